From an optimization exercise on the open Yosys and OpenROAD flow, aimed at small area; shortcuts taken in it are not production practice. At most, simulation tests tie the RTL to the original design; equivalence was not proved. Order is by start time. A run may have started before the one above it ended, and the first run may already hold edits. Some runs may be left out. An edit can pass the tests and still lose a function that they never use. No functional check of the RTL was part of run 18. The clock port is modelled as an ideal driver; clocking choices that lean on that would not hold on a real chip. No activity file was given, so power comes from the tool's default toggle rates.

**config.mk**
```make
export PLATFORM = sky130hd
export DESIGN_NAME = median_filter
export DESIGN_NICKNAME = median_filter
export VERILOG_FILES = /design/flow/design.v
export SDC_FILE = /design/flow/constraint.sdc
export NUM_CORES = 4
export LEC_CHECK = 0
export CAP_MARGIN = 20
export CORE_MARGIN = 2
export CORE_UTILIZATION = 40
export SLEW_MARGIN = 20
```
**design.v**
```verilog
`timescale 1ns / 1ps
module register(
    input clk,
    input en,
    input  [7:0] d,
    output [7:0] q
    );
    reg [7:0] out_q;
    always @(posedge clk) begin 
        if (en) 
            out_q <= d;
    end
    assign q = out_q;
endmodule
`timescale 1ns / 1ps
module comparator(
    input  [7:0] input1,
    input  [7:0] input2,
    output [7:0] max,
    output [7:0] min
    );
    reg [7:0] max_reg; 
    reg [7:0] min_reg;
    always @(*) begin 
        if (input1 > input2) begin
            max_reg <= input1;
            min_reg <= input2;
        end else begin 
            max_reg <= input2;
            min_reg <= input1;
        end 
    end
    assign max = max_reg;
    assign min = min_reg;
endmodule
`timescale 1ns / 1ps
module median_filter(
    input       clk,
    input [7:0] i_data,
    input       en1,
    input       en2,
    output [7:0] o_med
    );
    wire [7:0] d1_d2_s2;
    register d1(
    .clk(clk),
    .en(en1),
    .d(i_data),
    .q(d1_d2_s2)
    );
    wire [7:0] d2_s1;
    register d2(
    .clk(clk),
    .en(en1),
    .d(d1_d2_s2),
    .q(d2_s1)
    );
    wire [7:0] s1_c0;
    wire [7:0] s2_c0;
    wire [7:0] s3_c1;
    wire [7:0] c0_c2;
    wire [7:0] c0_c1;
    wire [7:0] c1_c2;
    wire [7:0] c1_l1;
    wire [7:0] c2_h1;
    wire [7:0] c2_m1;
    register s1(
    .clk(clk),
    .en(en2),
    .d(d2_s1),
    .q(s1_c0)
    );
    register s2(
    .clk(clk),
    .en(en2),
    .d(d1_d2_s2),
    .q(s2_c0)
    );
    register s3(
    .clk(clk),
    .en(en2),
    .d(i_data),
    .q(s3_c1)
    );
    comparator c0(
    .input1(s1_c0),
    .input2(s2_c0),
    .max(c0_c2),
    .min(c0_c1)
    );
    comparator c1(
    .input1(s3_c1),
    .input2(c0_c1),
    .max(c1_c2),
    .min(c1_l1)
    );
    comparator c2(
    .input1(c0_c2),
    .input2(c1_c2),
    .max(c2_h1),
    .min(c2_m1)
    );
    wire [7:0] h1_h2_c3_c6;
    wire [7:0] m1_m2_c4_c7;
    wire [7:0] l1_l2_c5_c8;
    register h1(
    .clk(clk),
    .en(en2),
    .d(c2_h1),
    .q(h1_h2_c3_c6)
    );
    register m1(
    .clk(clk),
    .en(en2),
    .d(c2_m1),
    .q(m1_m2_c4_c7)
    );
    register l1(
    .clk(clk),
    .en(en2),
    .d(c1_l1),
    .q(l1_l2_c5_c8)
    );
    wire [7:0] h2_c3;
    wire [7:0] m2_c4;
    wire [7:0] l2_c5;
    wire [7:0] c3_h3;
    wire [7:0] c4_mh3;
    wire [7:0] c4_ml3;
    wire [7:0] c5_l3;
    register h2(
    .clk(clk),
    .en(en2),
    .d(h1_h2_c3_c6),
    .q(h2_c3)
    );
    register m2(
    .clk(clk),
    .en(en2),
    .d(m1_m2_c4_c7),
    .q(m2_c4)
    );
    register l2(
    .clk(clk),
    .en(en2),
    .d(l1_l2_c5_c8),
    .q(l2_c5)
    );
    comparator c3(
    .input1(h2_c3),
    .input2(h1_h2_c3_c6),
    .max(),
    .min(c3_h3)
    );
    comparator c4(
    .input1(m2_c4),
    .input2(m1_m2_c4_c7),
    .max(c4_mh3),
    .min(c4_ml3)
    );
    comparator c5(
    .input1(l2_c5),
    .input2(l1_l2_c5_c8),
    .max(c5_l3),
    .min()
    );
    wire [7:0] h3_c6;
    wire [7:0] mh3_c9;
    wire [7:0] ml3_c7;
    wire [7:0] l3_c8;
    wire [7:0] c6_h4;
    wire [7:0] c7_c9;
    wire [7:0] c8_l4;
    wire [7:0] c9_m4;
    register h3(
    .clk(clk),
    .en(en2),
    .d(c3_h3),
    .q(h3_c6)
    );
    register mh3(
    .clk(clk),
    .en(en2),
    .d(c4_mh3),
    .q(mh3_c9)
    );
    register ml3(
    .clk(clk),
    .en(en2),
    .d(c4_ml3),
    .q(ml3_c7)
    );
    register l3(
    .clk(clk),
    .en(en2),
    .d(c5_l3),
    .q(l3_c8)
    );
    comparator c6(
    .input1(h3_c6),
    .input2(h1_h2_c3_c6),
    .max(),
    .min(c6_h4)
    );
    comparator c7(
    .input1(ml3_c7),
    .input2(m1_m2_c4_c7),
    .max(c7_c9),
    .min()
    );
    comparator c8(
    .input1(l3_c8),
    .input2(l1_l2_c5_c8),
    .max(c8_l4),
    .min()
    );
    comparator c9(
    .input1(c7_c9),
    .input2(mh3_c9),
    .max(),
    .min(c9_m4)
    );
    wire [7:0] h4_c10;
    wire [7:0] m4_c10;
    wire [7:0] l4_c11;
    wire [7:0] c10_c12;
    wire [7:0] c10_c11;
    wire [7:0] c11_c12;
     register h4(
    .clk(clk),
    .en(en2),
    .d(c6_h4),
    .q(h4_c10)
    );
    register m4(
    .clk(clk),
    .en(en2),
    .d(c9_m4),
    .q(m4_c10)
    );
    register l4(
    .clk(clk),
    .en(en2),
    .d(c8_l4),
    .q(l4_c11)
    );
    comparator c10(
    .input1(h4_c10),
    .input2(m4_c10),
    .max(c10_c12),
    .min(c10_c11)
    );
    comparator c11(
    .input1(c10_c11),
    .input2(l4_c11),
    .max(c11_c12),
    .min()
    );
    comparator c12(
    .input1(c10_c12),
    .input2(c11_c12),
    .max(),
    .min(o_med)
    );
endmodule
```
**run.sh**
```bash
#!/bin/bash
# synth_recipe.tcl (not shown) runs the flow's synth.tcl, then flattens the netlist and writes it again
# the make line also repeats each setting of config.mk as NAME=value (left out here)
make -C /OpenROAD-flow-scripts/flow DESIGN_CONFIG=/design/flow/config.mk WORK_HOME=/design/flow/orfs CLKGATE_MAP_FILE= SYNTH_SCRIPT=/design/flow/synth_recipe.tcl finish
```
**constraint.sdc**
```tcl
create_clock -name core_clock -period 10.0 [get_ports {clk}]
set_input_delay 2.0000 -clock core_clock [delete_from_list [all_inputs] [get_ports {clk}]]
set_output_delay 2.0000 -clock core_clock [all_outputs]
set_load 0.01 [all_outputs]
```
==> summary.md, run 1 <==
Logic synthesis
- async set or reset register ratio after synthesis: 0
- synthesis warning total: 2
- Post-synth EDFFs: 144
- count of unique library cells instantiated by Yosys: 40
- cell count after synthesis: 746
- synthesized flop and latch total: 144
- netlist area before placement: 8666 µm²
- syn nets: 860
- post-synthesis sequential area ratio: 0.4990
- mean area per synthesized cell: 11.62 µm²
- top flip-flop cell by instance count after synthesis: edfxtp_1

Power and ir drop
- portion of total power attributed to combinational logic: 0.530
- relative contribution of the clock network to total power: 0.188
- power dissipated by switching net loads: 1.301 mW
- cell area power density: 356.1 nW/µm²
- proportion of power drawn by flip-flops and latches: 0.282
- switching part of the total: 0.3752
- static leakage: 4.049 nW
- Max VDD drop: 0.0001750 V
- internal power of the cells: 2.166 mW

Clock tree
- cell at the root of the clock tree: clkbuf_16
- clock tree from TritonCTS: yes
- count of H-tree levels built during CTS: 4
- total of cells resized after clock tree synthesis: 0
- clock-pin slew on the worst setup and hold paths: 60 ps
- clock insertion delay at the later pin of the skew report: 430 ps
- post-CTS setup buffer count: 0
- total of hold buffers inserted after clock tree synthesis: 0
- Clock Sinks: 144
- Max Root-Sink Buffers: 2
- cts bufs inserted: 17

Placement
- weighted congestion reported at the end of routability-driven placement: 0.8541
- DP Area: 9139 µm²
- Post-DP HPWL: 12.54 mm
- placed cells: 1027
- input/output buffers: 18

GRT
- pin count of the biggest net entering global routing: 67
- grt ovf: 0
- number of antenna violations at the first check in global routing: 0
- global-route total usage across every layer: 0.1623
- number of global-route vias before repair: 5751
- global-route wire length before repair: 28.61 mm

Die
- initial standard-cell utilization of the core: 0.4097
- Total Die Area: 22860 µm²
- vertical die dimension: 151.2 µm
- Core Box Area: 21150 µm²
- Rows: 53
- die span in x: 151.2 µm
- top-level port count: 19

Layout
- final cell count without fillers: 1058
- Final Util: 0.4603
- layout cells sized above 1: 0.1379
- diode insertion count for antenna repair: 0
- area grow syn2layout: 12.36%
- final instance area: 9737 µm²
- fill cell total of the finished layout: 1944
- Final #Nets: 885

Timing
- Max transition margin: 0.4315
- largest clock skew in the final design: 9.756 ps
- count of endpoints failing setup in the final report: 0
- slew of the pin with the lowest slew margin: 852.8 ps
- number of hold violations in the final report: 0
- worst hold slack: 417.3 ps
- final setup TNS: 0 ps
- peak clock frequency supported by timing: 124.0 MHz
- number of pins with negative max-slew slack in the final report: 0
- RSZ-0062 raised after global routing: false
- Final Cycle Share: 0.8068
- minimum clock period after layout: 8068 ps

Status
- result of the run: finished clean

Detailed routing
- via count: 5604
- post-detailed-route DRC marker count: 0
- Pre-antenna DRT Iters: 7
- antenna-violating nets left: 0
- initial DRC count: 308
- WL/cell: 16.01 µm
- vias per std cell: 5.297
- final wirelength: 16.94 mm

Worst setup path
- data arrival time at the worst-slack endpoint: 6070 ps
- kind of critical path: flip-flop to output port
- crit path from: m4.out_q[3]
- worst endpoint required time: 8000 ps
- nature of the critical path endpoint: output port
- startpoint of the worst-slack reg-to-reg timing path: s2.out_q[1]
- crit-path max FO: 30
- kind of launch point of the worst setup path: flip-flop

Job
- number of max-cap violations: 0

Hold path
- Min-Delay Startpoint: d2.out_q[5]
- type of the worst min-delay path: flip-flop to flip-flop

[path summary, 6_finish.rpt]
kind	slack (ps)	end	cells past startpoint
worst min register to register	420	s1.out_q[5]	0
worst max register to register	2800	h1.out_q[0]	22
worst max-delay path	1930	o_med[1]	26
worst min-delay path	420	s1.out_q[5]	0
[synthesized netlist by cell type (16+ instances only)]
master,instances,area (µm²)
a21o_1,17,127.6
a21oi_1,34,170.2
a221oi_1,16,140.1
edfxtp_1,144,4324
ha_1,103,1289
inv_1,89,334.1
mux2_2,69,777.0
nand2_1,48,180.2
nand3_1,26,130.1
nor2_1,19,71.32
o21ai_0,68,340.3
[routing by layer]
metal	global-route usage	wire length (µm)
met3	0.02892	394
met4	0.06729	454
met5	0	0
met2	0.2726	8190
met1	0.2070	7898
[worst max-delay path, stage by stage, from the launching register on]
cell	delay, ps
edfxtp_1	390
inv_1	110
ha_1	250
and3_1	200
a221oi_1	250
o21ai_0	110
o21ai_1	70
buf_4	290
nand2_1	80
o21ai_0	130
ha_1	300
and3_1	200
a221oi_1	290
o21ai_0	120
o21ai_0	80
buf_4	230
mux2i_1	210
ha_1	250
nor2b_1	130
o21ai_0	140
a21oi_1	90
o21bai_1	130
a21o_1	260
nor2_1	80
mux2_2	320
a221oi_1	340
clkdlybuf4s50_1	590
[kinds of logic (layout without fill, tap and decap cells)]
family                     count (synthesis)  count (layout)  synth area share
AOI/OAI and AO/OA                        172             172            0.1239
adders and majority gates                103             103            0.1487
buffers and inverters                    105             142           0.04765
DFF                                      144             144            0.4990
muxes                                     79              79            0.1014
and+or+nand+nor                          143             143           0.07941
[state kept, by name, summed over array words and instances, names as in the netlist]
register,flops
m2.out_q,8
l3.out_q,8
h4.out_q,8
l2.out_q,8
s2.out_q,8
s3.out_q,8
m1.out_q,8
ml3.out_q,8
h1.out_q,8
h2.out_q,8
d2.out_q,8
l1.out_q,8
d1.out_q,8
l4.out_q,8
s1.out_q,8
mh3.out_q,8
m4.out_q,8
h3.out_q,8
[metrics by stage]
step	setup slack (ps)	power, mW
2_1_floorplan	2714	2.229
3_3_place_gp	2515	2.813
3_5_place_dp	2412	2.830
4_1_cts	1935	3.500
5_1_grt	1384	3.778
6_report	1932	3.467
[cell usage in the layout, fill, tap and decap left out, types with 2 or more instances in the layout]
master	synthesis	layout
edfxtp_1	144	144
ha_1	103	103
inv_1	89	89
mux2_2	69	69
o21ai_0	68	67
nand2_1	48	48
a21oi_1	34	34
nand3_1	26	26
nor2_1	19	19
a21o_1	17	17
clkbuf_16	0	17
clkdlybuf4s50_1	0	17
a221oi_1	16	16
nand2b_1	10	10
nor3_1	10	10
nor2b_1	9	9
mux2i_1	9	9
o21a_1	9	9
and3_1	8	8
o21ai_1	7	8
a222oi_1	7	7
nand4_1	5	5
buf_4	0	5
clkinv_1	0	4
bufinv_16	0	4
o21ai_2	3	3
or2_2	3	3
o2111ai_1	2	2
and2_1	2	2
a211oi_1	2	2
clkinvlp_4	0	2
clkinv_2	0	2
[final cells by class]
cell class | instances | area, µm² | area share
Inverter | 89 | 334.1 | 0.03431
Sequential cell | 144 | 4324 | 0.4441
Multi-Input combinational cell | 497 | 3929 | 0.4035
Timing Repair Buffer | 22 | 207.7 | 0.02133
Clock buffer | 18 | 429.2 | 0.04408
Tap cell | 275 | 344.1 | 0.03534
Clock inverter | 13 | 168.9 | 0.01735
[power groups by stage]
stage | clock network (mW) | registers, mW | logic [mW]
3_5_place_dp | 0 | 0.993 | 1.84
5_1_grt | 0.688 | 0.999 | 2.09
3_3_place_gp | 0 | 0.989 | 1.82
6_report | 0.651 | 0.978 | 1.84
2_1_floorplan | 0 | 0.943 | 1.29
4_1_cts | 0.666 | 0.981 | 1.85
==> run 2, diff against run 1 <==
==> design.v (replaced) <==
module register #(parameter W = 8) (
    input          clk,
    input          en,
    input  [W-1:0] d,
    output [W-1:0] q
    );
    reg [W-1:0] out_q;
    always @(posedge clk) begin
        if (en)
            out_q <= d;
    end
    assign q = out_q;
endmodule
module comparator(
    input  [7:0] input1,
    input  [7:0] input2,
    output       gt
    );
    wire [8:0] g;
    assign g[0] = 1'b0;
    genvar i;
    generate
        for (i = 0; i < 8; i = i + 1) begin : bit_gt
            assign g[i+1] = (input1[i] & ~input2[i]) | ((input1[i] | ~input2[i]) & g[i]);
        end
    endgenerate
    assign gt = g[8];
endmodule
`timescale 1ns / 1ps
module median_filter(
    input        clk,
    input  [7:0] i_data,
    input        en1,
    input        en2,
    output [7:0] o_med
    );
    reg  [7:0] p1, p2;
    reg        p2_gt_p1;
    reg  [7:0] lo1, mi1, hi1;
    reg  [7:0] lo12, hi12, mi2;
    reg        mi1_gt_mi2;
    reg  [7:0] med_n2, med_n1, med_o;
    wire p1_gt_d, p2_gt_d;
    comparator c_p1d (.input1(p1), .input2(i_data), .gt(p1_gt_d));
    comparator c_p2d (.input1(p2), .input2(i_data), .gt(p2_gt_d));
    reg [7:0] lo0, mi0, hi0;
    always @(*) begin
        if (p2_gt_p1) begin
            if (p1_gt_d) begin
                lo0 = i_data; mi0 = p1; hi0 = p2;
            end else if (p2_gt_d) begin
                lo0 = p1; mi0 = i_data; hi0 = p2;
            end else begin
                lo0 = p1; mi0 = p2; hi0 = i_data;
            end
        end else begin
            if (p2_gt_d) begin
                lo0 = i_data; mi0 = p2; hi0 = p1;
            end else if (p1_gt_d) begin
                lo0 = p2; mi0 = i_data; hi0 = p1;
            end else begin
                lo0 = p2; mi0 = p1; hi0 = i_data;
            end
        end
    end
    wire lo0_gt_lo12, hi0_gt_hi12;
    comparator c_lo (.input1(lo0), .input2(lo12), .gt(lo0_gt_lo12));
    comparator c_hi (.input1(hi0), .input2(hi12), .gt(hi0_gt_hi12));
    wire [7:0] lo_max = lo0_gt_lo12 ? lo0 : lo12;
    wire [7:0] hi_min = hi0_gt_hi12 ? hi12 : hi0;
    wire mi0_gt_mi1, mi0_gt_mi2;
    comparator c_m1 (.input1(mi0), .input2(mi1), .gt(mi0_gt_mi1));
    comparator c_m2 (.input1(mi0), .input2(mi2), .gt(mi0_gt_mi2));
    reg [7:0] mi_med;
    always @(*) begin
        if (mi0_gt_mi1 != mi0_gt_mi2)
            mi_med = mi0;
        else if (mi0_gt_mi1)
            mi_med = mi1_gt_mi2 ? mi1 : mi2;
        else
            mi_med = mi1_gt_mi2 ? mi2 : mi1;
    end
    wire a_gt_b, a_gt_c, b_gt_c;
    comparator c_ab (.input1(lo_max), .input2(mi_med), .gt(a_gt_b));
    comparator c_ac (.input1(lo_max), .input2(hi_min), .gt(a_gt_c));
    comparator c_bc (.input1(mi_med), .input2(hi_min), .gt(b_gt_c));
    reg [7:0] med;
    always @(*) begin
        if (a_gt_b != a_gt_c)
            med = lo_max;
        else if (a_gt_b)
            med = b_gt_c ? mi_med : hi_min;
        else
            med = b_gt_c ? hi_min : mi_med;
    end
    wire lo0_gt_lo1, hi0_gt_hi1;
    comparator c_l1 (.input1(lo0), .input2(lo1), .gt(lo0_gt_lo1));
    comparator c_h1 (.input1(hi0), .input2(hi1), .gt(hi0_gt_hi1));
    always @(posedge clk) begin
        if (en1) begin
            p1 <= i_data;
            p2 <= p1;
            p2_gt_p1 <= p1_gt_d;
        end
        if (en2) begin
            lo1 <= lo0;
            mi1 <= mi0;
            hi1 <= hi0;
            lo12 <= lo0_gt_lo1 ? lo0 : lo1;
            hi12 <= hi0_gt_hi1 ? hi1 : hi0;
            mi2 <= mi1;
            mi1_gt_mi2 <= mi0_gt_mi1;
            med_n2 <= med;
            med_n1 <= med_n2;
            med_o <= med_n1;
        end
    end
    assign o_med = med_o;
endmodule
--- a/config.mk
+++ b/config.mk
@@ -5,7 +5,8 @@
 export SDC_FILE = /design/flow/constraint.sdc
 export NUM_CORES = 4
 export LEC_CHECK = 0
+export ABC_AREA = 1
 export CAP_MARGIN = 20
 export CORE_MARGIN = 2
-export CORE_UTILIZATION = 40
+export CORE_UTILIZATION = 70
 export SLEW_MARGIN = 20
==> summary.md, run 2 <==
Clock tree
- post-CTS setup buffer count: 0, unchanged
- Clock Sinks: 90, -38%
- cts bufs inserted: 9, -8
- clock tree from TritonCTS: yes
- Max Root-Sink Buffers: 2, unchanged
- count of H-tree levels built during CTS: 3, -1
- cell at the root of the clock tree: clkbuf_8
- clock insertion delay at the later pin of the skew report: 370 ps, -60 ps
- total of cells resized after clock tree synthesis: 0, unchanged
- total of hold buffers inserted after clock tree synthesis: 0, unchanged
- clock-pin slew on the worst setup and hold paths: 90 ps, +30 ps

Timing
- final setup TNS: 0 ps, unchanged
- slew of the pin with the lowest slew margin: 785.3 ps, -67.50 ps
- largest clock skew in the final design: 8.401 ps, -1.355 ps
- Max transition margin: 0.4765, +0.04500
- number of pins with negative max-slew slack in the final report: 0, unchanged
- RSZ-0062 raised after global routing: false
- number of hold violations in the final report: 0, unchanged
- minimum clock period after layout: 6364 ps, -1703 ps
- count of endpoints failing setup in the final report: 0, unchanged
- Final Cycle Share: 0.6364, -0.1703
- peak clock frequency supported by timing: 157.1 MHz, +27%

Worst setup path
- Crit path largest cell delay: 600 ps, about the same
- crit-path max FO: 18, -40%
- nature of the critical path endpoint: flip-flop
- worst endpoint required time: 10140 ps, +2140 ps
- cell with the biggest individual delay on the critical path: clkdlybuf4s50_1
- data arrival time at the worst-slack endpoint: 6500 ps, +430 ps
- kind of launch point of the worst setup path: input port
- cell seen most often among critical-path stages: nand2_1
- kind of critical path: input port to flip-flop

Logic synthesis
- synthesis warning total: 1, -1
- async set or reset register ratio after synthesis: 0, unchanged
- netlist area before placement: 5974 µm², -31%
- Synth top cells by count: nand2_1 (285), inv_1 (113), edfxtp_1 (90)
- syn nets: 798, -7.2%
- Post-synth EDFFs: 90, -38%
- synthesized flop and latch total: 90, -38%
- top flip-flop cell by instance count after synthesis: edfxtp_1
- synth top area cells: edfxtp_1 (45%), nand2_1 (18%), inv_1 (7.1%)
- count of unique library cells instantiated by Yosys: 36, -10%
- post-synthesis sequential area ratio: 0.4524, -0.04663
- most frequently used cell type in the post-synthesis netlist: nand2_1
- top-area cell type share of the netlist area: 0.4524, -0.04663
- cell taking the most area after synthesis: edfxtp_1
- cell count after synthesis: 787, +5.5%
- mean area per synthesized cell: 7.591 µm², -35%

Detailed routing
- via count: 5313, -5.2%
- antenna-violating nets left: 0, unchanged
- final wirelength: 13.72 mm, -19%
- vias per std cell: 5.807, +9.6%
- Pre-antenna DRT Iters: 5, -2
- post-detailed-route DRC marker count: 0, unchanged
- initial DRC count: 442, +44%
- WL/cell: 14.99 µm, -6.4%

Layout
- most common cell after layout, fill and taps aside: nand2_1
- Final #Nets: 816, -7.8%
- commonest cells after routing, fill and taps aside: nand2_1 (285), inv_1 (113), edfxtp_1 (90)
- area grow syn2layout: 7.309%
- layout cells sized above 1: 0.1111, -0.02682
- diode insertion count for antenna repair: 0, unchanged
- final instance area: 6411 µm², -34%

GRT
- number of global-route vias before repair: 4885, -15%
- global-route total usage across every layer: 0.3162, +0.1539
- global-route wire length before repair: 22.36 mm, -22%
- pin count of the biggest net entering global routing: 64, -4.5%
- grt ovf: 0, unchanged
- number of antenna violations at the first check in global routing: 0, unchanged

Hold path
- type of the worst min-delay path: flip-flop to flip-flop

Placement
- input/output buffers: 18, unchanged
- DP Area: 6211 µm², -32%
- Post-DP HPWL: 10.36 mm, -17%
- weighted congestion reported at the end of routability-driven placement: 0.9412, +10%

Die
- Core Box Area: 8258 µm², -61%
- Rows: 33, -38%
- die span in x: 96.39 µm, -36%
- vertical die dimension: 96.39 µm, -36%
- top-level port count: 19, unchanged
- initial standard-cell utilization of the core: 0.7235, +0.3138
- Total Die Area: 9290 µm², -59%

Job
- number of max-cap violations: 0, unchanged

Power and ir drop
- Max VDD drop: 0.0001214 V, -31%
- static leakage: 3.056 nW, -25%
- cell area power density: 247.8 nW/µm², -30%

Status
- result of the run: finished clean

## run 2: layout make-up
type                            count  area [µm²]
Timing Repair Buffer               22       202.7
Fill cell                         573        1847
Clock buffer                        9       123.9
Tap cell                          105       131.4
Clock inverter                      7       76.32
Sequential cell                    90        2703
Multi-Input combinational cell    553        2685
Inverter                          129       489.2
## run 2: critical path: cells and delay by family
kind	cells	cell delay, ps
AO/OA/AOI/OAI	5	390
AND/OR/NAND/NOR	32	2860
buffers and inverters	7	1250
## run 2: kinds of logic after synthesis
group	after synthesis	share of synthesized area
and+or+nand+nor	424	0.3179
buffers and inverters	144	0.09822
AOI/OAI and AO/OA	126	0.1257
DFF	90	0.4524
xor gates and xnor gates	2	0.004189
adders and majority gates	1	0.001675
## run 2: final timing paths
path | start | endpoint | slack (ps) | cells after the start
setup / recovery | i_data[4] | med_n2[1] | 3640 | 44
hold / removal | med_n1[3] | med_o[3] | 430 | 0
hold reg to reg | med_n1[3] | med_o[3] | 430 | 0
setup reg to reg | p2[1] | med_n2[1] | 5410 | 44
## run 2: metal layers
layer | up-vias | global-route usage | share of wire | wire [µm]
li1 | 2609 | - | - | -
met1 | 2358 | 0.4074 | 0.41 | 5687
met2 | 295 | 0.5231 | 0.47 | 6390
met3 | 51 | 0.04888 | 0.076 | 1043
met4 | 0 | 0.1538 | 0.043 | 593
met5 | - | 0 | 0 | 0
## run 2: power breakdown
part	internal (mW)	total (mW)	switching, mW
registers	0.522	0.561	0.0397
clock network	0.118	0.260	0.142
logic	0.247	0.767	0.521
total	0.887	1.59	0.702
## run 2: through the flow
step | std cells | hold slack [ps] | setup WS (ps) | power (mW) | utilization
finish | 915 | 425.4 | 3636 | 1.589 | 0.7764
global route | 915 | 435.2 | 3259 | 1.709 | 0.7764
CTS | 915 | 426.4 | 3722 | 1.570 | 0.7764
detailed placement | 899 | 405.4 | 3381 | 1.314 | 0.7521
global placement | 898 | 402.0 | 3535 | 1.277 | 0.7515
floorplan | 787 | 400.3 | 4839 | 1.148 | -
==> run 3, diff against run 2 <==
==> flow/run.sh (new file) <==
#!/bin/bash
# The standard layout, with two changes:
#  - synthesis maps the logic with an area-oriented ABC script (area.abc)
#    and leaves out the full/half adder extraction; every step that makes
#    or names registers is the standard one, so the registers are the same;
#  - the port buffers are the smallest buffer, sky130_fd_sc_hd__buf_1.
# Each step's full output is in orfs/logs/; make's output is in flow.log.
set -euo pipefail
W=$PWD
sed -e "s#SYNTH_SCRIPT=[^ ]*#SYNTH_SCRIPT=$W/flow/synth.tcl ABC_SCRIPT_FILE=$W/flow/area.abc BUFFER_PORTS_ARGS=\"-buffer_cell sky130_fd_sc_hd__buf_1\"#" \
    standard.sh > my_standard.sh
bash my_standard.sh > flow.log 2>&1
==> flow/area.abc (new file) <==
strash
&get -n
&st
&synch2
&if -K 6 -a
&mfs
&st
&synch2
&put
dch -f
amap
==> flow/synth.tcl (new file) <==
# synth_recipe.tcl with an area-oriented ABC script and without adder extraction.
proc synth {args} { yosys synth -nofsm -noshare {*}$args }
proc extract_fa {args} { puts "extract_fa skipped" }
proc abc {args} {
  set out {}
  set skip 0
  foreach a $args {
    if { $skip } { set skip 0; continue }
    if { $a eq "-script" || $a eq "-D" } { set skip 1; continue }
    lappend out $a
  }
  yosys abc -script $::env(ABC_SCRIPT_FILE) {*}$out
}
source $::env(SCRIPTS_DIR)/synth.tcl
# left out here: clear keep_hierarchy, flatten, clean up, hide names made inside functions, write 1_2_yosys.v
==> standard.sh (new file) <==
#!/bin/bash
# synth_recipe.tcl (not shown) runs the flow's synth.tcl, then flattens the netlist and writes it again
# the make line also repeats each setting of config.mk as NAME=value (left out here)
make -C /OpenROAD-flow-scripts/flow DESIGN_CONFIG=/design/flow/config.mk WORK_HOME=/design/flow/orfs CLKGATE_MAP_FILE= SYNTH_SCRIPT=/design/flow/synth_recipe.tcl "${@:-finish}"
removed: run.sh
==> summary.md, run 3 <==
Worst setup path
- crit-path max FO: 10, -8
- kind of critical path: input port to flip-flop
- cell with the biggest individual delay on the critical path: nor2_1
- kind of launch point of the worst setup path: input port
- cell seen most often among critical-path stages: o21ai_0
- data arrival time at the worst-slack endpoint: 9220 ps, +2720 ps
- Crit path largest cell delay: 520 ps, -80 ps
- worst endpoint required time: 10080 ps, -60 ps
- Worst R2R Setup Slack: 2250 ps, -3160 ps
- nature of the critical path endpoint: flip-flop

Clock tree
- clock-pin slew on the worst setup and hold paths: 90 ps, about the same
- cell at the root of the clock tree: clkbuf_8
- total of cells resized after clock tree synthesis: 0, unchanged
- Clock Sinks: 90, unchanged
- count of H-tree levels built during CTS: 3, unchanged
- total of hold buffers inserted after clock tree synthesis: 0, unchanged
- cts bufs inserted: 9, unchanged
- post-CTS setup buffer count: 0, unchanged
- clock tree from TritonCTS: yes
- Max Root-Sink Buffers: 2, unchanged
- clock insertion delay at the later pin of the skew report: 370 ps, about the same

Logic synthesis
- cell taking the most area after synthesis: edfxtp_1
- most frequently used cell type in the post-synthesis netlist: edfxtp_1
- synth top area cells: edfxtp_1 (59%), o22ai_1 (9.2%), clkinv_1 (6.2%)
- Post-synth EDFFs: 90, unchanged
- simple-gate share of the synthesized area: 0.07201, -0.2459
- mean area per synthesized cell: 10.32 µm², +36%
- multiplexer share of the synthesized area: 0, unchanged
- synthesized flop and latch total: 90, unchanged
- syn nets: 457, -43%
- top flip-flop cell by instance count after synthesis: edfxtp_1
- synthesis warning total: 1, unchanged
- share of the synthesized netlist area taken by xor and xnor gates: 0, -0.004188
- netlist area before placement: 4604 µm², -23%
- count of unique library cells instantiated by Yosys: 22, -39%
- dominant combinational cell family by area after synthesis: compound AO/OA/AOI/OAI gates
- Post-Synth Adder-Cell Area: 0, -0.001675
- top-area cell type share of the netlist area: 0.5870, +0.1346
- async set or reset register ratio after synthesis: 0, unchanged
- Synth top cells by count: edfxtp_1 (90), clkinv_1 (76), o22ai_1 (68)
- Synth Area in Compound Gates: 0.2791, +0.1534
- post-synthesis sequential area ratio: 0.5870, +0.1346
- cell count after synthesis: 446, -43%

Layout
- most common cell after layout, fill and taps aside: edfxtp_1
- commonest cells after routing, fill and taps aside: edfxtp_1 (90), clkinv_1 (76), o22ai_1 (68)
- layout cells sized above 1: 0.05703, -0.05408
- final instance area: 5100 µm², -20%
- final cell count without fillers: 568, -38%
- area grow syn2layout: 10.76%
- diode insertion count for antenna repair: 0, unchanged
- Final #Nets: 497, -39%

Die
- Core Box Area: 6350 µm², -23%
- top-level port count: 19, unchanged
- vertical die dimension: 85.11 µm, -12%
- Rows: 29, -12%
- Total Die Area: 7243 µm², -22%
- die span in x: 85.11 µm, -12%
- initial standard-cell utilization of the core: 0.7251, +0.001638

Status
- result of the run: finished clean

GRT
- global-route wire length before repair: 16.66 mm, -25%
- number of antenna violations at the first check in global routing: 0, unchanged
- global-route total usage across every layer: 0.2973, -0.01890
- pin count of the biggest net entering global routing: 74, +16%
- grt ovf: 0, unchanged
- number of global-route vias before repair: 3424, -30%

Placement
- input/output buffers: 18, unchanged
- weighted congestion reported at the end of routability-driven placement: 1.008, +7.1%
- Post-DP HPWL: 7.371 mm, -29%
- DP Area: 4852 µm², -22%
- placed cells: 552, -39%

Timing
- final setup TNS: 0 ps, unchanged
- count of endpoints failing setup in the final report: 0, unchanged
- minimum clock period after layout: 9138 ps, +2774 ps
- Final Cycle Share: 0.9138, +0.2774
- slew of the pin with the lowest slew margin: 946.9 ps, +161.7 ps
- Max transition margin: 0.3687, -0.1078
- number of hold violations in the final report: 0, unchanged
- largest clock skew in the final design: 10.95 ps, +2.552 ps
- RSZ-0062 raised after global routing: false
- peak clock frequency supported by timing: 109.4 MHz, -30%
- number of pins with negative max-slew slack in the final report: 0, unchanged

Power and ir drop
- cell area power density: 279.7 nW/µm², +13%
- Max VDD drop: 0.0002273 V, +87%
- static leakage: 1.673 nW, -45%

Detailed routing
- routed length on met3: 1.007 mm, -3.5%
- top routing layer in use: met4
- initial DRC count: 562, +27%
- via count: 3970, -25%
- antenna-violating nets left: 0, unchanged
- metal2 WL: 4.756 mm, -26%
- final wirelength: 10.60 mm, -23%
- WL/cell: 18.67 µm, +25%
- post-detailed-route DRC marker count: 0, unchanged
- Pre-antenna DRT Iters: 6, +1
- vias per std cell: 6.989, +20%
- routed metal-1 wirelength: 4.448 mm, -22%

Job
- number of max-cap violations: 0, unchanged

Hold path
- type of the worst min-delay path: flip-flop to flip-flop

==> run 3: changes by cell type in the layout (fill, tap and decap cells not counted), moves of 34 or more <==
| cell | delta |
|---|---|
| nand2_1 | -266 |
| inv_1 | -113 |
| nand3_1 | -80 |
| clkinv_1 | +75 |
| o22ai_1 | +55 |
| nor2_1 | +46 |
| a21oi_1 | +34 |
==> run 3: cell type report <==
cell class                 count  area, µm²
inverter                      76      285.3
clock inverter                 7      123.9
fill                         385       1250
timing repair buffer          29      151.4
tap                           77      96.34
clock buffer                   9      123.9
sequential                    90       2703
multi-input combinational    280       1617
==> run 3: per-layer routing <==
metal  global-route usage  vias to the layer above
met1               0.4277                     1820
met3              0.04864                       48
met4               0.1342                        0
met2               0.4510                      270
met5                    0                        -
li1                     -                     1832
==> run 3: report_power, final <==
| part | switching [mW] | internal (mW) |
|---|---|---|
| logic | 0.357 | 0.210 |
| registers | 0.0382 | 0.520 |
| clock network | 0.133 | 0.168 |
==> run 3: path summary, 6_finish.rpt <==
check | cells past startpoint | to | start
worst min-delay path | 0 | med_n1[6] | med_n2[6]
worst max-delay path | 38 | med_n2[3] | i_data[1]
worst min register to register | 0 | med_n1[6] | med_n2[6]
worst max register to register | 39 | med_n2[3] | p1[1]
==> run 3: worst max-delay path, delay by kind of cell <==
| kind | cells | cell delay [ps] |
|---|---|---|
| AND/OR/NAND/NOR | 4 | 850 |
| AO/OA/AOI/OAI | 26 | 4800 |
| buffers and inverters | 8 | 1570 |
==> run 3: logic make-up after synthesis <==
kind of cell | Yosys count
AND/OR/NAND/NOR | 85
flip-flops | 90
AO/OA/AOI/OAI | 195
buffers and inverters | 76
==> run 3: through the flow <==
stage	utilization	worst slack, ps	hold slack [ps]	power, mW
finish	0.8032	862.0	414.8	1.426
CTS	0.8032	1157	417.7	1.406
global route	0.8032	15.16	423.6	1.493
floorplan	-	1651	400.3	0.9489
detailed placement	0.7641	785.9	404.5	1.109
global placement	0.7641	1165	402.7	1.093
==> run 4, diff against run 3 <==
==> flow/run.sh (replaced) <==
#!/bin/bash
# The standard layout, with two changes:
#  - synthesis maps the logic with an area-oriented ABC script (area.abc)
#    and leaves out the full/half adder extraction; every step that makes
#    or names registers is the standard one, so the registers are the same;
#  - the port buffers are the smallest buffer, sky130_fd_sc_hd__buf_1;
#  - clock tree synthesis uses small clock buffers, larger sink clusters
#    and no dummy loads.
# Each step's full output is in orfs/logs/; make's output is in flow.log.
set -euo pipefail
W=$PWD
CTS="-sink_clustering_enable -repair_clock_nets -dont_use_dummy_load -root_buf sky130_fd_sc_hd__clkbuf_16 -buf_list sky130_fd_sc_hd__clkbuf_16 -sink_clustering_size 100 -sink_clustering_max_diameter 500"
sed -e "s#SYNTH_SCRIPT=[^ ]*#SYNTH_SCRIPT=$W/flow/synth.tcl ABC_SCRIPT_FILE=$W/flow/area.abc BUFFER_PORTS_ARGS=\"-buffer_cell sky130_fd_sc_hd__buf_1\" CTS_ARGS=\"$CTS\"#" \
    standard.sh > my_standard.sh
bash my_standard.sh > flow.log 2>&1
==> summary.md, run 4 <==
Clock tree
- post-CTS setup buffer count: 0, unchanged
- Max Root-Sink Buffers: 2, unchanged
- clock tree from TritonCTS: yes
- cell at the root of the clock tree: clkbuf_16
- clock insertion delay at the later pin of the skew report: 340 ps, -30 ps
- count of H-tree levels built during CTS: 3, unchanged
- Clock Sinks: 90, unchanged
- cts bufs inserted: 9, unchanged
- clock-pin slew on the worst setup and hold paths: 70 ps, -20 ps

GRT
- global-route wire length before repair: 16.77 mm, +0.66%
- grt ovf: 0, unchanged
- number of antenna violations at the first check in global routing: 0, unchanged
- pin count of the biggest net entering global routing: 74, unchanged
- global-route total usage across every layer: 0.2963, -0.001049
- number of global-route vias before repair: 3483, +1.7%

Detailed routing
- vias per std cell: 6.986, about the same
- final wirelength: 10.58 mm, -0.20%
- WL/cell: 18.86 µm, +1.0%
- via count: 3919, -1.3%
- Pre-antenna DRT Iters: 7, +1
- antenna-violating nets left: 0, unchanged
- post-detailed-route DRC marker count: 0, unchanged
- initial DRC count: 513, -8.7%

Timing
- largest clock skew in the final design: 18.81 ps, +7.861 ps
- number of hold violations in the final report: 0, unchanged
- slew of the pin with the lowest slew margin: 933.1 ps, -13.83 ps
- number of pins with negative max-slew slack in the final report: 0, unchanged
- Max transition margin: 0.3779, +0.009223
- final critical-path setup slack: 867.6 ps, +5.570 ps
- RSZ-0062 raised after global routing: false
- Final Cycle Share: 0.9132, about the same
- peak clock frequency supported by timing: 109.5 MHz, about the same
- count of endpoints failing setup in the final report: 0, unchanged
- final setup TNS: 0 ps, unchanged
- minimum clock period after layout: 9132 ps, -5.570 ps

Die
- Core Box Area: 6350 µm², unchanged
- die span in x: 85.11 µm, unchanged
- Total Die Area: 7243 µm², unchanged
- initial standard-cell utilization of the core: 0.7251, unchanged
- vertical die dimension: 85.11 µm, unchanged
- top-level port count: 19, unchanged
- Rows: 29, unchanged

Status
- result of the run: finished clean

Logic synthesis
- top-area cell type share of the netlist area: 0.5870, unchanged
- Post-Synth Adder-Cell Area: 0, unchanged
- mean area per synthesized cell: 10.32 µm², unchanged
- synthesized flop and latch total: 90, unchanged
- synthesis warning total: 1, unchanged
- Synth Area in Compound Gates: 0.2791, unchanged
- count of unique library cells instantiated by Yosys: 22, unchanged
- simple-gate share of the synthesized area: 0.07201, unchanged
- cell taking the most area after synthesis: edfxtp_1
- share of the synthesized netlist area taken by xor and xnor gates: 0, unchanged
- most frequently used cell type in the post-synthesis netlist: edfxtp_1
- netlist area before placement: 4604 µm², unchanged
- multiplexer share of the synthesized area: 0, unchanged
- syn nets: 457, unchanged
- synth top area cells: edfxtp_1 (59%), o22ai_1 (9.2%), clkinv_1 (6.2%)
- post-synthesis sequential area ratio: 0.5870, unchanged
- dominant combinational cell family by area after synthesis: compound AO/OA/AOI/OAI gates
- Synth top cells by count: edfxtp_1 (90), clkinv_1 (76), o22ai_1 (68)
- top flip-flop cell by instance count after synthesis: edfxtp_1
- cell count after synthesis: 446, unchanged
- async set or reset register ratio after synthesis: 0, unchanged
- Post-synth EDFFs: 90, unchanged

Worst setup path
- worst endpoint required time: 10050 ps, -30 ps
- startpoint of the worst-slack reg-to-reg timing path: p1[1]
- data arrival time at the worst-slack endpoint: 9180 ps, -40 ps
- cell seen most often among critical-path stages: a221oi_1
- crit-path max FO: 8, -2
- nature of the critical path endpoint: flip-flop
- kind of critical path: input port to flip-flop
- crit path from: i_data[0]
- Crit path largest cell delay: 540 ps, +20 ps
- cell with the biggest individual delay on the critical path: o32ai_1
- kind of launch point of the worst setup path: input port

Power and ir drop
- cell area power density: 276.7 nW/µm², -1.1%
- Max VDD drop: 0.0002184 V, -3.9%
- static leakage: 1.663 nW, -0.57%

Layout
- final instance area: 5080 µm², -0.39%
- commonest cells after routing, fill and taps aside: edfxtp_1 (90), clkinv_1 (76), o22ai_1 (68)
- most common cell after layout, fill and taps aside: edfxtp_1
- Final #Nets: 497, unchanged
- area grow syn2layout: 10.33%
- final cell count without fillers: 561, -1.2%
- layout cells sized above 1: 0.04545, -0.01157
- fill cell total of the finished layout: 384, -0.26%
- diode insertion count for antenna repair: 0, unchanged

Placement
- Post-DP HPWL: 7.371 mm, unchanged
- minimum setup slack after placement: 785.9 ps, unchanged
- placed cells: 552, unchanged
- input/output buffers: 18, unchanged
- weighted congestion reported at the end of routability-driven placement: 1.008, unchanged
- DP Area: 4852 µm², unchanged

Job
- number of max-cap violations: 0, unchanged

Hold path
- Min-Delay Startpoint: med_n2[6]
- type of the worst min-delay path: flip-flop to flip-flop

[run 4: cell counts after synthesis]
No cell type changed its count.
[run 4: worst max-delay path: cells and delay by family]
family,cells,cell delay [ps]
AO/OA/AOI/OAI,24,4590
AND/OR/NAND/NOR,10,1510
buffers and inverters,6,1080
[run 4: power by group]
part	switching, mW	total, mW	leakage, nW	internal (mW)
clock network	0.118	0.276	0.111	0.158
logic	0.359	0.570	0.674	0.211
registers	0.0380	0.559	0.878	0.521
[run 4: cell type report]
cell class | count | area (µm²) | area share
Sequential cell | 90 | 2703 | 0.5320
Multi-Input combinational cell | 280 | 1619 | 0.3187
Clock buffer | 9 | 225.2 | 0.04433
Timing Repair Buffer | 29 | 151.4 | 0.02980
Inverter | 76 | 285.3 | 0.05616
Tap cell | 77 | 96.34 | 0.01897
[run 4: worst paths after layout]
path / slack (ps) / depth (start not counted) / end
max reg2reg: 2160 / 40 / med_n2[2]
min reg2reg: 410 / 0 / med_n1[6]
min: 410 / 0 / med_n1[6]
max: 870 / 40 / med_n2[2]
[run 4: layer usage]
metal  vias to the layer above  share of wire  global-route usage
met5                         -              0                   0
met4                         0          0.037              0.1400
met3                        46           0.10             0.05447
met2                       269           0.45              0.4489
met1                      1777           0.41              0.4197
li1                       1827              -                   -
[run 4: logic make-up (layout without fill, tap and decap cells)]
family	after synthesis	count (layout)
AOI/OAI and AO/OA	195	195
and+or+nand+nor	85	85
buffers and inverters	76	114
DFF	90	90
[run 4: per-stage QoR]
stage | total power [mW] | util | hold slack, ps
2_1_floorplan | 0.9489 | - | 400.3
6_report | 1.405 | 0.8000 | 409.3
4_1_cts | 1.388 | 0.7996 | 408.7
5_1_grt | 1.474 | 0.8000 | 418.7
3_5_place_dp | 1.109 | 0.7641 | 404.5
3_3_place_gp | 1.093 | 0.7641 | 402.7
[run 4: what timing repair did]
item | 4_1_cts | 5_1_grt
setup endpoints to repair | 0 | 5
hold buffers | 0 | 0
gates resized for setup | 0 | 1
==> run 5, diff against run 4 <==
--- a/flow/run.sh
+++ b/flow/run.sh
@@ -9,7 +9,7 @@
 # Each step's full output is in orfs/logs/; make's output is in flow.log.
 set -euo pipefail
 W=$PWD
-CTS="-sink_clustering_enable -repair_clock_nets -dont_use_dummy_load -root_buf sky130_fd_sc_hd__clkbuf_16 -buf_list sky130_fd_sc_hd__clkbuf_16 -sink_clustering_size 100 -sink_clustering_max_diameter 500"
+CTS="-sink_clustering_enable -repair_clock_nets -dont_use_dummy_load -root_buf sky130_fd_sc_hd__clkbuf_8 -buf_list sky130_fd_sc_hd__clkbuf_8"
 sed -e "s#SYNTH_SCRIPT=[^ ]*#SYNTH_SCRIPT=$W/flow/synth.tcl ABC_SCRIPT_FILE=$W/flow/area.abc BUFFER_PORTS_ARGS=\"-buffer_cell sky130_fd_sc_hd__buf_1\" CTS_ARGS=\"$CTS\"#" \
     standard.sh > my_standard.sh
 bash my_standard.sh > flow.log 2>&1
==> summary.md, run 5 <==
Placement
- Post-DP HPWL: 7.371 mm, unchanged
- input/output buffers: 18, unchanged
- weighted congestion reported at the end of routability-driven placement: 1.008, unchanged
- minimum setup slack after placement: 785.9 ps, unchanged
- placed cells: 552, unchanged

Layout
- commonest cells after routing, fill and taps aside: edfxtp_1 (90), clkinv_1 (76), o22ai_1 (68)
- diode insertion count for antenna repair: 0, unchanged
- most common cell after layout, fill and taps aside: edfxtp_1
- area grow syn2layout: 8.125%
- Final Util: 0.7840, -0.01596
- final cell count without fillers: 561, unchanged
- Final #Nets: 497, unchanged
- area taken by flip-flops and latches: 2703 µm², unchanged
- layout cells sized above 1: 0.04545, unchanged
- fill cell total of the finished layout: 393, +2.3%
- area occupied by multi-input gates: 1619 µm², unchanged

Worst setup path
- Crit path largest cell delay: 530 ps, about the same
- nature of the critical path endpoint: flip-flop
- kind of launch point of the worst setup path: input port
- worst endpoint required time: 10200 ps, +150 ps
- crit-path max FO: 8, unchanged
- family with the most delay on the worst path: compound AO/OA/AOI/OAI gates
- kind of critical path: input port to flip-flop
- buffering stage count on the worst path with inverters included: 6, unchanged
- cell with the biggest individual delay on the critical path: o32ai_1
- cell seen most often among critical-path stages: nor2_1
- data arrival time at the worst-slack endpoint: 9210 ps, +30 ps

Detailed routing
- top routing layer in use: met4
- Pre-antenna DRT Iters: 10, +3
- initial DRC count: 512, -0.19%
- post-detailed-route DRC marker count: 0, unchanged
- final wirelength: 10.54 mm, -0.38%
- vias per std cell: 6.963, -0.33%
- routed metal-1 wirelength: 4.424 mm, +1.3%
- metal2 WL: 4.884 mm, +2.8%
- via count: 3906, -0.33%
- antenna-violating nets left: 0, unchanged
- WL/cell: 18.79 µm, -0.38%
- routed length on met3: 986 µm, -7.8%

Die
- Rows: 29, unchanged
- initial standard-cell utilization of the core: 0.7251, unchanged
- die span in x: 85.11 µm, unchanged
- Total Die Area: 7243 µm², unchanged
- top-level port count: 19, unchanged
- vertical die dimension: 85.11 µm, unchanged
- Core Box Area: 6350 µm², unchanged

Clock tree
- Max Root-Sink Buffers: 2, unchanged
- Clock Sinks: 90, unchanged
- cell at the root of the clock tree: clkbuf_8
- count of H-tree levels built during CTS: 3, unchanged
- clock tree from TritonCTS: yes
- clock-pin slew on the worst setup and hold paths: 90 ps, +20 ps
- clock insertion delay at the later pin of the skew report: 370 ps, +30 ps
- cts bufs inserted: 9, unchanged
- post-CTS setup buffer count: 0, unchanged
- total of hold buffers inserted after clock tree synthesis: 0, unchanged

Hold path
- type of the worst min-delay path: flip-flop to flip-flop

Job
- number of max-cap violations: 0, unchanged

Power and ir drop
- relative contribution of the clock network to total power: 0.145, -0.052
- proportion of power drawn by flip-flops and latches: 0.426, +0.028
- static leakage: 1.617 nW, -2.8%
- portion of total power attributed to combinational logic: 0.430, +0.025
- switching part of the total: 0.3820, +0.01523
- cell area power density: 263.8 nW/µm², -4.7%
- power dissipated by switching net loads: 0.5016 mW, -2.7%
- Max VDD drop: 0.0001760 V, -19%
- internal power of the cells: 0.8115 mW, -8.8%

Logic synthesis
- async set or reset register ratio after synthesis: 0, unchanged
- Synth top cells by count: edfxtp_1 (90), clkinv_1 (76), o22ai_1 (68)
- multiplexer share of the synthesized area: 0, unchanged
- most frequently used cell type in the post-synthesis netlist: edfxtp_1
- mean area per synthesized cell: 10.32 µm², unchanged
- synthesized flop and latch total: 90, unchanged
- netlist area before placement: 4604 µm², unchanged
- dominant combinational cell family by area after synthesis: compound AO/OA/AOI/OAI gates
- synth top area cells: edfxtp_1 (59%), o22ai_1 (9.2%), clkinv_1 (6.2%)
- share of the synthesized netlist area taken by xor and xnor gates: 0, unchanged
- post-synthesis sequential area ratio: 0.5870, unchanged
- Synth Area in Compound Gates: 0.2791, unchanged
- top-area cell type share of the netlist area: 0.5870, unchanged
- Post-synth EDFFs: 90, unchanged
- cell taking the most area after synthesis: edfxtp_1
- syn nets: 457, unchanged
- cell count after synthesis: 446, unchanged
- Post-Synth Adder-Cell Area: 0, unchanged
- synthesis warning total: 1, unchanged
- simple-gate share of the synthesized area: 0.07201, unchanged
- top flip-flop cell by instance count after synthesis: edfxtp_1
- count of unique library cells instantiated by Yosys: 22, unchanged

GRT
- pin count of the biggest net entering global routing: 74, unchanged
- global-route total usage across every layer: 0.2976, +0.001321
- number of global-route vias before repair: 3468, -0.43%
- grt ovf: 0, unchanged
- global-route wire length before repair: 16.77 mm, unchanged
- number of antenna violations at the first check in global routing: 0, unchanged

Timing
- Final Cycle Share: 0.9011, -0.01214
- count of endpoints failing setup in the final report: 0, unchanged
- Max transition margin: 0.3753, -0.002601
- minimum clock period after layout: 9011 ps, -121.4 ps
- RSZ-0062 raised after global routing: false
- final setup TNS: 0 ps, unchanged
- number of pins with negative max-slew slack in the final report: 0, unchanged
- number of hold violations in the final report: 0, unchanged
- final critical-path setup slack: 989.0 ps, +121.4 ps
- largest clock skew in the final design: 30.04 ps, +11.23 ps
- slew of the pin with the lowest slew margin: 937.0 ps, +3.902 ps
- peak clock frequency supported by timing: 111.0 MHz, +1.3%

Status
- result of the run: finished clean

-- run 5: final timing paths --
check	start	cells past startpoint	slack [ps]	end
max	i_data[0]	40	990	med_n2[0]
min	med_n2[6]	0	400	med_n1[6]
max reg2reg	p1[1]	40	2240	med_n2[0]
min reg2reg	med_n2[6]	0	400	med_n1[6]
-- run 5: power by group through the flow --
stage	combinational, mW	sequential, mW	clock (mW)
after floorplan	0.393	0.555	0
after global placement	0.529	0.564	0
after detailed placement	0.543	0.566	0
after CTS	0.548	0.558	0.190
after global routing	0.614	0.566	0.202
final	0.564	0.559	0.190
-- run 5: cell families after synthesis --
kind of cell / Yosys count
AO/OA/AOI/OAI: 195
flip-flops: 90
AND/OR/NAND/NOR: 85
buffers and inverters: 76
-- run 5: what timing repair did --
item / in CTS / in global routing
hold endpoints to repair: 0 / 0
resized for setup: 0 / 1
setup endpoints to repair: 0 / 1
-- run 5: layout make-up --
class / count / share of cell area
inverters: 76 / 0.05730
flip-flops and latches: 90 / 0.5429
repair buffers: 29 / 0.03041
well taps: 77 / 0.01935
clock buffers: 9 / 0.02488
multi-input cells: 280 / 0.3252
-- run 5: through the flow --
stage / cell area, µm² / total power [mW] / hold WS, ps
global placement: 4852 / 1.093 / 402.7
global route: 4979 / 1.382 / 409.9
detailed placement: 4852 / 1.109 / 404.5
finish: 4979 / 1.313 / 401.1
CTS: 4976 / 1.296 / 403.5
floorplan: 4604 / 0.9489 / 400.3
-- run 5: worst reg2reg max path, delay by kind of cell (launching register included) --
kind,cells,cell delay (ps)
and+or+nand+nor,11,1660
AOI/OAI and AO/OA,23,4440
DFF,1,410
buffers and inverters,6,1100
-- run 5: routing by layer --
metal | vias up | track usage
met5 | - | 0
met4 | 0 | 0.1255
met3 | 23 | 0.05253
met2 | 274 | 0.4553
met1 | 1791 | 0.4260
li1 | 1818 | -
==> run 6, diff against run 5 <==
--- a/design.v
+++ b/design.v
@@ -34,11 +34,25 @@
     input        en2,
     output [7:0] o_med
     );
-    reg  [7:0] p1, p2;
+    localparam [7:0] INV_P = 8'hFF;
+    localparam [7:0] INV_LO1 = 8'hFF;
+    localparam [7:0] INV_MI1  = 8'h00;
+    localparam [7:0] INV_HI1  = 8'h00;
+    localparam [7:0] INV_LO12 = 8'h00;
+    localparam [7:0] INV_HI12 = 8'hFF;
+    reg  [7:0] p1_q, p2_q;
     reg        p2_gt_p1;
-    reg  [7:0] lo1, mi1, hi1;
-    reg  [7:0] lo12, hi12, mi2;
+    wire [7:0] p1 = p1_q ^ INV_P;
+    wire [7:0] p2 = p2_q ^ INV_P;
+    reg  [7:0] lo1_q, mi1_q, hi1_q;
+    wire [7:0] lo1 = lo1_q ^ INV_LO1;
+    wire [7:0] mi1 = mi1_q ^ INV_MI1;
+    wire [7:0] hi1 = hi1_q ^ INV_HI1;
+    reg  [7:0] lo12_q, hi12_q, mi2_q;
     reg        mi1_gt_mi2;
+    wire [7:0] lo12 = lo12_q ^ INV_LO12;
+    wire [7:0] hi12 = hi12_q ^ INV_HI12;
+    wire [7:0] mi2  = mi2_q ^ INV_MI1;
     reg  [7:0] med_n2, med_n1, med_o;
     wire p1_gt_d, p2_gt_d;
     comparator c_p1d (.input1(p1), .input2(i_data), .gt(p1_gt_d));
@@ -98,21 +112,21 @@
     comparator c_h1 (.input1(hi0), .input2(hi1), .gt(hi0_gt_hi1));
     always @(posedge clk) begin
         if (en1) begin
-            p1 <= i_data;
-            p2 <= p1;
+            p1_q <= i_data ^ INV_P;
+            p2_q <= p1_q;
             p2_gt_p1 <= p1_gt_d;
         end
         if (en2) begin
-            lo1 <= lo0;
-            mi1 <= mi0;
-            hi1 <= hi0;
-            lo12 <= lo0_gt_lo1 ? lo0 : lo1;
-            hi12 <= hi0_gt_hi1 ? hi1 : hi0;
-            mi2 <= mi1;
+            lo1_q  <= lo0 ^ INV_LO1;
+            mi1_q  <= mi0 ^ INV_MI1;
+            hi1_q  <= hi0 ^ INV_HI1;
+            lo12_q <= (lo0_gt_lo1 ? lo0 : lo1) ^ INV_LO12;
+            hi12_q <= (hi0_gt_hi1 ? hi1 : hi0) ^ INV_HI12;
+            mi2_q  <= mi1_q;
             mi1_gt_mi2 <= mi0_gt_mi1;
             med_n2 <= med;
             med_n1 <= med_n2;
-            med_o <= med_n1;
+            med_o  <= med_n1;
         end
     end
     assign o_med = med_o;
==> flow/run.sh (replaced) <==
#!/bin/bash
# The standard layout, with these changes:
#  - synthesis maps the logic with several area-oriented ABC scripts (abc/), keeping the smallest result,
#    and leaves out the full/half adder extraction; every step that makes
#    or names registers is the standard one, so the registers are the same;
#  - the port buffers are the smallest buffer, sky130_fd_sc_hd__buf_1;
#  - clock tree synthesis uses small clock buffers (clkbuf_4) and no dummy
#    loads; after it, post_cts.tcl upsizes each clock buffer whose flip-flop
#    clock pins would see a slow edge.
# Each step's full output is in orfs/logs/; make's output is in flow.log.
set -euo pipefail
W=$PWD
CTS="-sink_clustering_enable -repair_clock_nets -dont_use_dummy_load -root_buf sky130_fd_sc_hd__clkbuf_4 -buf_list sky130_fd_sc_hd__clkbuf_4"
sed -e "s#SYNTH_SCRIPT=[^ ]*#SYNTH_SCRIPT=$W/flow/synth.tcl ABC_SCRIPT_DIR=$W/flow/abc BUFFER_PORTS_ARGS=\"-buffer_cell sky130_fd_sc_hd__buf_1\"#" \
    standard.sh > my_standard.sh
export CTS_ARGS="$CTS"
export POST_CTS_TCL=$W/flow/post_cts.tcl
export CLOCK_SLEW_UPSIZE_NS=0.105
bash my_standard.sh > flow.log 2>&1
==> flow/abc/s01.abc (new file) <==
strash
&get -n
&st
&synch2
&if -K 6 -a
&mfs
&st
&synch2
&put
dch -f
amap
==> flow/abc/s02.abc (new file) <==
strash
&get -n
&st
&synch2
&put
dch -f
amap
==> flow/abc/s03.abc (new file) <==
strash
&get -n
&st
&synch2
&put
dch -f
amap -F 2
==> flow/abc/s04.abc (new file) <==
strash
&get -n
&st
&synch2
&if -K 4 -a
&mfs
&st
&synch2
&put
dch -f
amap
==> flow/abc/s05.abc (new file) <==
strash
&get -n
&st
&synch2
&if -K 5 -a
&mfs
&st
&synch2
&put
dch -f
amap
==> flow/abc/s06.abc (new file) <==
strash
&get -n
&st
&synch2
&if -K 6 -a
&mfs
&st
&synch2
&if -K 6 -a
&mfs
&st
&synch2
&put
dch -f
amap
==> flow/abc/s07.abc (new file) <==
strash
&get -n
&st
&dch
&if -K 6 -a
&mfs
&st
&synch2
&put
dch -f
amap
==> flow/abc/s08.abc (new file) <==
strash
&get -n
&st
&synch2
&if -K 6 -a
&mfs
&st
&synch2
&put
dch -f
amap
strash
dch -f
amap
==> flow/abc/s09.abc (new file) <==
strash
&get -n
&st
&synch2
&if -K 6 -a
&mfs
&st
&synch2
&put
dch
amap
==> flow/abc/s10.abc (new file) <==
strash
&get -n
&st
&syn2
&if -K 6 -a
&mfs
&st
&synch2
&put
dch -f
amap
==> flow/post_cts.tcl (new file) <==
# After clock tree synthesis: a clock buffer whose flip-flop clock pins see
# a slow edge is replaced by the next larger clock buffer, then the
# placement is legalised again.
estimate_parasitics -placement
set upsized 0
foreach inst [get_cells *] {
  set master [get_property $inst ref_name]
  if { $master ne "sky130_fd_sc_hd__clkbuf_4" } { continue }
  set out [get_pins -of_objects $inst -filter "direction == output"]
  set net [get_nets -of_objects $out]
  set worst 0
  foreach p [get_pins -of_objects $net -filter "direction == input"] {
    set s [get_property $p slew_max]
    if { $s > $worst } { set worst $s }
  }
  if { $worst > $::env(CLOCK_SLEW_UPSIZE_NS) } {
    puts "post_cts: [get_property $inst full_name] worst sink slew $worst ns, upsized to clkbuf_8"
    replace_cell $inst sky130_fd_sc_hd__clkbuf_8
    incr upsized
  }
}
if { $upsized > 0 } {
  detailed_placement
  check_placement -verbose
  estimate_parasitics -placement
}
puts "post_cts: $upsized clock buffers upsized"
==> flow/synth.tcl (replaced) <==
# synth_recipe.tcl, except for the ABC step and the adder extraction:
#  - full/half adder extraction is left out;
#  - the logic is mapped with each ABC script in ABC_SCRIPT_DIR (area
#    oriented, no delay target) and the mapping with the smallest cell area
#    is kept.
# Every step that makes or names registers is the standard one.
proc synth {args} { yosys synth -nofsm -noshare {*}$args }
proc extract_fa {args} { puts "extract_fa skipped" }
proc abc {args} {
  set out {}
  set lib {}
  set skip 0
  set prev {}
  foreach a $args {
    if { $prev eq "-liberty" } { set lib $a }
    set prev $a
    if { $skip } { set skip 0; continue }
    if { $a eq "-script" || $a eq "-D" } { set skip 1; continue }
    lappend out $a
  }
  yosys design -save pre_abc
  set best_area 1e30
  set best {}
  foreach s [lsort [glob $::env(ABC_SCRIPT_DIR)/*.abc]] {
    yosys design -load pre_abc
    yosys abc -script $s {*}$out
    set rpt $::env(OBJECTS_DIR)/abc_try.txt
    yosys tee -q -o $rpt stat -liberty $lib
    set fh [open $rpt r]
    set txt [read $fh]
    close $fh
    regexp {Chip area for module[^:]*:\s*([0-9.]+)} $txt -> area
    puts "ABC script [file tail $s]: area $area"
    if { $area < $best_area } {
      set best_area $area
      set best $s
      yosys design -save best_abc
    }
  }
  puts "ABC script kept: [file tail $best], area $best_area"
  yosys design -load best_abc
}
source $::env(SCRIPTS_DIR)/synth.tcl
# left out here: clear keep_hierarchy, flatten, clean up, hide names made inside functions, write 1_2_yosys.v
removed: flow/area.abc
==> summary.md, run 6 <==
Logic synthesis
- top-area cell type share of the netlist area: 0.6012, +0.01421
- cell count after synthesis: 406, -9.0%
- most frequently used cell type in the post-synthesis netlist: edfxtp_1
- Post-synth EDFFs: 90, unchanged
- Synth top cells by count: edfxtp_1 (90), o22ai_1 (64), clkinv_1 (51)
- synthesis warning total: 1, unchanged
- syn nets: 417, -8.8%
- async set or reset register ratio after synthesis: 0, unchanged
- cell taking the most area after synthesis: edfxtp_1
- netlist area before placement: 4496 µm², -2.4%
- mean area per synthesized cell: 11.07 µm², +7.3%
- post-synthesis sequential area ratio: 0.6012, +0.01421
- synthesized flop and latch total: 90, unchanged
- top flip-flop cell by instance count after synthesis: edfxtp_1
- count of unique library cells instantiated by Yosys: 25, +14%
- synth top area cells: edfxtp_1 (60%), o22ai_1 (8.9%), clkinv_1 (4.3%)

Status
- result of the run: finished clean

Placement
- input/output buffers: 18, unchanged
- weighted congestion reported at the end of routability-driven placement: 0.9067, -10%
- Post-DP HPWL: 7.277 mm, -1.3%

Power and ir drop
- static leakage: 1.533 nW, -5.2%
- portion of total power attributed to combinational logic: 0.431, about the same
- cell area power density: 266.8 nW/µm², +1.1%
- internal power of the cells: 0.7749 mW, -4.5%
- power dissipated by switching net loads: 0.5039 mW, +0.45%
- Max VDD drop: 0.0001982 V, +13%
- relative contribution of the clock network to total power: 0.131, -0.014
- proportion of power drawn by flip-flops and latches: 0.438, +0.012
- switching part of the total: 0.3940, +0.01203

Clock tree
- Clock Sinks: 90, unchanged
- clock-pin slew on the worst setup and hold paths: 110 ps, +20 ps
- clock insertion delay at the later pin of the skew report: 370 ps, about the same
- clock tree from TritonCTS: yes

Timing
- final setup TNS: 0 ps, unchanged
- RSZ-0062 raised after global routing: false
- peak clock frequency supported by timing: 107.3 MHz, -3.3%
- Final Cycle Share: 0.9317, +0.03063
- count of endpoints failing setup in the final report: 0, unchanged
- slew of the pin with the lowest slew margin: 1065 ps, +128.4 ps
- number of pins with negative max-slew slack in the final report: 0, unchanged
- Max transition margin: 0.2823, -0.09308
- minimum clock period after layout: 9317 ps, +306.3 ps
- largest clock skew in the final design: 28.83 ps, -1.218 ps
- number of hold violations in the final report: 0, unchanged

Detailed routing
- via count: 3800, -2.7%
- antenna-violating nets left: 0, unchanged
- vias per std cell: 7.393, +6.2%
- final wirelength: 10.33 mm, -2.0%
- Pre-antenna DRT Iters: 8, -2
- WL/cell: 20.10 µm, +7.0%
- post-detailed-route DRC marker count: 0, unchanged
- initial DRC count: 446, -13%

GRT
- pin count of the biggest net entering global routing: 74, unchanged
- global-route total usage across every layer: 0.3064, +0.008776
- global-route wire length before repair: 16.79 mm, +0.13%
- number of global-route vias before repair: 3368, -2.9%
- grt ovf: 0, unchanged
- number of antenna violations at the first check in global routing: 0, unchanged

Worst setup path
- worst endpoint required time: 10080 ps, -120 ps
- cell with the biggest individual delay on the critical path: nor2_1
- crit-path max FO: 11, +3
- data arrival time at the worst-slack endpoint: 9400 ps, +190 ps
- kind of launch point of the worst setup path: input port
- Crit path largest cell delay: 580 ps, +50 ps
- buffering stage count on the worst path with inverters included: 7, +1
- kind of critical path: input port to flip-flop
- family with the most delay on the worst path: compound AO/OA/AOI/OAI gates
- nature of the critical path endpoint: flip-flop

Die
- Rows: 29, unchanged
- Core Box Area: 6277 µm², -1.1%
- die span in x: 84.14 µm, -1.1%
- Total Die Area: 7080 µm², -2.3%
- initial standard-cell utilization of the core: 0.7162, -0.008958
- top-level port count: 19, unchanged
- vertical die dimension: 84.14 µm, -1.1%

Layout
- Final Util: 0.7636, -0.02044
- commonest cells after routing, fill and taps aside: edfxtp_1 (90), o22ai_1 (64), clkinv_1 (51)
- fill cell total of the finished layout: 411, +4.6%
- area grow syn2layout: 6.624%
- most common cell after layout, fill and taps aside: edfxtp_1
- layout cells sized above 1: 0.04119, -0.004265
- Final #Nets: 450, -9.5%
- diode insertion count for antenna repair: 0, unchanged

Job
- number of max-cap violations: 0, unchanged

Hold path
- type of the worst min-delay path: flip-flop to flip-flop

-- run 6: cell types whose count changed after synthesis, sizes merged, moves of 4 or more --
| cell | change |
|---|---|
| a21oi | -22 |
| a222oi | +9 |
| a22oi | -4 |
| clkinv | -25 |
| nor2 | -10 |
| nor3 | +4 |
| o21ai | +6 |
| o22ai | -4 |
-- run 6: area by class of cell --
type / count / area [µm²] / area share
sequential: 90 / 2703 / 0.5638
multi-input combinational: 265 / 1612 / 0.3362
inverter: 51 / 191.4 / 0.03994
timing repair buffer: 22 / 98.84 / 0.02062
tap: 77 / 96.34 / 0.02010
clock buffer: 9 / 92.59 / 0.01932
-- run 6: worst register-to-register path, delay by kind of cell, from the launching register on --
family | cells | cell delay [ps]
buffers and inverters | 5 | 1020
AND/OR/NAND/NOR | 9 | 2040
flip-flops | 1 | 470
AO/OA/AOI/OAI | 25 | 4150
-- run 6: cells by family (layout without fill, tap and decap cells) --
| group | after synthesis | after routing | share of synthesized area |
|---|---|---|---|
| compound gates | 184 | 184 | 0.2839 |
| simple gates | 81 | 81 | 0.07236 |
| flops | 90 | 90 | 0.6012 |
| buf+inv | 51 | 82 | 0.04258 |
-- run 6: final timing paths --
path,end,cells past startpoint,from,slack [ps]
setup reg to reg,med_n2[3],39,p2_q[1],2040
setup / recovery,med_n2[3],40,i_data[0],680
hold / removal,med_n1[3],0,med_n2[3],410
hold reg to reg,med_n1[3],0,med_n2[3],410
-- run 6: power groups by stage --
stage | Sequential, mW | Clock (mW) | Combinational [mW]
finish | 0.560 | 0.168 | 0.551
global route | 0.566 | 0.180 | 0.599
detailed placement | 0.565 | 0 | 0.529
global placement | 0.563 | 0 | 0.499
floorplan | 0.555 | 0 | 0.387
-- run 6: routing by layer --
metal  wire (µm)  global-route usage  vias up
li1            -                   -     1728
met1        4265              0.4361     1761
met2        4801              0.4596      277
met3         954             0.05998       34
met4         311              0.1496        0
met5           0                   0        -
-- run 6: metrics by stage --
stage          cell area (µm²)  setup WS (ps)  power (mW)  hold slack [ps]  cells
5_1_grt                   4793          7.130       1.345            421.8    514
3_3_place_gp              4691          714.9       1.062            400.9    505
2_1_floorplan             4496           1509      0.9426            400.3    406
6_report                  4793          682.7       1.279            411.9    514
3_5_place_dp              4691          381.6       1.093            404.5    505
==> run 7, diff against run 6 <==
--- a/config.mk
+++ b/config.mk
@@ -9,4 +9,5 @@
 export CAP_MARGIN = 20
 export CORE_MARGIN = 2
 export CORE_UTILIZATION = 70
+export GPL_TIMING_DRIVEN = 0
 export SLEW_MARGIN = 20
==> summary.md, run 7 <==
Hold path
- type of the worst min-delay path: flip-flop to flip-flop
- Hold Crit Depth: 0, unchanged
- Min-Delay Startpoint: med_n1[3]
- worst min-delay path endpoint: med_o[3]

GRT
- global-route wire length before repair: 16.08 mm, -4.2%
- number of antenna violations at the first check in global routing: 0, unchanged
- global-route total usage across every layer: 0.2883, -0.01806
- pin count of the biggest net entering global routing: 38, -49%
- number of global-route vias before repair: 3250, -3.5%
- grt ovf: 0, unchanged

Worst setup path
- Worst R2R Setup Slack: 2200 ps, +160 ps
- buffering stage count on the worst path with inverters included: 6, -1
- worst endpoint required time: 10060 ps, -20 ps
- startpoint of the worst-slack reg-to-reg timing path: p1_q[1]
- crit-path max FO: 11, unchanged
- kind of critical path: input port to flip-flop
- Crit path largest cell delay: 440 ps, -140 ps
- reg2reg path depth: 38, -2.6%
- Critical R2R Capture: med_n2[5]
- kind of launch point of the worst setup path: input port
- data arrival time at the worst-slack endpoint: 9180 ps, -220 ps
- cell with the biggest individual delay on the critical path: o22ai_1
- nature of the critical path endpoint: flip-flop
- family with the most delay on the worst path: compound AO/OA/AOI/OAI gates
- cell seen most often among critical-path stages: clkinv_1

Logic synthesis
- top flip-flop cell by instance count after synthesis: edfxtp_1
- count of unique library cells instantiated by Yosys: 25, unchanged
- syn nets: 417, unchanged
- cell count after synthesis: 406, unchanged
- Post-synth EDFFs: 90, unchanged
- cell taking the most area after synthesis: edfxtp_1
- most frequently used cell type in the post-synthesis netlist: edfxtp_1
- mean area per synthesized cell: 11.07 µm², unchanged
- Synth top cells by count: edfxtp_1 (90), o22ai_1 (64), clkinv_1 (51)
- synthesized flop and latch total: 90, unchanged
- synthesis warning total: 1, unchanged
- async set or reset register ratio after synthesis: 0, unchanged
- synth top area cells: edfxtp_1 (60%), o22ai_1 (8.9%), clkinv_1 (4.3%)
- top-area cell type share of the netlist area: 0.6012, unchanged
- post-synthesis sequential area ratio: 0.6012, unchanged
- netlist area before placement: 4496 µm², unchanged

Die
- die span in x: 84.14 µm, unchanged
- vertical die dimension: 84.14 µm, unchanged
- top-level port count: 19, unchanged
- Total Die Area: 7080 µm², unchanged
- initial standard-cell utilization of the core: 0.7162, unchanged
- Core Box Area: 6277 µm², unchanged
- Rows: 29, unchanged

Layout
- area taken by flip-flops and latches: 2703 µm², unchanged
- area grow syn2layout: 7.487%
- diode insertion count for antenna repair: 0, unchanged
- commonest cells after routing, fill and taps aside: edfxtp_1 (90), o22ai_1 (64), clkinv_1 (51)
- layout cells sized above 1: 0.05057, +0.009385
- area occupied by multi-input gates: 1634 µm², +1.4%
- Final Util: 0.7698, +0.006179
- Final #Nets: 448, -0.44%
- most common cell after layout, fill and taps aside: edfxtp_1
- fill cell total of the finished layout: 415, +0.97%

Clock tree
- clock insertion delay at the later pin of the skew report: 360 ps, about the same
- clock-pin slew on the worst setup and hold paths: 90 ps, -20 ps
- clock tree from TritonCTS: yes
- Clock Sinks: 90, unchanged

Timing
- Max transition margin: 0.2364, -0.04592
- number of pins with negative max-slew slack in the final report: 0, unchanged
- worst hold slack: 425.5 ps, +13.60 ps
- Final Cycle Share: 0.9114, -0.02031
- number of hold violations in the final report: 0, unchanged
- minimum clock period after layout: 9114 ps, -203.1 ps
- count of endpoints failing setup in the final report: 0, unchanged
- RSZ-0062 raised after global routing: false
- peak clock frequency supported by timing: 109.7 MHz, +2.2%
- slew of the pin with the lowest slew margin: 1145 ps, +80.13 ps
- largest clock skew in the final design: 25.60 ps, -3.224 ps

Detailed routing
- antenna-violating nets left: 0, unchanged
- initial DRC count: 560, +26%
- via count: 3705, -2.5%
- post-detailed-route DRC marker count: 0, unchanged
- final wirelength: 9.919 mm, -4.0%
- Pre-antenna DRT Iters: 8, unchanged
- WL/cell: 19.37 µm, -3.6%
- vias per std cell: 7.236, -2.1%

Power and ir drop
- Max VDD drop: 0.0001733 V, -13%
- cell area power density: 262.8 nW/µm², -1.5%
- static leakage: 1.539 nW, +0.44%

Placement
- weighted congestion reported at the end of routability-driven placement: 0.9336, +3.0%
- input/output buffers: 18, unchanged
- Post-DP HPWL: 7.101 mm, -2.4%

Status
- result of the run: finished clean

Job
- number of max-cap violations: 0, unchanged

run 7: layer usage:
metal / wire length [µm] / vias to the layer above / part of all wire / global-route usage
li1: - / 1723 / - / -
met1: 4146 / 1686 / 0.42 / 0.4156
met2: 4699 / 264 / 0.47 / 0.4444
met3: 795 / 32 / 0.080 / 0.04228
met4: 278 / 0 / 0.028 / 0.1261
met5: 0 / - / 0 / 0
run 7: worst max-delay path by stage:
stage                         start   endpoint  cells after the start
after floorplan           i_data[0]  med_n2[1]                     38
after global placement    i_data[2]  med_n2[1]                     39
after detailed placement  i_data[1]  med_n2[5]                     39
after global routing      i_data[1]  med_n2[5]                     35
final                     i_data[0]  med_n2[5]                     39
run 7: power breakdown:
group	total, mW	switching, mW	internal (mW)
Combinational	0.535	0.346	0.190
Sequential	0.560	0.0407	0.519
Clock	0.175	0.110	0.0640
Total	1.27	0.497	0.773
run 7: layout make-up:
type,instances,share of cell area
clock buffer,9,0.02046
inverter,51,0.03962
multi-input combinational,265,0.3382
sequential,90,0.5593
tap,77,0.01994
timing repair buffer,20,0.02253
run 7: metrics by stage:
step,std cells,setup WS (ps),total power [mW],setup TNS [ps],instance area (µm²)
2_1_floorplan,406,1509,0.9426,0,4496
3_3_place_gp,501,35.70,1.046,0,4659
3_5_place_dp,503,-368.2,1.077,-2454,4701
5_1_grt,512,156.6,1.338,0,4832
6_report,512,885.8,1.270,0,4832
run 7: cells by family (layout without fill, tap and decap cells):
family | count (synthesis) | after routing | synth area share
AO/OA/AOI/OAI | 184 | 184 | 0.2839
flip-flops | 90 | 90 | 0.6012
AND/OR/NAND/NOR | 81 | 81 | 0.07236
buffers and inverters | 51 | 80 | 0.04258
run 7: worst reg2reg max path, delay by kind of cell, from the launching register on:
kind | cells | cell delay [ps]
flops | 1 | 490
buf+inv | 3 | 810
compound gates | 24 | 4760
simple gates | 11 | 1540
==> run 8, diff against run 7 <==
--- a/flow/post_cts.tcl
+++ b/flow/post_cts.tcl
@@ -10,6 +10,8 @@
   set net [get_nets -of_objects $out]
   set worst 0
   foreach p [get_pins -of_objects $net -filter "direction == input"] {
+    set sink [get_property [get_cells -of_objects $p] ref_name]
+    if { [string match "*clkbuf*" $sink] } { continue }
     set s [get_property $p slew_max]
     if { $s > $worst } { set worst $s }
   }
--- a/config.mk
+++ b/config.mk
@@ -8,6 +8,6 @@
 export ABC_AREA = 1
 export CAP_MARGIN = 20
 export CORE_MARGIN = 2
-export CORE_UTILIZATION = 70
+export CORE_UTILIZATION = 80
 export GPL_TIMING_DRIVEN = 0
 export SLEW_MARGIN = 20
==> summary.md, run 8 <==
Status
- result of the run: finished clean

Logic synthesis
- top-area cell type share of the netlist area: 0.6012, unchanged
- most frequently used cell type in the post-synthesis netlist: edfxtp_1
- synth top area cells: edfxtp_1 (60%), o22ai_1 (8.9%), clkinv_1 (4.3%)
- count of unique library cells instantiated by Yosys: 25, unchanged
- async set or reset register ratio after synthesis: 0, unchanged
- netlist area before placement: 4496 µm², unchanged
- Post-synth EDFFs: 90, unchanged
- Synth top cells by count: edfxtp_1 (90), o22ai_1 (64), clkinv_1 (51)
- cell taking the most area after synthesis: edfxtp_1
- synthesized flop and latch total: 90, unchanged
- syn nets: 417, unchanged
- cell count after synthesis: 406, unchanged
- mean area per synthesized cell: 11.07 µm², unchanged
- post-synthesis sequential area ratio: 0.6012, unchanged
- top flip-flop cell by instance count after synthesis: edfxtp_1
- synthesis warning total: 1, unchanged

Detailed routing
- initial DRC count: 867, +55%
- via count: 3997, +7.9%
- antenna-violating nets left: 0, unchanged
- WL/cell: 22.11 µm, +14%
- Pre-antenna DRT Iters: 10, +2
- vias per std cell: 7.853, +8.5%
- final wirelength: 11.26 mm, +13%
- post-detailed-route DRC marker count: 0, unchanged

Timing
- Final Cycle Share: 0.9549, +0.04344
- slew of the pin with the lowest slew margin: 1032 ps, -113.6 ps
- minimum clock period after layout: 9549 ps, +434.4 ps
- largest clock skew in the final design: 35.41 ps, +9.810 ps
- peak clock frequency supported by timing: 104.7 MHz, -4.5%
- Max transition margin: 0.3121, +0.07574
- final setup TNS: 0 ps, unchanged
- number of hold violations in the final report: 0, unchanged
- number of pins with negative max-slew slack in the final report: 0, unchanged
- count of endpoints failing setup in the final report: 0, unchanged

GRT
- grt ovf: 0, unchanged
- global-route total usage across every layer: 0.3753, +0.08698
- busiest grt layer: met2
- routing usage on met1: 0.5037, +0.08802
- GRT met3 Usage: 0.06818, +0.02590
- global-route wire length before repair: 17.67 mm, +9.9%
- pin count of the biggest net entering global routing: 39, +2.6%
- number of antenna violations at the first check in global routing: 0, unchanged
- met2 layer usage reported by global route: 0.6000, +0.1556
- number of global-route vias before repair: 3508, +7.9%

Clock tree
- clock-pin slew on the worst setup and hold paths: 90 ps, about the same
- Clock Sinks: 90, unchanged
- clock insertion delay at the later pin of the skew report: 450 ps, +90 ps
- clock tree from TritonCTS: yes

Worst setup path
- cell with the biggest individual delay on the critical path: or2_0
- kind of critical path: input port to flip-flop
- Crit path largest cell delay: 420 ps, -20 ps
- nature of the critical path endpoint: flip-flop
- crit-path max FO: 9, -2
- kind of launch point of the worst setup path: input port
- cell seen most often among critical-path stages: o21ai_0
- buffering stage count on the worst path with inverters included: 4, -2
- data arrival time at the worst-slack endpoint: 9820 ps, +640 ps
- Worst R2R Setup Slack: 1650 ps, -550 ps
- family with the most delay on the worst path: compound AO/OA/AOI/OAI gates
- worst endpoint required time: 10270 ps, +210 ps

Layout
- final instance area: 4836 µm², about the same
- diode insertion count for antenna repair: 0, unchanged
- commonest cells after routing, fill and taps aside: edfxtp_1 (90), o22ai_1 (64), clkinv_1 (51)
- area grow syn2layout: 7.570%, about the same
- most common cell after layout, fill and taps aside: edfxtp_1
- layout cells sized above 1: 0.05721, +0.006634
- Final #Nets: 450, +0.45%
- Final Util: 0.8836, +0.1138

Power and ir drop
- static leakage: 1.551 nW, +0.77%
- proportion of power drawn by flip-flops and latches: 0.433, -0.008
- Max VDD drop: 0.0001382 V, -20%
- relative contribution of the clock network to total power: 0.128, -0.009
- internal power of the cells: 0.7771 mW, +0.48%
- cell area power density: 270.0 nW/µm², +2.7%
- portion of total power attributed to combinational logic: 0.439, +0.017
- power dissipated by switching net loads: 0.5287 mW, +6.4%
- switching part of the total: 0.4049, +0.01380

Die
- initial standard-cell utilization of the core: 0.8214, +0.1053
- vertical die dimension: 78.97 µm, -6.2%
- die span in x: 78.97 µm, -6.2%
- Total Die Area: 6235 µm², -12%
- Core Box Area: 5473 µm², -13%
- top-level port count: 19, unchanged
- Rows: 27, -6.9%

Placement
- input/output buffers: 18, unchanged
- Post-DP HPWL: 7.867 mm, +11%
- DP Area: 4674 µm², -0.56%
- weighted congestion reported at the end of routability-driven placement: 0.9344, about the same

Hold path
- type of the worst min-delay path: flip-flop to flip-flop

Job
- number of max-cap violations: 0, unchanged

-- run 8: cells by family after synthesis --
logic type | share of synthesized area
DFF | 0.6012
AOI/OAI and AO/OA | 0.2839
buffers and inverters | 0.04258
and+or+nand+nor | 0.07236
-- run 8: through the flow --
step	hold WS, ps	worst slack, ps	total power, mW	std cells
final	428.3	451.4	1.306	509
after floorplan	400.3	1509	0.9426	406
after global routing	433.2	-8.679	1.361	509
after detailed placement	405.7	-664.3	1.091	497
after global placement	401.0	7.947	1.043	496
-- run 8: area by class of cell --
cell class                      count  area, µm²
Sequential cell                    90       2703
Multi-Input combinational cell    265       1648
Fill cell                         255      636.9
Inverter                           51      191.4
Timing Repair Buffer               22      111.4
Clock buffer                        9      92.59
Tap cell                           72      90.09
-- run 8: worst register-to-register path, delay by kind of cell (launching register included) --
kind,cells,cell delay [ps]
simple gates,11,1700
compound gates,25,5200
buf+inv,3,770
flops,1,500
-- run 8: worst paths after layout --
kind / start / end / cells after the start
worst max-delay path: i_data[2] / med_n2[0] / 40
worst max register to register: p1_q[2] / med_n2[0] / 39
worst min-delay path: med_n1[3] / med_o[3] / 0
worst min register to register: med_n1[3] / med_o[3] / 0
-- run 8: per-layer routing --
metal / vias up / routed length (µm)
li1: 1726 / -
met1: 1810 / 3987
met2: 395 / 5371
met3: 66 / 1294
met4: 0 / 602
met5: - / 0
-- run 8: power by group through the flow --
stage	Combinational, mW	Sequential (mW)	Clock (mW)
finish	0.573	0.565	0.168
global placement	0.481	0.561	0
detailed placement	0.521	0.570	0
floorplan	0.387	0.555	0
global route	0.613	0.572	0.177
==> run 9, diff against run 8 <==
--- a/config.mk
+++ b/config.mk
@@ -6,8 +6,8 @@
 export NUM_CORES = 4
 export LEC_CHECK = 0
 export ABC_AREA = 1
-export CAP_MARGIN = 20
+export CAP_MARGIN = 5
 export CORE_MARGIN = 2
-export CORE_UTILIZATION = 80
+export CORE_UTILIZATION = 70
 export GPL_TIMING_DRIVEN = 0
-export SLEW_MARGIN = 20
+export SLEW_MARGIN = 5
==> summary.md, run 9 <==
Status
- result of the run: finished clean

Clock tree
- clock tree from TritonCTS: yes
- Clock Sinks: 90, unchanged
- clock-pin slew on the worst setup and hold paths: 80 ps, about the same
- clock insertion delay at the later pin of the skew report: 430 ps, -20 ps

Worst setup path
- worst endpoint required time: 10240 ps, -30 ps
- crit path from: i_data[0]
- endpoint of the worst setup timing path: med_n2[5]
- cell with the biggest individual delay on the critical path: o32ai_1
- family with the most delay on the worst path: compound AO/OA/AOI/OAI gates
- kind of launch point of the worst setup path: input port
- buffering stage count on the worst path with inverters included: 5, +1
- startpoint of the worst-slack reg-to-reg timing path: p2_q[1]
- reg2reg path depth: 38, -2.6%
- Crit path largest cell delay: 530 ps, +110 ps
- nature of the critical path endpoint: flip-flop
- logic depth of the worst setup path including buffers: 39, -2.5%
- Worst R2R Setup Slack: 1770 ps, +120 ps
- crit-path max FO: 10, +1
- data arrival time at the worst-slack endpoint: 9670 ps, -150 ps
- Critical R2R Capture: med_n2[5]
- kind of critical path: input port to flip-flop

Logic synthesis
- Post-synth EDFFs: 90, unchanged
- synthesis warning total: 1, unchanged
- synth top area cells: edfxtp_1 (60%), o22ai_1 (8.9%), clkinv_1 (4.3%)
- post-synthesis sequential area ratio: 0.6012, unchanged
- cell count after synthesis: 406, unchanged
- cell taking the most area after synthesis: edfxtp_1
- syn nets: 417, unchanged
- netlist area before placement: 4496 µm², unchanged
- synthesized flop and latch total: 90, unchanged
- count of unique library cells instantiated by Yosys: 25, unchanged
- top-area cell type share of the netlist area: 0.6012, unchanged
- most frequently used cell type in the post-synthesis netlist: edfxtp_1
- mean area per synthesized cell: 11.07 µm², unchanged
- Synth top cells by count: edfxtp_1 (90), o22ai_1 (64), clkinv_1 (51)
- top flip-flop cell by instance count after synthesis: edfxtp_1
- async set or reset register ratio after synthesis: 0, unchanged

Hold path
- type of the worst min-delay path: flip-flop to flip-flop
- Min-Delay Startpoint: med_n1[3]

Detailed routing
- vias per std cell: 7.209, -8.2%
- initial DRC count: 490, -43%
- WL/cell: 19.37 µm, -12%
- post-detailed-route DRC marker count: 0, unchanged
- final wirelength: 9.897 mm, -12%
- antenna-violating nets left: 0, unchanged
- via count: 3684, -7.8%
- Pre-antenna DRT Iters: 9, -1

Placement
- Post-DP HPWL: 7.060 mm, -10%
- input/output buffers: 18, unchanged
- weighted congestion reported at the end of routability-driven placement: 0.9336, about the same
- placed cells: 502, +1.0%
- DP Area: 4681 µm², +0.13%
- minimum setup slack after placement: -432.9 ps, +231.4 ps

Die
- Total Die Area: 7080 µm², +14%
- die span in x: 84.14 µm, +6.6%
- vertical die dimension: 84.14 µm, +6.6%
- Core Box Area: 6277 µm², +15%
- top-level port count: 19, unchanged
- initial standard-cell utilization of the core: 0.7162, -0.1053
- Rows: 29, +7.4%

GRT
- number of global-route vias before repair: 3214, -8.4%
- global-route wire length before repair: 15.87 mm, -10%
- number of antenna violations at the first check in global routing: 0, unchanged
- global-route total usage across every layer: 0.2871, -0.08817
- pin count of the biggest net entering global routing: 38, -2.6%
- grt ovf: 0, unchanged

Layout
- Final #Nets: 447, -0.67%
- most common cell after layout, fill and taps aside: edfxtp_1
- diode insertion count for antenna repair: 0, unchanged
- layout cells sized above 1: 0.04147, -0.01573
- final cell count without fillers: 511, +0.39%
- commonest cells after routing, fill and taps aside: edfxtp_1 (90), o22ai_1 (64), clkinv_1 (51)
- area grow syn2layout: 6.568%
- final instance area: 4791 µm², -0.93%

Timing
- slew of the pin with the lowest slew margin: 1110 ps, +77.83 ps
- number of hold violations in the final report: 0, unchanged
- largest clock skew in the final design: 22.66 ps, -12.76 ps
- minimum clock period after layout: 9426 ps, -122.7 ps
- final critical-path setup slack: 574.1 ps, +122.7 ps
- count of endpoints failing setup in the final report: 0, unchanged
- peak clock frequency supported by timing: 106.1 MHz, +1.3%
- Max transition margin: 0.2602, -0.05189
- number of pins with negative max-slew slack in the final report: 0, unchanged
- Final Cycle Share: 0.9426, -0.01227

Job
- number of max-cap violations: 0, unchanged

Power and ir drop
- Max VDD drop: 0.0001584 V, +15%
- power dissipated by switching net loads: 0.4915 mW, -7.0%
- relative contribution of the clock network to total power: 0.132, +0.004
- static leakage: 1.523 nW, -1.8%
- internal power of the cells: 0.7654 mW, -1.5%
- switching part of the total: 0.3910, -0.01383
- proportion of power drawn by flip-flops and latches: 0.445, +0.012
- total power draw: 1.257 mW, -3.8%
- portion of total power attributed to combinational logic: 0.422, -0.017
- cell area power density: 262.3 nW/µm², -2.8%

run 9: per-layer routing:
layer  wire length (µm)  GRT usage  vias up
met3                875    0.05998       25
met2               4603     0.4336      235
met4                263     0.1305        0
met5                  0          0        -
met1               4155     0.4075     1705
li1                   -          -     1719
run 9: worst min path at each step:
stage / endpoint / cells after the start
detailed placement: med_o[3] / 0
global placement: med_o[4] / 0
finish: med_o[3] / 0
floorplan: med_n1[0] / 0
global route: med_n1[7] / 0
run 9: worst reg2reg max path: cells and delay by family, from the launching register on:
| family | cells | cell delay, ps |
|---|---|---|
| AOI/OAI and AO/OA | 25 | 5390 |
| buffers and inverters | 4 | 990 |
| and+or+nand+nor | 9 | 1180 |
| DFF | 1 | 470 |
run 9: layout make-up:
| class | count | area [µm²] |
|---|---|---|
| multi-input cells | 265 | 1619 |
| flip-flops and latches | 90 | 2703 |
| well taps | 77 | 96.34 |
| clock buffers | 9 | 92.59 |
| inverters | 51 | 191.4 |
| fillers | 416 | 1486 |
| repair buffers | 19 | 88.84 |
run 9: metrics by stage:
stage          TNS [ps]  hold slack [ps]    util
5_1_grt          -78.69            436.9  0.7632
2_1_floorplan         0            400.3       -
3_5_place_dp      -2956            404.5  0.7457
3_3_place_gp          0            400.5  0.7423
6_report              0            423.3  0.7632
run 9: logic make-up (layout without fill, tap and decap cells):
logic type	count (synthesis)	after routing	share of synthesized area
buffers and inverters	51	79	0.04258
AND/OR/NAND/NOR	81	81	0.07236
flip-flops	90	90	0.6012
AO/OA/AOI/OAI	184	184	0.2839
run 9: power groups by stage:
stage	Combinational (mW)	Sequential, mW	Clock, mW
global route	0.578	0.568	0.179
detailed placement	0.509	0.567	0
finish	0.531	0.560	0.166
floorplan	0.387	0.555	0
global placement	0.484	0.562	0
==> run 10, diff against run 9 <==
--- a/flow/run.sh
+++ b/flow/run.sh
@@ -3,7 +3,8 @@
 #  - synthesis maps the logic with several area-oriented ABC scripts (abc/), keeping the smallest result,
 #    and leaves out the full/half adder extraction; every step that makes
 #    or names registers is the standard one, so the registers are the same;
-#  - the port buffers are the smallest buffer, sky130_fd_sc_hd__buf_1;
+#  - the port buffers are the smallest buffer, sky130_fd_sc_hd__buf_1,
+#    except en2's, which post_gpl.tcl makes a buf_4 (en2 has a large fanout);
 #  - clock tree synthesis uses small clock buffers (clkbuf_4) and no dummy
 #    loads; after it, post_cts.tcl upsizes each clock buffer whose flip-flop
 #    clock pins would see a slow edge.
@@ -14,6 +15,7 @@
 sed -e "s#SYNTH_SCRIPT=[^ ]*#SYNTH_SCRIPT=$W/flow/synth.tcl ABC_SCRIPT_DIR=$W/flow/abc BUFFER_PORTS_ARGS=\"-buffer_cell sky130_fd_sc_hd__buf_1\"#" \
     standard.sh > my_standard.sh
 export CTS_ARGS="$CTS"
+export POST_GLOBAL_PLACE_TCL=$W/flow/post_gpl.tcl
 export POST_CTS_TCL=$W/flow/post_cts.tcl
 export CLOCK_SLEW_UPSIZE_NS=0.105
 bash my_standard.sh > flow.log 2>&1
==> flow/post_gpl.tcl (new file) <==
# After global placement: en2 drives the load enable of nearly every
# register, so its port buffer is a sky130_fd_sc_hd__buf_4 instead of the
# smallest buffer.
foreach port {en2} {
  set net [get_nets -of_objects [get_ports $port]]
  foreach pin [get_pins -of_objects $net -filter "direction == input"] {
    set inst [get_cells -of_objects $pin]
    if { [get_property $inst ref_name] eq "sky130_fd_sc_hd__buf_1" } {
      puts "post_gpl: [get_property $inst full_name] on port $port made sky130_fd_sc_hd__buf_4"
      replace_cell $inst sky130_fd_sc_hd__buf_4
    }
  }
}
==> summary.md, run 10 <==
Die
- initial standard-cell utilization of the core: 0.7162, unchanged
- vertical die dimension: 84.14 µm, unchanged
- die span in x: 84.14 µm, unchanged
- Rows: 29, unchanged
- top-level port count: 19, unchanged

Status
- result of the run: did not finish
- first error: [ERROR STA-0100] unsupported object type Port.
- Failed at: global placement

Logic synthesis
- most frequently used cell type in the post-synthesis netlist: edfxtp_1
- top-area cell type share of the netlist area: 0.6012, unchanged
- synth top area cells: edfxtp_1 (60%), o22ai_1 (8.9%), clkinv_1 (4.3%)
- Synth top cells by count: edfxtp_1 (90), o22ai_1 (64), clkinv_1 (51)
- synthesized flop and latch total: 90, unchanged
- syn nets: 417, unchanged
- post-synthesis sequential area ratio: 0.6012, unchanged
- Post-synth EDFFs: 90, unchanged
- mean area per synthesized cell: 11.07 µm², unchanged
- cell count after synthesis: 406, unchanged
- count of unique library cells instantiated by Yosys: 25, unchanged
- top flip-flop cell by instance count after synthesis: edfxtp_1
- cell taking the most area after synthesis: edfxtp_1
- synthesis warning total: 1, unchanged
- async set or reset register ratio after synthesis: 0, unchanged
- netlist area before placement: 4496 µm², unchanged

Placement
- input/output buffers: 18, unchanged

## run 10: cell counts after synthesis
No cell type changed its count.
## run 10: logic make-up after synthesis
| family | Yosys count | synth area share |
|---|---|---|
| buffers and inverters | 51 | 0.04258 |
| AO/OA/AOI/OAI | 184 | 0.2839 |
| flip-flops | 90 | 0.6012 |
| AND/OR/NAND/NOR | 81 | 0.07236 |
==> run 11, diff against run 10 <==
--- a/flow/post_gpl.tcl
+++ b/flow/post_gpl.tcl
@@ -2,7 +2,7 @@
 # register, so its port buffer is a sky130_fd_sc_hd__buf_4 instead of the
 # smallest buffer.
 foreach port {en2} {
-  set net [get_nets -of_objects [get_ports $port]]
+  set net [get_nets $port]
   foreach pin [get_pins -of_objects $net -filter "direction == input"] {
     set inst [get_cells -of_objects $pin]
     if { [get_property $inst ref_name] eq "sky130_fd_sc_hd__buf_1" } {
==> summary.md, run 11 <==
Layout
- layout cells sized above 1: 0.04157
- area grow syn2layout: 6.401%
- most common cell after layout, fill and taps aside: edfxtp_1
- diode insertion count for antenna repair: 0
- commonest cells after routing, fill and taps aside: edfxtp_1 (90), o22ai_1 (64), clkinv_1 (51)
- fill cell total of the finished layout: 413
- Final #Nets: 446
- final cell count without fillers: 510
- final instance area: 4783 µm²

Die
- initial standard-cell utilization of the core: 0.7162, unchanged
- top-level port count: 19, unchanged
- Total Die Area: 7080 µm²
- Rows: 29, unchanged
- Core Box Area: 6277 µm²
- vertical die dimension: 84.14 µm, unchanged
- die span in x: 84.14 µm, unchanged

Logic synthesis
- cell count after synthesis: 406, unchanged
- dominant combinational cell family by area after synthesis: compound AO/OA/AOI/OAI gates
- count of unique library cells instantiated by Yosys: 25, unchanged
- simple-gate share of the synthesized area: 0.07236, unchanged
- cell taking the most area after synthesis: edfxtp_1
- post-synthesis sequential area ratio: 0.6012, unchanged
- syn nets: 417, unchanged
- synth top area cells: edfxtp_1 (60%), o22ai_1 (8.9%), clkinv_1 (4.3%)
- Synth top cells by count: edfxtp_1 (90), o22ai_1 (64), clkinv_1 (51)
- netlist area before placement: 4496 µm², unchanged
- Post-synth EDFFs: 90, unchanged
- async set or reset register ratio after synthesis: 0, unchanged
- mean area per synthesized cell: 11.07 µm², unchanged
- synthesis warning total: 1, unchanged
- most frequently used cell type in the post-synthesis netlist: edfxtp_1
- top-area cell type share of the netlist area: 0.6012, unchanged
- top flip-flop cell by instance count after synthesis: edfxtp_1
- multiplexer share of the synthesized area: 0, unchanged
- synthesized flop and latch total: 90, unchanged
- Synth Area in Compound Gates: 0.2839, unchanged
- Post-Synth Adder-Cell Area: 0, unchanged
- share of the synthesized netlist area taken by xor and xnor gates: 0, unchanged

Detailed routing
- metal2 WL: 4.506 mm
- post-detailed-route DRC marker count: 0
- top routing layer in use: met4
- initial DRC count: 547
- WL/cell: 19.15 µm
- vias per std cell: 7.225
- routed length on met3: 829 µm
- routed metal-1 wirelength: 4.106 mm
- Pre-antenna DRT Iters: 5
- final wirelength: 9.764 mm
- antenna-violating nets left: 0
- via count: 3685

Worst setup path
- family with the most delay on the worst path: compound AO/OA/AOI/OAI gates
- worst endpoint required time: 10150 ps
- crit path from: i_data[0]
- logic depth of the worst setup path including buffers: 38
- Worst R2R Setup Slack: 1850 ps
- kind of critical path: input port to flip-flop
- Critical R2R Capture: med_n2[6]
- cell with the biggest individual delay on the critical path: o32ai_1
- startpoint of the worst-slack reg-to-reg timing path: p2_q[0]
- cell seen most often among critical-path stages: a21oi_1
- nature of the critical path endpoint: flip-flop
- reg2reg path depth: 37
- buffering stage count on the worst path with inverters included: 5
- data arrival time at the worst-slack endpoint: 9520 ps
- Crit path largest cell delay: 540 ps
- crit-path max FO: 11
- kind of launch point of the worst setup path: input port

Timing
- slew of the pin with the lowest slew margin: 1089 ps
- largest clock skew in the final design: 29.96 ps
- Max transition margin: 0.2741
- number of hold violations in the final report: 0
- number of pins with negative max-slew slack in the final report: 0
- minimum clock period after layout: 9366 ps
- Final Cycle Share: 0.9366
- peak clock frequency supported by timing: 106.8 MHz
- count of endpoints failing setup in the final report: 0

Placement
- input/output buffers: 18, unchanged
- placed cells: 501
- DP Area: 4663 µm²
- Post-DP HPWL: 6.966 mm

Power and ir drop
- Max VDD drop: 0.0001713 V
- total power draw: 1.261 mW
- static leakage: 1.518 nW
- cell area power density: 263.6 nW/µm²

GRT
- number of antenna violations at the first check in global routing: 0
- global-route wire length before repair: 15.75 mm
- number of global-route vias before repair: 3205
- pin count of the biggest net entering global routing: 74
- grt ovf: 0
- global-route total usage across every layer: 0.2844

Hold path
- worst min-delay path endpoint: med_o[3]
- type of the worst min-delay path: flip-flop to flip-flop
- Min-Delay Startpoint: med_n1[3]
- Hold Crit Depth: 0

Clock tree
- clock-pin slew on the worst setup and hold paths: 90 ps
- clock tree from TritonCTS: yes
- Clock Sinks: 90
- clock insertion delay at the later pin of the skew report: 440 ps

Status
- result of the run: finished clean

Job
- number of max-cap violations: 0

-- run 11: cell counts after synthesis --
No cell type changed its count.
-- run 11: layer usage --
| metal | up-vias | track usage |
|---|---|---|
| met5 | - | 0 |
| met1 | 1686 | 0.4137 |
| met2 | 245 | 0.4228 |
| met4 | 0 | 0.1422 |
| met3 | 31 | 0.04621 |
| li1 | 1723 | - |
-- run 11: cell type report --
cell class / instances / area, µm² / share of cell area
sequential: 90 / 2703 / 0.5650
multi-input combinational: 265 / 1623 / 0.3393
inverter: 51 / 191.4 / 0.04002
clock buffer: 9 / 98.84 / 0.02066
tap: 77 / 96.34 / 0.02014
timing repair buffer: 18 / 71.32 / 0.01491
-- run 11: worst reg2reg max path, delay by kind of cell, from the launching register on --
kind	cells	cell delay (ps)
compound gates	25	4900
simple gates	8	1510
buf+inv	4	1070
flops	1	440
-- run 11: where the power goes --
part | internal (mW) | switching [mW]
logic | 0.187 | 0.342
registers | 0.520 | 0.0405
clock network | 0.0630 | 0.109
-- run 11: worst max path at each step --
| stage | slack, ps | to |
|---|---|---|
| floorplan | 1510 | med_n2[1] |
| detailed placement | -400 | med_n2[1] |
| global route | -20 | med_n2[5] |
| finish | 630 | med_n2[6] |
| global placement | 40 | med_n2[1] |
-- run 11: logic make-up after synthesis --
group                  Yosys count
buffers and inverters           51
AOI/OAI and AO/OA              184
and+or+nand+nor                 81
DFF                             90
-- run 11: through the flow --
step	hold WS (ps)	utilization	setup slack [ps]	setup TNS, ps
floorplan	400.3	-	1509	0
global placement	400.5	0.7423	35.70	0
detailed placement	404.5	0.7429	-397.0	-2712
global route	435.5	0.7620	-23.76	-36.26
finish	423.9	0.7620	634.2	0
==> run 12, diff against run 11 <==
--- a/design.v
+++ b/design.v
@@ -34,12 +34,12 @@
     input        en2,
     output [7:0] o_med
     );
-    localparam [7:0] INV_P = 8'hFF;
+    localparam [7:0] INV_P = 8'h00;
     localparam [7:0] INV_LO1 = 8'hFF;
     localparam [7:0] INV_MI1  = 8'h00;
-    localparam [7:0] INV_HI1  = 8'h00;
+    localparam [7:0] INV_HI1 = 8'hFF;
     localparam [7:0] INV_LO12 = 8'h00;
-    localparam [7:0] INV_HI12 = 8'hFF;
+    localparam [7:0] INV_HI12 = 8'h00;
     reg  [7:0] p1_q, p2_q;
     reg        p2_gt_p1;
     wire [7:0] p1 = p1_q ^ INV_P;
@@ -57,26 +57,18 @@
     wire p1_gt_d, p2_gt_d;
     comparator c_p1d (.input1(p1), .input2(i_data), .gt(p1_gt_d));
     comparator c_p2d (.input1(p2), .input2(i_data), .gt(p2_gt_d));
-    reg [7:0] lo0, mi0, hi0;
-    always @(*) begin
-        if (p2_gt_p1) begin
-            if (p1_gt_d) begin
-                lo0 = i_data; mi0 = p1; hi0 = p2;
-            end else if (p2_gt_d) begin
-                lo0 = p1; mi0 = i_data; hi0 = p2;
-            end else begin
-                lo0 = p1; mi0 = p2; hi0 = i_data;
-            end
-        end else begin
-            if (p2_gt_d) begin
-                lo0 = i_data; mi0 = p2; hi0 = p1;
-            end else if (p1_gt_d) begin
-                lo0 = p2; mi0 = i_data; hi0 = p1;
-            end else begin
-                lo0 = p2; mi0 = p1; hi0 = i_data;
-            end
-        end
-    end
+    wire lo_d  = p2_gt_p1 ? p1_gt_d : p2_gt_d;
+    wire lo_p1 = p2_gt_p1 & ~p1_gt_d;
+    wire lo_p2 = ~p2_gt_p1 & ~p2_gt_d;
+    wire hi_d  = p2_gt_p1 ? ~p2_gt_d : ~p1_gt_d;
+    wire hi_p1 = ~p2_gt_p1 & p1_gt_d;
+    wire hi_p2 = p2_gt_p1 & p2_gt_d;
+    wire mi_d  = ~lo_d & ~hi_d;
+    wire mi_p1 = ~lo_p1 & ~hi_p1;
+    wire mi_p2 = ~lo_p2 & ~hi_p2;
+    wire [7:0] lo0 = ({8{lo_p2}} & p2) | ({8{lo_p1}} & p1) | ({8{lo_d}} & i_data);
+    wire [7:0] mi0 = ({8{mi_p2}} & p2) | ({8{mi_p1}} & p1) | ({8{mi_d}} & i_data);
+    wire [7:0] hi0 = ({8{hi_p2}} & p2) | ({8{hi_p1}} & p1) | ({8{hi_d}} & i_data);
     wire lo0_gt_lo12, hi0_gt_hi12;
     comparator c_lo (.input1(lo0), .input2(lo12), .gt(lo0_gt_lo12));
     comparator c_hi (.input1(hi0), .input2(hi12), .gt(hi0_gt_hi12));
@@ -85,28 +77,18 @@
     wire mi0_gt_mi1, mi0_gt_mi2;
     comparator c_m1 (.input1(mi0), .input2(mi1), .gt(mi0_gt_mi1));
     comparator c_m2 (.input1(mi0), .input2(mi2), .gt(mi0_gt_mi2));
-    reg [7:0] mi_med;
-    always @(*) begin
-        if (mi0_gt_mi1 != mi0_gt_mi2)
-            mi_med = mi0;
-        else if (mi0_gt_mi1)
-            mi_med = mi1_gt_mi2 ? mi1 : mi2;
-        else
-            mi_med = mi1_gt_mi2 ? mi2 : mi1;
-    end
+    wire m_0 = mi0_gt_mi1 ^ mi0_gt_mi2;
+    wire m_1 = ~m_0 & (mi0_gt_mi1 ~^ mi1_gt_mi2);
+    wire m_2 = ~m_0 & (mi0_gt_mi1 ^ mi1_gt_mi2);
+    wire [7:0] mi_med = ({8{m_0}} & mi0) | ({8{m_1}} & mi1) | ({8{m_2}} & mi2);
     wire a_gt_b, a_gt_c, b_gt_c;
     comparator c_ab (.input1(lo_max), .input2(mi_med), .gt(a_gt_b));
     comparator c_ac (.input1(lo_max), .input2(hi_min), .gt(a_gt_c));
     comparator c_bc (.input1(mi_med), .input2(hi_min), .gt(b_gt_c));
-    reg [7:0] med;
-    always @(*) begin
-        if (a_gt_b != a_gt_c)
-            med = lo_max;
-        else if (a_gt_b)
-            med = b_gt_c ? mi_med : hi_min;
-        else
-            med = b_gt_c ? hi_min : mi_med;
-    end
+    wire sel_lo = a_gt_b ^ a_gt_c;
+    wire sel_mi = ~sel_lo & (a_gt_b ~^ b_gt_c);
+    wire sel_hi = ~sel_lo & (a_gt_b ^ b_gt_c);
+    wire [7:0] med = ({8{sel_lo}} & lo_max) | ({8{sel_mi}} & mi_med) | ({8{sel_hi}} & hi_min);
     wire lo0_gt_lo1, hi0_gt_hi1;
     comparator c_l1 (.input1(lo0), .input2(lo1), .gt(lo0_gt_lo1));
     comparator c_h1 (.input1(hi0), .input2(hi1), .gt(hi0_gt_hi1));
--- a/flow/run.sh
+++ b/flow/run.sh
@@ -17,5 +17,5 @@
 export CTS_ARGS="$CTS"
 export POST_GLOBAL_PLACE_TCL=$W/flow/post_gpl.tcl
 export POST_CTS_TCL=$W/flow/post_cts.tcl
-export CLOCK_SLEW_UPSIZE_NS=0.105
+export CLOCK_SLEW_UPSIZE_NS=0.115
 bash my_standard.sh > flow.log 2>&1
==> flow/abc/s11.abc (new file) <==
strash
&get -n
&nf -a -R 1000
&put
==> flow/abc/s12.abc (new file) <==
strash
dch -f
amap
==> flow/abc/s13.abc (new file) <==
strash
&get -n
&dch
&nf -a -R 1000
&put
==> flow/abc/s14.abc (new file) <==
strash
&get -n
&st
&synch2
&if -K 6 -a
&mfs
&st
&synch2
&put
dch -f
amap -F 2 -A 4
==> flow/abc/s15.abc (new file) <==
strash
&get -n
&st
&synch2
&if -K 6 -a
&mfs
&st
&synch2
&put
dch -f
amap -F 1 -A 8
==> flow/abc/s16.abc (new file) <==
strash
&get -n
&st
&synch2
&if -K 6 -a
&mfs
&st
&synch2
&put
dch -f
amap -F 4 -A 4
==> flow/abc/s17.abc (new file) <==
strash
&get -n
&st
&synch2
&if -K 6 -a
&mfs
&st
&synch2
&put
dch -f
amap -m
==> flow/abc/s18.abc (new file) <==
strash
dch -f
amap -F 2 -A 4
==> flow/abc/s19.abc (new file) <==
strash
dch -f
amap -F 4 -A 4
==> summary.md, run 12 <==
Status
- result of the run: finished clean

Detailed routing
- WL/cell: 19.93 µm, +4.1%
- antenna-violating nets left: 0, unchanged
- vias per std cell: 7.189, -0.51%
- final wirelength: 10.12 mm, +3.7%
- initial DRC count: 532, -2.7%
- via count: 3652, -0.90%
- post-detailed-route DRC marker count: 0, unchanged
- Pre-antenna DRT Iters: 9, +4

Worst setup path
- cell with the biggest individual delay on the critical path: a222oi_1
- Worst R2R Setup Slack: 2070 ps, +220 ps
- cell seen most often among critical-path stages: a21oi_1
- Critical R2R Capture: med_n2[2]
- Crit path largest cell delay: 710 ps, +170 ps
- startpoint of the worst-slack reg-to-reg timing path: p2_q[1]
- nature of the critical path endpoint: flip-flop
- data arrival time at the worst-slack endpoint: 9450 ps, -70 ps
- crit-path max FO: 10, -1
- worst endpoint required time: 10140 ps, about the same
- kind of launch point of the worst setup path: input port
- reg2reg path depth: 43, +16%
- kind of critical path: input port to flip-flop

Die
- Total Die Area: 7033 µm², -0.66%
- die span in x: 83.86 µm, -0.33%
- top-level port count: 19, unchanged
- vertical die dimension: 83.86 µm, -0.33%
- initial standard-cell utilization of the core: 0.7153, -0.0008484
- Core Box Area: 6241 µm², -0.58%
- Rows: 29, unchanged

Power and ir drop
- proportion of power drawn by flip-flops and latches: 0.413, -0.031
- internal power of the cells: 0.8360 mW, +8.7%
- static leakage: 1.611 nW, +6.1%
- relative contribution of the clock network to total power: 0.121, -0.016
- portion of total power attributed to combinational logic: 0.466, +0.047
- power dissipated by switching net loads: 0.5374 mW, +9.3%
- Max VDD drop: 0.0002273 V, +33%
- total power draw: 1.373 mW, +8.9%
- cell area power density: 280.1 nW/µm², +6.3%
- switching part of the total: 0.3913, +0.001491

GRT
- number of global-route vias before repair: 3324, +3.7%
- pin count of the biggest net entering global routing: 74, unchanged
- number of antenna violations at the first check in global routing: 0, unchanged
- grt ovf: 0, unchanged
- global-route wire length before repair: 16.33 mm, +3.7%
- global-route total usage across every layer: 0.2990, +0.01453

Timing
- minimum clock period after layout: 9309 ps, -56.85 ps
- worst hold slack: 417.7 ps, -6.205 ps
- number of pins with negative max-slew slack in the final report: 0, unchanged
- number of hold violations in the final report: 0, unchanged
- final setup TNS: 0 ps, unchanged
- Max transition margin: 0.3112, +0.03708
- count of endpoints failing setup in the final report: 0, unchanged
- largest clock skew in the final design: 28.73 ps, -1.227 ps
- peak clock frequency supported by timing: 107.4 MHz, +0.61%
- Final Cycle Share: 0.9309, -0.005685
- slew of the pin with the lowest slew margin: 1022 ps, -66.43 ps

Logic synthesis
- netlist area before placement: 4464 µm², -0.70%
- Synth top cells by count: edfxtp_1 (90), clkinv_1 (59), o22ai_1 (41)
- synth top area cells: edfxtp_1 (61%), a222oi_1 (7.4%), o22ai_1 (5.7%)
- top flip-flop cell by instance count after synthesis: edfxtp_1
- cell count after synthesis: 388, -4.4%
- Post-synth EDFFs: 90, unchanged
- count of unique library cells instantiated by Yosys: 20, -20%
- mean area per synthesized cell: 11.51 µm², +3.9%
- async set or reset register ratio after synthesis: 0, unchanged
- top-area cell type share of the netlist area: 0.6054, +0.004212
- cell taking the most area after synthesis: edfxtp_1
- synthesis warning total: 1, unchanged
- synthesized flop and latch total: 90, unchanged
- most frequently used cell type in the post-synthesis netlist: edfxtp_1
- post-synthesis sequential area ratio: 0.6054, +0.004212
- syn nets: 399, -4.3%

Layout
- area taken by flip-flops and latches: 2703 µm², unchanged
- commonest cells after routing, fill and taps aside: edfxtp_1 (90), clkinv_1 (58), o22ai_1 (41)
- fill cell total of the finished layout: 388, -6.1%
- most common cell after layout, fill and taps aside: edfxtp_1
- layout cells sized above 1: 0.08817, +0.04660
- area grow syn2layout: 9.837%
- final instance area: 4903 µm², +2.5%
- Final #Nets: 444, -0.45%
- diode insertion count for antenna repair: 0, unchanged
- area occupied by multi-input gates: 1599 µm², -1.5%

Hold path
- Min-Delay Startpoint: med_n1[7]
- type of the worst min-delay path: flip-flop to flip-flop
- Hold Crit Depth: 0, unchanged
- worst min-delay path endpoint: med_o[7]

Placement
- DP Area: 4632 µm², -0.67%
- input/output buffers: 18, unchanged
- Post-DP HPWL: 7.068 mm, +1.5%

Clock tree
- Clock Sinks: 90, unchanged
- clock tree from TritonCTS: yes
- clock insertion delay at the later pin of the skew report: 430 ps, about the same
- clock-pin slew on the worst setup and hold paths: 110 ps, +20 ps

Job
- number of max-cap violations: 0, unchanged

==> run 12: changes by cell type in the layout (fill, tap and decap cells not counted), moves of 9 or more <==
cell and change:
nand2_1 +9, o22ai_1 -23, nor2_1 -21, o22a_1 -9, buf_4 +16, a222oi_1 +14
==> run 12: final cells by class <==
class	instances	share of cell area
Clock buffer	9	0.01888
Sequential cell	90	0.5512
Multi-Input combinational cell	239	0.3261
Tap cell	77	0.01965
Inverter	59	0.04516
Timing Repair Buffer	34	0.03904
==> run 12: metrics by stage <==
step,std cells,util,setup slack [ps]
2_1_floorplan,388,-,796.0
3_5_place_dp,483,0.7422,-1417
3_3_place_gp,483,0.7416,-1124
6_report,508,0.7857,691.0
5_1_grt,508,0.7857,-1.090
==> run 12: routing by layer <==
metal  track usage  routed length, µm  up-vias
li1              -                  -     1707
met1        0.4343               4192     1697
met2        0.4713               4947      225
met3       0.05045                799       23
met4       0.09091                183        0
met5             0                  0        -
==> run 12: worst max-delay path, delay by kind of cell <==
kind                   cells  cell delay, ps
buffers and inverters      5             870
AO/OA/AOI/OAI             27            4330
AND/OR/NAND/NOR           13            2240
==> run 12: power groups by stage <==
stage | Clock, mW | Combinational (mW) | Sequential [mW]
floorplan | 0 | 0.402 | 0.563
global placement | 0 | 0.514 | 0.571
detailed placement | 0 | 0.539 | 0.574
global route | 0.180 | 0.703 | 0.575
finish | 0.166 | 0.640 | 0.567
==> run 12: worst max-delay path by stage <==
stage	startpoint	to	slack [ps]	cells past startpoint
floorplan	i_data[1]	med_n2[0]	800	46
global placement	i_data[1]	med_n2[0]	-1120	47
detailed placement	i_data[1]	med_n2[2]	-1420	47
global route	i_data[1]	med_n2[0]	-1	47
finish	i_data[1]	med_n2[2]	690	45
==> run 12: kinds of logic (layout without fill, tap and decap cells) <==
family | Yosys count | in the layout | synth area share
flops | 90 | 90 | 0.6054
buf+inv | 59 | 102 | 0.04961
simple gates | 64 | 64 | 0.05801
compound gates | 175 | 175 | 0.2870
==> run 13, diff against run 12 <==
==> design.v: back to that of run 6 <==
--- a/flow/run.sh
+++ b/flow/run.sh
@@ -15,6 +15,7 @@
 sed -e "s#SYNTH_SCRIPT=[^ ]*#SYNTH_SCRIPT=$W/flow/synth.tcl ABC_SCRIPT_DIR=$W/flow/abc BUFFER_PORTS_ARGS=\"-buffer_cell sky130_fd_sc_hd__buf_1\"#" \
     standard.sh > my_standard.sh
 export CTS_ARGS="$CTS"
+export ABC_MAX_DELAY_PS=6600
 export POST_GLOBAL_PLACE_TCL=$W/flow/post_gpl.tcl
 export POST_CTS_TCL=$W/flow/post_cts.tcl
 export CLOCK_SLEW_UPSIZE_NS=0.115
==> flow/abc/s01.abc (replaced) <==
strash
&get -n
&st
&synch2
&if -K 6 -a
&mfs
&st
&synch2
&put
dch -f
amap
topo
stime -p
==> flow/abc/s02.abc (replaced) <==
strash
&get -n
&st
&synch2
&put
dch -f
amap
topo
stime -p
==> flow/abc/s03.abc (replaced) <==
strash
&get -n
&st
&synch2
&put
dch -f
amap -F 2
topo
stime -p
==> flow/abc/s04.abc (replaced) <==
strash
&get -n
&st
&synch2
&if -K 4 -a
&mfs
&st
&synch2
&put
dch -f
amap
topo
stime -p
==> flow/abc/s05.abc (replaced) <==
strash
&get -n
&st
&synch2
&if -K 5 -a
&mfs
&st
&synch2
&put
dch -f
amap
topo
stime -p
--- a/flow/abc/s06.abc
+++ b/flow/abc/s06.abc
@@ -13,3 +13,5 @@
 &put
 dch -f
 amap
+topo
+stime -p
==> flow/abc/s07.abc (replaced) <==
strash
&get -n
&st
&dch
&if -K 6 -a
&mfs
&st
&synch2
&put
dch -f
amap
topo
stime -p
--- a/flow/abc/s08.abc
+++ b/flow/abc/s08.abc
@@ -12,3 +12,5 @@
 strash
 dch -f
 amap
+topo
+stime -p
==> flow/abc/s09.abc (replaced) <==
strash
&get -n
&st
&synch2
&if -K 6 -a
&mfs
&st
&synch2
&put
dch
amap
topo
stime -p
==> flow/abc/s10.abc (replaced) <==
strash
&get -n
&st
&syn2
&if -K 6 -a
&mfs
&st
&synch2
&put
dch -f
amap
topo
stime -p
==> flow/abc/s11.abc (replaced) <==
strash
&get -n
&nf -a -R 1000
&put
topo
stime -p
==> flow/abc/s12.abc (replaced) <==
strash
dch -f
amap
topo
stime -p
==> flow/abc/s13.abc (replaced) <==
strash
&get -n
&dch
&nf -a -R 1000
&put
topo
stime -p
==> flow/abc/s14.abc (replaced) <==
strash
&get -n
&st
&synch2
&if -K 6 -a
&mfs
&st
&synch2
&put
dch -f
amap -F 2 -A 4
topo
stime -p
==> flow/abc/s15.abc (replaced) <==
strash
&get -n
&st
&synch2
&if -K 6 -a
&mfs
&st
&synch2
&put
dch -f
amap -F 1 -A 8
topo
stime -p
==> flow/abc/s16.abc (replaced) <==
strash
&get -n
&st
&synch2
&if -K 6 -a
&mfs
&st
&synch2
&put
dch -f
amap -F 4 -A 4
topo
stime -p
==> flow/abc/s17.abc (replaced) <==
strash
&get -n
&st
&synch2
&if -K 6 -a
&mfs
&st
&synch2
&put
dch -f
amap -m
topo
stime -p
==> flow/abc/s18.abc (replaced) <==
strash
dch -f
amap -F 2 -A 4
topo
stime -p
==> flow/abc/s19.abc (replaced) <==
strash
dch -f
amap -F 4 -A 4
topo
stime -p
==> flow/synth.tcl (replaced) <==
# synth_recipe.tcl, except for the ABC step and the adder extraction:
#  - full/half adder extraction is left out;
#  - the logic is mapped with each ABC script in ABC_SCRIPT_DIR (area
#    oriented, no delay target); of the mappings whose delay, as ABC's stime
#    estimates it, is at most ABC_MAX_DELAY_PS, the one with the smallest
#    cell area is kept (if none is, the fastest one).
# Every step that makes or names registers is the standard one.
proc synth {args} { yosys synth -nofsm -noshare {*}$args }
proc extract_fa {args} { puts "extract_fa skipped" }
proc abc {args} {
  set out {}
  set lib {}
  set skip 0
  set prev {}
  foreach a $args {
    if { $prev eq "-liberty" } { set lib $a }
    set prev $a
    if { $skip } { set skip 0; continue }
    if { $a eq "-script" || $a eq "-D" } { set skip 1; continue }
    lappend out $a
  }
  yosys design -save pre_abc
  set limit $::env(ABC_MAX_DELAY_PS)
  set best_area 1e30
  set best {}
  set fast_delay 1e30
  set fast {}
  foreach s [lsort [glob $::env(ABC_SCRIPT_DIR)/*.abc]] {
    yosys design -load pre_abc
    set log $::env(OBJECTS_DIR)/abc_try.log
    yosys tee -q -o $log abc -script $s {*}$out
    set fh [open $log r]
    set txt [read $fh]
    close $fh
    set delay 1e30
    foreach {m d} [regexp -all -inline {Delay\s*=\s*([0-9.]+)\s*ps} $txt] { set delay $d }
    set rpt $::env(OBJECTS_DIR)/abc_try.txt
    yosys tee -q -o $rpt stat -liberty $lib
    set fh [open $rpt r]
    set txt [read $fh]
    close $fh
    regexp {Chip area for module[^:]*:\s*([0-9.]+)} $txt -> area
    puts "ABC script [file tail $s]: area $area delay $delay ps"
    if { $delay <= $limit && $area < $best_area } {
      set best_area $area
      set best $s
      yosys design -save best_abc
    }
    if { $delay < $fast_delay } {
      set fast_delay $delay
      set fast $s
      yosys design -save fast_abc
    }
  }
  if { $best ne {} } {
    puts "ABC script kept: [file tail $best], area $best_area"
    yosys design -load best_abc
  } else {
    puts "ABC script kept (none within $limit ps): [file tail $fast], delay $fast_delay"
    yosys design -load fast_abc
  }
}
source $::env(SCRIPTS_DIR)/synth.tcl
# left out here: clear keep_hierarchy, flatten, clean up, hide names made inside functions, write 1_2_yosys.v
==> summary.md, run 13 <==
Logic synthesis
- top-area cell type share of the netlist area: 0.6022, -0.003207
- Synth top cells by count: edfxtp_1 (90), clkinv_1 (70), o22ai_1 (70)
- count of unique library cells instantiated by Yosys: 23, +15%
- most frequently used cell type in the post-synthesis netlist: edfxtp_1
- Post-synth EDFFs: 90, unchanged
- async set or reset register ratio after synthesis: 0, unchanged
- cell count after synthesis: 404, +4.1%
- top flip-flop cell by instance count after synthesis: edfxtp_1
- synthesis warning total: 1, unchanged
- cell taking the most area after synthesis: edfxtp_1
- synth top area cells: edfxtp_1 (60%), o22ai_1 (9.8%), clkinv_1 (5.9%)
- synthesized flop and latch total: 90, unchanged
- post-synthesis sequential area ratio: 0.6022, -0.003207
- mean area per synthesized cell: 11.11 µm², -3.4%
- netlist area before placement: 4488 µm², +0.53%
- syn nets: 415, +4.0%

Layout
- layout cells sized above 1: 0.05909, -0.02908
- fill cell total of the finished layout: 394, +1.5%
- diode insertion count for antenna repair: 0, unchanged
- Final #Nets: 453, +2.0%
- most common cell after layout, fill and taps aside: edfxtp_1
- commonest cells after routing, fill and taps aside: edfxtp_1 (90), clkinv_1 (70), o22ai_1 (70)
- area grow syn2layout: 7.583%

Job
- number of max-cap violations: 0, unchanged

Timing
- slew of the pin with the lowest slew margin: 1001 ps, -21.53 ps
- worst hold slack: 401.7 ps, -15.96 ps
- number of hold violations in the final report: 0, unchanged
- peak clock frequency supported by timing: 103.8 MHz, -3.4%
- Final Cycle Share: 0.9635, +0.03264
- count of endpoints failing setup in the final report: 0, unchanged
- largest clock skew in the final design: 37.35 ps, +8.622 ps
- final critical-path setup slack: 364.6 ps, -326.5 ps
- minimum clock period after layout: 9635 ps, +326.4 ps
- Max transition margin: 0.3327, +0.02156
- number of pins with negative max-slew slack in the final report: 0, unchanged

Detailed routing
- initial DRC count: 585, +10%
- post-detailed-route DRC marker count: 0, unchanged
- antenna-violating nets left: 0, unchanged
- via count: 3826, +4.8%
- vias per std cell: 7.400, +2.9%
- WL/cell: 20.00 µm, +0.38%
- final wirelength: 10.34 mm, +2.2%
- Pre-antenna DRT Iters: 9, unchanged

Placement
- input/output buffers: 18, unchanged
- minimum setup slack after placement: -323.3 ps, +1094 ps
- Post-DP HPWL: 7.103 mm, +0.51%

Hold path
- Hold Crit Depth: 0, unchanged
- worst min-delay path endpoint: med_n1[7]
- Min-Delay Startpoint: med_n2[7]
- type of the worst min-delay path: flip-flop to flip-flop

GRT
- global-route total usage across every layer: 0.2837, -0.01530
- grt ovf: 0, unchanged
- global-route wire length before repair: 15.59 mm, -4.6%
- number of global-route vias before repair: 3322, -0.060%
- number of antenna violations at the first check in global routing: 0, unchanged
- pin count of the biggest net entering global routing: 74, unchanged

Worst setup path
- crit-path max FO: 11, +1
- Worst R2R Setup Slack: 1790 ps, -280 ps
- kind of critical path: input port to flip-flop
- data arrival time at the worst-slack endpoint: 9770 ps, +320 ps
- worst endpoint required time: 10130 ps, about the same
- nature of the critical path endpoint: flip-flop
- Crit path largest cell delay: 440 ps, -270 ps
- reg2reg path depth: 38, -12%
- startpoint of the worst-slack reg-to-reg timing path: p2_q[1]
- cell with the biggest individual delay on the critical path: nor2_1
- cell seen most often among critical-path stages: o221ai_1
- kind of launch point of the worst setup path: input port
- Critical R2R Capture: med_n2[0]

Die
- initial standard-cell utilization of the core: 0.7150, about the same
- top-level port count: 19, unchanged
- Total Die Area: 7068 µm², +0.50%
- vertical die dimension: 84.07 µm, +0.25%
- die span in x: 84.07 µm, +0.25%
- Rows: 29, unchanged
- Core Box Area: 6277 µm², +0.58%

Power and ir drop
- static leakage: 1.529 nW, -5.1%
- cell area power density: 264.1 nW/µm², -5.7%
- Max VDD drop: 0.0002195 V, -3.4%

Status
- result of the run: finished clean

Clock tree
- clock-pin slew on the worst setup and hold paths: 100 ps, about the same
- clock insertion delay at the later pin of the skew report: 440 ps, about the same
- clock tree from TritonCTS: yes
- Clock Sinks: 90, unchanged

[run 13: cells by family (layout without fill, tap and decap cells)]
logic type | Yosys count | after routing | share of synthesized area
simple gates | 62 | 62 | 0.05436
flops | 90 | 90 | 0.6022
buf+inv | 70 | 106 | 0.05854
compound gates | 182 | 182 | 0.2849
[run 13: cell type report]
cell class / instances / area (µm²) / area share
Tap cell: 77 / 96.34 / 0.01995
Timing Repair Buffer: 27 / 138.9 / 0.02876
Clock buffer: 9 / 86.33 / 0.01788
Sequential cell: 90 / 2703 / 0.5597
Multi-Input combinational cell: 244 / 1541 / 0.3193
Inverter: 70 / 262.8 / 0.05442
[run 13: power breakdown]
group / internal [mW] / switching (mW) / total (mW) / leakage (nW)
Combinational: 0.196 / 0.358 / 0.554 / 0.598
Sequential: 0.520 / 0.0381 / 0.558 / 0.882
Clock: 0.0547 / 0.109 / 0.164 / 0.0492
[run 13: metrics by stage]
stage               setup TNS, ps  total power, mW  utilization  instances  area (µm²)
finish                          0            1.275       0.7692        517        4828
global route               -140.4            1.339       0.7692        517        4828
detailed placement          -1923            1.077       0.7417        499        4656
global placement           -385.2            1.047       0.7411        499        4652
floorplan                       0           0.9416            -        404        4488
[run 13: how the worst max path moves through the flow]
stage | start | to | cells past startpoint
2_1_floorplan | i_data[0] | med_n2[0] | 34
3_3_place_gp | i_data[0] | med_n2[0] | 35
3_5_place_dp | i_data[0] | med_n2[0] | 35
5_1_grt | i_data[1] | med_n2[0] | 39
6_report | i_data[1] | med_n2[0] | 39
[run 13: worst max-delay path: cells and delay by family]
kind            cells  cell delay, ps
compound gates     26            4710
buf+inv             7            1420
simple gates        6            1590
[run 13: metal layers]
metal | share of wire | track usage
met5 | 0 | 0
met3 | 0.10 | 0.05935
met4 | 0.035 | 0.1378
met2 | 0.47 | 0.4336
met1 | 0.40 | 0.3904
==> run 14, diff against run 13 <==
--- a/flow/run.sh
+++ b/flow/run.sh
@@ -15,6 +15,8 @@
 sed -e "s#SYNTH_SCRIPT=[^ ]*#SYNTH_SCRIPT=$W/flow/synth.tcl ABC_SCRIPT_DIR=$W/flow/abc BUFFER_PORTS_ARGS=\"-buffer_cell sky130_fd_sc_hd__buf_1\"#" \
     standard.sh > my_standard.sh
 export CTS_ARGS="$CTS"
+export SETUP_MOVE_SEQUENCE=unbuffer,sizeup,swap
+export RECOVER_POWER=100
 export ABC_MAX_DELAY_PS=6600
 export POST_GLOBAL_PLACE_TCL=$W/flow/post_gpl.tcl
 export POST_CTS_TCL=$W/flow/post_cts.tcl
==> summary.md, run 14 <==
Status
- result of the run: failed layout checks
- list of failed layout checks: max-capacitance violations, max-slew violations

Logic synthesis
- cell taking the most area after synthesis: edfxtp_1
- count of unique library cells instantiated by Yosys: 23, unchanged
- synth top area cells: edfxtp_1 (60%), o22ai_1 (9.8%), clkinv_1 (5.9%)
- mean area per synthesized cell: 11.11 µm², unchanged
- Post-synth EDFFs: 90, unchanged
- top-area cell type share of the netlist area: 0.6022, unchanged
- synthesis warning total: 1, unchanged
- synthesized flop and latch total: 90, unchanged
- top flip-flop cell by instance count after synthesis: edfxtp_1
- cell count after synthesis: 404, unchanged
- most frequently used cell type in the post-synthesis netlist: edfxtp_1
- post-synthesis sequential area ratio: 0.6022, unchanged
- Synth top cells by count: edfxtp_1 (90), clkinv_1 (70), o22ai_1 (70)
- async set or reset register ratio after synthesis: 0, unchanged
- syn nets: 415, unchanged
- netlist area before placement: 4488 µm², unchanged

GRT
- global-route total usage across every layer: 0.2837, unchanged
- pin count of the biggest net entering global routing: 74, unchanged
- number of global-route vias before repair: 3322, unchanged
- number of antenna violations at the first check in global routing: 0, unchanged
- grt ovf: 0, unchanged
- global-route wire length before repair: 15.59 mm, unchanged

Power and ir drop
- total power draw: 1.270 mW, -0.41%
- static leakage: 1.489 nW, -2.6%
- cell area power density: 265.4 nW/µm², +0.48%
- Max VDD drop: 0.0002203 V, +0.38%

Layout
- fill cell total of the finished layout: 406, +3.0%
- layout cells sized above 1: 0.04640, -0.01269
- final cell count without fillers: 508, -1.7%
- Final Util: 0.7624, -0.006777
- commonest cells after routing, fill and taps aside: edfxtp_1 (90), clkinv_1 (70), o22ai_1 (69)
- final instance area: 4786 µm², -0.88%
- area grow syn2layout: 6.635%
- Final #Nets: 444, -2.0%
- most common cell after layout, fill and taps aside: edfxtp_1
- diode insertion count for antenna repair: 0, unchanged

Worst setup path
- worst endpoint required time: 10140 ps, about the same
- Crit path largest cell delay: 410 ps, -30 ps
- Worst R2R Setup Slack: 1880 ps, +90 ps
- cell seen most often among critical-path stages: o221ai_1
- data arrival time at the worst-slack endpoint: 9500 ps, -270 ps
- kind of critical path: input port to flip-flop
- crit-path max FO: 11, unchanged
- nature of the critical path endpoint: flip-flop
- kind of launch point of the worst setup path: input port
- cell with the biggest individual delay on the critical path: nor2_2

Job
- number of max-cap violations: 1, +1

Detailed routing
- WL/cell: 19.82 µm, -0.91%
- vias per std cell: 7.409, +0.12%
- post-detailed-route DRC marker count: 0, unchanged
- via count: 3764, -1.6%
- final wirelength: 10.07 mm, -2.6%
- initial DRC count: 588, +0.51%
- Pre-antenna DRT Iters: 7, -2
- antenna-violating nets left: 0, unchanged

Timing
- Final Cycle Share: 0.9367, -0.02686
- worst hold slack: 402.3 ps, +0.5330 ps
- count of endpoints failing setup in the final report: 0, unchanged
- number of hold violations in the final report: 0, unchanged
- minimum clock period after layout: 9367 ps, -268.6 ps
- largest clock skew in the final design: 37.40 ps, +0.04450 ps
- peak clock frequency supported by timing: 106.8 MHz, +2.9%
- final critical-path setup slack: 633.2 ps, +268.6 ps
- slew of the pin with the lowest slew margin: 3733 ps, +2732 ps
- final setup TNS: 0 ps, unchanged
- Max transition margin: -1.489, -1.821
- number of pins with negative max-slew slack in the final report: 74, +74

Clock tree
- clock insertion delay at the later pin of the skew report: 440 ps, about the same
- clock tree from TritonCTS: yes
- clock-pin slew on the worst setup and hold paths: 100 ps, about the same
- Clock Sinks: 90, unchanged

Hold path
- type of the worst min-delay path: flip-flop to flip-flop

Placement
- placed cells: 499, unchanged
- Post-DP HPWL: 7.103 mm, unchanged
- input/output buffers: 18, unchanged
- DP Area: 4656 µm², unchanged
- minimum setup slack after placement: -323.3 ps, unchanged

Die
- top-level port count: 19, unchanged
- Core Box Area: 6277 µm², unchanged
- die span in x: 84.07 µm, unchanged
- Rows: 29, unchanged
- initial standard-cell utilization of the core: 0.7150, unchanged
- vertical die dimension: 84.07 µm, unchanged
- Total Die Area: 7068 µm², unchanged

-- run 14: cell types whose count changed in the layout (fill, tap and decap cells not counted) --
cell,change
buf_4,-10
o21ai_1,-1
clkbuf_1,+2
nor2_4,+1
a21oi_1,-1
o22ai_2,+1
nor2_1,-1
a21oi_4,+1
buf_1,-1
o21ai_2,+1
o22ai_1,-1
-- run 14: worst paths after layout --
path,endpoint,start,cells past startpoint
max reg2reg,med_n2[0],p1_q[0],34
max,med_n2[0],i_data[1],37
min,med_n1[7],med_n2[7],0
min reg2reg,med_n1[7],med_n2[7],0
-- run 14: cell families (layout without fill, tap and decap cells) --
group           Yosys count  after routing  synth area share
buf+inv                  70             97           0.05854
compound gates          182            182            0.2849
simple gates             62             62           0.05436
flops                    90             90            0.6022
-- run 14: critical path: cells and delay by family --
family / cells / cell delay [ps]
AOI/OAI and AO/OA: 26 / 4940
buffers and inverters: 5 / 990
and+or+nand+nor: 6 / 1530
-- run 14: metal layers --
layer | GRT usage | up-vias | part of all wire
li1 | - | 1708 | -
met5 | 0 | - | 0
met1 | 0.3904 | 1743 | 0.39
met4 | 0.1378 | 0 | 0.037
met3 | 0.05935 | 40 | 0.10
met2 | 0.4336 | 273 | 0.47
-- run 14: layout make-up --
class                      instances  area, µm²  share of cell area
timing repair buffer              18      67.56             0.01412
clock buffer                       9      86.33             0.01804
sequential                        90       2703              0.5647
tap                               77      96.34             0.02013
multi-input combinational        244       1570              0.3281
inverter                          70      262.8             0.05490
-- run 14: report_power, final --
group | switching (mW) | internal (mW)
clock network | 0.107 | 0.0547
logic | 0.360 | 0.190
registers | 0.0379 | 0.521
total | 0.505 | 0.765
==> run 15, diff against run 14 <==
--- a/flow/run.sh
+++ b/flow/run.sh
@@ -16,7 +16,6 @@
     standard.sh > my_standard.sh
 export CTS_ARGS="$CTS"
 export SETUP_MOVE_SEQUENCE=unbuffer,sizeup,swap
-export RECOVER_POWER=100
 export ABC_MAX_DELAY_PS=6600
 export POST_GLOBAL_PLACE_TCL=$W/flow/post_gpl.tcl
 export POST_CTS_TCL=$W/flow/post_cts.tcl
==> summary.md, run 15 <==
Status
- result of the run: finished clean

Detailed routing
- final wirelength: 10.09 mm, +0.22%
- initial DRC count: 588, unchanged
- vias per std cell: 7.425, +0.21%
- Pre-antenna DRT Iters: 9, +2
- WL/cell: 19.86 µm, +0.22%
- antenna-violating nets left: 0, unchanged
- post-detailed-route DRC marker count: 0, unchanged
- via count: 3772, +0.21%

GRT
- pin count of the biggest net entering global routing: 74, unchanged
- number of antenna violations at the first check in global routing: 0, unchanged
- number of global-route vias before repair: 3322, unchanged
- grt ovf: 0, unchanged
- global-route wire length before repair: 15.59 mm, unchanged
- global-route total usage across every layer: 0.2837, unchanged

Layout
- area grow syn2layout: 6.719%, about the same
- diode insertion count for antenna repair: 0, unchanged
- commonest cells after routing, fill and taps aside: edfxtp_1 (90), clkinv_1 (70), o22ai_1 (69)
- layout cells sized above 1: 0.04872, +0.002320
- final instance area: 4790 µm², about the same
- most common cell after layout, fill and taps aside: edfxtp_1
- Final #Nets: 444, unchanged

Worst setup path
- cell seen most often among critical-path stages: o221ai_1
- Crit path largest cell delay: 420 ps, about the same
- nature of the critical path endpoint: flip-flop
- worst endpoint required time: 10140 ps, about the same
- kind of critical path: input port to flip-flop
- data arrival time at the worst-slack endpoint: 9520 ps, +20 ps
- crit-path max FO: 11, unchanged
- cell with the biggest individual delay on the critical path: nor2_2
- kind of launch point of the worst setup path: input port

Die
- vertical die dimension: 84.07 µm, unchanged
- die span in x: 84.07 µm, unchanged
- Core Box Area: 6277 µm², unchanged
- Total Die Area: 7068 µm², unchanged
- top-level port count: 19, unchanged
- initial standard-cell utilization of the core: 0.7150, unchanged
- Rows: 29, unchanged

Logic synthesis
- async set or reset register ratio after synthesis: 0, unchanged
- Synth top cells by count: edfxtp_1 (90), clkinv_1 (70), o22ai_1 (70)
- count of unique library cells instantiated by Yosys: 23, unchanged
- synthesis warning total: 1, unchanged
- synthesized flop and latch total: 90, unchanged
- post-synthesis sequential area ratio: 0.6022, unchanged
- most frequently used cell type in the post-synthesis netlist: edfxtp_1
- cell count after synthesis: 404, unchanged
- syn nets: 415, unchanged
- netlist area before placement: 4488 µm², unchanged
- synth top area cells: edfxtp_1 (60%), o22ai_1 (9.8%), clkinv_1 (5.9%)
- cell taking the most area after synthesis: edfxtp_1
- mean area per synthesized cell: 11.11 µm², unchanged
- top-area cell type share of the netlist area: 0.6022, unchanged
- top flip-flop cell by instance count after synthesis: edfxtp_1
- Post-synth EDFFs: 90, unchanged

Clock tree
- clock tree from TritonCTS: yes
- clock insertion delay at the later pin of the skew report: 440 ps, about the same
- Clock Sinks: 90, unchanged
- clock-pin slew on the worst setup and hold paths: 100 ps, about the same

Power and ir drop
- cell area power density: 265.0 nW/µm², -0.16%
- Max VDD drop: 0.0002203 V, about the same
- static leakage: 1.493 nW, +0.24%
- total power draw: 1.269 mW, about the same

Timing
- largest clock skew in the final design: 37.83 ps, +0.4336 ps
- minimum clock period after layout: 9382 ps, +15.39 ps
- final critical-path setup slack: 617.8 ps, -15.39 ps
- number of hold violations in the final report: 0, unchanged
- count of endpoints failing setup in the final report: 0, unchanged
- number of pins with negative max-slew slack in the final report: 0, -100%
- worst hold slack: 402.5 ps, +0.2260 ps
- Max transition margin: 0.2539, +1.742
- slew of the pin with the lowest slew margin: 1119 ps, -2614 ps
- Final Cycle Share: 0.9382, +0.001539
- peak clock frequency supported by timing: 106.6 MHz, -0.16%

Placement
- input/output buffers: 18, unchanged
- minimum setup slack after placement: -323.3 ps, unchanged
- DP Area: 4656 µm², unchanged
- Post-DP HPWL: 7.103 mm, unchanged

Job
- number of max-cap violations: 0, -1

Hold path
- type of the worst min-delay path: flip-flop to flip-flop

-- run 15: changes by cell type in the layout (fill, tap and decap cells not counted), sizes merged --
cell and change:
buf +2, clkbuf -2
-- run 15: per-layer routing --
| layer | global-route usage | up-vias | share of wire |
|---|---|---|---|
| met3 | 0.05935 | 40 | 0.099 |
| met1 | 0.3904 | 1747 | 0.39 |
| li1 | - | 1707 | - |
| met4 | 0.1378 | 0 | 0.037 |
| met5 | 0 | - | 0 |
| met2 | 0.4336 | 278 | 0.47 |
-- run 15: cell type report --
class	count	area, µm²
sequential	90	2703
multi-input combinational	244	1570
fill	407	1488
inverter	70	262.8
tap	77	96.34
clock buffer	9	86.33
timing repair buffer	18	71.32
-- run 15: final timing paths --
| kind | startpoint | end | slack, ps | depth (start not counted) |
|---|---|---|---|---|
| max | i_data[1] | med_n2[0] | 620 | 37 |
| min | med_n2[7] | med_n1[7] | 400 | 0 |
| max reg2reg | p1_q[0] | med_n2[0] | 1850 | 34 |
| min reg2reg | med_n2[7] | med_n1[7] | 400 | 0 |
-- run 15: power by group --
group | switching, mW | total, mW | internal (mW)
logic | 0.360 | 0.550 | 0.190
registers | 0.0380 | 0.558 | 0.520
clock network | 0.107 | 0.161 | 0.0547
-- run 15: logic make-up after synthesis --
kind of cell    share of synthesized area
compound gates                     0.2849
simple gates                      0.05436
flops                              0.6022
buf+inv                           0.05854
-- run 15: stage by stage --
stage	TNS, ps	cells	util
floorplan	0	404	-
global placement	-385.2	499	0.7411
detailed placement	-1923	499	0.7417
global route	-49.92	508	0.7630
finish	0	508	0.7630
-- run 15: worst max-delay path: cells and delay by family --
family                 cells  cell delay, ps
AND/OR/NAND/NOR            6            1530
AO/OA/AOI/OAI             26            4930
buffers and inverters      5             990
==> run 16, diff against run 15 <==
--- a/design.v
+++ b/design.v
@@ -36,7 +36,7 @@
     );
     localparam [7:0] INV_P = 8'hFF;
     localparam [7:0] INV_LO1 = 8'hFF;
-    localparam [7:0] INV_MI1  = 8'h00;
+    localparam [7:0] INV_MI1 = 8'hFF;
     localparam [7:0] INV_HI1  = 8'h00;
     localparam [7:0] INV_LO12 = 8'h00;
     localparam [7:0] INV_HI12 = 8'hFF;
==> flow/run.sh (replaced) <==
#!/bin/bash
# The standard layout, with these changes:
#  - synthesis maps the logic with several area-oriented ABC scripts (abc/)
#    and keeps the smallest result that is fast enough (see synth.tcl), and
#    leaves out the full/half adder extraction; every step that makes or
#    names registers is the standard one, so the registers are the same;
#  - the port buffers are the smallest buffer, sky130_fd_sc_hd__buf_1,
#    except en2's, which post_gpl.tcl makes a buf_4 (en2 has a large fanout);
#  - clock tree synthesis uses small clock buffers (clkbuf_4) and no dummy
#    loads; after it, post_cts.tcl upsizes each clock buffer whose flip-flop
#    clock pins would see a slow edge;
#  - timing repair sizes cells up but inserts no buffers
#    (SETUP_MOVE_SEQUENCE).
# Each step's full output is in orfs/logs/; make's output is in flow.log.
set -euo pipefail
W=$PWD
CTS="-sink_clustering_enable -repair_clock_nets -dont_use_dummy_load -root_buf sky130_fd_sc_hd__clkbuf_4 -buf_list sky130_fd_sc_hd__clkbuf_4"
sed -e "s#SYNTH_SCRIPT=[^ ]*#SYNTH_SCRIPT=$W/flow/synth.tcl ABC_SCRIPT_DIR=$W/flow/abc BUFFER_PORTS_ARGS=\"-buffer_cell sky130_fd_sc_hd__buf_1\"#" \
    standard.sh > my_standard.sh
export CTS_ARGS="$CTS"
export SETUP_MOVE_SEQUENCE=unbuffer,sizeup,swap
export ABC_MAX_DELAY_PS=6600
export POST_GLOBAL_PLACE_TCL=$W/flow/post_gpl.tcl
export POST_CTS_TCL=$W/flow/post_cts.tcl
export CLOCK_SLEW_UPSIZE_NS=0.110
bash my_standard.sh > flow.log 2>&1
==> summary.md, run 16 <==
GRT
- number of antenna violations at the first check in global routing: 0, unchanged
- GRT met3 Usage: 0.05143, -0.007913
- met2 layer usage reported by global route: 0.4713, +0.03765
- number of global-route vias before repair: 3399, +2.3%
- busiest grt layer: met2
- grt ovf: 0, unchanged
- routing usage on met1: 0.4092, +0.01880
- global-route total usage across every layer: 0.2976, +0.01393
- pin count of the biggest net entering global routing: 74, unchanged
- global-route wire length before repair: 16.44 mm, +5.4%

Layout
- diode insertion count for antenna repair: 0, unchanged
- Final #Nets: 432, -2.7%
- layout cells sized above 1: 0.05967, +0.01094
- final instance area: 4772 µm², -0.37%
- most common cell after layout, fill and taps aside: edfxtp_1
- commonest cells after routing, fill and taps aside: edfxtp_1 (90), clkinv_1 (63), o22ai_1 (63)
- area grow syn2layout: 7.045%

Worst setup path
- cell with the biggest individual delay on the critical path: a222oi_1
- cell seen most often among critical-path stages: o221ai_1
- data arrival time at the worst-slack endpoint: 9630 ps, +110 ps
- worst endpoint required time: 10140 ps, about the same
- kind of launch point of the worst setup path: input port
- family with the most delay on the worst path: compound AO/OA/AOI/OAI gates
- nature of the critical path endpoint: flip-flop
- Crit path largest cell delay: 510 ps, +90 ps
- kind of critical path: input port to flip-flop
- crit-path max FO: 10, -1
- buffering stage count on the worst path with inverters included: 6, +1

Logic synthesis
- count of unique library cells instantiated by Yosys: 20, -13%
- Synth top cells by count: edfxtp_1 (90), clkinv_1 (67), o22ai_1 (64)
- synthesized flop and latch total: 90, unchanged
- most frequently used cell type in the post-synthesis netlist: edfxtp_1
- async set or reset register ratio after synthesis: 0, unchanged
- cell count after synthesis: 392, -3.0%
- synth top area cells: edfxtp_1 (61%), o22ai_1 (9.0%), a222oi_1 (6.1%)
- netlist area before placement: 4458 µm², -0.67%
- synthesis warning total: 1, unchanged
- mean area per synthesized cell: 11.37 µm², +2.4%
- top flip-flop cell by instance count after synthesis: edfxtp_1
- cell taking the most area after synthesis: edfxtp_1
- top-area cell type share of the netlist area: 0.6062, +0.004056
- Post-synth EDFFs: 90, unchanged
- post-synthesis sequential area ratio: 0.6062, +0.004056
- syn nets: 403, -2.9%

Placement
- input/output buffers: 18, unchanged
- DP Area: 4626 µm², -0.65%
- Post-DP HPWL: 7.303 mm, +2.8%

Timing
- RSZ-0062 raised after global routing: false
- number of hold violations in the final report: 0, unchanged
- final setup TNS: 0 ps, unchanged
- worst hold slack: 416.7 ps, +14.24 ps
- Final Cycle Share: 0.9484, +0.01020
- slew of the pin with the lowest slew margin: 993.0 ps, -126.2 ps
- minimum clock period after layout: 9484 ps, +102.0 ps
- largest clock skew in the final design: 28.16 ps, -9.669 ps
- Max transition margin: 0.3310, +0.07711
- count of endpoints failing setup in the final report: 0, unchanged
- peak clock frequency supported by timing: 105.4 MHz, -1.1%
- number of pins with negative max-slew slack in the final report: 0, unchanged

Job
- number of max-cap violations: 0, unchanged

Power and ir drop
- Max VDD drop: 0.0001986 V, -9.8%
- switching part of the total: 0.3968, -0.0009441
- proportion of power drawn by flip-flops and latches: 0.439, about the same
- cell area power density: 267.6 nW/µm², +1.0%
- portion of total power attributed to combinational logic: 0.427, -0.006
- relative contribution of the clock network to total power: 0.134, +0.007
- power dissipated by switching net loads: 0.5067 mW, +0.40%
- internal power of the cells: 0.7704 mW, +0.79%
- static leakage: 1.482 nW, -0.75%

Detailed routing
- Pre-antenna DRT Iters: 12, +3
- post-detailed-route DRC marker count: 0, unchanged
- antenna-violating nets left: 0, unchanged
- WL/cell: 21.08 µm, +6.1%
- vias per std cell: 7.446, +0.27%
- final wirelength: 10.45 mm, +3.6%
- via count: 3693, -2.1%
- initial DRC count: 692, +18%

Clock tree
- Clock Sinks: 90, unchanged
- clock tree from TritonCTS: yes
- clock insertion delay at the later pin of the skew report: 430 ps, about the same
- clock-pin slew on the worst setup and hold paths: 90 ps, about the same

Die
- Total Die Area: 7023 µm², -0.63%
- initial standard-cell utilization of the core: 0.7143, about the same
- die span in x: 83.81 µm, -0.32%
- Rows: 29, unchanged
- Core Box Area: 6241 µm², -0.58%
- top-level port count: 19, unchanged
- vertical die dimension: 83.81 µm, -0.32%

Hold path
- type of the worst min-delay path: flip-flop to flip-flop

Status
- result of the run: finished clean

run 16: changes by cell type after synthesis, moves of 3 or more:
cell      change
o22ai_1       -6
nand2_1      -14
clkinv_1      -3
o21ai_0       -7
a21oi_1      +11
nor2_1        +4
o211ai_1      +3
run 16: logic make-up after synthesis:
kind of cell	after synthesis	share of synthesized area
AO/OA/AOI/OAI	186	0.2950
AND/OR/NAND/NOR	49	0.04238
buffers and inverters	67	0.05641
flip-flops	90	0.6062
run 16: path summary, 6_finish.rpt:
| check | startpoint | endpoint | slack [ps] | cells past startpoint |
|---|---|---|---|---|
| min | med_n1[4] | med_o[4] | 420 | 0 |
| max | i_data[1] | med_n2[2] | 520 | 37 |
| max reg2reg | p1_q[2] | med_n2[2] | 1790 | 35 |
| min reg2reg | med_n1[4] | med_o[4] | 420 | 0 |
run 16: power groups by stage:
stage / Clock, mW / Sequential (mW) / Combinational (mW)
floorplan: 0 / 0.557 / 0.381
global placement: 0 / 0.563 / 0.482
detailed placement: 0 / 0.566 / 0.512
global route: 0.184 / 0.567 / 0.588
finish: 0.171 / 0.561 / 0.545
run 16: final cells by class:
| type | count | area [µm²] |
|---|---|---|
| Clock buffer | 9 | 98.84 |
| Fill cell | 437 | 1469 |
| Inverter | 67 | 252.7 |
| Multi-Input combinational cell | 235 | 1550 |
| Sequential cell | 90 | 2703 |
| Tap cell | 77 | 96.34 |
| Timing Repair Buffer | 18 | 71.32 |
run 16: metrics by stage:
stage	power, mW	setup slack (ps)	std cells	utilization
finish	1.277	515.8	496	0.7646
global route	1.338	61.22	496	0.7646
floorplan	0.9380	1500	392	-
global placement	1.046	-154.4	487	0.7406
detailed placement	1.078	-770.5	487	0.7412
run 16: per-layer routing:
metal | vias up | part of all wire
li1 | 1694 | -
met1 | 1725 | 0.39
met2 | 245 | 0.49
met3 | 29 | 0.090
met4 | 0 | 0.030
met5 | - | 0
==> run 17, diff against run 16 <==
--- a/flow/run.sh
+++ b/flow/run.sh
@@ -19,7 +19,7 @@
     standard.sh > my_standard.sh
 export CTS_ARGS="$CTS"
 export SETUP_MOVE_SEQUENCE=unbuffer,sizeup,swap
-export ABC_MAX_DELAY_PS=6600
+export ABC_MAX_DELAY_PS=6300
 export POST_GLOBAL_PLACE_TCL=$W/flow/post_gpl.tcl
 export POST_CTS_TCL=$W/flow/post_cts.tcl
 export CLOCK_SLEW_UPSIZE_NS=0.110
==> summary.md, run 17 <==
Clock tree
- clock tree from TritonCTS: yes
- Clock Sinks: 90, unchanged
- clock insertion delay at the later pin of the skew report: 430 ps, about the same
- clock-pin slew on the worst setup and hold paths: 90 ps, about the same

Timing
- slew of the pin with the lowest slew margin: 939.6 ps, -53.41 ps
- final setup TNS: 0 ps, unchanged
- number of pins with negative max-slew slack in the final report: 0, unchanged
- RSZ-0062 raised after global routing: false
- largest clock skew in the final design: 19.96 ps, -8.199 ps
- count of endpoints failing setup in the final report: 0, unchanged
- peak clock frequency supported by timing: 104.6 MHz, -0.78%
- worst hold slack: 423.9 ps, +7.154 ps
- Max transition margin: 0.3736, +0.04261
- number of hold violations in the final report: 0, unchanged
- minimum clock period after layout: 9559 ps, +74.39 ps
- Final Cycle Share: 0.9559, +0.007439

Worst setup path
- startpoint of the worst-slack reg-to-reg timing path: p1_q[1]
- data arrival time at the worst-slack endpoint: 9700 ps, +70 ps
- cell seen most often among critical-path stages: o21ai_0
- crit path from: i_data[1]
- crit-path max FO: 9, -1
- kind of critical path: input port to flip-flop
- cell with the biggest individual delay on the critical path: o21ai_0
- nature of the critical path endpoint: flip-flop
- reg2reg path depth: 34, -2.9%
- kind of launch point of the worst setup path: input port
- Worst R2R Setup Slack: 1840 ps, +50 ps
- Crit path largest cell delay: 580 ps, +70 ps
- worst endpoint required time: 10140 ps, about the same
- Critical R2R Capture: med_n2[2]

GRT
- global-route wire length before repair: 17.10 mm, +4.0%
- met2 layer usage reported by global route: 0.4903, +0.01906
- number of global-route vias before repair: 3587, +5.5%
- pin count of the biggest net entering global routing: 74, unchanged
- GRT met3 Usage: 0.05605, +0.004613
- busiest grt layer: met2
- global-route total usage across every layer: 0.3066, +0.009008
- routing usage on met1: 0.4038, -0.005422
- number of antenna violations at the first check in global routing: 0, unchanged
- grt ovf: 0, unchanged

Logic synthesis
- Synth top cells by count: edfxtp_1 (90), o22ai_1 (72), clkinv_1 (55)
- mean area per synthesized cell: 10.77 µm², -5.3%
- Post-Synth Adder-Cell Area: 0, unchanged
- syn nets: 433, +7.4%
- Post-synth EDFFs: 90, unchanged
- top-area cell type share of the netlist area: 0.5944, -0.01184
- cell taking the most area after synthesis: edfxtp_1
- cell count after synthesis: 422, +7.7%
- dominant combinational cell family by area after synthesis: compound AO/OA/AOI/OAI gates
- async set or reset register ratio after synthesis: 0, unchanged
- top flip-flop cell by instance count after synthesis: edfxtp_1
- share of the synthesized netlist area taken by xor and xnor gates: 0, unchanged
- most frequently used cell type in the post-synthesis netlist: edfxtp_1
- Synth Area in Compound Gates: 0.2821, -0.01292
- netlist area before placement: 4547 µm², +2.0%
- simple-gate share of the synthesized area: 0.07815, +0.03577
- synthesis warning total: 1, unchanged
- count of unique library cells instantiated by Yosys: 26, +30%
- post-synthesis sequential area ratio: 0.5944, -0.01184
- multiplexer share of the synthesized area: 0, unchanged
- synthesized flop and latch total: 90, unchanged
- synth top area cells: edfxtp_1 (59%), o22ai_1 (9.9%), clkinv_1 (4.5%)

Layout
- Final #Nets: 462, +6.9%
- commonest cells after routing, fill and taps aside: edfxtp_1 (90), o22ai_1 (72), clkinv_1 (55)
- most common cell after layout, fill and taps aside: edfxtp_1
- layout cells sized above 1: 0.03341, -0.02626
- final instance area: 4836 µm², +1.3%
- diode insertion count for antenna repair: 0, unchanged
- Final Util: 0.7660, +0.001318
- area grow syn2layout: 6.357%

Detailed routing
- final wirelength: 10.58 mm, +1.2%
- Pre-antenna DRT Iters: 9, -3
- via count: 3832, +3.8%
- antenna-violating nets left: 0, unchanged
- post-detailed-route DRC marker count: 0, unchanged
- initial DRC count: 447, -35%
- WL/cell: 20.12 µm, -4.5%
- vias per std cell: 7.285, -2.2%

Power and ir drop
- portion of total power attributed to combinational logic: 0.425, -0.002
- switching part of the total: 0.3974, +0.0005984
- total power draw: 1.286 mW, +0.67%
- cell area power density: 265.8 nW/µm², -0.66%
- power dissipated by switching net loads: 0.5109 mW, +0.82%
- relative contribution of the clock network to total power: 0.137, +0.003
- Max VDD drop: 0.0001531 V, -23%
- internal power of the cells: 0.7747 mW, +0.56%
- proportion of power drawn by flip-flops and latches: 0.438, about the same
- static leakage: 1.533 nW, +3.5%

Die
- Core Box Area: 6314 µm², +1.2%
- initial standard-cell utilization of the core: 0.7202, +0.005860
- vertical die dimension: 84.60 µm, +0.94%
- die span in x: 84.60 µm, +0.94%
- top-level port count: 19, unchanged
- Rows: 29, unchanged
- Total Die Area: 7156 µm², +1.9%

Placement
- input/output buffers: 18, unchanged
- Post-DP HPWL: 7.555 mm, +3.4%
- DP Area: 4715 µm², +1.9%

Hold path
- type of the worst min-delay path: flip-flop to flip-flop
- worst min-delay path endpoint: med_o[5]
- Min-Delay Startpoint: med_n1[5]
- Hold Crit Depth: 0, unchanged

Job
- number of max-cap violations: 0, unchanged

Status
- result of the run: finished clean

[run 17: changes by cell type after synthesis, moves of 4 or more]
cell	delta
a222oi_1	-10
clkinv_1	-12
nand2_1	+12
nor2_1	+15
o21ai_0	+4
o221ai_1	-10
o22a_1	+9
o22ai_1	+8
or2_0	+5
[run 17: worst max-delay path by stage]
| stage | cells after the start | end | slack (ps) |
|---|---|---|---|
| after floorplan | 32 | med_n2[1] | 1800 |
| after global placement | 33 | med_n2[2] | 300 |
| after detailed placement | 33 | med_n2[2] | -180 |
| after global routing | 33 | med_n2[2] | 60 |
| final | 35 | med_n2[2] | 440 |
[run 17: metal layers]
metal,part of all wire,vias to the layer above,wire (µm)
li1,-,1760,-
met1,0.40,1790,4238
met2,0.48,247,5030
met3,0.086,35,907
met4,0.038,0,406
met5,0,-,0
[run 17: cells by family after synthesis]
| group | after synthesis |
|---|---|
| AO/OA/AOI/OAI | 190 |
| flip-flops | 90 |
| AND/OR/NAND/NOR | 87 |
| buffers and inverters | 55 |
[run 17: stage by stage]
step,std cells,worst slack [ps]
2_1_floorplan,422,1797
3_3_place_gp,517,302.1
3_5_place_dp,517,-175.2
5_1_grt,526,59.17
6_report,526,441.4
[run 17: cell type report]
cell class	count	area (µm²)
inverter	55	206.4
sequential	90	2703
clock buffer	9	105.1
tap	77	96.34
fill	424	1478
timing repair buffer	18	71.32
multi-input combinational	277	1654
[run 17: power by group through the flow]
stage,sequential (mW),combinational [mW],clock [mW]
floorplan,0.557,0.392,0
global placement,0.565,0.496,0
detailed placement,0.570,0.522,0
global route,0.571,0.597,0.191
finish,0.563,0.546,0.176
[run 17: critical path, delay by kind of cell]
| family | cells | cell delay [ps] |
|---|---|---|
| simple gates | 7 | 1510 |
| compound gates | 24 | 5180 |
| buf+inv | 4 | 1020 |
==> run 18, diff against run 17 <==
--- a/design.v
+++ b/design.v
@@ -34,12 +34,12 @@
     input        en2,
     output [7:0] o_med
     );
-    localparam [7:0] INV_P = 8'hFF;
-    localparam [7:0] INV_LO1 = 8'hFF;
-    localparam [7:0] INV_MI1 = 8'hFF;
-    localparam [7:0] INV_HI1  = 8'h00;
+    localparam [7:0] INV_P = 8'h00;
+    localparam [7:0] INV_LO1 = 8'h00;
+    localparam [7:0] INV_MI1  = 8'h00;
+    localparam [7:0] INV_HI1 = 8'hFF;
     localparam [7:0] INV_LO12 = 8'h00;
-    localparam [7:0] INV_HI12 = 8'hFF;
+    localparam [7:0] INV_HI12 = 8'h00;
     reg  [7:0] p1_q, p2_q;
     reg        p2_gt_p1;
     wire [7:0] p1 = p1_q ^ INV_P;
@@ -57,26 +57,18 @@
     wire p1_gt_d, p2_gt_d;
     comparator c_p1d (.input1(p1), .input2(i_data), .gt(p1_gt_d));
     comparator c_p2d (.input1(p2), .input2(i_data), .gt(p2_gt_d));
-    reg [7:0] lo0, mi0, hi0;
-    always @(*) begin
-        if (p2_gt_p1) begin
-            if (p1_gt_d) begin
-                lo0 = i_data; mi0 = p1; hi0 = p2;
-            end else if (p2_gt_d) begin
-                lo0 = p1; mi0 = i_data; hi0 = p2;
-            end else begin
-                lo0 = p1; mi0 = p2; hi0 = i_data;
-            end
-        end else begin
-            if (p2_gt_d) begin
-                lo0 = i_data; mi0 = p2; hi0 = p1;
-            end else if (p1_gt_d) begin
-                lo0 = p2; mi0 = i_data; hi0 = p1;
-            end else begin
-                lo0 = p2; mi0 = p1; hi0 = i_data;
-            end
-        end
-    end
+    wire lo_d  = p2_gt_p1 ? p1_gt_d : p2_gt_d;
+    wire lo_p1 = p2_gt_p1 & ~p1_gt_d;
+    wire lo_p2 = ~p2_gt_p1 & ~p2_gt_d;
+    wire hi_d  = p2_gt_p1 ? ~p2_gt_d : ~p1_gt_d;
+    wire hi_p1 = ~p2_gt_p1 & p1_gt_d;
+    wire hi_p2 = p2_gt_p1 & p2_gt_d;
+    wire mi_d  = ~lo_d & ~hi_d;
+    wire mi_p1 = ~lo_p1 & ~hi_p1;
+    wire mi_p2 = ~lo_p2 & ~hi_p2;
+    wire [7:0] lo0 = ({8{lo_p2}} & p2) | ({8{lo_p1}} & p1) | ({8{lo_d}} & i_data);
+    wire [7:0] mi0 = ({8{mi_p2}} & p2) | ({8{mi_p1}} & p1) | ({8{mi_d}} & i_data);
+    wire [7:0] hi0 = ({8{hi_p2}} & p2) | ({8{hi_p1}} & p1) | ({8{hi_d}} & i_data);
     wire lo0_gt_lo12, hi0_gt_hi12;
     comparator c_lo (.input1(lo0), .input2(lo12), .gt(lo0_gt_lo12));
     comparator c_hi (.input1(hi0), .input2(hi12), .gt(hi0_gt_hi12));
@@ -85,28 +77,18 @@
     wire mi0_gt_mi1, mi0_gt_mi2;
     comparator c_m1 (.input1(mi0), .input2(mi1), .gt(mi0_gt_mi1));
     comparator c_m2 (.input1(mi0), .input2(mi2), .gt(mi0_gt_mi2));
-    reg [7:0] mi_med;
-    always @(*) begin
-        if (mi0_gt_mi1 != mi0_gt_mi2)
-            mi_med = mi0;
-        else if (mi0_gt_mi1)
-            mi_med = mi1_gt_mi2 ? mi1 : mi2;
-        else
-            mi_med = mi1_gt_mi2 ? mi2 : mi1;
-    end
+    wire m_0 = mi0_gt_mi1 ^ mi0_gt_mi2;
+    wire m_1 = ~m_0 & (mi0_gt_mi1 ~^ mi1_gt_mi2);
+    wire m_2 = ~m_0 & (mi0_gt_mi1 ^ mi1_gt_mi2);
+    wire [7:0] mi_med = ({8{m_0}} & mi0) | ({8{m_1}} & mi1) | ({8{m_2}} & mi2);
     wire a_gt_b, a_gt_c, b_gt_c;
     comparator c_ab (.input1(lo_max), .input2(mi_med), .gt(a_gt_b));
     comparator c_ac (.input1(lo_max), .input2(hi_min), .gt(a_gt_c));
     comparator c_bc (.input1(mi_med), .input2(hi_min), .gt(b_gt_c));
-    reg [7:0] med;
-    always @(*) begin
-        if (a_gt_b != a_gt_c)
-            med = lo_max;
-        else if (a_gt_b)
-            med = b_gt_c ? mi_med : hi_min;
-        else
-            med = b_gt_c ? hi_min : mi_med;
-    end
+    wire sel_lo = a_gt_b ^ a_gt_c;
+    wire sel_mi = ~sel_lo & (a_gt_b ~^ b_gt_c);
+    wire sel_hi = ~sel_lo & (a_gt_b ^ b_gt_c);
+    wire [7:0] med = ({8{sel_lo}} & lo_max) | ({8{sel_mi}} & mi_med) | ({8{sel_hi}} & hi_min);
     wire lo0_gt_lo1, hi0_gt_hi1;
     comparator c_l1 (.input1(lo0), .input2(lo1), .gt(lo0_gt_lo1));
     comparator c_h1 (.input1(hi0), .input2(hi1), .gt(hi0_gt_hi1));
--- a/flow/run.sh
+++ b/flow/run.sh
@@ -19,7 +19,7 @@
     standard.sh > my_standard.sh
 export CTS_ARGS="$CTS"
 export SETUP_MOVE_SEQUENCE=unbuffer,sizeup,swap
-export ABC_MAX_DELAY_PS=6300
+export ABC_MAX_DELAY_PS=6600
 export POST_GLOBAL_PLACE_TCL=$W/flow/post_gpl.tcl
 export POST_CTS_TCL=$W/flow/post_cts.tcl
 export CLOCK_SLEW_UPSIZE_NS=0.110
==> summary.md, run 18 <==
Power and ir drop
- static leakage: 1.494 nW, -2.5%
- portion of total power attributed to combinational logic: 0.416, -0.009
- switching part of the total: 0.3868, -0.01058
- Max VDD drop: 0.0001714 V, +12%
- proportion of power drawn by flip-flops and latches: 0.451, +0.013
- power dissipated by switching net loads: 0.4752 mW, -7.0%
- internal power of the cells: 0.7533 mW, -2.8%
- cell area power density: 255.8 nW/µm², -3.8%
- relative contribution of the clock network to total power: 0.132, -0.005

GRT
- grt ovf: 0, unchanged
- number of antenna violations at the first check in global routing: 0, unchanged
- global-route total usage across every layer: 0.2840, -0.02257
- number of global-route vias before repair: 3249, -9.4%
- pin count of the biggest net entering global routing: 74, unchanged
- global-route wire length before repair: 15.68 mm, -8.3%

Detailed routing
- vias per std cell: 7.436, +2.1%
- via count: 3718, -3.0%
- post-detailed-route DRC marker count: 0, unchanged
- initial DRC count: 582, +30%
- Pre-antenna DRT Iters: 11, +2
- WL/cell: 19.96 µm, -0.81%
- final wirelength: 9.978 mm, -5.7%
- antenna-violating nets left: 0, unchanged

Logic synthesis
- syn nets: 407, -6.0%
- top flip-flop cell by instance count after synthesis: edfxtp_1
- Synth top cells by count: edfxtp_1 (90), clkinv_1 (74), o22ai_1 (57)
- synth top area cells: edfxtp_1 (60%), o22ai_1 (8.0%), a222oi_1 (6.7%)
- count of unique library cells instantiated by Yosys: 23, -12%
- netlist area before placement: 4483 µm², -1.4%
- cell taking the most area after synthesis: edfxtp_1
- top-area cell type share of the netlist area: 0.6028, +0.008460
- synthesis warning total: 1, unchanged
- cell count after synthesis: 396, -6.2%
- synthesized flop and latch total: 90, unchanged
- Post-synth EDFFs: 90, unchanged
- most frequently used cell type in the post-synthesis netlist: edfxtp_1
- async set or reset register ratio after synthesis: 0, unchanged
- mean area per synthesized cell: 11.32 µm², +5.1%
- post-synthesis sequential area ratio: 0.6028, +0.008460

Clock tree
- clock tree from TritonCTS: yes
- clock insertion delay at the later pin of the skew report: 430 ps, about the same
- clock-pin slew on the worst setup and hold paths: 110 ps, +20 ps
- Clock Sinks: 90, unchanged

Worst setup path
- kind of launch point of the worst setup path: input port
- reg2reg path depth: 34, unchanged
- crit-path max FO: 9, unchanged
- nature of the critical path endpoint: flip-flop
- Crit path largest cell delay: 980 ps, +400 ps
- cell with the biggest individual delay on the critical path: a222oi_1
- startpoint of the worst-slack reg-to-reg timing path: p1_q[1]
- Critical R2R Capture: med_n2[2]
- data arrival time at the worst-slack endpoint: 9640 ps, -60 ps
- Worst R2R Setup Slack: 2040 ps, +200 ps
- worst endpoint required time: 10140 ps, about the same
- kind of critical path: input port to flip-flop

Job
- number of max-cap violations: 0, unchanged

Hold path
- Hold Crit Depth: 0, unchanged
- worst min-delay path endpoint: med_n1[1]
- type of the worst min-delay path: flip-flop to flip-flop
- Min-Delay Startpoint: med_n2[1]

Die
- Core Box Area: 6277 µm², -0.57%
- initial standard-cell utilization of the core: 0.7142, -0.006003
- vertical die dimension: 84.03 µm, -0.67%
- Total Die Area: 7060 µm², -1.3%
- die span in x: 84.03 µm, -0.67%
- Rows: 29, unchanged
- top-level port count: 19, unchanged

Timing
- RSZ-0062 raised after global routing: false
- slew of the pin with the lowest slew margin: 1077 ps, +137.0 ps
- Max transition margin: 0.2823, -0.09133
- count of endpoints failing setup in the final report: 0, unchanged
- largest clock skew in the final design: 34.10 ps, +14.14 ps
- minimum clock period after layout: 9504 ps, -54.42 ps
- number of hold violations in the final report: 0, unchanged
- Final Cycle Share: 0.9504, -0.005442
- number of pins with negative max-slew slack in the final report: 0, unchanged
- peak clock frequency supported by timing: 105.2 MHz, +0.57%

Layout
- final cell count without fillers: 500, -4.9%
- diode insertion count for antenna repair: 0, unchanged
- Final #Nets: 436, -5.6%
- area grow syn2layout: 7.145%
- commonest cells after routing, fill and taps aside: edfxtp_1 (90), clkinv_1 (71), o22ai_1 (53)
- layout cells sized above 1: 0.05674, +0.02333
- most common cell after layout, fill and taps aside: edfxtp_1
- Final Util: 0.7652, about the same

Status
- result of the run: finished clean

Placement
- Post-DP HPWL: 7.136 mm, -5.5%
- placed cells: 491, -5.0%
- input/output buffers: 18, unchanged

==> run 18: cell types whose count changed in the layout (fill, tap and decap cells not counted), sizes merged, moves of 4 or more <==
cell    before  now
o221ai       6   18
a31oi        4    0
or2          7    3
o21ai       25   35
o22ai       72   57
a222oi      17   30
nand2       23   11
clkinv      55   71
o22a        12    4
a21oi       29   13
nor2        51   30
==> run 18: cell families (layout without fill, tap and decap cells) <==
| kind of cell | count (synthesis) | after routing | share of synthesized area |
|---|---|---|---|
| AO/OA/AOI/OAI | 183 | 183 | 0.2903 |
| AND/OR/NAND/NOR | 49 | 49 | 0.04494 |
| buffers and inverters | 74 | 101 | 0.06196 |
| flip-flops | 90 | 90 | 0.6028 |
==> run 18: worst max-delay path by stage <==
stage	slack, ps	startpoint	to
detailed placement	-1030	i_data[1]	med_n2[6]
global placement	-660	i_data[1]	med_n2[2]
floorplan	1340	i_data[1]	med_n2[2]
global route	10	i_data[1]	med_n2[2]
finish	500	i_data[1]	med_n2[2]
==> run 18: power by group through the flow <==
stage	combinational [mW]	clock, mW	sequential, mW
after floorplan	0.352	0	0.553
after global placement	0.453	0	0.557
after detailed placement	0.468	0	0.563
after global routing	0.558	0.175	0.562
final	0.512	0.162	0.555
==> run 18: routing by layer <==
layer	track usage	wire (µm)
met4	0.1261	301
met3	0.04847	1029
met1	0.3895	3931
met2	0.4495	4715
met5	0	0
==> run 18: stage by stage <==
stage               TNS (ps)  worst slack, ps  instance area (µm²)  hold slack [ps]  power, mW
floorplan                  0             1336                 4483            400.3     0.9048
global placement       -4482           -662.6                 4647            400.2      1.010
detailed placement     -6983            -1027                 4651            408.1      1.031
global route               0            14.08                 4803            424.1      1.296
finish                     0            495.8                 4803            407.6      1.229
==> run 18: cell type report <==
type                            instances  area, µm²
Sequential cell                        90       2703
Multi-Input combinational cell        232       1559
Fill cell                             392       1474
Inverter                               74      281.5
Tap cell                               77      96.34
Clock buffer                            9      92.59
Timing Repair Buffer                   18      71.32
==> run 18: critical path: cells and delay by family <==
kind,cells,cell delay [ps]
compound gates,27,5650
simple gates,5,1210
buf+inv,4,770
==> run 19, diff against run 18 <==
==> design.v: back to that of run 16 <==
--- a/config.mk
+++ b/config.mk
@@ -8,6 +8,6 @@
 export ABC_AREA = 1
 export CAP_MARGIN = 5
 export CORE_MARGIN = 2
-export CORE_UTILIZATION = 70
+export CORE_UTILIZATION = 60
 export GPL_TIMING_DRIVEN = 0
 export SLEW_MARGIN = 5
==> summary.md, run 19 <==
Status
- result of the run: finished clean

Worst setup path
- cell with the biggest individual delay on the critical path: a222oi_1
- reg2reg path depth: 37, +8.8%
- data arrival time at the worst-slack endpoint: 9380 ps, -260 ps
- crit-path max FO: 10, +1
- kind of critical path: input port to flip-flop
- nature of the critical path endpoint: flip-flop
- cell seen most often among critical-path stages: o221ai_1
- Crit path largest cell delay: 730 ps, -250 ps
- worst endpoint required time: 10150 ps, about the same
- kind of launch point of the worst setup path: input port

Layout
- commonest cells after routing, fill and taps aside: edfxtp_1 (90), o22ai_1 (64), clkinv_1 (63)
- most common cell after layout, fill and taps aside: edfxtp_1
- Final #Nets: 432, -0.92%
- area grow syn2layout: 7.550%
- Final Util: 0.6646, -0.1006
- diode insertion count for antenna repair: 0, unchanged
- final instance area: 4795 µm², -0.18%
- layout cells sized above 1: 0.05728, +0.0005416

Detailed routing
- via count: 3536, -4.9%
- Pre-antenna DRT Iters: 6, -5
- WL/cell: 18.79 µm, -5.8%
- initial DRC count: 525, -9.8%
- vias per std cell: 6.826, -8.2%
- final wirelength: 9.734 mm, -2.4%
- post-detailed-route DRC marker count: 0, unchanged
- antenna-violating nets left: 0, unchanged

Timing
- Final Cycle Share: 0.9224, -0.02800
- Max transition margin: 0.3446, +0.06233
- RSZ-0062 raised after global routing: false
- final critical-path setup slack: 775.9 ps, +280.0 ps
- slew of the pin with the lowest slew margin: 972.8 ps, -103.8 ps
- final setup TNS: 0 ps, unchanged
- minimum clock period after layout: 9224 ps, -280.0 ps
- number of hold violations in the final report: 0, unchanged
- number of pins with negative max-slew slack in the final report: 0, unchanged
- count of endpoints failing setup in the final report: 0, unchanged
- largest clock skew in the final design: 28.73 ps, -5.368 ps
- peak clock frequency supported by timing: 108.4 MHz, +3.0%

Placement
- DP Area: 4653 µm², about the same
- input/output buffers: 18, unchanged
- minimum setup slack after placement: -476.5 ps, +550.8 ps
- Post-DP HPWL: 6.971 mm, -2.3%

Die
- Core Box Area: 7214 µm², +15%
- top-level port count: 19, unchanged
- die span in x: 90.20 µm, +7.3%
- initial standard-cell utilization of the core: 0.6179, -0.09624
- Total Die Area: 8135 µm², +15%
- vertical die dimension: 90.20 µm, +7.3%
- Rows: 31, +6.9%

Logic synthesis
- post-synthesis sequential area ratio: 0.6062, +0.003384
- netlist area before placement: 4458 µm², -0.56%
- mean area per synthesized cell: 11.37 µm², +0.46%
- top-area cell type share of the netlist area: 0.6062, +0.003384
- Post-synth EDFFs: 90, unchanged
- cell taking the most area after synthesis: edfxtp_1
- async set or reset register ratio after synthesis: 0, unchanged
- most frequently used cell type in the post-synthesis netlist: edfxtp_1
- cell count after synthesis: 392, -1.0%
- Synth top cells by count: edfxtp_1 (90), clkinv_1 (67), o22ai_1 (64)
- synthesis warning total: 1, unchanged
- synth top area cells: edfxtp_1 (61%), o22ai_1 (9.0%), a222oi_1 (6.1%)
- top flip-flop cell by instance count after synthesis: edfxtp_1
- syn nets: 403, -0.98%
- count of unique library cells instantiated by Yosys: 20, -13%
- synthesized flop and latch total: 90, unchanged

Power and ir drop
- Max VDD drop: 0.0001351 V, -21%
- static leakage: 1.480 nW, -0.97%
- total power draw: 1.253 mW, +2.0%
- cell area power density: 261.4 nW/µm², +2.2%

GRT
- pin count of the biggest net entering global routing: 74, unchanged
- number of antenna violations at the first check in global routing: 0, unchanged
- global-route wire length before repair: 15.79 mm, +0.71%
- global-route total usage across every layer: 0.2438, -0.04025
- grt ovf: 0, unchanged
- number of global-route vias before repair: 3222, -0.83%

Hold path
- Hold Crit Depth: 0, unchanged
- type of the worst min-delay path: flip-flop to flip-flop

Job
- number of max-cap violations: 0, unchanged

Clock tree
- clock tree from TritonCTS: yes
- clock insertion delay at the later pin of the skew report: 430 ps, about the same
- clock-pin slew on the worst setup and hold paths: 90 ps, -20 ps
- Clock Sinks: 90, unchanged

[run 19: logic make-up after synthesis]
family,Yosys count,share of synthesized area
AOI/OAI and AO/OA,186,0.2950
buffers and inverters,67,0.05641
DFF,90,0.6062
and+or+nand+nor,49,0.04238
[run 19: final cells by class]
class,count,area (µm²)
tap,99,123.9
clock buffer,9,98.84
timing repair buffer,18,71.32
multi-input combinational,235,1546
inverter,67,251.5
fill,602,2420
sequential,90,2703
[run 19: power by group]
group	internal [mW]	switching [mW]	total (mW)
Sequential	0.520	0.0379	0.558
Clock	0.0632	0.108	0.172
Combinational	0.186	0.338	0.524
Total	0.769	0.484	1.25
[run 19: layer usage]
metal	up-vias	share of wire	routed length, µm	global-route usage
li1	1690	-	-	-
met2	131	0.47	4548	0.3797
met1	1695	0.45	4345	0.3486
met3	20	0.059	570	0.03269
met5	-	0	0	0
met4	0	0.028	269	0.1026
[run 19: final timing paths]
kind	from	end	slack [ps]
max	i_data[1]	med_n2[0]	780
min	med_n2[4]	med_n1[4]	410
max reg2reg	p1_q[1]	med_n2[0]	2180
min reg2reg	med_n2[4]	med_n1[4]	410
[run 19: critical path, delay by kind of cell]
kind | cells | cell delay (ps)
AND/OR/NAND/NOR | 8 | 1350
buffers and inverters | 5 | 880
AO/OA/AOI/OAI | 25 | 5110
[run 19: metrics by stage]
step	instances	hold WS, ps
2_1_floorplan	392	400.3
3_3_place_gp	509	400.7
3_5_place_dp	509	405.2
5_1_grt	518	422.0
6_report	518	407.6
==> run 20, diff against run 19 <==
--- a/config.mk
+++ b/config.mk
@@ -8,6 +8,6 @@
 export ABC_AREA = 1
 export CAP_MARGIN = 5
 export CORE_MARGIN = 2
-export CORE_UTILIZATION = 60
+export CORE_UTILIZATION = 75
 export GPL_TIMING_DRIVEN = 0
 export SLEW_MARGIN = 5
==> summary.md, run 20 <==
Status
- result of the run: finished clean

Worst setup path
- crit path from: i_data[1]
- data arrival time at the worst-slack endpoint: 9740 ps, +360 ps
- cell with the biggest individual delay on the critical path: a222oi_1
- worst endpoint required time: 10240 ps, +90 ps
- endpoint of the worst setup timing path: med_n2[5]
- Crit path largest cell delay: 660 ps, -70 ps
- Critical R2R Capture: med_n2[5]
- Worst R2R Setup Slack: 1790 ps, -390 ps
- nature of the critical path endpoint: flip-flop
- crit-path max FO: 10, unchanged
- reg2reg path depth: 37, unchanged
- kind of critical path: input port to flip-flop
- startpoint of the worst-slack reg-to-reg timing path: p1_q[1]
- kind of launch point of the worst setup path: input port
- cell seen most often among critical-path stages: o221ai_1

Logic synthesis
- dominant combinational cell family by area after synthesis: compound AO/OA/AOI/OAI gates
- Post-synth EDFFs: 90, unchanged
- Synth Area in Compound Gates: 0.2950, unchanged
- synth top area cells: edfxtp_1 (61%), o22ai_1 (9.0%), a222oi_1 (6.1%)
- Synth top cells by count: edfxtp_1 (90), clkinv_1 (67), o22ai_1 (64)
- cell taking the most area after synthesis: edfxtp_1
- synthesized flop and latch total: 90, unchanged
- synthesis warning total: 1, unchanged
- top flip-flop cell by instance count after synthesis: edfxtp_1
- syn nets: 403, unchanged
- Post-Synth Adder-Cell Area: 0, unchanged
- share of the synthesized netlist area taken by xor and xnor gates: 0, unchanged
- top-area cell type share of the netlist area: 0.6062, unchanged
- count of unique library cells instantiated by Yosys: 20, unchanged
- multiplexer share of the synthesized area: 0, unchanged
- netlist area before placement: 4458 µm², unchanged
- mean area per synthesized cell: 11.37 µm², unchanged
- simple-gate share of the synthesized area: 0.04238, unchanged
- async set or reset register ratio after synthesis: 0, unchanged
- most frequently used cell type in the post-synthesis netlist: edfxtp_1
- cell count after synthesis: 392, unchanged
- post-synthesis sequential area ratio: 0.6062, unchanged

Die
- Core Box Area: 5816 µm², -19%
- top-level port count: 19, unchanged
- Rows: 28, -9.7%
- vertical die dimension: 81.10 µm, -10%
- Total Die Area: 6576 µm², -19%
- die span in x: 81.10 µm, -10%
- initial standard-cell utilization of the core: 0.7666, +0.1486

Power and ir drop
- portion of total power attributed to combinational logic: 0.437, +0.019
- proportion of power drawn by flip-flops and latches: 0.432, -0.013
- power dissipated by switching net loads: 0.5343 mW, +10%
- static leakage: 1.489 nW, +0.60%
- internal power of the cells: 0.7751 mW, +0.75%
- total power draw: 1.309 mW, +4.5%
- cell area power density: 273.4 nW/µm², +4.6%
- switching part of the total: 0.4080, +0.02190
- Max VDD drop: 0.0001726 V, +28%
- relative contribution of the clock network to total power: 0.131, -0.006

Detailed routing
- vias per std cell: 7.769, +14%
- via count: 3838, +8.5%
- Pre-antenna DRT Iters: 7, +1
- antenna-violating nets left: 0, unchanged
- WL/cell: 22.12 µm, +18%
- post-detailed-route DRC marker count: 0, unchanged
- initial DRC count: 795, +51%
- final wirelength: 10.93 mm, +12%

Timing
- slew of the pin with the lowest slew margin: 946.4 ps, -26.39 ps
- number of hold violations in the final report: 0, unchanged
- final setup TNS: 0 ps, unchanged
- Final Cycle Share: 0.9495, +0.02708
- minimum clock period after layout: 9495 ps, +270.8 ps
- peak clock frequency supported by timing: 105.3 MHz, -2.9%
- worst hold slack: 425.8 ps, +18.22 ps
- count of endpoints failing setup in the final report: 0, unchanged
- number of pins with negative max-slew slack in the final report: 0, unchanged
- largest clock skew in the final design: 27.50 ps, -1.234 ps
- Max transition margin: 0.3691, +0.02445

Job
- number of max-cap violations: 0, unchanged

Clock tree
- clock tree from TritonCTS: yes
- Clock Sinks: 90, unchanged
- clock-pin slew on the worst setup and hold paths: 90 ps, about the same
- clock insertion delay at the later pin of the skew report: 430 ps, about the same

Layout
- Final Util: 0.8236, +0.1590
- Final #Nets: 432, unchanged
- commonest cells after routing, fill and taps aside: edfxtp_1 (90), clkinv_1 (62), o22ai_1 (62)
- diode insertion count for antenna repair: 0, unchanged
- fill cell total of the finished layout: 332, -45%
- layout cells sized above 1: 0.06921, +0.01193
- area grow syn2layout: 7.437%
- most common cell after layout, fill and taps aside: edfxtp_1

Placement
- input/output buffers: 18, unchanged
- Post-DP HPWL: 7.477 mm, +7.3%

GRT
- global-route total usage across every layer: 0.3468, +0.1030
- number of global-route vias before repair: 3441, +6.8%
- grt ovf: 0, unchanged
- global-route wire length before repair: 16.97 mm, +7.4%
- pin count of the biggest net entering global routing: 74, unchanged
- number of antenna violations at the first check in global routing: 0, unchanged

Hold path
- type of the worst min-delay path: flip-flop to flip-flop

run 20: cell counts after synthesis:
No cell type changed its count.
run 20: critical path: cells and delay by family:
family / cells / cell delay (ps)
AOI/OAI and AO/OA: 23 / 5170
and+or+nand+nor: 8 / 1330
buffers and inverters: 6 / 1230
run 20: routing by layer:
metal  share of wire  track usage
met4           0.042       0.1695
met1            0.37       0.4698
met3            0.11      0.06111
met5               0            0
met2            0.48       0.5488
run 20: cell type report:
class                      count  area [µm²]  area share
sequential                    90        2703      0.5643
inverter                      67       254.0     0.05303
clock buffer                   9       98.84     0.02064
timing repair buffer          18       71.32     0.01489
multi-input combinational    235        1569      0.3276
tap                           75       93.84     0.01959
run 20: worst min-delay path by stage:
stage	start	cells past startpoint	slack (ps)	to
after floorplan	med_n2[0]	0	400	med_n1[0]
after global placement	med_n2[0]	0	400	med_n1[0]
after detailed placement	med_n2[4]	0	410	med_n1[4]
after global routing	med_n1[4]	0	440	med_o[4]
final	med_n1[4]	0	430	med_o[4]
run 20: power by group through the flow:
| stage | sequential, mW | combinational, mW | clock (mW) |
|---|---|---|---|
| floorplan | 0.557 | 0.381 | 0 |
| global placement | 0.563 | 0.484 | 0 |
| detailed placement | 0.570 | 0.520 | 0 |
| global route | 0.571 | 0.612 | 0.181 |
| finish | 0.566 | 0.572 | 0.171 |
run 20: logic make-up (layout without fill, tap and decap cells):
logic type / count (synthesis) / after routing
AND/OR/NAND/NOR: 49 / 49
buffers and inverters: 67 / 94
flip-flops: 90 / 90
AO/OA/AOI/OAI: 186 / 186
run 20: metrics by stage:
| step | instance area [µm²] | std cells | setup slack (ps) |
|---|---|---|---|
| 2_1_floorplan | 4458 | 392 | 1500 |
| 3_3_place_gp | 4619 | 485 | -197.3 |
| 3_5_place_dp | 4623 | 485 | -940.9 |
| 5_1_grt | 4790 | 494 | -23.37 |
| 6_report | 4790 | 494 | 505.0 |

[separate check: timing with driven ports]
How much do the figures lean on ideal ports? The routed layouts below were timed once more, with nothing changed but the port constraints.
Step 1 sets driving cells, clkbuf_16 on the clock port and buf_2 on the other inputs (assumed; they add their load-dependent delay and slew).
Step 2 moves the port delays by t, midway between the first and last clock arrival at a register: inputs arrive t later, outputs are due t later. That takes back most of the time a late clock gives input paths.
Slacks: ideal ports / drivers / drivers and shift; pairs: ideal ports / drivers.
run | t, ns | setup WS [ns] | worst setup path after step 2
run 1 | 0.464 | 1.932 / 1.888 / 2.352 | register to output
run 2 | 0.401 | 3.636 / 3.637 / 3.236 | input to register
run 3 | 0.391 | 0.862 / 0.861 / 0.471 | input to register
run 4 | 0.362 | 0.868 / 0.878 / 0.516 | input to register
run 5 | 0.382 | 0.989 / 0.996 / 0.614 | input to register
run 6 | 0.386 | 0.683 / 0.691 / 0.305 | input to register
run 7 | 0.375 | 0.886 / 0.895 / 0.520 | input to register
run 8 | 0.463 | 0.451 / 0.457 / -0.006 | input to register
run 9 | 0.452 | 0.574 / 0.584 / 0.132 | input to register
run 11 | 0.452 | 0.634 / 0.640 / 0.188 | input to register
run 12 | 0.445 | 0.691 / 0.699 / 0.254 | input to register
run 13 | 0.454 | 0.365 / 0.362 / -0.092 | input to register
run 14 | 0.447 | 0.633 / 0.635 / 0.189 | input to register
run 15 | 0.446 | 0.618 / 0.620 / 0.174 | input to register
run 16 | 0.447 | 0.516 / 0.523 / 0.076 | input to register
run 17 | 0.452 | 0.441 / 0.449 / -0.003 | input to register
run 18 | 0.441 | 0.496 / 0.495 / 0.054 | input to register
run 19 | 0.440 | 0.776 / 0.784 / 0.345 | input to register
run 20 | 0.443 | 0.505 / 0.512 / 0.069 | input to register
With both steps, setup timing fails in run 8, run 13 and run 17, where it was met with ideal ports.
